This design comes from an exercise in tuning for small area, a short achievable clock period and few clock cycles per item on the open sky130 flow, not from production work.
At most, simulation tests tie the RTL to the original design; equivalence was not proved.
The runs stand in the order in which they began. Some may have run side by side, so a run need not build on the results above it, and the first need not be the original design.
Not every run is shown, and edits may drop behaviour that the tests do not exercise.
For run 2, only the layout was checked, not whether the RTL still works.
Power is estimated from default activity; no workload was simulated.

--- design/flow/config.mk ---
export PLATFORM = sky130hd
export DESIGN_NAME = attention_microkernel_engine
export DESIGN_NICKNAME = attention_microkernel_engine
export VERILOG_FILES = /design/flow/design.v
export SDC_FILE = /design/flow/constraint.sdc
export NUM_CORES = 4
export LEC_CHECK = 0
export CAP_MARGIN = 20
export CORE_MARGIN = 2
export CORE_UTILIZATION = 40
export SLEW_MARGIN = 20
--- design/flow/constraint.sdc ---
create_clock -name core_clock -period 17.0 [get_ports {clk_i}]
set_input_delay 3.4000 -clock core_clock [delete_from_list [all_inputs] [get_ports {clk_i}]]
set_output_delay 3.4000 -clock core_clock [all_outputs]
set_load 0.01 [all_outputs]
--- design/flow/design.v ---
`timescale 1ns / 1ps
module attention_microkernel_engine #(
    parameter int unsigned XLEN      = 32,
    parameter int unsigned MAX_K     = 256,   
    parameter int unsigned WORD_ELEMS = 4     
) (
    input  logic                   clk_i,
    input  logic                   rst_ni,
    input  logic                   cfg_valid_i,
    input  logic [$clog2(MAX_K+1)-1:0] cfg_k_i,         
    input  logic signed [15:0]      cfg_scale_i,        
    input  logic [3:0]             cfg_shift_i,        
    input  logic signed [31:0]      cfg_clip_min_i,
    input  logic signed [31:0]      cfg_clip_max_i,
    input  logic                   cfg_enable_scale_i,
    input  logic                   cfg_enable_clip_i,
    input  logic                   load_q_valid_i,
    input  logic [$clog2((MAX_K+WORD_ELEMS-1)/WORD_ELEMS)-1:0] load_q_idx_i,
    input  logic [31:0]            load_q_word_i,
    input  logic                   load_k_valid_i,
    input  logic [$clog2((MAX_K+WORD_ELEMS-1)/WORD_ELEMS)-1:0] load_k_idx_i,
    input  logic [31:0]            load_k_word_i,
    input  logic                   start_i,
    output logic                   busy_o,
    output logic                   done_o,
    output logic                   result_valid_o,
    output logic signed [31:0]      result_o
);
  localparam int unsigned MAX_WORDS = (MAX_K + WORD_ELEMS - 1) / WORD_ELEMS;
  localparam int unsigned WORD_W    = $clog2(MAX_WORDS);
  logic [31:0] q_words [0:MAX_WORDS-1];
  logic [31:0] k_words [0:MAX_WORDS-1];
  logic [$clog2(MAX_K+1)-1:0] k_q;
  logic signed [15:0]         scale_q;
  logic [3:0]                 shift_q;
  logic signed [31:0]         clip_min_q, clip_max_q;
  logic                       en_scale_q, en_clip_q;
  typedef enum logic [1:0] {IDLE, RUN, FINALIZE} state_t;
  state_t state_q, state_d;
  logic [WORD_W-1:0] word_idx_q, word_idx_d;
  logic [WORD_W:0]   k_words_q;
  logic signed [31:0] acc_q, acc_d;
  logic signed [31:0] dot4;
  function automatic logic signed [7:0] s8(input logic [7:0] b);
    s8 = $signed(b);
  endfunction
  always @(*) begin
    logic [31:0] qw;
    logic [31:0] kw;
    qw = q_words[word_idx_q];
    kw = k_words[word_idx_q];
    dot4 =
      ($signed(s8(qw[7:0]))   * $signed(s8(kw[7:0])))   +
      ($signed(s8(qw[15:8]))  * $signed(s8(kw[15:8])))  +
      ($signed(s8(qw[23:16])) * $signed(s8(kw[23:16]))) +
      ($signed(s8(qw[31:24])) * $signed(s8(kw[31:24])));
  end
  always_comb begin
    if (k_q > MAX_K) k_words_q = (WORD_W+1)'(MAX_WORDS);
    else k_words_q = (WORD_W+1)'((k_q + (WORD_ELEMS-1)) / WORD_ELEMS);
  end
  always_comb begin
    state_d = state_q;
    word_idx_d = word_idx_q;
    acc_d = acc_q;
    busy_o = (state_q != IDLE);
    done_o = 1'b0;
    result_valid_o = 1'b0;
    result_o = '0;
    case (state_q)
      IDLE: begin
        acc_d = '0;
        word_idx_d = '0;
        if (start_i) begin
          state_d = RUN;
        end
      end
      RUN: begin
        if (k_words_q != '0) acc_d = acc_q + dot4;
        if (k_words_q == '0 || {1'b0, word_idx_q} == (k_words_q - 1'b1)) begin
          state_d = FINALIZE;
        end else begin
          word_idx_d = word_idx_q + 1;
        end
      end
      FINALIZE: begin
        logic signed [31:0] tmp;
        tmp = acc_q;
        if (en_scale_q) begin
          logic signed [47:0] prod;
          prod = $signed(tmp) * $signed(scale_q);  
          tmp = $signed(prod >>> (8 + shift_q));
        end
        if (en_clip_q) begin
          if (tmp > clip_max_q) tmp = clip_max_q;
          else if (tmp < clip_min_q) tmp = clip_min_q;
        end
        result_o = tmp;
        result_valid_o = 1'b1;
        done_o = 1'b1;
        state_d = IDLE;
      end
      default: begin
        state_d = IDLE;
      end
    endcase
  end
  integer i_init;
  always_ff @(posedge clk_i or negedge rst_ni) begin
    if (!rst_ni) begin
      state_q <= IDLE;
      word_idx_q <= '0;
      acc_q <= '0;
      k_q <= '0;
      scale_q <= '0;
      shift_q <= '0;
      clip_min_q <= '0;
      clip_max_q <= '0;
      en_scale_q <= 1'b0;
      en_clip_q <= 1'b0;
      for (i_init = 0; i_init < MAX_WORDS; i_init = i_init + 1) begin
        q_words[i_init] <= '0;
        k_words[i_init] <= '0;
      end
    end else begin
      state_q <= state_d;
      word_idx_q <= word_idx_d;
      acc_q <= acc_d;
      if (cfg_valid_i) begin
        k_q <= cfg_k_i;
        scale_q <= cfg_scale_i;
        shift_q <= cfg_shift_i;
        clip_min_q <= cfg_clip_min_i;
        clip_max_q <= cfg_clip_max_i;
        en_scale_q <= cfg_enable_scale_i;
        en_clip_q <= cfg_enable_clip_i;
      end
      if (load_q_valid_i) begin
        q_words[load_q_idx_i] <= load_q_word_i;
      end
      if (load_k_valid_i) begin
        k_words[load_k_idx_i] <= load_k_word_i;
      end
    end
  end
endmodule
--- design/flow/run.sh ---
#!/bin/bash
# synth_recipe.tcl (not shown) runs the flow's synth.tcl, then flattens the netlist and writes it again
# the make line also repeats each setting of config.mk as NAME=value (left out here)
make -C /OpenROAD-flow-scripts/flow DESIGN_CONFIG=/design/flow/config.mk WORK_HOME=/design/flow/orfs CLKGATE_MAP_FILE= SYNTH_SCRIPT=/design/flow/synth_recipe.tcl finish
==> summary.txt, run 1 <==
RUN STATUS
----------------------------------------------------------------------------------------------------
Status                                                                                  finished clean

CELLS AND AREA
----------------------------------------------------------------------------------------------------
Finished Layout Cells                                                                          24590
Final standard cell utilization of the core                                                   44.99%
Area added between synthesis and finish                                                       11.94%
Number of fill cells                                                                           49490
Layout net count                                                                               18360
Design Area, Final                                                                        245300 µm²
Share of final-layout standard cells stronger than drive strength 1                           33.54%

CLOCK TREE
----------------------------------------------------------------------------------------------------
Clock network latency to the later pin of the worst-skew pair                                1.05 ns
Number of H-tree branching levels                                                                  5
Clock-pin slew reported for the worst setup and hold paths after clock tree synthesis        0.06 ns
Total of cells resized after clock tree synthesis                                                  0
Setup Fix Bufs, Post-CTS                                                                           0
Clock Tree Buf Depth                                                                               4
Clock tree from TritonCTS                                                                      built
Quantity of hold-fixing buffers added after cts                                                    0
# clock sinks                                                                                   4231
Clock root cell                                                                            clkbuf_16
Number of buffers inserted during clock tree synthesis                                           438

GLOBAL ROUTE
----------------------------------------------------------------------------------------------------
Total congestion overflow                                                                          0
Pin count of the biggest net entering global routing                                             184
Global-route wire length before repair                                                       1263 mm
Antenna violations before repair                                                                  83
Peak-usage layer in the global routing report                                                   met2
Fraction of met3 tracks used by global routing                                                7.495%
Met2 track demand over resource                                                               48.28%
Met1 Usage GRT                                                                                43.67%
Global router's overall resource usage                                                        32.40%
Via count of the first global-routing pass                                                    154800

ROUTING
----------------------------------------------------------------------------------------------------
Starting DRC count in detailed routing                                                         22000
Post-detailed-route count of antenna-violating nets                                                0
First-pass iteration count of the detailed router                                                  9
Average wire length per cell after detail routing                                           37.33 µm
DR DRC count                                                                                       0
Via count normalized by instance count                                                         6.502
Final wirelength                                                                            917.8 mm
Overall via count from detail_route                                                           159900

SYNTHESIS
----------------------------------------------------------------------------------------------------
Seq/Total Area, Yosys                                                                         48.31%
Post-synthesis cell count                                                                      17280
Syn. warnings                                                                                      3
Yosys top cell by area                                                                       dfrtp_1
Dominant cell by count in the synthesized netlist                                            dfrtp_1
Unique masters post-synth                                                                         89
Avg Synthesized Cell Area                                                                  12.68 µm²
Fraction of synthesized cell area taken by the top area cell type                             48.31%
Largest cells by area after synthesis                                                   dfrtp_1, mux2_2, fa_1
Most used flip-flop cell after synthesis                                                     dfrtp_1
Synthesized area                                                                          219100 µm²
Synthesized flop and latch total                                                                4231
Number of enable-type register cells in the synthesized netlist                                    0
Most used standard cells in the synthesized netlist                                     dfrtp_1, mux2_2, inv_1
Fraction of registers with async set or reset after synthesis                                 100.0%

SETUP PATH
----------------------------------------------------------------------------------------------------
Startpoint class of the critical path                                                      flip-flop
Type of destination of the critical path                                                primary output
Slowest cell delay on critical path                                                          0.69 ns
Crit path max fanout                                                                              28
Required @ worst endpoint                                                                   13.60 ns
Type of the setup path with the least slack                                             flip-flop to primary output
Critical Path AT                                                                            12.98 ns
Most common cell type on the critical path                                                      fa_1
Cell with the largest stage delay on the worst path                                          dfrtp_1

PLACE
----------------------------------------------------------------------------------------------------
Post-detailed-placement cell area                                                         230400 µm²
Half-perimeter wire length after detailed placement                                         519.2 mm
Inst Count DP                                                                                  23730
IO Port Bufs                                                                                     211
GPL Wtd Cong                                                                                  0.8857

STA
----------------------------------------------------------------------------------------------------
Worst setup skew after layout                                                             0.05232 ns
Maximum operating frequency                                                                61.05 MHz
Hold Vio Cnt, Final                                                                                0
Actual slew at the worst max-slew pin                                                       1.305 ns
Final Cycle Share                                                                             96.35%
Clock period minus worst slack                                                              16.38 ns
Unrepaired setup endpoints after global routing                                                false
Max-slew violations                                                                                0
Slew Limit Headroom                                                                           13.01%
Setup_tns                                                                                       0 ns
Count of endpoints failing setup in the final report                                               0

DIE
----------------------------------------------------------------------------------------------------
Chip Height                                                                                 744.2 µm
Number of I/O pins                                                                               212
Horizontal extent of the die                                                                744.2 µm
Total die area                                                                            553800 µm²
Row Count                                                                                        271
Initial Utilization                                                                           40.19%
Core area                                                                                 545200 µm²

RUN
----------------------------------------------------------------------------------------------------
Max-cap check violation count                                                                      0

MIN PATH
----------------------------------------------------------------------------------------------------
HP Class                                                                                flip-flop to flip-flop

## critical path, delay by kind of cell, from the launching register on
| family | cells | cell delay (ns) |
|---|---|---|
| and+or+nand+nor | 7 | 1.66 |
| adders and majority gates | 8 | 3.70 |
| muxes | 1 | 0.55 |
| AOI/OAI and AO/OA | 13 | 3.81 |
| buffers and inverters | 8 | 1.49 |
| DFF | 1 | 0.69 |
## cells in the final DEF (no fill, tap or decap), types with 32 or more instances in the layout
cell	count
nand4_1	310
dfrtp_1	4225
clkbuf_8	122
o21a_1	39
nor2_1	234
nand2_1	590
a22oi_1	573
buf_12	60
nand2_4	85
xnor2_1	56
buf_4	434
clkbuf_1	99
fa_1	944
a221oi_1	687
a22o_1	679
nand3_1	146
ha_1	303
and2_1	206
a21oi_1	110
clkinv_2	71
inv_1	1189
mux2i_1	85
a31oi_1	40
xor2_1	36
diode_2	58
nand2b_1	32
or2_2	140
nor3_1	83
clkdlybuf4s50_1	145
a21o_1	47
clkbuf_16	444
nor2_4	105
buf_2	53
nor4_1	35
or4_1	34
a222oi_1	66
o21ai_0	195
mux2_2	4135
## per-layer routing
layer,routed length (µm),up-vias
li1,-,61290
met1,359000,85590
met2,398300,10270
met3,100400,2707
met4,59870,36
met5,230,-
## cells by family after synthesis
logic type,after synthesis,share of synthesized area (%)
buffers and inverters,2667,4.585
flip-flops,4231,48.31
XOR/XNOR,92,0.3677
AO/OA/AOI/OAI,2672,9.721
multiplexers,4252,21.87
adder cells (fa/ha/maj),1247,10.35
AND/OR/NAND/NOR,2116,4.784
## state kept, by name, indices dropped and copies added, names as in the netlist
signal,flops
k_words,2048
q_words,2048
acc_q,32
clip_max_q,32
clip_min_q,32
scale_q,16
k_q,9
word_idx_q,6
shift_q,4
state_q,2
en_clip_q,1
en_scale_q,1
## final timing paths
path / end / depth (start not counted) / slack, ns / startpoint
hold / removal: k_words[8][25]$_DFFE_PN0P_ / 1 / 0.50 / k_words[8][25]$_DFFE_PN0P_
hold reg to reg: k_words[8][25]$_DFFE_PN0P_ / 1 / 0.50 / k_words[8][25]$_DFFE_PN0P_
setup / recovery: result_o[29] / 37 / 0.62 / scale_q[3]$_DFFE_PN0P_
setup reg to reg: acc_q[30]$_DFFE_PN0P_ / 34 / 3.84 / word_idx_q[4]$_DFFE_PN0P_
min in group asynchronous: k_words[42][24]$_DFFE_PN0P_ / 1 / 2.33 / rst_ni
max in group asynchronous: q_words[59][7]$_DFFE_PN0P_ / 5 / 10.85 / rst_ni
## cell type report
class	instances	area, µm²	share of cell area [%]
inverters	1195	4486	1.829
clock buffers	665	13160	5.365
well taps	7234	9051	3.690
clock inverters	133	1453	0.5922
repair buffers	695	6259	2.551
diodes	58	145.1	0.05917
flip-flops and latches	4231	105900	43.16
multi-input cells	10380	104900	42.75
## stage by stage
step                      setup WS, ns  hold slack [ns]
after floorplan                  3.666           0.4782
after global placement           1.740           0.4857
after detailed placement         1.519           0.4931
after CTS                       0.3860           0.5060
after global routing           0.07281           0.5107
final                           0.6203           0.5037
Testbench counts, summed over its fixed seeds: cycles 39,432, items 512.
Power of run 1 is not shown: the default activity estimate is doubtful for this run.
==> run 2: changes to the inputs <==
==> design/flow/design.v (replaced) <==
`timescale 1ns / 1ps
module attention_microkernel_engine #(
    parameter int unsigned XLEN      = 32,
    parameter int unsigned MAX_K     = 256,   
    parameter int unsigned WORD_ELEMS = 4     
) (
    input  logic                   clk_i,
    input  logic                   rst_ni,
    input  logic                   cfg_valid_i,
    input  logic [$clog2(MAX_K+1)-1:0] cfg_k_i,
    input  logic signed [15:0]      cfg_scale_i,
    input  logic [3:0]             cfg_shift_i,
    input  logic signed [31:0]      cfg_clip_min_i,
    input  logic signed [31:0]      cfg_clip_max_i,
    input  logic                   cfg_enable_scale_i,
    input  logic                   cfg_enable_clip_i,
    input  logic                   load_q_valid_i,
    input  logic [$clog2((MAX_K+WORD_ELEMS-1)/WORD_ELEMS)-1:0] load_q_idx_i,
    input  logic [31:0]            load_q_word_i,
    input  logic                   load_k_valid_i,
    input  logic [$clog2((MAX_K+WORD_ELEMS-1)/WORD_ELEMS)-1:0] load_k_idx_i,
    input  logic [31:0]            load_k_word_i,
    input  logic                   start_i,
    output logic                   busy_o,
    output logic                   done_o,
    output logic                   result_valid_o,
    output logic signed [31:0]      result_o
);
  localparam int unsigned MAX_WORDS = (MAX_K + WORD_ELEMS - 1) / WORD_ELEMS;
  localparam int unsigned WORD_W    = $clog2(MAX_WORDS);
  localparam int unsigned CNT_W     = WORD_W + 1;
  localparam int unsigned K_W       = $clog2(MAX_K+1);
  localparam int unsigned ACC_W     = 24;
  logic                in_qv, in_kv, in_start;
  logic [WORD_W-1:0]   in_qi, in_ki;
  logic [31:0]         in_qw, in_kw;
  always_ff @(posedge clk_i or negedge rst_ni) begin
    if (!rst_ni) begin
      in_qv    <= 1'b0;
      in_kv    <= 1'b0;
      in_start <= 1'b0;
    end else begin
      in_qv    <= load_q_valid_i;
      in_kv    <= load_k_valid_i;
      in_start <= start_i;
    end
  end
  always_ff @(posedge clk_i) begin
    in_qi <= load_q_idx_i;
    in_qw <= load_q_word_i;
    in_ki <= load_k_idx_i;
    in_kw <= load_k_word_i;
  end
  logic [CNT_W-1:0]    nw_q;        
  logic signed [15:0]  scale_q;
  logic [3:0]          shift_q;
  logic signed [31:0]  clip_min_q, clip_max_q;
  logic                en_scale_q, en_clip_q;
  logic [CNT_W-1:0]    cfg_nw;
  always_comb begin
    if (cfg_k_i > K_W'(MAX_K)) cfg_nw = CNT_W'(MAX_WORDS);
    else cfg_nw = CNT_W'((cfg_k_i + K_W'(WORD_ELEMS-1)) / WORD_ELEMS);
  end
  always_ff @(posedge clk_i or negedge rst_ni) begin
    if (!rst_ni) begin
      nw_q       <= '0;
      en_scale_q <= 1'b0;
      en_clip_q  <= 1'b0;
    end else if (cfg_valid_i) begin
      nw_q       <= cfg_nw;
      en_scale_q <= cfg_enable_scale_i;
      en_clip_q  <= cfg_enable_clip_i;
    end
  end
  always_ff @(posedge clk_i) begin
    if (cfg_valid_i) begin
      scale_q    <= cfg_scale_i;
      shift_q    <= cfg_shift_i;
      clip_min_q <= cfg_clip_min_i;
      clip_max_q <= cfg_clip_max_i;
    end
  end
  logic [MAX_WORDS-1:0][31:0] q_mem, k_mem;
  logic [MAX_WORDS-1:0]       q_vld, k_vld;
  always_ff @(posedge clk_i) begin
    if (in_qv) q_mem[in_qi] <= in_qw;
    if (in_kv) k_mem[in_ki] <= in_kw;
  end
  always_ff @(posedge clk_i or negedge rst_ni) begin
    if (!rst_ni) begin
      q_vld <= '0;
      k_vld <= '0;
    end else begin
      if (in_qv) q_vld[in_qi] <= 1'b1;
      if (in_kv) k_vld[in_ki] <= 1'b1;
    end
  end
  logic [CNT_W-1:0]  cov_q, cov_eff, cov_d;
  logic              restart, ext;
  logic [WORD_W-1:0] rd_idx;
  logic [31:0]       q_rd, k_rd, q_0, k_0, q_op, k_op;
  logic              pend_q, pend_now, tok;
  assign q_rd = q_mem[cov_q[WORD_W-1:0]] & {32{q_vld[cov_q[WORD_W-1:0]]}};
  assign k_rd = k_mem[cov_q[WORD_W-1:0]] & {32{k_vld[cov_q[WORD_W-1:0]]}};
  assign q_0  = q_mem[0] & {32{q_vld[0]}};
  assign k_0  = k_mem[0] & {32{k_vld[0]}};
  always_comb begin
    restart = (in_qv && {1'b0, in_qi} < cov_q) ||
              (in_kv && {1'b0, in_ki} < cov_q) ||
              (cov_q > nw_q);
    cov_eff = restart ? '0 : cov_q;
    ext     = cov_eff < nw_q;
    rd_idx  = cov_eff[WORD_W-1:0];
    if (in_qv && in_qi == rd_idx) q_op = in_qw;
    else q_op = restart ? q_0 : q_rd;
    if (in_kv && in_ki == rd_idx) k_op = in_kw;
    else k_op = restart ? k_0 : k_rd;
    cov_d    = cov_eff + CNT_W'(ext);
    pend_now = pend_q | in_start;
    tok      = pend_now && (cov_d == nw_q);
  end
  logic        op_v, op_clr, op_tok;
  logic [31:0] op_q, op_k;
  always_ff @(posedge clk_i or negedge rst_ni) begin
    if (!rst_ni) begin
      cov_q  <= '0;
      pend_q <= 1'b0;
      op_v   <= 1'b0;
      op_clr <= 1'b0;
      op_tok <= 1'b0;
    end else begin
      cov_q  <= cov_d;
      pend_q <= pend_now & ~tok;
      op_v   <= ext;
      op_clr <= restart;
      op_tok <= tok;
    end
  end
  always_ff @(posedge clk_i) begin
    op_q <= q_op;
    op_k <= k_op;
  end
  logic signed [17:0] dot4, dot_q;
  logic               dot_v, dot_clr, dot_tok;
  always_comb begin
    logic signed [7:0]  qa, kb;
    logic signed [15:0] pr;
    dot4 = '0;
    for (int b = 0; b < 4; b++) begin
      qa   = op_q[8*b +: 8];
      kb   = op_k[8*b +: 8];
      pr   = qa * kb;
      dot4 = dot4 + 18'(pr);
    end
  end
  always_ff @(posedge clk_i or negedge rst_ni) begin
    if (!rst_ni) begin
      dot_v   <= 1'b0;
      dot_clr <= 1'b0;
      dot_tok <= 1'b0;
    end else begin
      dot_v   <= op_v;
      dot_clr <= op_clr;
      dot_tok <= op_tok;
    end
  end
  always_ff @(posedge clk_i) begin
    dot_q <= dot4;
  end
  logic signed [ACC_W-1:0] acc_q;
  logic                    acc_tok;
  always_ff @(posedge clk_i or negedge rst_ni) begin
    if (!rst_ni) begin
      acc_q   <= '0;
      acc_tok <= 1'b0;
    end else begin
      acc_q   <= (dot_clr ? '0 : acc_q) + (dot_v ? ACC_W'(dot_q) : '0);
      acc_tok <= dot_tok;
    end
  end
  logic signed [ACC_W+15:0] prod_q;
  logic                     prod_tok;
  always_ff @(posedge clk_i) begin
    prod_q <= acc_q * scale_q;
  end
  always_ff @(posedge clk_i or negedge rst_ni) begin
    if (!rst_ni) prod_tok <= 1'b0;
    else prod_tok <= acc_tok;
  end
  logic signed [31:0] res_q;
  logic               done_q, busy_q;
  always_ff @(posedge clk_i) begin
    logic signed [ACC_W+15:0] sh;
    logic signed [31:0] tmp;
    if (en_scale_q) begin
      sh  = prod_q >>> (8 + shift_q);
      tmp = 32'(sh);
    end else begin
      tmp = {{(32-ACC_W){acc_q[ACC_W-1]}}, acc_q};
    end
    if (en_clip_q) begin
      if (tmp > clip_max_q) tmp = clip_max_q;
      else if (tmp < clip_min_q) tmp = clip_min_q;
    end
    res_q <= tmp;
  end
  always_ff @(posedge clk_i or negedge rst_ni) begin
    if (!rst_ni) begin
      done_q <= 1'b0;
      busy_q <= 1'b0;
    end else begin
      done_q <= prod_tok;
      busy_q <= start_i | (busy_q & ~done_q);
    end
  end
  assign busy_o         = busy_q;
  assign done_o         = done_q;
  assign result_valid_o = done_q;
  assign result_o       = res_q;
endmodule
==> run 2 against run 1 <==
  * Area after synthesis up 14%
  * Routed wire length fell by 15%
  * Cell area is 13% higher
  * Flip-flop and latch count up 353
  * Synthesized cell count shrank 6.1%
  * Utilization shrank 0.44 points
  * Hold slack got worse by 0.15 ns
  * Non-clock buffer count is 66 lower
  * Via count decreased by 4.4%
  * Die area grew 14%
  * Clock skew grew 0.030 ns
  * First-iteration DRC count is 8.0% lower
  * Highest routed layer unchanged
==> summary.txt, run 2 <==
GLOBAL ROUTE
----------------------------------------------------------------------------------------------------
Via count of the first global-routing pass                                                    150400   -2.9%
Antenna violations before repair                                                                  78   -6.0%
Global router's overall resource usage                                                        24.05%   -8.3 points
Global-route wire length before repair                                                       1119 mm   -11%
Total congestion overflow                                                                          0   unchanged
Pin count of the biggest net entering global routing                                             182   -1.1%

CELLS AND AREA
----------------------------------------------------------------------------------------------------
Final standard cell utilization of the core                                                   44.55%   -0.44 points
Number of fill cells                                                                           55130   +11%
Sequential Area                                                                           134600 µm²   +27%
Leading registers by flop count                                                         k_mem (2048), q_mem (2048)
Area added between synthesis and finish                                                       11.15%
Most frequent standard cell in the layout excluding fill and tap cells                      edfxtp_1
Area of combinational cells with multiple inputs                                          106400 µm²   +1.5%
Share of final-layout standard cells stronger than drive strength 1                           34.59%   +1.1 points
Design Area, Final                                                                        277400 µm²   +13%
Layout net count                                                                               17110   -6.9%
Most used cells in the layout excluding fill and tap cells                              edfxtp_1, mux2_2, mux4_2, nand2_1, inv_1

SETUP PATH
----------------------------------------------------------------------------------------------------
Critical Path AT                                                                             8.19 ns   -4.79 ns
Crit path max fanout                                                                              14   -50%
Type of destination of the critical path                                                   flip-flop
Buffer and inverter count on the worst path                                                        6   -2
Slowest cell delay on critical path                                                          0.65 ns   -0.04 ns
Required @ worst endpoint                                                                   18.00 ns   +4.40 ns
Critical path cell sequence                                                             buf_4, nand2_1, fa_1, inv_1, fa_1, inv_1, fa_1, inv_1, fa_1, inv_1, fa_1, inv_1, fa_1, ha_1, a21o_1, a21o_1, a21oi_1, o31ai_1, a32o_1, a211oi_1, o21ai_0, a21oi_1, o21ai_0, xor2_1
Most common cell type on the critical path                                                      fa_1
Startpoint class of the critical path                                                      flip-flop
Cell with the largest stage delay on the worst path                                         edfxtp_1
Family with the most delay on the worst path                                             adder cells
Type of the setup path with the least slack                                             flip-flop to flip-flop

SYNTHESIS
----------------------------------------------------------------------------------------------------
Largest cells by area after synthesis                                                   edfxtp_1, mux2_2, mux4_2
Synthesized flop and latch total                                                                4584   +8.3%
Most used standard cells in the synthesized netlist                                     edfxtp_1, mux2_2, mux4_2
Fraction of synthesized cell area taken by the top area cell type                             50.30%   +2.0 points
Avg Synthesized Cell Area                                                                  15.39 µm²   +21%
Synthesized area                                                                          249600 µm²   +14%
Dominant cell by count in the synthesized netlist                                           edfxtp_1
Fraction of registers with async set or reset after synthesis                                 3.970%   -96 points
Unique masters post-synth                                                                         72   -19%
Syn. warnings                                                                                      1   -2
Post-synthesis cell count                                                                      16220   -6.1%
Number of enable-type register cells in the synthesized netlist                                 4180   +4180
Most used flip-flop cell after synthesis                                                    edfxtp_1
Seq/Total Area, Yosys                                                                         53.90%   +5.6 points
Yosys top cell by area                                                                      edfxtp_1

DIE
----------------------------------------------------------------------------------------------------
Initial Utilization                                                                           40.08%   -0.11 points
Core area                                                                                 622600 µm²   +14%
Number of I/O pins                                                                               212   unchanged
Row Count                                                                                        290   +7.0%
Total die area                                                                            630200 µm²   +14%
Chip Height                                                                                 793.9 µm   +6.7%
Horizontal extent of the die                                                                793.9 µm   +6.7%

ROUTING
----------------------------------------------------------------------------------------------------
Starting DRC count in detailed routing                                                         20230   -8.0%
Post-detailed-route count of antenna-violating nets                                                0   unchanged
Final wirelength                                                                            781.2 mm   -15%
First-pass iteration count of the detailed router                                                  6   -3
Via count normalized by instance count                                                         6.179   -5.0%
DR DRC count                                                                                       0   unchanged
Average wire length per cell after detail routing                                           31.58 µm   -15%
Overall via count from detail_route                                                           152800   -4.4%

CLOCK TREE
----------------------------------------------------------------------------------------------------
Clock tree from TritonCTS                                                                      built
Clock-pin slew reported for the worst setup and hold paths after clock tree synthesis        0.06 ns   about the same
Total of cells resized after clock tree synthesis                                                  0   unchanged
Clock network latency to the later pin of the worst-skew pair                                1.12 ns   +0.07 ns
Quantity of hold-fixing buffers added after cts                                                    0   unchanged
Clock Tree Buf Depth                                                                               4   unchanged
Setup Fix Bufs, Post-CTS                                                                           0   unchanged
Number of buffers inserted during clock tree synthesis                                           532   +21%
# clock sinks                                                                                   4584   +8.3%
Number of H-tree branching levels                                                                  6   +1
Clock root cell                                                                            clkbuf_16

STA
----------------------------------------------------------------------------------------------------
Maximum operating frequency                                                                139.0 MHz   +130%
Clock period minus worst slack                                                              7.193 ns   -9.186 ns
Final hold slack                                                                           0.3535 ns   -0.1503 ns
Worst setup skew after layout                                                             0.08238 ns   +0.03005 ns
Max-slew violations                                                                                0   unchanged
Unrepaired setup endpoints after global routing                                                false
Hold Vio Cnt, Final                                                                                0   unchanged
Actual slew at the worst max-slew pin                                                       1.246 ns   -0.05837 ns
Final Cycle Share                                                                             42.31%   -54 points
Slew Limit Headroom                                                                           16.90%   +3.9 points
Count of endpoints failing setup in the final report                                               0   unchanged

RUN
----------------------------------------------------------------------------------------------------
Max-cap check violation count                                                                      0   unchanged

POWER
----------------------------------------------------------------------------------------------------
VDD IR-drop max                                                                            0.9962 mV
Total power density per cell area                                                       194.9 nW/µm²
Leakage power                                                                              0.1006 µW

PLACE
----------------------------------------------------------------------------------------------------
Half-perimeter wire length after detailed placement                                         455.9 mm   -12%
GPL Wtd Cong                                                                                  0.8598   -2.9%
IO Port Bufs                                                                                     211   unchanged
Post-detailed-placement cell area                                                         260500 µm²   +13%

RUN STATUS
----------------------------------------------------------------------------------------------------
Status                                                                                  finished clean

MIN PATH
----------------------------------------------------------------------------------------------------
HP Class                                                                                flip-flop to flip-flop

-- run 2: cell types whose count changed after synthesis, sizes merged, moves of 252 or more --
cell | previous run | this run
dfrtp | 4231 | 182
mux4 | 16 | 1408
a22o | 679 | 346
edfxtp | 0 | 4180
o21ai | 205 | 627
nand2 | 678 | 1144
a32o | 1 | 435
nand4 | 310 | 21
mux2 | 4135 | 2910
a22oi | 573 | 0
fa | 944 | 692
a221oi | 688 | 3
-- run 2: kinds of logic (layout without fill, tap and decap cells) --
kind of cell	count (synthesis)	in the layout	synth area share, %
AOI/OAI and AO/OA	1806	1806	5.388
other	0	66	0
adders and majority gates	1005	1005	7.121
DFF	4584	4584	53.90
muxes	4346	4346	25.95
and+or+nand+nor	1942	1942	3.462
buffers and inverters	2417	2542	3.749
xor gates and xnor gates	120	120	0.4267
-- run 2: area by class of cell --
| class | count | share of cell area [%] |
|---|---|---|
| diodes | 66 | 0.05954 |
| clock inverters | 234 | 0.7632 |
| well taps | 8322 | 3.754 |
| inverters | 957 | 1.300 |
| multi-input cells | 9219 | 38.36 |
| clock buffers | 722 | 5.245 |
| flip-flops and latches | 4584 | 48.53 |
| repair buffers | 629 | 1.988 |
-- run 2: power by group --
| group | internal [µW] | switching [µW] |
|---|---|---|
| Sequential | 13800 | 823 |
| Combinational | 12700 | 15500 |
| Clock | 6370 | 4870 |
| Total | 32800 | 21200 |
-- run 2: metal layers --
layer | up-vias | global-route usage (%) | routed length [µm]
met1 | 81890 | 35.00 | 331200
met4 | 24 | 7.226 | 25710
met2 | 7605 | 36.45 | 348400
met3 | 1285 | 4.925 | 75660
met5 | - | 0 | 162
li1 | 62020 | - | -
-- run 2: worst paths after layout --
path | start | slack, ns | depth (start not counted) | to
worst max-delay path | scale_q[1]$_DFFE_PP_ | 9.81 | 24 | prod_q[32]$_DFF_P_
worst min-delay path | op_v$_DFF_PN0_ | 0.35 | 0 | dot_v$_DFF_PN0_
worst max register to register | scale_q[1]$_DFFE_PP_ | 9.81 | 24 | prod_q[32]$_DFF_P_
worst min register to register | op_v$_DFF_PN0_ | 0.35 | 0 | dot_v$_DFF_PN0_
max in group asynchronous | rst_ni | 13.46 | 2 | in_qv$_DFF_PN0_
min in group asynchronous | rst_ni | 2.31 | 1 | en_scale_q$_DFFE_PN0P_
-- run 2: worst register-to-register path, cell delays in order (launching register included) --
cell and delay, ns:
edfxtp_1 0.65, buf_4 0.32, nand2_1 0.11, fa_1 0.55, inv_1 0.06, fa_1 0.54
inv_1 0.06, fa_1 0.50, inv_1 0.06, fa_1 0.55, inv_1 0.05, fa_1 0.48
inv_1 0.05, fa_1 0.43, ha_1 0.36, a21o_1 0.18, a21o_1 0.23, a21oi_1 0.16
o31ai_1 0.17, a32o_1 0.29, a211oi_1 0.45, o21ai_0 0.24, a21oi_1 0.29, o21ai_0 0.14
xor2_1 0.15
-- run 2: per-stage QoR --
step	setup TNS, ns	instances	worst slack, ns	total power (µW)
2_1_floorplan	-7.536	16220	-1.640	35390
3_3_place_gp	0	23710	9.786	42810
3_5_place_dp	0	23710	9.746	42990
4_1_cts	0	24670	9.763	54380
5_1_grt	0	24690	9.346	57920
6_report	0	24730	9.807	54050
## Run 3: large edit since run 2, in outline
design/flow/design.v: 220 -> 1281 lines; modules unchanged: 0
  attention_microkernel_engine: edited, 219 -> 1253 lines, shown in part
  attn_ks_add: new, 27 lines
==> module attention_microkernel_engine, changes in run 3, first 52 of 1272 lines <==
@@ -29,27 +29,7 @@
   localparam int unsigned WORD_W    = $clog2(MAX_WORDS);
   localparam int unsigned CNT_W     = WORD_W + 1;
   localparam int unsigned K_W       = $clog2(MAX_K+1);
-  localparam int unsigned ACC_W     = 24;
-  logic                in_qv, in_kv, in_start;
-  logic [WORD_W-1:0]   in_qi, in_ki;
-  logic [31:0]         in_qw, in_kw;
-  always_ff @(posedge clk_i or negedge rst_ni) begin
-    if (!rst_ni) begin
-      in_qv    <= 1'b0;
-      in_kv    <= 1'b0;
-      in_start <= 1'b0;
-    end else begin
-      in_qv    <= load_q_valid_i;
-      in_kv    <= load_k_valid_i;
-      in_start <= start_i;
-    end
-  end
-  always_ff @(posedge clk_i) begin
-    in_qi <= load_q_idx_i;
-    in_qw <= load_q_word_i;
-    in_ki <= load_k_idx_i;
-    in_kw <= load_k_word_i;
-  end
+  localparam int unsigned ACC_W     = 24;    
   logic [CNT_W-1:0]    nw_q;        
   logic signed [15:0]  scale_q;
   logic [3:0]          shift_q;
@@ -79,108 +59,1162 @@
       clip_max_q <= cfg_clip_max_i;
     end
   end
-  logic [MAX_WORDS-1:0][31:0] q_mem, k_mem;
+  logic [MAX_WORDS-1:0][31:0] q_mem, k_ring;
   logic [MAX_WORDS-1:0]       q_vld, k_vld;
-  always_ff @(posedge clk_i) begin
-    if (in_qv) q_mem[in_qi] <= in_qw;
-    if (in_kv) k_mem[in_ki] <= in_kw;
+  logic [MAX_WORDS-1:0]       q_we, k_we;
+  logic [WORD_W-1:0]          k_head;      
+  logic [WORD_W-1:0]          k_head1;     
+  logic [WORD_W-1:0]          k_slot;      
+  assign k_slot = load_k_idx_i - k_head1;
+  always_comb begin
+    for (int w = 0; w < MAX_WORDS; w++) begin
+      q_we[w] = load_q_valid_i && (load_q_idx_i == WORD_W'(w));
+      k_we[w] = load_k_valid_i && (k_slot == WORD_W'(w));
+    end
+  end
+  for (genvar w = 0; w < MAX_WORDS; w++) begin : g_mem
+    always_ff @(posedge clk_i) begin
==> module attn_ks_add as of run 3 <==
module attn_ks_add #(
    parameter int unsigned W = 24
) (
    input  logic [W-1:0] a,
    input  logic [W-1:0] b,
    output logic [W-1:0] y
);
  localparam int unsigned L = $clog2(W);
  logic [L:0][W-1:0] g, p;
  always_comb begin
    g[0] = a & b;
    p[0] = a ^ b;
    for (int l = 0; l < L; l++) begin
      for (int i = 0; i < W; i++) begin
        if (i >= (1 << l)) begin
          g[l+1][i] = g[l][i] | (p[l][i] & g[l][i - (1 << l)]);
          p[l+1][i] = p[l][i] & p[l][i - (1 << l)];
        end else begin
          g[l+1][i] = g[l][i];
          p[l+1][i] = p[l][i];
        end
      end
    end
    y[0] = p[0][0];
    for (int i = 1; i < W; i++) y[i] = p[0][i] ^ g[L][i-1];
  end
endmodule
==> run 3 against run 2 <==
  * Sequential power is 8% lower
  * Maximum frequency decreased by 7.7%
  * Clock-buffer cell count shrank 72
  * Routed wire length is 23% lower
  * Register-to-register slack lost 0.60 ns
  * Flip-flop and latch count is 73 lower
  * Cell area down 28%
  * Worst setup slack lost 0.60 ns
  * Largest cell class unchanged
==> summary.txt, run 3 <==
RUN STATUS
----------------------------------------------------------------------------------------------------
Status                                                                                  finished clean

DIE
----------------------------------------------------------------------------------------------------
Total die area                                                                            445600 µm²   -29%
Number of I/O pins                                                                               212   unchanged
Horizontal extent of the die                                                                667.5 µm   -16%
Row Count                                                                                        243   -16%
Chip Height                                                                                 667.5 µm   -16%
Initial Utilization                                                                           40.19%   +0.11 points
Core area                                                                                 438100 µm²   -30%

CLOCK TREE
----------------------------------------------------------------------------------------------------
Clock-pin slew reported for the worst setup and hold paths after clock tree synthesis        0.06 ns   about the same
# clock sinks                                                                                   4511   -1.6%
Clock Tree Buf Depth                                                                               4   unchanged
Quantity of hold-fixing buffers added after cts                                                    0   unchanged
Number of H-tree branching levels                                                                  5   -1
Total of cells resized after clock tree synthesis                                                  0   unchanged
Clock tree from TritonCTS                                                                      built
Number of buffers inserted during clock tree synthesis                                           451   -15%
Setup Fix Bufs, Post-CTS                                                                           0   unchanged
Clock network latency to the later pin of the worst-skew pair                                1.07 ns   -0.05 ns
Clock root cell                                                                            clkbuf_16

STA
----------------------------------------------------------------------------------------------------
Actual slew at the worst max-slew pin                                                       1.322 ns   +0.07563 ns
Max-slew violations                                                                                0   unchanged
Hold Vio Cnt, Final                                                                                0   unchanged
Count of endpoints failing setup in the final report                                               0   unchanged
Setup_tns                                                                                       0 ns   unchanged
Maximum operating frequency                                                                128.3 MHz   -7.7%
Final Cycle Share                                                                             45.84%   +3.5 points
Slew Limit Headroom                                                                           11.86%   -5.0 points
Worst setup skew after layout                                                              0.1347 ns   +0.05237 ns
Unrepaired setup endpoints after global routing                                                false
Clock period minus worst slack                                                              7.792 ns   +0.5987 ns

CELLS AND AREA
----------------------------------------------------------------------------------------------------
Share of final-layout standard cells stronger than drive strength 1                           27.05%   -7.5 points
Layout net count                                                                               13230   -23%
Final standard cell utilization of the core                                                   45.68%   +1.1 points
Leading registers by flop count                                                         k_ring (2048), q_mem (2048)
Area added between synthesis and finish                                                       13.66%
Most frequent standard cell in the layout excluding fill and tap cells                       dfxtp_1
Design Area, Final                                                                        200100 µm²   -28%
Most used cells in the layout excluding fill and tap cells                              dfxtp_1, edfxtp_1, mux2_2, a22oi_1, inv_1
Finished Layout Cells                                                                          18880   -24%

SYNTHESIS
----------------------------------------------------------------------------------------------------
Seq/Total Area, Yosys                                                                         63.93%   +10 points
Fraction of synthesized cell area taken by the top area cell type                             36.36%   -14 points
Most used flip-flop cell after synthesis                                                     dfxtp_1
Avg Synthesized Cell Area                                                                  13.97 µm²   -9.2%
Combinational family with the most area after synthesis                                 multiplexers
Area fraction in compound gates after synthesis                                               8.463%   +3.1 points
Most used standard cells in the synthesized netlist                                     dfxtp_1, edfxtp_1, mux2_2
Synthesized area                                                                          176100 µm²   -29%
Dominant cell by count in the synthesized netlist                                            dfxtp_1
Synthesized flop and latch total                                                                4511   -1.6%
Parity-gate share of the synthesized area counting xor and xnor cells                         1.388%   +0.96 points
Yosys top cell by area                                                                      edfxtp_1
Multiplexer share of the synthesized area                                                     13.83%   -12 points
Fraction of registers with async set or reset after synthesis                                 4.145%   +0.18 points
Post-synthesis cell count                                                                      12610   -22%
Largest cells by area after synthesis                                                   edfxtp_1, dfxtp_1, mux2_2
Number of enable-type register cells in the synthesized netlist                                 2132   -49%
Unique masters post-synth                                                                         81   +13%
Post-synthesis adder-cell area fraction                                                       4.498%   -2.6 points
Syn. warnings                                                                                      3   +2
Area share of and/or/nand/nor cells after synthesis                                           4.537%   +1.1 points

PLACE
----------------------------------------------------------------------------------------------------
Half-perimeter wire length after detailed placement                                         337.6 mm   -26%
Post-detailed-placement cell area                                                         184900 µm²   -29%
GPL Wtd Cong                                                                                  0.8748   +1.7%
IO Port Bufs                                                                                     211   unchanged
Inst Count DP                                                                                  18010   -24%

SETUP PATH
----------------------------------------------------------------------------------------------------
Type of destination of the critical path                                                   flip-flop
Critical Path AT                                                                             8.61 ns   +0.42 ns
Startpoint class of the critical path                                                      flip-flop
Crit path max fanout                                                                               8   -6
Register-to-Register Path Depth                                                                   24   unchanged
Required @ worst endpoint                                                                   17.82 ns   -0.18 ns
Type of the setup path with the least slack                                             flip-flop to flip-flop

GLOBAL ROUTE
----------------------------------------------------------------------------------------------------
Global-route wire length before repair                                                      837.0 mm   -25%
Global router's overall resource usage                                                        26.28%   +2.2 points
Antenna violations before repair                                                                  60   -23%
Via count of the first global-routing pass                                                    106400   -29%
Total congestion overflow                                                                          0   unchanged
Pin count of the biggest net entering global routing                                              74   -59%

RUN
----------------------------------------------------------------------------------------------------
Max-cap check violation count                                                                      0   unchanged

ROUTING
----------------------------------------------------------------------------------------------------
Starting DRC count in detailed routing                                                         16020   -21%
Via count normalized by instance count                                                         5.936   -3.9%
Final wirelength                                                                            601.8 mm   -23%
Post-detailed-route count of antenna-violating nets                                                0   unchanged
Overall via count from detail_route                                                           112000   -27%
First-pass iteration count of the detailed router                                                  8   +2
Average wire length per cell after detail routing                                           31.88 µm   +0.94%
DR DRC count                                                                                       0   unchanged

MIN PATH
----------------------------------------------------------------------------------------------------
Hold depth                                                                                         0   unchanged
HP Class                                                                                flip-flop to flip-flop

POWER
----------------------------------------------------------------------------------------------------
Leakage power                                                                             0.07566 µW   -25%
Total power density per cell area                                                       175.1 nW/µm²   -10%
VDD IR-drop max                                                                            0.3350 mV   -66%

## run 3: changes by cell type in the layout (fill, tap and decap cells not counted), sizes merged, moves of 161 or more
cell	before	now
a221oi	3	164
o21ai	627	174
dfxtp	222	2192
nand2	1144	360
mux4	1408	18
nor2	209	495
fa	692	267
edfxtp	4180	2132
a22oi	0	1001
and2	305	27
mux2	2910	2065
a22o	346	74
inv	981	540
a32o	435	0
## run 3: path summary, 6_finish.rpt
kind / start / to / slack [ns]
worst min-delay path: prod_tok$_DFF_PN0_ / done_q$_DFF_PN0_ / 0.35
worst min register to register: prod_tok$_DFF_PN0_ / done_q$_DFF_PN0_ / 0.35
max in group asynchronous: rst_ni / busy_q$_DFF_PN0_ / 13.21
min in group asynchronous: rst_ni / en_clip_q$_DFFE_PN0P_ / 2.34
worst max register to register: op_q[3]$_DFF_P_ / acc_q[22]$_DFF_PN0_ / 9.21
worst max-delay path: op_q[3]$_DFF_P_ / acc_q[22]$_DFF_PN0_ / 9.21
## run 3: worst max-delay path: stages (launching register included)
cell and delay, ns:
dfxtp_1 0.81, a22oi_1 0.22, xnor2_1 0.24, fa_1 0.21, inv_1 0.05, fa_1 0.47, inv_1 0.09, fa_1 0.51
inv_1 0.06, fa_1 0.41, inv_1 0.08, fa_1 0.45, fa_1 0.56, inv_1 0.06, fa_1 0.50, inv_1 0.04
ha_1 0.36, a21o_1 0.19, a21oi_1 0.16, o21ai_0 0.16, a2111oi_0 0.77, nor3_1 0.22, nor4_1 0.44, nor2_1 0.14
o311ai_0 0.34
## run 3: kinds of logic after synthesis
group,count (synthesis)
AOI/OAI and AO/OA,2004
adders and majority gates,474
and+or+nand+nor,1629
xor gates and xnor gates,279
DFF,4511
buffers and inverters,1557
muxes,2153
## run 3: power by group
group / total (µW) / switching, µW / internal (µW)
sequential: 13500 / 561 / 12900
combinational: 11400 / 6320 / 5090
clock: 10200 / 4330 / 5840
## run 3: layout make-up
cell class	instances	area, µm²
diodes	21	52.55
clock buffers	650	13060
clock inverters	195	2147
fillers	38830	238000
inverters	544	2042
multi-input cells	6539	58440
flip-flops and latches	4511	112600
well taps	5880	7357
repair buffers	536	4467
## run 3: per-stage QoR
step	total power [µW]	setup WS [ns]	hold slack, ns
floorplan	22060	10.34	0.3312
global placement	24880	8.367	0.3411
detailed placement	25010	8.220	0.3425
CTS	35130	9.235	0.3562
global route	37130	8.932	0.3577
finish	35040	9.208	0.3530
## run 3: routing by layer
layer / part of all wire [%] / track usage (%)
met1: 38 / 35.04
met2: 44 / 40.66
met3: 12 / 6.305
met4: 5.3 / 11.68
met5: 0.023 / 0
Testbench counts for the RTL of run 3, summed over its fixed seeds: cycles 21,256, items 512.
## Run 4: large edit since run 3, in outline
design/flow/design.v: 1281 -> 1360 lines; modules unchanged: 1
  attention_microkernel_engine: edited, 1253 -> 1332 lines, shown in part
==> module attention_microkernel_engine, changes in run 4, first 55 of 2039 lines <==
@@ -30,11 +30,34 @@
   localparam int unsigned CNT_W     = WORD_W + 1;
   localparam int unsigned K_W       = $clog2(MAX_K+1);
   localparam int unsigned ACC_W     = 24;    
+  localparam int unsigned P_W       = 40;    
+  logic                in_qv, in_kv, in_start, in_cfg;
+  logic [WORD_W-1:0]   in_qi, in_ki;
+  logic [31:0]         in_qw, in_kw;
+  always_ff @(posedge clk_i or negedge rst_ni) begin
+    if (!rst_ni) begin
+      in_qv    <= 1'b0;
+      in_kv    <= 1'b0;
+      in_start <= 1'b0;
+      in_cfg   <= 1'b0;
+    end else begin
+      in_qv    <= load_q_valid_i;
+      in_kv    <= load_k_valid_i;
+      in_start <= start_i;
+      in_cfg   <= cfg_valid_i;
+    end
+  end
+  always_ff @(posedge clk_i) begin
+    in_qi <= load_q_idx_i;
+    in_qw <= load_q_word_i;
+    in_ki <= load_k_idx_i;
+    in_kw <= load_k_word_i;
+  end
   logic [CNT_W-1:0]    nw_q;        
-  logic signed [15:0]  scale_q;
   logic [3:0]          shift_q;
   logic signed [31:0]  clip_min_q, clip_max_q;
   logic                en_scale_q, en_clip_q;
+  logic [7:0]          sc_one, sc_two, sc_neg;    
   logic [CNT_W-1:0]    cfg_nw;
   always_comb begin
     if (cfg_k_i > K_W'(MAX_K)) cfg_nw = CNT_W'(MAX_WORDS);
@@ -53,29 +76,50 @@
   end
   always_ff @(posedge clk_i) begin
     if (cfg_valid_i) begin
-      scale_q    <= cfg_scale_i;
       shift_q    <= cfg_shift_i;
       clip_min_q <= cfg_clip_min_i;
       clip_max_q <= cfg_clip_max_i;
+      for (int d = 0; d < 8; d++) begin
+        logic b2, b1, b0;
+        b2 = cfg_scale_i[2*d+1];
+        b1 = cfg_scale_i[2*d];
+        b0 = (d == 0) ? 1'b0 : cfg_scale_i[2*d-1];
+        sc_one[d] <= b1 ^ b0;
+        sc_two[d] <= (b2 & ~b1 & ~b0) | (~b2 & b1 & b0);
+        sc_neg[d] <= b2;
+      end
     end
   end
--- a/design/flow/config.mk
+++ b/design/flow/config.mk
@@ -5,6 +5,7 @@
 export SDC_FILE = /design/flow/constraint.sdc
 export NUM_CORES = 4
 export LEC_CHECK = 0
+export ABC_AREA = 1
 export CAP_MARGIN = 20
 export CORE_MARGIN = 2
 export CORE_UTILIZATION = 40
==> run 4 against run 3 <==
  * Maximum frequency rose by 34%
  * Clock skew is 0.031 ns lower
  * Clock power is essentially flat
  * Routed wire length grew 5.8%
  * Synthesized cell count rose by 41%
  * Combinational power increased by 11%
  * Critical path depth shrank 2
  * Flip-flop and latch count rose by 271
  * Critical endpoint is now pc_q[19]$_DFF_P_
  * Highest routed layer unchanged
==> summary.txt, run 4 <==
RUN STATUS
----------------------------------------------------------------------------------------------------
Status                                                                                  finished clean

GLOBAL ROUTE
----------------------------------------------------------------------------------------------------
Antenna violations before repair                                                                  36   -40%
Global-route wire length before repair                                                      905.4 mm   +8.2%
Global router's overall resource usage                                                        26.19%   -0.087 points
Total congestion overflow                                                                          0   unchanged
Pin count of the biggest net entering global routing                                              90   +22%
Via count of the first global-routing pass                                                    125800   +18%

STA
----------------------------------------------------------------------------------------------------
Max-slew violations                                                                                0   unchanged
Hold Vio Cnt, Final                                                                                0   unchanged
Least setup slack across all paths after layout                                             11.17 ns   +1.962 ns
Final Cycle Share                                                                             34.30%   -12 points
Setup_tns                                                                                       0 ns   unchanged
Maximum operating frequency                                                                171.5 MHz   +34%
Unrepaired setup endpoints after global routing                                                false
Slew Limit Headroom                                                                           16.69%   +4.8 points
Count of endpoints failing setup in the final report                                               0   unchanged
Actual slew at the worst max-slew pin                                                       1.247 ns   -0.07536 ns
Worst setup skew after layout                                                              0.1037 ns   -0.03102 ns
Clock period minus worst slack                                                              5.830 ns   -1.962 ns

SYNTHESIS
----------------------------------------------------------------------------------------------------
Post-synthesis cell count                                                                      17830   +41%
Most used standard cells in the synthesized netlist                                     nand2_1, o21ai_0, dfxtp_1
Fraction of registers with async set or reset after synthesis                                 4.475%   +0.33 points
Synthesized area                                                                          186600 µm²   +5.9%
Seq/Total Area, Yosys                                                                         63.37%   -0.56 points
Yosys top cell by area                                                                      edfxtp_1
Dominant cell by count in the synthesized netlist                                            nand2_1
Unique masters post-synth                                                                         67   -17%
Syn. warnings                                                                                      3   unchanged
Number of enable-type register cells in the synthesized netlist                                 2140   +0.38%
Most used flip-flop cell after synthesis                                                     dfxtp_1
Largest cells by area after synthesis                                                   edfxtp_1, dfxtp_1, nand2_1
Synthesized flop and latch total                                                                4782   +6.0%
Avg Synthesized Cell Area                                                                  10.46 µm²   -25%
Fraction of synthesized cell area taken by the top area cell type                             34.45%   -1.9 points

CELLS AND AREA
----------------------------------------------------------------------------------------------------
Share of final-layout standard cells stronger than drive strength 1                           7.870%   -19 points
Most used cells in the layout excluding fill and tap cells                              nand2_1, o21ai_0, dfxtp_1, edfxtp_1, inv_1
Most frequent standard cell in the layout excluding fill and tap cells                       nand2_1
Leading registers by flop count                                                         k_ring (2048), q_mem (2048)
Number of fill cells                                                                           43050   +11%
Area added between synthesis and finish                                                       13.20%
Layout net count                                                                               18550   +40%
Design Area, Final                                                                        211200 µm²   +5.5%
Finished Layout Cells                                                                          24390   +29%

DIE
----------------------------------------------------------------------------------------------------
Chip Height                                                                                 686.9 µm   +2.9%
Total die area                                                                            471900 µm²   +5.9%
Number of I/O pins                                                                               212   unchanged
Horizontal extent of the die                                                                686.9 µm   +2.9%
Core area                                                                                 463900 µm²   +5.9%
Row Count                                                                                        250   +2.9%
Initial Utilization                                                                           40.22%   about the same

CLOCK TREE
----------------------------------------------------------------------------------------------------
Clock network latency to the later pin of the worst-skew pair                                1.06 ns   about the same
Clock Tree Buf Depth                                                                               4   unchanged
Quantity of hold-fixing buffers added after cts                                                    0   unchanged
# clock sinks                                                                                   4782   +6.0%
Clock-pin slew reported for the worst setup and hold paths after clock tree synthesis        0.06 ns   about the same
Number of buffers inserted during clock tree synthesis                                           475   +5.3%
Total of cells resized after clock tree synthesis                                                  0   unchanged
Clock root cell                                                                            clkbuf_16
Setup Fix Bufs, Post-CTS                                                                           0   unchanged
Number of H-tree branching levels                                                                  5   unchanged
Clock tree from TritonCTS                                                                      built

MIN PATH
----------------------------------------------------------------------------------------------------
Worst Min Path Start                                                                    acc_tok$_DFF_PN0_
HP Class                                                                                flip-flop to flip-flop

ROUTING
----------------------------------------------------------------------------------------------------
Via count normalized by instance count                                                         5.488   -7.5%
Final wirelength                                                                            636.9 mm   +5.8%
Starting DRC count in detailed routing                                                         16430   +2.6%
Overall via count from detail_route                                                           133800   +19%
DR DRC count                                                                                       0   unchanged
First-pass iteration count of the detailed router                                                  7   -1
Post-detailed-route count of antenna-violating nets                                                0   unchanged
Average wire length per cell after detail routing                                           26.12 µm   -18%

SETUP PATH
----------------------------------------------------------------------------------------------------
Setup crit start                                                                        acc_s[1]$_DFF_PN0_
End of the worst register-to-register path                                              pc_q[19]$_DFF_P_
Type of destination of the critical path                                                   flip-flop
Last element of the critical path                                                       pc_q[19]$_DFF_P_
Startpoint class of the critical path                                                      flip-flop
Register-to-Register Path Depth                                                                   22   -8.3%
Critical Path AT                                                                             6.72 ns   -1.89 ns
Worst reg2reg startpoint                                                                acc_s[1]$_DFF_PN0_
Type of the setup path with the least slack                                             flip-flop to flip-flop
Required @ worst endpoint                                                                   17.89 ns   +0.07 ns
Crit path max fanout                                                                              17   +9
Reg2reg setup slack                                                                         11.17 ns   +1.96 ns

PLACE
----------------------------------------------------------------------------------------------------
Inst Count DP                                                                                  23480   +30%
GPL Wtd Cong                                                                                  0.9387   +7.3%
IO Port Bufs                                                                                     211   unchanged
Pre-CTS setup slack                                                                         11.26 ns   +3.036 ns
Half-perimeter wire length after detailed placement                                         400.3 mm   +19%
Post-detailed-placement cell area                                                         195300 µm²   +5.7%

RUN
----------------------------------------------------------------------------------------------------
Max-cap check violation count                                                                      0   unchanged

POWER
----------------------------------------------------------------------------------------------------
VDD IR-drop max                                                                            0.2152 mV   -36%
Total power density per cell area                                                       177.6 nW/µm²   +1.5%
Leakage power                                                                             0.08275 µW   +9.4%

run 4: changes by cell type after synthesis, moves of 171 or more:
cell / change
a22o_1: +307
inv_1: +827
dfxtp_1: +236
nand3_1: +445
o22ai_1: +237
xnor2_1: -171
a22oi_1: -986
mux2_2: -2055
nand2_1: +3815
xor2_1: +270
o21ai_0: +2289
run 4: worst min-delay path by stage:
stage	end	slack [ns]	cells past startpoint
2_1_floorplan	acc_tok$_DFF_PN0_	0.33	0
3_3_place_gp	acc_tok$_DFF_PN0_	0.35	0
3_5_place_dp	done_q$_DFF_PN0_	0.34	0
4_1_cts	prod_tok$_DFF_PN0_	0.35	0
5_1_grt	prod_tok$_DFF_PN0_	0.34	0
6_report	prod_tok$_DFF_PN0_	0.32	0
run 4: layout make-up:
class                           count  area, µm²  share of cell area [%]
Clock buffer                      647      13350                   6.322
Timing Repair Buffer              535       4584                   2.171
Multi-Input combinational cell  10540      59440                   28.15
Inverter                         1446       5433                   2.573
Antenna cell                       17      42.54                 0.02014
Tap cell                         6174       7725                   3.658
Clock inverter                    242       2328                   1.103
Sequential cell                  4782     118300                   56.00
run 4: critical path: stages, from the launching register on:
cell,delay [ns]
dfrtp_1,0.38
ha_1,0.23
fa_1,0.44
nand2_1,0.09
inv_1,0.05
o21ai_0,0.19
nand2_1,0.16
a31oi_1,0.22
inv_1,0.10
nand2_1,0.09
nand3_1,0.06
nand2_1,0.45
clkinv_1,0.77
nand2_1,0.27
nand2_1,0.08
nand2_1,0.07
nand2_1,0.09
fa_1,0.40
fa_1,0.51
inv_1,0.06
fa_1,0.54
inv_1,0.06
fa_1,0.43
run 4: metal layers:
layer | track usage (%) | share of wire [%]
met1 | 34.94 | 40
met2 | 41.08 | 45
met3 | 5.557 | 9.9
met4 | 11.70 | 5.2
met5 | 0 | 0.023
run 4: where the power goes:
part / internal, µW / total (µW) / switching (µW)
registers: 13700 / 14300 / 560
logic: 4570 / 12700 / 8160
clock network: 5910 / 10500 / 4620
total: 24200 / 37500 / 13300
run 4: stage by stage:
step	power [µW]	util, %	hold slack [ns]
2_1_floorplan	23000	-	0.3312
3_3_place_gp	26970	42.10	0.3480
3_5_place_dp	27160	42.11	0.3378
4_1_cts	37650	45.49	0.3463
5_1_grt	39980	45.52	0.3415
6_report	37510	45.52	0.3203
run 4: logic make-up after synthesis:
logic type      after synthesis  share of synthesized area (%)
mux                          58                         0.3172
compound gates             3784                          11.68
flops                      4782                          63.37
buf+inv                    2507                          5.153
simple gates               5731                          12.56
other cells                   1                       0.002010
xor+xnor                    381                          1.801
fa+ha+maj                   587                          5.120
Testbench counts for the RTL of run 4, summed over its fixed seeds: cycles 21,768, items 512.
==> run 5: changes to the inputs <==
==> design/flow/flow/run.sh (new file) <==
#!/bin/bash
# The standard layout (standard.sh), with two changes to how it is made:
# - ports are buffered with buf_4 cells instead of the cell buffer_ports picks;
# - repair_timing aims for 12 ns of setup slack (a 5 ns period) instead of 0,
#   so it sizes the paths that would set the achieved period.
# The clock period and all constraints are the design's.
set -euo pipefail
bash standard.sh \
  BUFFER_PORTS_ARGS="-buffer_cell sky130_fd_sc_hd__buf_4" \
  SETUP_SLACK_MARGIN=12 \
  finish > make_finish.log 2>&1
==> design/flow/standard.sh (new file) <==
#!/bin/bash
# synth_recipe.tcl (not shown) runs the flow's synth.tcl, then flattens the netlist and writes it again
# the make line also repeats each setting of config.mk as NAME=value (left out here)
make -C /OpenROAD-flow-scripts/flow DESIGN_CONFIG=/design/flow/config.mk WORK_HOME=/design/flow/orfs CLKGATE_MAP_FILE= SYNTH_SCRIPT=/design/flow/synth_recipe.tcl "${@:-finish}"
removed: design/flow/run.sh
==> run 5 against run 4 <==
  * Flip-flop and latch count stayed put
  * Synthesized cell count stayed put
  * Cell area hardly changed
  * Total power hardly changed
  * Area after synthesis stayed put
  * Die area stayed put
  * Critical endpoint is now op_q[30]$_DFF_P_
  * Clock skew is 0.0044 ns higher
  * Still clean on timing, DRC and antenna
==> summary.txt, run 5 <==
DIE
----------------------------------------------------------------------------------------------------
Horizontal extent of the die                                                                686.9 µm   unchanged
Number of I/O pins                                                                               212   unchanged
Initial Utilization                                                                           40.22%   unchanged
Total die area                                                                            471900 µm²   unchanged
Row Count                                                                                        250   unchanged
Core area                                                                                 463900 µm²   unchanged
Chip Height                                                                                 686.9 µm   unchanged

POWER
----------------------------------------------------------------------------------------------------
Fraction of power spent switching nets                                                        35.62%   +0.067 points
P_sw                                                                                        13360 µW   +0.21%
Combinational Power Share                                                                      34.6%   +0.7 points
Leakage power                                                                             0.08280 µW   about the same
Clk pwr share                                                                                  27.4%   -0.7 points
Total power density per cell area                                                       177.8 nW/µm²   +0.10%
Part of the power in registers                                                                 38.0%   about the same
VDD IR-drop max                                                                            0.2826 mV   +31%
Design internal power                                                                       24150 µW   about the same

SETUP PATH
----------------------------------------------------------------------------------------------------
Required @ worst endpoint                                                                   17.92 ns   +0.03 ns
Type of destination of the critical path                                                   flip-flop
Startpoint class of the critical path                                                      flip-flop
Critical Path AT                                                                             5.96 ns   -0.76 ns
Type of the setup path with the least slack                                             flip-flop to flip-flop
Crit path max fanout                                                                              24   +7

SYNTHESIS
----------------------------------------------------------------------------------------------------
Syn. warnings                                                                                      3   unchanged
Number of enable-type register cells in the synthesized netlist                                 2140   unchanged
Area share of and/or/nand/nor cells after synthesis                                           12.56%   unchanged
Parity-gate share of the synthesized area counting xor and xnor cells                         1.801%   unchanged
Multiplexer share of the synthesized area                                                    0.3172%   unchanged
Combinational family with the most area after synthesis                                 simple AND/OR/NAND/NOR gates
Dominant cell by count in the synthesized netlist                                            nand2_1
Synthesized flop and latch total                                                                4782   unchanged
Yosys top cell by area                                                                      edfxtp_1
Most used flip-flop cell after synthesis                                                     dfxtp_1
Fraction of registers with async set or reset after synthesis                                 4.475%   unchanged
Avg Synthesized Cell Area                                                                  10.46 µm²   unchanged
Largest cells by area after synthesis                                                   edfxtp_1, dfxtp_1, nand2_1
Area fraction in compound gates after synthesis                                               11.68%   unchanged
Fraction of synthesized cell area taken by the top area cell type                             34.45%   unchanged
Most used standard cells in the synthesized netlist                                     nand2_1, o21ai_0, dfxtp_1
Post-synthesis adder-cell area fraction                                                       5.120%   unchanged
Seq/Total Area, Yosys                                                                         63.37%   unchanged
Post-synthesis cell count                                                                      17830   unchanged
Synthesized area                                                                          186600 µm²   unchanged
Unique masters post-synth                                                                         67   unchanged

ROUTING
----------------------------------------------------------------------------------------------------
Starting DRC count in detailed routing                                                         17180   +4.6%
Overall via count from detail_route                                                           133800   -0.041%
First-pass iteration count of the detailed router                                                  6   -1
Post-detailed-route count of antenna-violating nets                                                0   unchanged
DR DRC count                                                                                       0   unchanged
Via count normalized by instance count                                                         5.482   -0.10%
Final wirelength                                                                            640.2 mm   +0.53%
Average wire length per cell after detail routing                                           26.24 µm   +0.47%

CELLS AND AREA
----------------------------------------------------------------------------------------------------
Leading registers by flop count                                                         k_ring (2048), q_mem (2048)
Most frequent standard cell in the layout excluding fill and tap cells                       nand2_1
Layout net count                                                                               18570   +0.14%
Share of final-layout standard cells stronger than drive strength 1                           9.365%   +1.5 points
Area added between synthesis and finish                                                       13.10%   about the same
Most used cells in the layout excluding fill and tap cells                              nand2_1, o21ai_0, dfxtp_1, edfxtp_1, inv_1

STA
----------------------------------------------------------------------------------------------------
Slew Limit Headroom                                                                           12.47%   -4.2 points
Least setup slack across all paths after layout                                             11.96 ns   +0.7900 ns
Final Cycle Share                                                                             29.65%   -4.6 points
Unrepaired setup endpoints after global routing                                                 true
Actual slew at the worst max-slew pin                                                       1.310 ns   +0.06312 ns
Clock period minus worst slack                                                              5.040 ns   -0.7900 ns
Worst setup skew after layout                                                              0.1081 ns   +0.004414 ns
Count of endpoints failing setup in the final report                                               0   unchanged
Maximum operating frequency                                                                198.4 MHz   +16%
Hold Vio Cnt, Final                                                                                0   unchanged
Setup_tns                                                                                       0 ns   unchanged
Max-slew violations                                                                                0   unchanged

CLOCK TREE
----------------------------------------------------------------------------------------------------
Clock network latency to the later pin of the worst-skew pair                                1.07 ns   about the same
Clock tree from TritonCTS                                                                      built
Number of H-tree branching levels                                                                  5   unchanged
# clock sinks                                                                                   4782   unchanged
Clock root cell                                                                            clkbuf_16
Clock-pin slew reported for the worst setup and hold paths after clock tree synthesis        0.06 ns   about the same
Number of buffers inserted during clock tree synthesis                                           470   -1.1%
Quantity of hold-fixing buffers added after cts                                                    0   unchanged
Clock Tree Buf Depth                                                                               4   unchanged

GLOBAL ROUTE
----------------------------------------------------------------------------------------------------
Global router's overall resource usage                                                        26.36%   +0.16 points
Total congestion overflow                                                                          0   unchanged
Pin count of the biggest net entering global routing                                             138   +53%
Antenna violations before repair                                                                  37   +2.8%
Global-route wire length before repair                                                      910.9 mm   +0.60%
Via count of the first global-routing pass                                                    126200   +0.33%

PLACE
----------------------------------------------------------------------------------------------------
IO Port Bufs                                                                                     211   unchanged
Half-perimeter wire length after detailed placement                                         405.3 mm   +1.3%
Pre-CTS setup slack                                                                         11.22 ns   -0.03160 ns
GPL Wtd Cong                                                                                  0.9694   +3.3%

RUN STATUS
----------------------------------------------------------------------------------------------------
Status                                                                                  finished clean

RUN
----------------------------------------------------------------------------------------------------
Max-cap check violation count                                                                      0   unchanged

MIN PATH
----------------------------------------------------------------------------------------------------
HP Class                                                                                flip-flop to flip-flop

run 5: cell counts after synthesis:
Identical to the previous run, type by type.
run 5: worst max-delay path: stages (launching register included):
cell	delay, ns
dfrtp_1	0.46
inv_1	0.20
ha_1	0.37
inv_1	0.10
nor2_1	0.57
nand3_1	0.73
inv_1	0.56
buf_4	0.56
nand2_1	0.10
nand2_1	0.08
inv_1	0.04
nand4_1	0.09
a211oi_1	0.09
nand3_1	0.19
o21ai_0	0.29
nand3_1	0.19
o211ai_1	0.15
inv_1	0.09
run 5: area by class of cell:
type                       instances  area, µm²
antenna                           11      27.53
clock buffer                     705      13520
clock inverter                   174       1623
fill                           43020     252900
inverter                        1446       5488
multi-input combinational      10550      59930
sequential                      4782     118300
tap                             6174       7725
timing repair buffer             563       4412
timing repair inverter             1      7.507
run 5: layer usage:
layer / vias up / GRT usage [%] / share of wire [%]
met1: 65150 / 35.03 / 40
li1: 60280 / - / -
met2: 6749 / 40.91 / 44
met5: - / 0 / 0.026
met4: 18 / 12.81 / 5.7
met3: 1587 / 5.727 / 10
run 5: logic make-up after synthesis:
kind of cell | after synthesis
AOI/OAI and AO/OA | 3784
xor gates and xnor gates | 381
adders and majority gates | 587
buffers and inverters | 2507
DFF | 4782
muxes | 58
other | 1
and+or+nand+nor | 5731
run 5: path summary, 6_finish.rpt:
check,start,end,slack [ns],depth (start not counted)
min in group asynchronous,rst_ni,q_vld[5]$_DFFE_PN0P_,2.36,1
max in group asynchronous,rst_ni,acc_s[1]$_DFF_PN0_,13.14,2
max reg2reg,cov_q[0]$_DFF_PN0_,op_q[30]$_DFF_P_,11.96,17
min,k_ring[960]$_DFF_P_,k_ring[928]$_DFF_P_,0.34,2
min reg2reg,k_ring[960]$_DFF_P_,k_ring[928]$_DFF_P_,0.34,2
max,cov_q[0]$_DFF_PN0_,op_q[30]$_DFF_P_,11.96,17
run 5: repair_timing:
action / CTS / global route
buffers inserted: 6 / 20
pin swaps: 0 / 15
endpoints found under the setup margin: 90 / 120
gates cloned: 1 / 4
resized for setup: 60 / 91
run 5: per-stage QoR:
step,utilization [%],hold slack [ns],std cells,area [µm²],total power (µW)
after floorplan,-,0.3312,17830,186600,23000
after global placement,41.99,0.3357,23480,194800,26890
after detailed placement,41.99,0.3381,23480,194800,27060
after CTS,45.31,0.3452,24360,210200,37400
after global routing,45.48,0.3475,24390,211000,40120
final,45.48,0.3389,24400,211000,37520
run 5: power by group through the flow:
| stage | registers [µW] | clock network [µW] | logic (µW) |
|---|---|---|---|
| floorplan | 14300 | 0 | 8720 |
| global placement | 14500 | 0 | 12400 |
| detailed placement | 14500 | 0 | 12600 |
| CTS | 14300 | 10400 | 12800 |
| global route | 14400 | 10800 | 14900 |
| finish | 14300 | 10300 | 13000 |
==> run 6: changes to the inputs <==
--- a/design/flow/design.v
+++ b/design/flow/design.v
@@ -35,25 +35,14 @@
   logic                in_qv, in_kv, in_start, in_cfg;
   logic [WORD_W-1:0]   in_qi, in_ki;
   logic [31:0]         in_qw, in_kw;
-  always_ff @(posedge clk_i or negedge rst_ni) begin
-    if (!rst_ni) begin
-      in_qv    <= 1'b0;
-      in_kv    <= 1'b0;
-      in_start <= 1'b0;
-      in_cfg   <= 1'b0;
-    end else begin
-      in_qv    <= load_q_valid_i;
-      in_kv    <= load_k_valid_i;
-      in_start <= start_i;
-      in_cfg   <= cfg_valid_i;
-    end
-  end
-  always_ff @(posedge clk_i) begin
-    in_qi <= load_q_idx_i;
-    in_qw <= load_q_word_i;
-    in_ki <= load_k_idx_i;
-    in_kw <= load_k_word_i;
-  end
+  assign in_qv    = load_q_valid_i;
+  assign in_kv    = load_k_valid_i;
+  assign in_start = start_i;
+  assign in_cfg   = cfg_valid_i;
+  assign in_qi    = load_q_idx_i;
+  assign in_qw    = load_q_word_i;
+  assign in_ki    = load_k_idx_i;
+  assign in_kw    = load_k_word_i;
   logic [CNT_W-1:0]    nw_q;        
   logic [3:0]          shift_q;
   logic signed [31:0]  clip_min_q, clip_max_q;
@@ -110,17 +99,28 @@
   logic [WORD_W-1:0]          k_head;      
   logic [WORD_W-1:0]          k_head1;     
   logic [WORD_W-1:0]          k_slot;      
-  assign k_slot = in_ki - k_head1;
+  logic                kp_v;
+  logic [WORD_W-1:0]   kp_i;
+  logic [31:0]         kp_w;
+  always_ff @(posedge clk_i or negedge rst_ni) begin
+    if (!rst_ni) kp_v <= 1'b0;
+    else kp_v <= in_kv;
+  end
+  always_ff @(posedge clk_i) begin
+    kp_i <= in_ki;
+    kp_w <= in_kw;
+  end
+  assign k_slot = kp_i - k_head1;
   always_comb begin
     for (int w = 0; w < MAX_WORDS; w++) begin
       q_we[w] = in_qv && (in_qi == WORD_W'(w));
-      k_we[w] = in_kv && (k_slot == WORD_W'(w));
+      k_we[w] = kp_v && (k_slot == WORD_W'(w));
     end
   end
   for (genvar w = 0; w < MAX_WORDS; w++) begin : g_mem
     always_ff @(posedge clk_i) begin
       if (q_we[w]) q_mem[w] <= in_qw;
-      k_ring[w] <= k_we[w] ? in_kw : k_ring[(w + 1) % MAX_WORDS];
+      k_ring[w] <= k_we[w] ? kp_w : k_ring[(w + 1) % MAX_WORDS];
     end
   end
   always_ff @(posedge clk_i or negedge rst_ni) begin
@@ -147,7 +147,7 @@
     q_rd = '0;
     for (int w = 0; w < MAX_WORDS; w++) q_rd = q_rd | (q_mem[w] & {32{cov_oh[w] & q_vld[w]}});
   end
-  assign k_rd = k_ring[0] & {32{k_vld[0]}};
+  assign k_rd = (kp_v && kp_i == k_head) ? kp_w : (k_ring[0] & {32{k_vld[0]}});
   assign q_0  = q_mem[0] & {32{q_vld[0]}};
   always_comb begin
     logic qbyp0, kbyp0, npos0, ext0, tok0;
@@ -157,9 +157,9 @@
               (in_kv && {1'b0, in_ki} < cov_q);
     qbyp0 = in_qv && in_qi == '0;
     kbyp0 = in_kv && in_ki == '0;
-    npos0 = nw_q != '0;
+    npos0 = in_cfg ? (cfg_k_i != '0) : (nw_q != '0);
     ext0  = npos0 && (kbyp0 || k_head == '0);
-    tok0  = ext0 ? (nw_q == CNT_W'(1)) : !npos0;
+    tok0  = ext0 ? (in_cfg ? (cfg_k_i <= K_W'(WORD_ELEMS)) : (nw_q == CNT_W'(1))) : !npos0;
     qbyp1 = in_qv && in_qi == cov_q[WORD_W-1:0];
     kbyp1 = in_kv && in_ki == cov_q[WORD_W-1:0];
     ext1  = (cov_q < nw_q) && (kbyp1 || k_head == cov_q[WORD_W-1:0]);
@@ -176,7 +176,6 @@
   logic        op_clr, op_tok;
   logic [31:0] op_q;
   logic [15:0] op_one, op_two, op_neg;
-  logic [ACC_W-1:0] op_nk;
   localparam logic [ACC_W-1:0] MAC_K = ACC_W'(16690176);
   always_ff @(posedge clk_i or negedge rst_ni) begin
     if (!rst_ni) begin
@@ -202,10 +201,6 @@
       op_two[d] <= (b2 & ~b1 & ~b0) | (~b2 & b1 & b0);
       op_neg[d] <= b2;
     end
-    op_nk <= MAC_K + ACC_W'({k_op[31], 1'b0, k_op[29], 1'b0, k_op[27], 1'b0, k_op[25]})
-                   + ACC_W'({k_op[23], 1'b0, k_op[21], 1'b0, k_op[19], 1'b0, k_op[17]})
-                   + ACC_W'({k_op[15], 1'b0, k_op[13], 1'b0, k_op[11], 1'b0, k_op[9]})
-                   + ACC_W'({k_op[7], 1'b0, k_op[5], 1'b0, k_op[3], 1'b0, k_op[1]});
   end
   logic [7:0]        op_qb0, op_qb1, op_qb2, op_qb3;
   logic [ACC_W-1:0]  acc_in_s, acc_in_c, mac_s, mac_c, acc_s, acc_c;
@@ -213,6 +208,12 @@
   assign {op_qb3, op_qb2, op_qb1, op_qb0} = op_q;
   assign acc_in_s = op_clr ? '0 : acc_s;
   assign acc_in_c = op_clr ? '0 : acc_c;
+  logic [ACC_W-1:0] mac_nk;
+  always_comb begin
+    mac_nk = MAC_K;
+    for (int b = 0; b < 4; b++)
+      mac_nk = mac_nk + ACC_W'({op_neg[4*b+3], 1'b0, op_neg[4*b+2], 1'b0, op_neg[4*b+1], 1'b0, op_neg[4*b]});
+  end
   wire mac_w0 = ((op_one[0] & op_qb0[0]) | (op_two[0] & 1'b0)) ^ op_neg[0];
   wire mac_w1 = ((op_one[0] & op_qb0[1]) | (op_two[0] & op_qb0[0])) ^ op_neg[0];
   wire mac_w2 = ((op_one[0] & op_qb0[2]) | (op_two[0] & op_qb0[1])) ^ op_neg[0];
@@ -391,8 +392,8 @@
   wire mac_w175 = (mac_w87 & mac_w94) | (mac_w87 & mac_w101) | (mac_w94 & mac_w101);
   wire mac_w176 = ~mac_w116 ^ mac_w123 ^ mac_w130;
   wire mac_w177 = (~mac_w116 & mac_w123) | (~mac_w116 & mac_w130) | (mac_w123 & mac_w130);
-  wire mac_w178 = mac_w137 ^ op_nk[8];
-  wire mac_w179 = mac_w137 & op_nk[8];
+  wire mac_w178 = mac_w137 ^ acc_in_s[8];
+  wire mac_w179 = mac_w137 & acc_in_s[8];
   wire mac_w180 = mac_w16 ^ mac_w23 ^ mac_w30;
   wire mac_w181 = (mac_w16 & mac_w23) | (mac_w16 & mac_w30) | (mac_w23 & mac_w30);
   wire mac_w182 = mac_w52 ^ mac_w59 ^ mac_w66;
@@ -427,64 +428,64 @@
   wire mac_w211 = (mac_w55 & mac_w77) | (mac_w55 & mac_w84) | (mac_w77 & mac_w84);
   wire mac_w212 = mac_w91 ^ mac_w113 ^ mac_w120;
   wire mac_w213 = (mac_w91 & mac_w113) | (mac_w91 & mac_w120) | (mac_w113 & mac_w120);
-  wire mac_w214 = mac_w127 ^ op_nk[5];
-  wire mac_w215 = mac_w127 & op_nk[5];
+  wire mac_w214 = mac_w127 ^ acc_in_s[5];
+  wire mac_w215 = mac_w127 & acc_in_s[5];
   wire mac_w216 = mac_w147 ^ mac_w149 ^ mac_w150;
   wire mac_w217 = (mac_w147 & mac_w149) | (mac_w147 & mac_w150) | (mac_w149 & mac_w150);
   wire mac_w218 = mac_w152 ^ mac_w154 ^ mac_w156;
   wire mac_w219 = (mac_w152 & mac_w154) | (mac_w152 & mac_w156) | (mac_w154 & mac_w156);
   wire mac_w220 = mac_w114 ^ mac_w121 ^ mac_w128;
   wire mac_w221 = (mac_w114 & mac_w121) | (mac_w114 & mac_w128) | (mac_w121 & mac_w128);
-  wire mac_w222 = mac_w135 ^ op_nk[6] ^ acc_in_s[6];
-  wire mac_w223 = (mac_w135 & op_nk[6]) | (mac_w135 & acc_in_s[6]) | (op_nk[6] & acc_in_s[6]);
+  wire mac_w222 = mac_w135 ^ acc_in_s[6] ^ acc_in_c[6];
+  wire mac_w223 = (mac_w135 & acc_in_s[6]) | (mac_w135 & acc_in_c[6]) | (acc_in_s[6] & acc_in_c[6]);
   wire mac_w224 = mac_w151 ^ mac_w153 ^ mac_w155;
   wire mac_w225 = (mac_w151 & mac_w153) | (mac_w151 & mac_w155) | (mac_w153 & mac_w155);
   wire mac_w226 = mac_w157 ^ mac_w158 ^ mac_w160;
   wire mac_w227 = (mac_w157 & mac_w158) | (mac_w157 & mac_w160) | (mac_w158 & mac_w160);
   wire mac_w228 = mac_w162 ^ mac_w164 ^ mac_w166;
   wire mac_w229 = (mac_w162 & mac_w164) | (mac_w162 & mac_w166) | (mac_w164 & mac_w166);
-  wire mac_w230 = mac_w136 ^ op_nk[7] ^ acc_in_s[7];
-  wire mac_w231 = (mac_w136 & op_nk[7]) | (mac_w136 & acc_in_s[7]) | (op_nk[7] & acc_in_s[7]);
+  wire mac_w230 = mac_w136 ^ acc_in_s[7] ^ acc_in_c[7];
+  wire mac_w231 = (mac_w136 & acc_in_s[7]) | (mac_w136 & acc_in_c[7]) | (acc_in_s[7] & acc_in_c[7]);
   wire mac_w232 = mac_w159 ^ mac_w161 ^ mac_w163;
   wire mac_w233 = (mac_w159 & mac_w161) | (mac_w159 & mac_w163) | (mac_w161 & mac_w163);
   wire mac_w234 = mac_w165 ^ mac_w167 ^ mac_w168;
   wire mac_w235 = (mac_w165 & mac_w167) | (mac_w165 & mac_w168) | (mac_w167 & mac_w168);
   wire mac_w236 = mac_w170 ^ mac_w172 ^ mac_w174;
   wire mac_w237 = (mac_w170 & mac_w172) | (mac_w170 & mac_w174) | (mac_w172 & mac_w174);
-  wire mac_w238 = mac_w176 ^ mac_w178 ^ acc_in_s[8];
-  wire mac_w239 = (mac_w176 & mac_w178) | (mac_w176 & acc_in_s[8]) | (mac_w178 & acc_in_s[8]);
+  wire mac_w238 = mac_w176 ^ mac_w178 ^ acc_in_c[8];
+  wire mac_w239 = (mac_w176 & mac_w178) | (mac_w176 & acc_in_c[8]) | (mac_w178 & acc_in_c[8]);
   wire mac_w240 = mac_w169 ^ mac_w171 ^ mac_w173;
   wire mac_w241 = (mac_w169 & mac_w171) | (mac_w169 & mac_w173) | (mac_w171 & mac_w173);
   wire mac_w242 = mac_w175 ^ mac_w177 ^ mac_w179;
   wire mac_w243 = (mac_w175 & mac_w177) | (mac_w175 & mac_w179) | (mac_w177 & mac_w179);
   wire mac_w244 = mac_w180 ^ mac_w182 ^ mac_w184;
   wire mac_w245 = (mac_w180 & mac_w182) | (mac_w180 & mac_w184) | (mac_w182 & mac_w184);
-  wire mac_w246 = mac_w186 ^ op_nk[9] ^ acc_in_s[9];
-  wire mac_w247 = (mac_w186 & op_nk[9]) | (mac_w186 & acc_in_s[9]) | (op_nk[9] & acc_in_s[9]);
+  wire mac_w246 = mac_w186 ^ acc_in_s[9] ^ acc_in_c[9];
+  wire mac_w247 = (mac_w186 & acc_in_s[9]) | (mac_w186 & acc_in_c[9]) | (acc_in_s[9] & acc_in_c[9]);
   wire mac_w248 = mac_w181 ^ mac_w183 ^ mac_w185;
   wire mac_w249 = (mac_w181 & mac_w183) | (mac_w181 & mac_w185) | (mac_w183 & mac_w185);
   wire mac_w250 = mac_w187 ^ mac_w188 ^ mac_w190;
   wire mac_w251 = (mac_w187 & mac_w188) | (mac_w187 & mac_w190) | (mac_w188 & mac_w190);
   wire mac_w252 = mac_w192 ^ ~mac_w125 ^ mac_w132;
   wire mac_w253 = (mac_w192 & ~mac_w125) | (mac_w192 & mac_w132) | (~mac_w125 & mac_w132);
-  wire mac_w254 = mac_w139 ^ op_nk[10] ^ acc_in_s[10];
-  wire mac_w255 = (mac_w139 & op_nk[10]) | (mac_w139 & acc_in_s[10]) | (op_nk[10] & acc_in_s[10]);
+  wire mac_w254 = mac_w139 ^ acc_in_s[10] ^ acc_in_c[10];
+  wire mac_w255 = (mac_w139 & acc_in_s[10]) | (mac_w139 & acc_in_c[10]) | (acc_in_s[10] & acc_in_c[10]);
   wire mac_w256 = mac_w189 ^ mac_w191 ^ mac_w193;
   wire mac_w257 = (mac_w189 & mac_w191) | (mac_w189 & mac_w193) | (mac_w191 & mac_w193);
   wire mac_w258 = mac_w194 ^ mac_w61 ^ mac_w68;
   wire mac_w259 = (mac_w194 & mac_w61) | (mac_w194 & mac_w68) | (mac_w61 & mac_w68);
   wire mac_w260 = mac_w97 ^ mac_w104 ^ mac_w133;
   wire mac_w261 = (mac_w97 & mac_w104) | (mac_w97 & mac_w133) | (mac_w104 & mac_w133);
-  wire mac_w262 = mac_w140 ^ op_nk[11] ^ acc_in_s[11];
-  wire mac_w263 = (mac_w140 & op_nk[11]) | (mac_w140 & acc_in_s[11]) | (op_nk[11] & acc_in_s[11]);
+  wire mac_w262 = mac_w140 ^ acc_in_s[11] ^ acc_in_c[11];
+  wire mac_w263 = (mac_w140 & acc_in_s[11]) | (mac_w140 & acc_in_c[11]) | (acc_in_s[11] & acc_in_c[11]);
   wire mac_w264 = mac_w195 ^ ~mac_w26 ^ mac_w33;
   wire mac_w265 = (mac_w195 & ~mac_w26) | (mac_w195 & mac_w33) | (~mac_w26 & mac_w33);
   wire mac_w266 = ~mac_w62 ^ mac_w69 ^ ~mac_w98;
   wire mac_w267 = (~mac_w62 & mac_w69) | (~mac_w62 & ~mac_w98) | (mac_w69 & ~mac_w98);
   wire mac_w268 = mac_w105 ^ ~mac_w134 ^ mac_w141;
   wire mac_w269 = (mac_w105 & ~mac_w134) | (mac_w105 & mac_w141) | (~mac_w134 & mac_w141);
-  wire mac_w270 = op_nk[12] ^ acc_in_s[12];
-  wire mac_w271 = op_nk[12] & acc_in_s[12];
+  wire mac_w270 = acc_in_s[12] ^ acc_in_c[12];
+  wire mac_w271 = acc_in_s[12] & acc_in_c[12];
   wire mac_w272 = mac_w34 ^ mac_w70 ^ mac_w106;
   wire mac_w273 = (mac_w34 & mac_w70) | (mac_w34 & mac_w106) | (mac_w70 & mac_w106);
   wire mac_w274 = mac_w0 ^ mac_w36;
@@ -499,88 +500,88 @@
   wire mac_w283 = (mac_w197 & mac_w198) | (mac_w197 & mac_w200) | (mac_w198 & mac_w200);
   wire mac_w284 = mac_w82 ^ mac_w111 ^ mac_w118;
   wire mac_w285 = (mac_w82 & mac_w111) | (mac_w82 & mac_w118) | (mac_w111 & mac_w118);
-  wire mac_w286 = op_nk[3] ^ acc_in_s[3];
-  wire mac_w287 = op_nk[3] & acc_in_s[3];
+  wire mac_w286 = acc_in_s[3] ^ acc_in_c[3];
+  wire mac_w287 = acc_in_s[3] & acc_in_c[3];
   wire mac_w288 = mac_w199 ^ mac_w201 ^ mac_w202;
   wire mac_w289 = (mac_w199 & mac_w201) | (mac_w199 & mac_w202) | (mac_w201 & mac_w202);
   wire mac_w290 = mac_w204 ^ mac_w206 ^ mac_w126;
   wire mac_w291 = (mac_w204 & mac_w206) | (mac_w204 & mac_w126) | (mac_w206 & mac_w126);
-  wire mac_w292 = op_nk[4] ^ acc_in_s[4] ^ acc_in_c[4];
-  wire mac_w293 = (op_nk[4] & acc_in_s[4]) | (op_nk[4] & acc_in_c[4]) | (acc_in_s[4] & acc_in_c[4]);
+  wire mac_w292 = acc_in_s[4] ^ acc_in_c[4] ^ mac_nk[4];
+  wire mac_w293 = (acc_in_s[4] & acc_in_c[4]) | (acc_in_s[4] & mac_nk[4]) | (acc_in_c[4] & mac_nk[4]);
   wire mac_w294 = mac_w203 ^ mac_w205 ^ mac_w207;
   wire mac_w295 = (mac_w203 & mac_w205) | (mac_w203 & mac_w207) | (mac_w205 & mac_w207);
   wire mac_w296 = mac_w208 ^ mac_w210 ^ mac_w212;
   wire mac_w297 = (mac_w208 & mac_w210) | (mac_w208 & mac_w212) | (mac_w210 & mac_w212);
-  wire mac_w298 = mac_w214 ^ acc_in_s[5] ^ acc_in_c[5];
-  wire mac_w299 = (mac_w214 & acc_in_s[5]) | (mac_w214 & acc_in_c[5]) | (acc_in_s[5] & acc_in_c[5]);
+  wire mac_w298 = mac_w214 ^ acc_in_c[5] ^ mac_nk[5];
+  wire mac_w299 = (mac_w214 & acc_in_c[5]) | (mac_w214 & mac_nk[5]) | (acc_in_c[5] & mac_nk[5]);
   wire mac_w300 = mac_w209 ^ mac_w211 ^ mac_w213;
   wire mac_w301 = (mac_w209 & mac_w211) | (mac_w209 & mac_w213) | (mac_w211 & mac_w213);
   wire mac_w302 = mac_w215 ^ mac_w216 ^ mac_w218;
   wire mac_w303 = (mac_w215 & mac_w216) | (mac_w215 & mac_w218) | (mac_w216 & mac_w218);
-  wire mac_w304 = mac_w220 ^ mac_w222 ^ acc_in_c[6];
-  wire mac_w305 = (mac_w220 & mac_w222) | (mac_w220 & acc_in_c[6]) | (mac_w222 & acc_in_c[6]);
+  wire mac_w304 = mac_w220 ^ mac_w222 ^ mac_nk[6];
+  wire mac_w305 = (mac_w220 & mac_w222) | (mac_w220 & mac_nk[6]) | (mac_w222 & mac_nk[6]);
   wire mac_w306 = mac_w217 ^ mac_w219 ^ mac_w221;
   wire mac_w307 = (mac_w217 & mac_w219) | (mac_w217 & mac_w221) | (mac_w219 & mac_w221);
   wire mac_w308 = mac_w223 ^ mac_w224 ^ mac_w226;
   wire mac_w309 = (mac_w223 & mac_w224) | (mac_w223 & mac_w226) | (mac_w224 & mac_w226);
-  wire mac_w310 = mac_w228 ^ mac_w230 ^ acc_in_c[7];
-  wire mac_w311 = (mac_w228 & mac_w230) | (mac_w228 & acc_in_c[7]) | (mac_w230 & acc_in_c[7]);
+  wire mac_w310 = mac_w228 ^ mac_w230 ^ mac_nk[7];
+  wire mac_w311 = (mac_w228 & mac_w230) | (mac_w228 & mac_nk[7]) | (mac_w230 & mac_nk[7]);
   wire mac_w312 = mac_w225 ^ mac_w227 ^ mac_w229;
   wire mac_w313 = (mac_w225 & mac_w227) | (mac_w225 & mac_w229) | (mac_w227 & mac_w229);
   wire mac_w314 = mac_w231 ^ mac_w232 ^ mac_w234;
   wire mac_w315 = (mac_w231 & mac_w232) | (mac_w231 & mac_w234) | (mac_w232 & mac_w234);
-  wire mac_w316 = mac_w236 ^ mac_w238 ^ acc_in_c[8];
-  wire mac_w317 = (mac_w236 & mac_w238) | (mac_w236 & acc_in_c[8]) | (mac_w238 & acc_in_c[8]);
+  wire mac_w316 = mac_w236 ^ mac_w238 ^ mac_nk[8];
+  wire mac_w317 = (mac_w236 & mac_w238) | (mac_w236 & mac_nk[8]) | (mac_w238 & mac_nk[8]);
   wire mac_w318 = mac_w233 ^ mac_w235 ^ mac_w237;
   wire mac_w319 = (mac_w233 & mac_w235) | (mac_w233 & mac_w237) | (mac_w235 & mac_w237);
   wire mac_w320 = mac_w239 ^ mac_w240 ^ mac_w242;
   wire mac_w321 = (mac_w239 & mac_w240) | (mac_w239 & mac_w242) | (mac_w240 & mac_w242);
-  wire mac_w322 = mac_w244 ^ mac_w246 ^ acc_in_c[9];
-  wire mac_w323 = (mac_w244 & mac_w246) | (mac_w244 & acc_in_c[9]) | (mac_w246 & acc_in_c[9]);
+  wire mac_w322 = mac_w244 ^ mac_w246 ^ mac_nk[9];
+  wire mac_w323 = (mac_w244 & mac_w246) | (mac_w244 & mac_nk[9]) | (mac_w246 & mac_nk[9]);
   wire mac_w324 = mac_w241 ^ mac_w243 ^ mac_w245;
   wire mac_w325 = (mac_w241 & mac_w243) | (mac_w241 & mac_w245) | (mac_w243 & mac_w245);
   wire mac_w326 = mac_w247 ^ mac_w248 ^ mac_w250;
   wire mac_w327 = (mac_w247 & mac_w248) | (mac_w247 & mac_w250) | (mac_w248 & mac_w250);
-  wire mac_w328 = mac_w252 ^ mac_w254 ^ acc_in_c[10];
-  wire mac_w329 = (mac_w252 & mac_w254) | (mac_w252 & acc_in_c[10]) | (mac_w254 & acc_in_c[10]);
+  wire mac_w328 = mac_w252 ^ mac_w254 ^ mac_nk[10];
+  wire mac_w329 = (mac_w252 & mac_w254) | (mac_w252 & mac_nk[10]) | (mac_w254 & mac_nk[10]);
   wire mac_w330 = mac_w249 ^ mac_w251 ^ mac_w253;
   wire mac_w331 = (mac_w249 & mac_w251) | (mac_w249 & mac_w253) | (mac_w251 & mac_w253);
   wire mac_w332 = mac_w255 ^ mac_w256 ^ mac_w258;
   wire mac_w333 = (mac_w255 & mac_w256) | (mac_w255 & mac_w258) | (mac_w256 & mac_w258);
-  wire mac_w334 = mac_w260 ^ mac_w262 ^ acc_in_c[11];
-  wire mac_w335 = (mac_w260 & mac_w262) | (mac_w260 & acc_in_c[11]) | (mac_w262 & acc_in_c[11]);
+  wire mac_w334 = mac_w260 ^ mac_w262 ^ mac_nk[11];
+  wire mac_w335 = (mac_w260 & mac_w262) | (mac_w260 & mac_nk[11]) | (mac_w262 & mac_nk[11]);
   wire mac_w336 = mac_w257 ^ mac_w259 ^ mac_w261;
   wire mac_w337 = (mac_w257 & mac_w259) | (mac_w257 & mac_w261) | (mac_w259 & mac_w261);
   wire mac_w338 = mac_w263 ^ mac_w264 ^ mac_w266;
   wire mac_w339 = (mac_w263 & mac_w264) | (mac_w263 & mac_w266) | (mac_w264 & mac_w266);
-  wire mac_w340 = mac_w268 ^ mac_w270 ^ acc_in_c[12];
-  wire mac_w341 = (mac_w268 & mac_w270) | (mac_w268 & acc_in_c[12]) | (mac_w270 & acc_in_c[12]);
+  wire mac_w340 = mac_w268 ^ mac_w270 ^ mac_nk[12];
+  wire mac_w341 = (mac_w268 & mac_w270) | (mac_w268 & mac_nk[12]) | (mac_w270 & mac_nk[12]);
   wire mac_w342 = mac_w265 ^ mac_w267 ^ mac_w269;
   wire mac_w343 = (mac_w265 & mac_w267) | (mac_w265 & mac_w269) | (mac_w267 & mac_w269);
   wire mac_w344 = mac_w271 ^ mac_w272 ^ mac_w142;
   wire mac_w345 = (mac_w271 & mac_w272) | (mac_w271 & mac_w142) | (mac_w272 & mac_w142);
-  wire mac_w346 = op_nk[13] ^ acc_in_s[13] ^ acc_in_c[13];
-  wire mac_w347 = (op_nk[13] & acc_in_s[13]) | (op_nk[13] & acc_in_c[13]) | (acc_in_s[13] & acc_in_c[13]);
+  wire mac_w346 = acc_in_s[13] ^ acc_in_c[13] ^ mac_nk[13];
+  wire mac_w347 = (acc_in_s[13] & acc_in_c[13]) | (acc_in_s[13] & mac_nk[13]) | (acc_in_c[13] & mac_nk[13]);
   wire mac_w348 = mac_w273 ^ ~mac_w35 ^ ~mac_w71;
   wire mac_w349 = (mac_w273 & ~mac_w35) | (mac_w273 & ~mac_w71) | (~mac_w35 & ~mac_w71);
-  wire mac_w350 = ~mac_w107 ^ ~mac_w143 ^ op_nk[14];
-  wire mac_w351 = (~mac_w107 & ~mac_w143) | (~mac_w107 & op_nk[14]) | (~mac_w143 & op_nk[14]);
-  wire mac_w352 = acc_in_s[14] ^ acc_in_c[14];
-  wire mac_w353 = acc_in_s[14] & acc_in_c[14];
+  wire mac_w350 = ~mac_w107 ^ ~mac_w143 ^ acc_in_s[14];
+  wire mac_w351 = (~mac_w107 & ~mac_w143) | (~mac_w107 & acc_in_s[14]) | (~mac_w143 & acc_in_s[14]);
+  wire mac_w352 = acc_in_c[14] ^ mac_nk[14];
+  wire mac_w353 = acc_in_c[14] & mac_nk[14];
   wire mac_w354 = mac_w274 ^ mac_w72 ^ mac_w108;
   wire mac_w355 = (mac_w274 & mac_w72) | (mac_w274 & mac_w108) | (mac_w72 & mac_w108);
   wire mac_w356 = mac_w275 ^ mac_w276 ^ mac_w109;
   wire mac_w357 = (mac_w275 & mac_w276) | (mac_w275 & mac_w109) | (mac_w276 & mac_w109);
-  wire mac_w358 = op_nk[1] ^ acc_in_s[1];
-  wire mac_w359 = op_nk[1] & acc_in_s[1];
+  wire mac_w358 = acc_in_s[1] ^ acc_in_c[1];
+  wire mac_w359 = acc_in_s[1] & acc_in_c[1];
   wire mac_w360 = mac_w277 ^ mac_w278 ^ mac_w280;
   wire mac_w361 = (mac_w277 & mac_w278) | (mac_w277 & mac_w280) | (mac_w278 & mac_w280);
-  wire mac_w362 = op_nk[2] ^ acc_in_s[2] ^ acc_in_c[2];
-  wire mac_w363 = (op_nk[2] & acc_in_s[2]) | (op_nk[2] & acc_in_c[2]) | (acc_in_s[2] & acc_in_c[2]);
+  wire mac_w362 = acc_in_s[2] ^ acc_in_c[2] ^ mac_nk[2];
+  wire mac_w363 = (acc_in_s[2] & acc_in_c[2]) | (acc_in_s[2] & mac_nk[2]) | (acc_in_c[2] & mac_nk[2]);
   wire mac_w364 = mac_w279 ^ mac_w281 ^ mac_w282;
   wire mac_w365 = (mac_w279 & mac_w281) | (mac_w279 & mac_w282) | (mac_w281 & mac_w282);
-  wire mac_w366 = mac_w284 ^ mac_w286 ^ acc_in_c[3];
-  wire mac_w367 = (mac_w284 & mac_w286) | (mac_w284 & acc_in_c[3]) | (mac_w286 & acc_in_c[3]);
+  wire mac_w366 = mac_w284 ^ mac_w286 ^ mac_nk[3];
+  wire mac_w367 = (mac_w284 & mac_w286) | (mac_w284 & mac_nk[3]) | (mac_w286 & mac_nk[3]);
   wire mac_w368 = mac_w283 ^ mac_w285 ^ mac_w287;
   wire mac_w369 = (mac_w283 & mac_w285) | (mac_w283 & mac_w287) | (mac_w285 & mac_w287);
   wire mac_w370 = mac_w288 ^ mac_w290 ^ mac_w292;
@@ -627,12 +628,12 @@
   wire mac_w411 = (mac_w348 & mac_w350) | (mac_w348 & mac_w352) | (mac_w350 & mac_w352);
   wire mac_w412 = mac_w349 ^ mac_w351 ^ mac_w353;
   wire mac_w413 = (mac_w349 & mac_w351) | (mac_w349 & mac_w353) | (mac_w351 & mac_w353);
-  wire mac_w414 = op_nk[15] ^ acc_in_s[15] ^ acc_in_c[15];
-  wire mac_w415 = (op_nk[15] & acc_in_s[15]) | (op_nk[15] & acc_in_c[15]) | (acc_in_s[15] & acc_in_c[15]);
-  wire mac_w416 = op_nk[16] ^ acc_in_s[16];
-  wire mac_w417 = op_nk[16] & acc_in_s[16];
-  wire mac_w418 = mac_w354 ^ op_nk[0];
-  wire mac_w419 = mac_w354 & op_nk[0];
+  wire mac_w414 = acc_in_s[15] ^ acc_in_c[15] ^ mac_nk[15];
+  wire mac_w415 = (acc_in_s[15] & acc_in_c[15]) | (acc_in_s[15] & mac_nk[15]) | (acc_in_c[15] & mac_nk[15]);
+  wire mac_w416 = acc_in_s[16] ^ acc_in_c[16];
+  wire mac_w417 = acc_in_s[16] & acc_in_c[16];
+  wire mac_w418 = mac_w354 ^ acc_in_s[0];
+  wire mac_w419 = mac_w354 & acc_in_s[0];
   wire mac_w420 = mac_w355 ^ mac_w356 ^ mac_w358;
   wire mac_w421 = (mac_w355 & mac_w356) | (mac_w355 & mac_w358) | (mac_w356 & mac_w358);
   wire mac_w422 = mac_w357 ^ mac_w359 ^ mac_w360;
@@ -665,24 +666,24 @@
   wire mac_w449 = (mac_w409 & mac_w411) | (mac_w409 & mac_w412) | (mac_w411 & mac_w412);
   wire mac_w450 = mac_w413 ^ mac_w415 ^ mac_w416;
   wire mac_w451 = (mac_w413 & mac_w415) | (mac_w413 & mac_w416) | (mac_w415 & mac_w416);
-  wire mac_w452 = mac_w417 ^ op_nk[17] ^ acc_in_s[17];
-  wire mac_w453 = (mac_w417 & op_nk[17]) | (mac_w417 & acc_in_s[17]) | (op_nk[17] & acc_in_s[17]);
-  wire mac_w454 = op_nk[18] ^ acc_in_s[18];
-  wire mac_w455 = op_nk[18] & acc_in_s[18];
-  wire mac_w456 = op_nk[19] ^ acc_in_s[19];
-  wire mac_w457 = op_nk[19] & acc_in_s[19];
-  wire mac_w458 = op_nk[20] ^ acc_in_s[20];
-  wire mac_w459 = op_nk[20] & acc_in_s[20];
-  wire mac_w460 = op_nk[21] ^ acc_in_s[21];
-  wire mac_w461 = op_nk[21] & acc_in_s[21];
-  wire mac_w462 = op_nk[22] ^ acc_in_s[22];
-  wire mac_w463 = op_nk[22] & acc_in_s[22];
-  wire mac_w464 = op_nk[23] ^ acc_in_s[23];
-  wire mac_w465 = op_nk[23] & acc_in_s[23];
-  wire mac_w466 = mac_w418 ^ acc_in_s[0];
-  wire mac_w467 = mac_w418 & acc_in_s[0];
-  wire mac_w468 = mac_w419 ^ mac_w420 ^ acc_in_c[1];
-  wire mac_w469 = (mac_w419 & mac_w420) | (mac_w419 & acc_in_c[1]) | (mac_w420 & acc_in_c[1]);
+  wire mac_w452 = mac_w417 ^ acc_in_s[17] ^ acc_in_c[17];
+  wire mac_w453 = (mac_w417 & acc_in_s[17]) | (mac_w417 & acc_in_c[17]) | (acc_in_s[17] & acc_in_c[17]);
+  wire mac_w454 = acc_in_s[18] ^ acc_in_c[18];
+  wire mac_w455 = acc_in_s[18] & acc_in_c[18];
+  wire mac_w456 = acc_in_s[19] ^ acc_in_c[19];
+  wire mac_w457 = acc_in_s[19] & acc_in_c[19];
+  wire mac_w458 = acc_in_s[20] ^ acc_in_c[20];
+  wire mac_w459 = acc_in_s[20] & acc_in_c[20];
+  wire mac_w460 = acc_in_s[21] ^ acc_in_c[21];
+  wire mac_w461 = acc_in_s[21] & acc_in_c[21];
+  wire mac_w462 = acc_in_s[22] ^ acc_in_c[22];
+  wire mac_w463 = acc_in_s[22] & acc_in_c[22];
+  wire mac_w464 = acc_in_s[23] ^ acc_in_c[23];
+  wire mac_w465 = acc_in_s[23] & acc_in_c[23];
+  wire mac_w466 = mac_w418 ^ acc_in_c[0];
+  wire mac_w467 = mac_w418 & acc_in_c[0];
+  wire mac_w468 = mac_w419 ^ mac_w420 ^ mac_nk[1];
+  wire mac_w469 = (mac_w419 & mac_w420) | (mac_w419 & mac_nk[1]) | (mac_w420 & mac_nk[1]);
   wire mac_w470 = mac_w421 ^ mac_w422 ^ mac_w362;
   wire mac_w471 = (mac_w421 & mac_w422) | (mac_w421 & mac_w362) | (mac_w422 & mac_w362);
   wire mac_w472 = mac_w423 ^ mac_w424 ^ mac_w366;
@@ -711,24 +712,24 @@
   wire mac_w495 = (mac_w445 & mac_w446) | (mac_w445 & mac_w410) | (mac_w446 & mac_w410);
   wire mac_w496 = mac_w447 ^ mac_w448 ^ mac_w414;
   wire mac_w497 = (mac_w447 & mac_w448) | (mac_w447 & mac_w414) | (mac_w448 & mac_w414);
-  wire mac_w498 = mac_w449 ^ mac_w450 ^ acc_in_c[16];
-  wire mac_w499 = (mac_w449 & mac_w450) | (mac_w449 & acc_in_c[16]) | (mac_w450 & acc_in_c[16]);
-  wire mac_w500 = mac_w451 ^ mac_w452 ^ acc_in_c[17];
-  wire mac_w501 = (mac_w451 & mac_w452) | (mac_w451 & acc_in_c[17]) | (mac_w452 & acc_in_c[17]);
-  wire mac_w502 = mac_w453 ^ mac_w454 ^ acc_in_c[18];
-  wire mac_w503 = (mac_w453 & mac_w454) | (mac_w453 & acc_in_c[18]) | (mac_w454 & acc_in_c[18]);
-  wire mac_w504 = mac_w455 ^ mac_w456 ^ acc_in_c[19];
-  wire mac_w505 = (mac_w455 & mac_w456) | (mac_w455 & acc_in_c[19]) | (mac_w456 & acc_in_c[19]);
-  wire mac_w506 = mac_w457 ^ mac_w458 ^ acc_in_c[20];
-  wire mac_w507 = (mac_w457 & mac_w458) | (mac_w457 & acc_in_c[20]) | (mac_w458 & acc_in_c[20]);
-  wire mac_w508 = mac_w459 ^ mac_w460 ^ acc_in_c[21];
-  wire mac_w509 = (mac_w459 & mac_w460) | (mac_w459 & acc_in_c[21]) | (mac_w460 & acc_in_c[21]);
-  wire mac_w510 = mac_w461 ^ mac_w462 ^ acc_in_c[22];
-  wire mac_w511 = (mac_w461 & mac_w462) | (mac_w461 & acc_in_c[22]) | (mac_w462 & acc_in_c[22]);
-  wire mac_w512 = mac_w463 ^ mac_w464 ^ acc_in_c[23];
-  wire mac_w513 = (mac_w463 & mac_w464) | (mac_w463 & acc_in_c[23]) | (mac_w464 & acc_in_c[23]);
+  wire mac_w498 = mac_w449 ^ mac_w450 ^ mac_nk[16];
+  wire mac_w499 = (mac_w449 & mac_w450) | (mac_w449 & mac_nk[16]) | (mac_w450 & mac_nk[16]);
+  wire mac_w500 = mac_w451 ^ mac_w452 ^ mac_nk[17];
+  wire mac_w501 = (mac_w451 & mac_w452) | (mac_w451 & mac_nk[17]) | (mac_w452 & mac_nk[17]);
+  wire mac_w502 = mac_w453 ^ mac_w454 ^ mac_nk[18];
+  wire mac_w503 = (mac_w453 & mac_w454) | (mac_w453 & mac_nk[18]) | (mac_w454 & mac_nk[18]);
+  wire mac_w504 = mac_w455 ^ mac_w456 ^ mac_nk[19];
+  wire mac_w505 = (mac_w455 & mac_w456) | (mac_w455 & mac_nk[19]) | (mac_w456 & mac_nk[19]);
+  wire mac_w506 = mac_w457 ^ mac_w458 ^ mac_nk[20];
+  wire mac_w507 = (mac_w457 & mac_w458) | (mac_w457 & mac_nk[20]) | (mac_w458 & mac_nk[20]);
+  wire mac_w508 = mac_w459 ^ mac_w460 ^ mac_nk[21];
+  wire mac_w509 = (mac_w459 & mac_w460) | (mac_w459 & mac_nk[21]) | (mac_w460 & mac_nk[21]);
+  wire mac_w510 = mac_w461 ^ mac_w462 ^ mac_nk[22];
+  wire mac_w511 = (mac_w461 & mac_w462) | (mac_w461 & mac_nk[22]) | (mac_w462 & mac_nk[22]);
+  wire mac_w512 = mac_w463 ^ mac_w464 ^ mac_nk[23];
+  wire mac_w513 = (mac_w463 & mac_w464) | (mac_w463 & mac_nk[23]) | (mac_w464 & mac_nk[23]);
   assign mac_s = {mac_w511, mac_w509, mac_w507, mac_w505, mac_w503, mac_w501, mac_w499, mac_w497, mac_w495, mac_w493, mac_w491, mac_w489, mac_w487, mac_w485, mac_w483, mac_w481, mac_w479, mac_w477, mac_w475, mac_w473, mac_w471, mac_w469, mac_w467, mac_w466};
-  assign mac_c = {mac_w512, mac_w510, mac_w508, mac_w506, mac_w504, mac_w502, mac_w500, mac_w498, mac_w496, mac_w494, mac_w492, mac_w490, mac_w488, mac_w486, mac_w484, mac_w482, mac_w480, mac_w478, mac_w476, mac_w474, mac_w472, mac_w470, mac_w468, acc_in_c[0]};
+  assign mac_c = {mac_w512, mac_w510, mac_w508, mac_w506, mac_w504, mac_w502, mac_w500, mac_w498, mac_w496, mac_w494, mac_w492, mac_w490, mac_w488, mac_w486, mac_w484, mac_w482, mac_w480, mac_w478, mac_w476, mac_w474, mac_w472, mac_w470, mac_w468, mac_nk[0]};
   always_ff @(posedge clk_i or negedge rst_ni) begin
     if (!rst_ni) begin
       acc_s   <= '0;
==> run 6 against run 5 <==
  * Register-to-register slack got worse by 0.03 ns
  * Largest power group is now combinational logic
  * Synthesized cell count is 0.61% higher
  * Critical path depth shrank 15
  * Clock-buffer cell count decreased by 21
  * Sequential power hardly changed
  * Final cell count increased by 0.39%
  * Area after synthesis about the same
==> summary.txt, run 6 <==
RUN STATUS
----------------------------------------------------------------------------------------------------
Status                                                                                  finished clean

CLOCK TREE
----------------------------------------------------------------------------------------------------
Number of buffers inserted during clock tree synthesis                                           471   +0.21%
Clock tree from TritonCTS                                                                      built
# clock sinks                                                                                   4733   -1.0%
Clock root cell                                                                            clkbuf_16
Clock Tree Buf Depth                                                                               4   unchanged
Clock-pin slew reported for the worst setup and hold paths after clock tree synthesis        0.06 ns   about the same
Quantity of hold-fixing buffers added after cts                                                    0   unchanged
Clock network latency to the later pin of the worst-skew pair                                1.04 ns   -0.03 ns
Number of H-tree branching levels                                                                  5   unchanged

SYNTHESIS
----------------------------------------------------------------------------------------------------
Yosys top cell by area                                                                      edfxtp_1
Syn. warnings                                                                                      3   unchanged
Most used standard cells in the synthesized netlist                                     nand2_1, o21ai_0, dfxtp_1
Number of enable-type register cells in the synthesized netlist                                 2140   unchanged
Fraction of synthesized cell area taken by the top area cell type                             34.46%   about the same
Seq/Total Area, Yosys                                                                         62.87%   -0.50 points
Synthesized flop and latch total                                                                4733   -1.0%
Post-synthesis cell count                                                                      17940   +0.61%
Dominant cell by count in the synthesized netlist                                            nand2_1
Fraction of registers with async set or reset after synthesis                                 4.479%   about the same
Synthesized area                                                                          186500 µm²   about the same
Most used flip-flop cell after synthesis                                                     dfxtp_1
Unique masters post-synth                                                                         74   +10%
Largest cells by area after synthesis                                                   edfxtp_1, dfxtp_1, nand2_1
Avg Synthesized Cell Area                                                                  10.39 µm²   -0.65%

STA
----------------------------------------------------------------------------------------------------
Count of endpoints failing setup in the final report                                               0   unchanged
Maximum operating frequency                                                                192.9 MHz   -2.8%
Worst setup skew after layout                                                              0.1042 ns   -0.003893 ns
Max-slew violations                                                                                0   unchanged
Slew Limit Headroom                                                                           15.06%   +2.6 points
Hold Vio Cnt, Final                                                                                0   unchanged
Final Cycle Share                                                                             30.49%   +0.84 points
Clock period minus worst slack                                                              5.184 ns   +0.1434 ns
Actual slew at the worst max-slew pin                                                       1.274 ns   -0.03575 ns
Unrepaired setup endpoints after global routing                                                 true
Setup_tns                                                                                       0 ns   unchanged

ROUTING
----------------------------------------------------------------------------------------------------
Starting DRC count in detailed routing                                                         15190   -12%
Via count normalized by instance count                                                         5.474   -0.15%
Final wirelength                                                                            623.8 mm   -2.6%
Overall via count from detail_route                                                           134100   +0.24%
Average wire length per cell after detail routing                                           25.47 µm   -2.9%
DR DRC count                                                                                       0   unchanged
Post-detailed-route count of antenna-violating nets                                                0   unchanged
First-pass iteration count of the detailed router                                                  8   +2

RUN
----------------------------------------------------------------------------------------------------
Max-cap check violation count                                                                      0   unchanged

GLOBAL ROUTE
----------------------------------------------------------------------------------------------------
Antenna violations before repair                                                                  36   -2.7%
Global-route wire length before repair                                                      885.5 mm   -2.8%
Via count of the first global-routing pass                                                    123700   -2.0%
Global router's overall resource usage                                                        25.50%   -0.86 points
Pin count of the biggest net entering global routing                                              98   -29%
Total congestion overflow                                                                          0   unchanged

MIN PATH
----------------------------------------------------------------------------------------------------
Worst Hold Path EP                                                                      acc_tok$_DFF_PN0_
Worst Min Path Start                                                                    op_tok$_DFF_PN0_
HP Class                                                                                flip-flop to flip-flop
Hold depth                                                                                         0   -2

SETUP PATH
----------------------------------------------------------------------------------------------------
Register-to-Register Path Depth                                                                   15   -2
Type of the setup path with the least slack                                             flip-flop to primary output
Critical Path AT                                                                             1.78 ns   -4.18 ns
Startpoint class of the critical path                                                      flip-flop
Crit path max fanout                                                                               2   -92%
End of the worst register-to-register path                                              op_q[5]$_DFF_P_
Reg2reg setup slack                                                                         11.93 ns   -0.03 ns
Worst reg2reg startpoint                                                                cov_q[0]$_DFF_PN0_
Type of destination of the critical path                                                primary output
Setup crit start                                                                        done_q$_DFF_PN0_
Required @ worst endpoint                                                                   13.60 ns   -4.32 ns

CELLS AND AREA
----------------------------------------------------------------------------------------------------
Share of final-layout standard cells stronger than drive strength 1                           9.685%   +0.32 points
Design Area, Final                                                                        211700 µm²   +0.32%
Leading registers by flop count                                                         k_ring (2048), q_mem (2048)
Area of combinational cells with multiple inputs                                           61160 µm²   +2.1%
Sequential Area                                                                           117300 µm²   -0.86%
Most used cells in the layout excluding fill and tap cells                              nand2_1, o21ai_0, dfxtp_1, edfxtp_1, inv_1
Number of fill cells                                                                           43180   +0.37%
Area added between synthesis and finish                                                       13.52%
Most frequent standard cell in the layout excluding fill and tap cells                       nand2_1
Layout net count                                                                               18680   +0.57%
Final standard cell utilization of the core                                                   45.63%   +0.15 points

DIE
----------------------------------------------------------------------------------------------------
Chip Height                                                                                 686.8 µm   about the same
Number of I/O pins                                                                               212   unchanged
Total die area                                                                            471600 µm²   about the same
Row Count                                                                                        250   unchanged
Horizontal extent of the die                                                                686.8 µm   about the same
Initial Utilization                                                                           40.20%   about the same
Core area                                                                                 463900 µm²   unchanged

POWER
----------------------------------------------------------------------------------------------------
Total power density per cell area                                                       183.9 nW/µm²   +3.4%
VDD IR-drop max                                                                            0.2410 mV   -15%
Leakage power                                                                             0.08323 µW   +0.52%

PLACE
----------------------------------------------------------------------------------------------------
Post-detailed-placement cell area                                                         194300 µm²   -0.28%
IO Port Bufs                                                                                     211   unchanged
GPL Wtd Cong                                                                                  0.9554   -1.4%
Half-perimeter wire length after detailed placement                                         389.9 mm   -3.8%

-- run 6: changes by cell type in the layout (fill, tap and decap cells not counted), sizes merged, moves of 31 or more --
cell / previous run / this run
nand2: 4176 / 4294
dfxtp: 2428 / 2381
nand3: 574 / 647
a221oi: 171 / 126
xor2: 372 / 339
o21ai: 2555 / 2493
a211oi: 52 / 84
a22o: 381 / 412
o211ai: 30 / 63
-- run 6: per-layer routing --
| metal | global-route usage (%) | routed length (µm) |
|---|---|---|
| met2 | 38.64 | 268800 |
| met5 | 0 | 347 |
| met4 | 10.50 | 30010 |
| met3 | 5.607 | 62630 |
| met1 | 35.38 | 262000 |
-- run 6: how the worst max path moves through the flow --
stage	to	cells past startpoint
floorplan	op_two[10]$_DFF_P_	18
global placement	op_two[14]$_DFF_P_	18
detailed placement	op_two[14]$_DFF_P_	18
CTS	done_o	2
global route	done_o	2
finish	done_o	2
-- run 6: cells by family after synthesis --
family	Yosys count	synth area share, %
compound gates	3805	11.85
xor+xnor	357	1.681
fa+ha+maj	595	5.152
buf+inv	2512	5.280
flops	4733	62.87
mux	52	0.2838
other cells	1	0.002011
simple gates	5885	12.88
-- run 6: through the flow --
step | instances | worst slack (ns) | hold WS, ns | power, µW
final | 24500 | 11.82 | 0.3505 | 38920
after detailed placement | 23520 | 9.659 | 0.3364 | 28230
after global routing | 24470 | 11.80 | 0.3636 | 41510
after global placement | 23510 | 9.614 | 0.3332 | 28030
after CTS | 24400 | 11.78 | 0.3516 | 38780
after floorplan | 17940 | 11.59 | 0.3312 | 23290
-- run 6: layout make-up --
| type | instances | area share, % |
|---|---|---|
| flip-flops and latches | 4733 | 55.39 |
| multi-input cells | 10700 | 28.89 |
| clock buffers | 684 | 6.408 |
| well taps | 6174 | 3.649 |
| inverters | 1423 | 2.566 |
| repair buffers | 573 | 2.186 |
| clock inverters | 178 | 0.8618 |
| diodes | 26 | 0.03074 |
| repair inverters | 2 | 0.01064 |
-- run 6: where the power goes --
| part | switching [µW] | internal (µW) | leakage [µW] | total [µW] |
|---|---|---|---|---|
| Clock | 4520 | 5870 | 0.00756 | 10400 |
| Sequential | 565 | 13600 | 0.0415 | 14100 |
| Combinational | 9080 | 5310 | 0.0342 | 14400 |
| Total | 14200 | 24800 | 0.0832 | 38900 |
-- run 6: repair_timing --
item                       CTS  global route
setup buffers               16            61
cloned                       3             9
pin swaps                   12            42
gates resized for setup     91           146
setup endpoints to repair  161           190
hold endpoints to repair     0             0
-- run 6: worst max-delay path, stage by stage, from the launching register on --
cell and delay [ns]:
dfrtp_2 0.45, buf_12 0.16, buf_6 0.12
Testbench counts for the RTL of run 6, summed over its fixed seeds: cycles 21,256, items 512.
==> run 7: changes to the inputs <==
--- a/design/flow/design.v
+++ b/design/flow/design.v
@@ -142,8 +142,11 @@
   logic              restart, ext, tok, pend_q, pend_now;
   logic [31:0]       q_rd, k_rd, q_0, q_op, k_op;
   logic [MAX_WORDS-1:0] cov_oh;
+  always_ff @(posedge clk_i or negedge rst_ni) begin
+    if (!rst_ni) cov_oh <= MAX_WORDS'(1);
+    else for (int w = 0; w < MAX_WORDS; w++) cov_oh[w] <= (cov_d[WORD_W-1:0] == WORD_W'(w));
+  end
   always_comb begin
-    for (int w = 0; w < MAX_WORDS; w++) cov_oh[w] = (cov_q[WORD_W-1:0] == WORD_W'(w));
     q_rd = '0;
     for (int w = 0; w < MAX_WORDS; w++) q_rd = q_rd | (q_mem[w] & {32{cov_oh[w] & q_vld[w]}});
   end
==> run 7 against run 6 <==
  * Routed wire length rose by 3.0%
  * Sequential share of layout area increased by 0.089 points
  * Largest cell class unchanged
  * Combinational power grew 6%
  * Clock power about the same
  * Hold slack lost 0.017 ns
  * Global-route usage rose by 0.76 points
  * First-iteration DRC count is 10% higher
  * Worst setup slack better by 0.12 ns
  * Die area increased by 0.83%
  * Clock skew is 0.027 ns higher
  * Sequential power hardly changed
==> summary.txt, run 7 <==
STA
----------------------------------------------------------------------------------------------------
Least setup slack across all paths after layout                                             11.93 ns   +0.1151 ns
Unrepaired setup endpoints after global routing                                                 true
Maximum operating frequency                                                                197.3 MHz   +2.3%
Worst setup skew after layout                                                              0.1309 ns   +0.02668 ns
Count of endpoints failing setup in the final report                                               0   unchanged
Actual slew at the worst max-slew pin                                                       1.227 ns   -0.04751 ns
Final Cycle Share                                                                             29.82%   -0.68 points
Setup_tns                                                                                       0 ns   unchanged
Max-slew violations                                                                                0   unchanged
Final hold slack                                                                           0.3336 ns   -0.01693 ns
Clock period minus worst slack                                                              5.069 ns   -0.1151 ns
Slew Limit Headroom                                                                           17.47%   +2.4 points
Hold Vio Cnt, Final                                                                                0   unchanged

PLACE
----------------------------------------------------------------------------------------------------
IO Port Bufs                                                                                     211   unchanged
GPL Wtd Cong                                                                                  0.9475   -0.83%
Half-perimeter wire length after detailed placement                                         396.5 mm   +1.7%
Pre-CTS setup slack                                                                         9.114 ns   -0.5451 ns
Inst Count DP                                                                                  23670   +0.64%
Post-detailed-placement cell area                                                         196100 µm²   +0.94%

ROUTING
----------------------------------------------------------------------------------------------------
Starting DRC count in detailed routing                                                         16730   +10%
Average wire length per cell after detail routing                                           26.06 µm   +2.3%
Final wirelength                                                                            642.5 mm   +3.0%
Via count normalized by instance count                                                         5.475   about the same
Overall via count from detail_route                                                           134900   +0.63%
Post-detailed-route count of antenna-violating nets                                                0   unchanged
First-pass iteration count of the detailed router                                                  7   -1
DR DRC count                                                                                       0   unchanged

RUN STATUS
----------------------------------------------------------------------------------------------------
Status                                                                                  finished clean

SYNTHESIS
----------------------------------------------------------------------------------------------------
Dominant cell by count in the synthesized netlist                                            nand2_1
Fraction of synthesized cell area taken by the top area cell type                             34.18%   -0.29 points
Seq/Total Area, Yosys                                                                         63.20%   +0.33 points
Post-synthesis cell count                                                                      18080   +0.76%
Most used standard cells in the synthesized netlist                                     nand2_1, o21ai_0, dfxtp_1
Fraction of registers with async set or reset after synthesis                                 5.754%   +1.3 points
Synthesized flop and latch total                                                                4797   +1.4%
Synthesized area                                                                          188000 µm²   +0.84%
Avg Synthesized Cell Area                                                                  10.40 µm²   about the same
Syn. warnings                                                                                      3   unchanged
Most used flip-flop cell after synthesis                                                     dfxtp_1
Number of enable-type register cells in the synthesized netlist                                 2140   unchanged
Yosys top cell by area                                                                      edfxtp_1
Largest cells by area after synthesis                                                   edfxtp_1, dfxtp_1, nand2_1
Unique masters post-synth                                                                         70   -5.4%

MIN PATH
----------------------------------------------------------------------------------------------------
Worst Min Path Start                                                                    op_tok$_DFF_PN0_
Hold depth                                                                                         0   unchanged
HP Class                                                                                flip-flop to flip-flop

CELLS AND AREA
----------------------------------------------------------------------------------------------------
Design Area, Final                                                                        214300 µm²   +1.2%
Finished Layout Cells                                                                          24650   +0.62%
Layout net count                                                                               18790   +0.58%
Share of final-layout standard cells stronger than drive strength 1                           10.26%   +0.57 points
Most used cells in the layout excluding fill and tap cells                              nand2_1, o21ai_0, dfxtp_1, edfxtp_1, inv_1
Most frequent standard cell in the layout excluding fill and tap cells                       nand2_1
Leading registers by flop count                                                         k_ring (2048), q_mem (2048)
Area added between synthesis and finish                                                       13.96%

SETUP PATH
----------------------------------------------------------------------------------------------------
Type of destination of the critical path                                                   flip-flop
Critical Path AT                                                                             5.69 ns   +3.91 ns
Worst reg2reg startpoint                                                                acc_s[11]$_DFF_PN0_
Setup crit start                                                                        load_q_valid_i
Startpoint class of the critical path                                                   primary input
Type of the setup path with the least slack                                             primary input to flip-flop
Required @ worst endpoint                                                                   17.62 ns   +4.02 ns
Register-to-Register Path Depth                                                                   14   -1
Crit path max fanout                                                                              19   +17

CLOCK TREE
----------------------------------------------------------------------------------------------------
Clock root cell                                                                            clkbuf_16
Quantity of hold-fixing buffers added after cts                                                    0   unchanged
Clock tree from TritonCTS                                                                      built
Number of buffers inserted during clock tree synthesis                                           475   +0.85%
Clock network latency to the later pin of the worst-skew pair                                1.09 ns   +0.05 ns
Number of H-tree branching levels                                                                  5   unchanged
Clock-pin slew reported for the worst setup and hold paths after clock tree synthesis        0.06 ns   about the same
# clock sinks                                                                                   4797   +1.4%
Clock Tree Buf Depth                                                                               4   unchanged

GLOBAL ROUTE
----------------------------------------------------------------------------------------------------
Pin count of the biggest net entering global routing                                             110   +12%
Via count of the first global-routing pass                                                    125800   +1.7%
Global router's overall resource usage                                                        26.26%   +0.76 points
Global-route wire length before repair                                                      912.5 mm   +3.0%
Antenna violations before repair                                                                  38   +5.6%
Total congestion overflow                                                                          0   unchanged

DIE
----------------------------------------------------------------------------------------------------
Total die area                                                                            475600 µm²   +0.83%
Horizontal extent of the die                                                                689.6 µm   +0.42%
Chip Height                                                                                 689.6 µm   +0.42%
Row Count                                                                                        251   +0.40%
Number of I/O pins                                                                               212   unchanged
Core area                                                                                 467600 µm²   +0.81%
Initial Utilization                                                                           40.21%   about the same

POWER
----------------------------------------------------------------------------------------------------
Leakage power                                                                             0.08427 µW   +1.2%
VDD IR-drop max                                                                            0.4974 mV   +110%
Total power density per cell area                                                       187.4 nW/µm²   +1.9%

RUN
----------------------------------------------------------------------------------------------------
Max-cap check violation count                                                                      0   unchanged

-- run 7: final timing paths --
check / slack (ns) / end
hold / removal: 0.33 / acc_tok$_DFF_PN0_
max in group asynchronous: 12.40 / k_vld[28]$_DFF_PN0_
setup / recovery: 11.93 / q_mem[921]$_DFFE_PP_
hold reg to reg: 0.33 / acc_tok$_DFF_PN0_
min in group asynchronous: 2.44 / cov_oh[32]$_DFF_PN0_
setup reg to reg: 12.09 / pc_q[19]$_DFF_P_
-- run 7: layer usage --
metal | global-route usage [%] | routed length, µm | vias to the layer above
met4 | 11.76 | 34300 | 26
li1 | - | - | 60960
met5 | 0 | 184 | -
met1 | 35.68 | 260700 | 65800
met3 | 4.941 | 62490 | 1457
met2 | 40.88 | 284800 | 6707
-- run 7: layout make-up --
type | count | area [µm²]
fill | 43150 | 253300
sequential | 4797 | 118900
multi-input combinational | 10710 | 61280
clock buffer | 661 | 13410
tap | 6198 | 7755
inverter | 1475 | 5614
timing repair buffer | 552 | 4715
clock inverter | 230 | 2536
antenna | 19 | 47.55
timing repair inverter | 3 | 43.79
-- run 7: what timing repair did --
action	4_1_cts	5_1_grt
setup endpoints to repair	272	240
gates resized for setup	149	179
cloned	7	11
pin swaps	15	54
buffers inserted	25	30
-- run 7: critical path: stages --
cell and delay, ns:
buf_4 0.16, inv_1 0.09, nor3_1 0.17, inv_1 0.06, buf_4 0.28, nor2_4 0.86
buf_4 0.62
-- run 7: logic make-up (layout without fill, tap and decap cells) --
family / Yosys count / after routing / share of synthesized area (%)
mux: 45 / 45 / 0.2442
simple gates: 6023 / 6024 / 13.09
compound gates: 3697 / 3697 / 11.45
fa+ha+maj: 592 / 592 / 5.089
flops: 4797 / 4797 / 63.20
xor+xnor: 354 / 354 / 1.661
other cells: 1 / 21 / 0.001994
buf+inv: 2568 / 2921 / 5.265
-- run 7: power breakdown --
group,internal [µW],switching (µW)
registers,13700,571
logic,5500,9710
clock network,6030,4600
total,25300,14900
-- run 7: stage by stage --
step / power (µW) / util [%]
floorplan: 23200 / -
global placement: 28860 / 41.93
detailed placement: 29060 / 41.93
CTS: 39920 / 45.53
global route: 42730 / 45.81
finish: 40150 / 45.82
Testbench counts for the RTL of run 7, summed over its fixed seeds: cycles 21,256, items 512.
==> run 8: changes to the inputs <==
--- a/design/flow/design.v
+++ b/design/flow/design.v
@@ -1327,7 +1327,7 @@
       busy_q <= 1'b0;
     end else begin
       done_q <= prod_tok;
-      busy_q <= start_i | (busy_q & ~done_q);
+      busy_q <= start_i | pend_q | op_tok | acc_tok | prod_tok;
     end
   end
   assign busy_o         = busy_q;
==> run 8 against run 7 <==
  * Global-route usage decreased by 0.22 points
  * Die area decreased by 0.13%
  * Utilization about the same
  * Register-to-register slack about the same
  * Synthesized cell count decreased by 0.67%
  * Maximum frequency decreased by 0.62%
  * Hold slack got worse by 0.012 ns
  * Clock skew increased by 0.027 ns
  * Sequential share of layout area about the same
  * Routed wire length decreased by 0.76%
  * Critical path type is now flip-flop to primary output
  * Critical endpoint is now done_o
  * Largest power group is now sequential cells
==> summary.txt, run 8 <==
DIE
----------------------------------------------------------------------------------------------------
Total die area                                                                            475000 µm²   -0.13%
Row Count                                                                                        251   unchanged
Number of I/O pins                                                                               212   unchanged
Initial Utilization                                                                           40.18%   about the same
Horizontal extent of the die                                                                689.2 µm   about the same
Core area                                                                                 467300 µm²   about the same
Chip Height                                                                                 689.2 µm   about the same

CELLS AND AREA
----------------------------------------------------------------------------------------------------
Leading registers by flop count                                                         k_ring (2048), q_mem (2048)
Final standard cell utilization of the core                                                   45.85%   about the same
Sequential Area                                                                           118900 µm²   about the same
Number of fill cells                                                                           43370   +0.52%
Most used cells in the layout excluding fill and tap cells                              nand2_1, dfxtp_1, edfxtp_1, o21ai_0, inv_1
Layout net count                                                                               18680   -0.57%
Design Area, Final                                                                        214300 µm²   about the same
Area added between synthesis and finish                                                       14.10%
Most frequent standard cell in the layout excluding fill and tap cells                       nand2_1
Area of combinational cells with multiple inputs                                           61260 µm²   about the same
Share of final-layout standard cells stronger than drive strength 1                           10.53%   +0.27 points

SETUP PATH
----------------------------------------------------------------------------------------------------
Required @ worst endpoint                                                                   13.60 ns   -4.02 ns
Critical path cell sequence                                                                    buf_6
Buffer and inverter count on the worst path                                                        1   -4
Type of the setup path with the least slack                                             flip-flop to primary output
Startpoint class of the critical path                                                      flip-flop
Family with the most delay on the worst path                                              flip-flops
Crit path max fanout                                                                               2   -17
Slowest cell delay on critical path                                                          0.47 ns   -0.39 ns
Type of destination of the critical path                                                primary output
Cell with the largest stage delay on the worst path                                          dfrtp_2
Critical Path AT                                                                             1.70 ns   -3.99 ns

SYNTHESIS
----------------------------------------------------------------------------------------------------
Yosys top cell by area                                                                      edfxtp_1
Post-synthesis cell count                                                                      17960   -0.67%
Syn. warnings                                                                                      3   unchanged
Fraction of synthesized cell area taken by the top area cell type                             34.22%   +0.045 points
Dominant cell by count in the synthesized netlist                                            nand2_1
Number of enable-type register cells in the synthesized netlist                                 2140   unchanged
Unique masters post-synth                                                                         64   -8.6%
Seq/Total Area, Yosys                                                                         63.28%   +0.083 points
Fraction of registers with async set or reset after synthesis                                 5.754%   unchanged
Most used standard cells in the synthesized netlist                                     nand2_1, dfxtp_1, edfxtp_1
Avg Synthesized Cell Area                                                                  10.46 µm²   +0.55%
Synthesized flop and latch total                                                                4797   unchanged
Largest cells by area after synthesis                                                   edfxtp_1, dfxtp_1, nand2_1
Synthesized area                                                                          187800 µm²   -0.13%
Most used flip-flop cell after synthesis                                                     dfxtp_1

POWER
----------------------------------------------------------------------------------------------------
Total power density per cell area                                                       171.6 nW/µm²   -8.4%
VDD IR-drop max                                                                            0.3166 mV   -36%
Leakage power                                                                             0.08384 µW   -0.50%

CLOCK TREE
----------------------------------------------------------------------------------------------------
Clock tree from TritonCTS                                                                      built
Quantity of hold-fixing buffers added after cts                                                    0   unchanged
Number of buffers inserted during clock tree synthesis                                           475   unchanged
Clock network latency to the later pin of the worst-skew pair                                1.08 ns   about the same
Number of H-tree branching levels                                                                  5   unchanged
# clock sinks                                                                                   4797   unchanged
Clock Tree Buf Depth                                                                               4   unchanged
Clock-pin slew reported for the worst setup and hold paths after clock tree synthesis        0.07 ns   about the same
Clock root cell                                                                            clkbuf_16

STA
----------------------------------------------------------------------------------------------------
Worst setup skew after layout                                                              0.1581 ns   +0.02719 ns
Hold Vio Cnt, Final                                                                                0   unchanged
Slew Limit Headroom                                                                           14.77%   -2.7 points
Setup_tns                                                                                       0 ns   unchanged
Max-slew violations                                                                                0   unchanged
Count of endpoints failing setup in the final report                                               0   unchanged
Final hold slack                                                                           0.3215 ns   -0.01201 ns
Clock period minus worst slack                                                              5.100 ns   +0.03170 ns
Final Cycle Share                                                                             30.00%   +0.19 points
Maximum operating frequency                                                                196.1 MHz   -0.62%
Actual slew at the worst max-slew pin                                                       1.267 ns   +0.04018 ns
Unrepaired setup endpoints after global routing                                                 true

PLACE
----------------------------------------------------------------------------------------------------
Post-detailed-placement cell area                                                         196200 µm²   about the same
IO Port Bufs                                                                                     211   unchanged
GPL Wtd Cong                                                                                  0.9344   -1.4%
Half-perimeter wire length after detailed placement                                         395.1 mm   -0.36%

ROUTING
----------------------------------------------------------------------------------------------------
Final wirelength                                                                            637.5 mm   -0.76%
DR DRC count                                                                                       0   unchanged
Starting DRC count in detailed routing                                                         16390   -2.1%
Post-detailed-route count of antenna-violating nets                                                0   unchanged
First-pass iteration count of the detailed router                                                  8   +1
Average wire length per cell after detail routing                                           25.98 µm   -0.32%
Overall via count from detail_route                                                           136300   +0.97%
Via count normalized by instance count                                                         5.553   +1.4%

GLOBAL ROUTE
----------------------------------------------------------------------------------------------------
Pin count of the biggest net entering global routing                                              91   -17%
Global router's overall resource usage                                                        26.04%   -0.22 points
Via count of the first global-routing pass                                                    125500   -0.25%
Total congestion overflow                                                                          0   unchanged
Global-route wire length before repair                                                      906.5 mm   -0.65%
Antenna violations before repair                                                                  47   +24%

RUN
----------------------------------------------------------------------------------------------------
Max-cap check violation count                                                                      0   unchanged

RUN STATUS
----------------------------------------------------------------------------------------------------
Status                                                                                  finished clean

MIN PATH
----------------------------------------------------------------------------------------------------
HP Class                                                                                flip-flop to flip-flop

==> run 8: report_power, final <==
group          internal, µW  total (µW)  switching (µW)
combinational          4330       11800            7430
sequential            13700       14200             537
clock                  6180       10800            4620
total                 24200       36800           12600
==> run 8: cell families (layout without fill, tap and decap cells) <==
family	Yosys count	in the layout	share of synthesized area [%]
mux	58	58	0.3138
fa+ha+maj	592	592	5.096
xor+xnor	366	366	1.711
buf+inv	2531	2894	5.220
flops	4797	4797	63.28
simple gates	5885	5889	12.80
other cells	1	19	0.001997
compound gates	3725	3726	11.57
==> run 8: repair_timing <==
action	in CTS	in global routing
pin swaps	21	61
resized for setup	157	162
setup buffers	33	26
setup endpoints to repair	385	473
cloned	6	5
==> run 8: final timing paths <==
kind	depth (start not counted)	from	to	slack, ns
max	1	done_q$_DFF_PN0_	done_o	11.90
min	1	k_vld[40]$_DFF_PN0_	k_vld[39]$_DFF_PN0_	0.32
max reg2reg	24	acc_c[0]$_DFF_PN0_	pc_q[22]$_DFF_P_	12.08
min reg2reg	1	k_vld[40]$_DFF_PN0_	k_vld[39]$_DFF_PN0_	0.32
max in group asynchronous	5	rst_ni	q_vld[36]$_DFFE_PN0P_	12.29
min in group asynchronous	1	rst_ni	k_vld[39]$_DFF_PN0_	2.32
==> run 8: final cells by class <==
| type | count | share of cell area (%) |
|---|---|---|
| Antenna cell | 17 | 0.01985 |
| Clock buffer | 656 | 6.243 |
| Clock inverter | 234 | 1.244 |
| Inverter | 1433 | 2.565 |
| Multi-Input combinational cell | 10630 | 28.59 |
| Sequential cell | 4797 | 55.48 |
| Tap cell | 6198 | 3.619 |
| Timing Repair Buffer | 568 | 2.214 |
| Timing Repair inverter | 3 | 0.02102 |
==> run 8: stage by stage <==
| step | cells | power, µW | setup slack (ns) |
|---|---|---|---|
| 2_1_floorplan | 17960 | 22010 | 11.71 |
| 3_5_place_dp | 23560 | 25710 | 9.340 |
| 6_report | 24540 | 36770 | 11.90 |
| 4_1_cts | 24490 | 36690 | 11.83 |
| 3_3_place_gp | 23560 | 25480 | 9.259 |
| 5_1_grt | 24520 | 39070 | 11.86 |
==> run 8: metal layers <==
| layer | global-route usage [%] | wire length [µm] |
|---|---|---|
| met1 | 36.61 | 268600 |
| met2 | 38.85 | 272300 |
| met3 | 6.543 | 69460 |
| met4 | 9.439 | 26660 |
| met5 | 0 | 471 |
Testbench counts for the RTL of run 8, summed over its fixed seeds: cycles 21,256, items 512.
==> run 9: changes to the inputs <==
--- a/design/flow/design.v
+++ b/design/flow/design.v
@@ -1327,7 +1327,7 @@
       busy_q <= 1'b0;
     end else begin
       done_q <= prod_tok;
-      busy_q <= start_i | pend_q | op_tok | acc_tok | prod_tok;
+      busy_q <= start_i | (busy_q & ~done_q);
     end
   end
   assign busy_o         = busy_q;
==> design/flow/flow/run.sh (replaced) <==
#!/bin/bash
# The standard layout (standard.sh), with two changes to how it is made:
# - ports are buffered with buf_4 cells instead of the cell buffer_ports picks;
# - repair_timing aims for 12.3 ns of setup slack (a 4.7 ns period) instead of 0,
#   so it sizes the paths that would set the achieved period.
# The clock period and all constraints are the design's.
set -euo pipefail
bash standard.sh \
  BUFFER_PORTS_ARGS="-buffer_cell sky130_fd_sc_hd__buf_4" \
  SETUP_SLACK_MARGIN=12.3 \
  finish > make_finish.log 2>&1
==> run 9 against run 8 <==
  * Utilization rose by 0.70 points
  * Largest power group is now combinational logic
  * Synthesized cell count rose by 0.68%
  * First-iteration DRC count fell by 3.1%
  * Critical path type is now primary input to flip-flop
  * Routed wire length rose by 1.2%
  * Via count fell by 0.28%
  * Clock power barely moved
  * Sequential share of layout area fell by 0.86 points
  * Clock skew fell by 0.012 ns
  * Largest cell class unchanged
  * Final cell count rose by 1.0%
  * Global-route usage rose by 0.27 points
==> summary.txt, run 9 <==
RUN STATUS
----------------------------------------------------------------------------------------------------
Status                                                                                  finished clean

SYNTHESIS
----------------------------------------------------------------------------------------------------
Largest cells by area after synthesis                                                   edfxtp_1, dfxtp_1, nand2_1
Avg Synthesized Cell Area                                                                  10.40 µm²   -0.54%
Number of enable-type register cells in the synthesized netlist                                 2140   unchanged
Most used standard cells in the synthesized netlist                                     nand2_1, o21ai_0, dfxtp_1
Unique masters post-synth                                                                         70   +9.4%
Fraction of registers with async set or reset after synthesis                                 5.754%   unchanged
Seq/Total Area, Yosys                                                                         63.20%   -0.083 points
Post-synthesis cell count                                                                      18080   +0.68%
Most used flip-flop cell after synthesis                                                     dfxtp_1
Synthesized area                                                                          188000 µm²   +0.13%
Syn. warnings                                                                                      3   unchanged
Yosys top cell by area                                                                      edfxtp_1
Dominant cell by count in the synthesized netlist                                            nand2_1
Synthesized flop and latch total                                                                4797   unchanged
Fraction of synthesized cell area taken by the top area cell type                             34.18%   -0.045 points

PLACE
----------------------------------------------------------------------------------------------------
GPL Wtd Cong                                                                                  0.9145   -2.1%
Pre-CTS setup slack                                                                         9.352 ns   +0.01192 ns
Inst Count DP                                                                                  23690   +0.55%
Half-perimeter wire length after detailed placement                                         400.7 mm   +1.4%
IO Port Bufs                                                                                     211   unchanged

ROUTING
----------------------------------------------------------------------------------------------------
DR DRC count                                                                                       0   unchanged
Average wire length per cell after detail routing                                           26.03 µm   +0.20%
Post-detailed-route count of antenna-violating nets                                                0   unchanged
Overall via count from detail_route                                                           135900   -0.28%
First-pass iteration count of the detailed router                                                  7   -1
Via count normalized by instance count                                                         5.482   -1.3%
Final wirelength                                                                            645.3 mm   +1.2%
Starting DRC count in detailed routing                                                         15890   -3.1%

POWER
----------------------------------------------------------------------------------------------------
Total power density per cell area                                                       183.1 nW/µm²   +6.7%
VDD IR-drop max                                                                            0.6426 mV   +100%
Leakage power                                                                             0.08521 µW   +1.6%

CLOCK TREE
----------------------------------------------------------------------------------------------------
Clock tree from TritonCTS                                                                      built
# clock sinks                                                                                   4797   unchanged
Clock-pin slew reported for the worst setup and hold paths after clock tree synthesis        0.06 ns   about the same
Number of H-tree branching levels                                                                  5   unchanged
Clock root cell                                                                            clkbuf_16
Clock network latency to the later pin of the worst-skew pair                                1.08 ns   about the same
Clock Tree Buf Depth                                                                               4   unchanged
Number of buffers inserted during clock tree synthesis                                           477   +0.42%
Quantity of hold-fixing buffers added after cts                                                    0   unchanged

DIE
----------------------------------------------------------------------------------------------------
Initial Utilization                                                                           40.21%   about the same
Horizontal extent of the die                                                                689.6 µm   about the same
Core area                                                                                 467600 µm²   about the same
Chip Height                                                                                 689.6 µm   about the same
Total die area                                                                            475600 µm²   +0.13%
Row Count                                                                                        251   unchanged
Number of I/O pins                                                                               212   unchanged

CELLS AND AREA
----------------------------------------------------------------------------------------------------
Number of fill cells                                                                           42770   -1.4%
Leading registers by flop count                                                         k_ring (2048), q_mem (2048)
Area added between synthesis and finish                                                       15.77%
Most used cells in the layout excluding fill and tap cells                              nand2_1, o21ai_0, dfxtp_1, edfxtp_1, inv_1
Share of final-layout standard cells stronger than drive strength 1                           13.07%   +2.5 points
Most frequent standard cell in the layout excluding fill and tap cells                       nand2_1
Layout net count                                                                               18930   +1.4%
Finished Layout Cells                                                                          24790   +1.0%

GLOBAL ROUTE
----------------------------------------------------------------------------------------------------
Pin count of the biggest net entering global routing                                             113   +24%
Antenna violations before repair                                                                  26   -45%
Via count of the first global-routing pass                                                    127800   +1.8%
Global router's overall resource usage                                                        26.31%   +0.27 points
Total congestion overflow                                                                          0   unchanged
Global-route wire length before repair                                                      916.3 mm   +1.1%

SETUP PATH
----------------------------------------------------------------------------------------------------
Crit path max fanout                                                                              33   +31
Slowest cell delay on critical path                                                          0.65 ns   +0.18 ns
Required @ worst endpoint                                                                   17.92 ns   +4.32 ns
Startpoint class of the critical path                                                   primary input
Cell with the largest stage delay on the worst path                                            buf_4
Type of destination of the critical path                                                   flip-flop
Type of the setup path with the least slack                                             primary input to flip-flop
Critical Path AT                                                                             6.00 ns   +4.30 ns
Critical path cell sequence                                                             buf_4, inv_1, nor3_2, inv_2, nor2_4, buf_4, inv_2, nand2_8, nand2_8, buf_12, buf_16, o211a_1

STA
----------------------------------------------------------------------------------------------------
Actual slew at the worst max-slew pin                                                       1.285 ns   +0.01820 ns
Slew Limit Headroom                                                                           13.68%   -1.1 points
Least setup slack across all paths after layout                                             11.92 ns   +0.02080 ns
Max-slew violations                                                                                0   unchanged
Worst setup skew after layout                                                              0.1458 ns   -0.01232 ns
Maximum operating frequency                                                                196.9 MHz   +0.41%
Count of endpoints failing setup in the final report                                               0   unchanged
Clock period minus worst slack                                                              5.080 ns   -0.02080 ns
Final Cycle Share                                                                             29.88%   -0.12 points
Hold Vio Cnt, Final                                                                                0   unchanged
Setup_tns                                                                                       0 ns   unchanged
Unrepaired setup endpoints after global routing                                                 true

RUN
----------------------------------------------------------------------------------------------------
Max-cap check violation count                                                                      0   unchanged

MIN PATH
----------------------------------------------------------------------------------------------------
HP Class                                                                                flip-flop to flip-flop

[run 9: logic make-up after synthesis]
kind of cell             count (synthesis)  share of synthesized area [%]
multiplexers                            45                         0.2442
AND/OR/NAND/NOR                       6023                          13.09
adder cells (fa/ha/maj)                592                          5.089
AO/OA/AOI/OAI                         3697                          11.45
flip-flops                            4797                          63.20
XOR/XNOR                               354                          1.661
other                                    1                       0.001994
buffers and inverters                 2568                          5.265
[run 9: layer usage]
metal	up-vias	wire, µm	track usage [%]
li1	61240	-	-
met1	66480	255400	34.41
met2	6512	294200	42.41
met3	1623	60040	5.046
met4	26	35450	11.91
met5	-	159	0
[run 9: final timing paths]
path / startpoint / slack (ns) / endpoint / cells past startpoint
setup / recovery: load_q_valid_i / 11.92 / op_q[22]$_DFF_P_ / 12
hold / removal: k_ring[1223]$_DFF_P_ / 0.31 / k_ring[1191]$_DFF_P_ / 2
setup reg to reg: acc_c[4]$_DFF_PN0_ / 12.02 / pc_q[23]$_DFF_P_ / 26
hold reg to reg: k_ring[1223]$_DFF_P_ / 0.31 / k_ring[1191]$_DFF_P_ / 2
max in group asynchronous: rst_ni / 12.54 / k_vld[20]$_DFF_PN0_ / 3
min in group asynchronous: rst_ni / 2.45 / cov_q[4]$_DFF_PN0_ / 1
[run 9: stage by stage]
| stage | area [µm²] | utilization (%) | hold slack (ns) | total power (µW) |
|---|---|---|---|---|
| 6_report | 217700 | 46.55 | 0.3122 | 39860 |
| 5_1_grt | 217700 | 46.55 | 0.3246 | 42350 |
| 4_1_cts | 215000 | 45.98 | 0.3103 | 38990 |
| 3_5_place_dp | 196300 | 41.98 | 0.3363 | 27740 |
| 3_3_place_gp | 196300 | 41.97 | 0.3363 | 27500 |
| 2_1_floorplan | 189100 | - | 0.3312 | 23210 |
[run 9: cell type report]
class	count	area [µm²]	share of cell area, %
clock inverters	222	2396	1.101
well taps	6198	7755	3.563
repair buffers	690	6445	2.961
inverters	1475	5659	2.600
clock buffers	672	13420	6.165
diodes	11	27.53	0.01265
flip-flops and latches	4797	118900	54.62
repair inverters	3	50.05	0.02299
multi-input cells	10720	63030	28.95
[run 9: power breakdown]
group          total [µW]  internal, µW  leakage [µW]  switching, µW
Clock               10600          6050       0.00772           4590
Combinational       14900          5780        0.0350           9140
Sequential          14300         13700        0.0425            547
[run 9: critical path: cells and delay by family]
family	cells	cell delay (ns)
simple gates	4	0.53
compound gates	1	0.22
buf+inv	7	1.77
[run 9: repair_timing]
| action | CTS | global route |
|---|---|---|
| cloned | 22 | 10 |
| pin swaps | 147 | 181 |
| setup buffers | 97 | 60 |
| gates resized for setup | 449 | 482 |
| endpoints found under the setup margin | 838 | 394 |
Testbench counts for the RTL of run 9, summed over its fixed seeds: cycles 21,256, items 512.
==> run 10: changes to the inputs <==
--- a/design/flow/design.v
+++ b/design/flow/design.v
@@ -99,27 +99,34 @@
   logic [WORD_W-1:0]          k_head;      
   logic [WORD_W-1:0]          k_head1;     
   logic [WORD_W-1:0]          k_slot;      
-  logic                kp_v;
-  logic [WORD_W-1:0]   kp_i;
-  logic [31:0]         kp_w;
+  logic                kp_v, qp_v;
+  logic [WORD_W-1:0]   kp_i, qp_i;
+  logic [31:0]         kp_w, qp_w;
   always_ff @(posedge clk_i or negedge rst_ni) begin
-    if (!rst_ni) kp_v <= 1'b0;
-    else kp_v <= in_kv;
+    if (!rst_ni) begin
+      kp_v <= 1'b0;
+      qp_v <= 1'b0;
+    end else begin
+      kp_v <= in_kv;
+      qp_v <= in_qv;
+    end
   end
   always_ff @(posedge clk_i) begin
     kp_i <= in_ki;
     kp_w <= in_kw;
+    qp_i <= in_qi;
+    qp_w <= in_qw;
   end
   assign k_slot = kp_i - k_head1;
   always_comb begin
     for (int w = 0; w < MAX_WORDS; w++) begin
-      q_we[w] = in_qv && (in_qi == WORD_W'(w));
+      q_we[w] = qp_v && (qp_i == WORD_W'(w));
       k_we[w] = kp_v && (k_slot == WORD_W'(w));
     end
   end
   for (genvar w = 0; w < MAX_WORDS; w++) begin : g_mem
     always_ff @(posedge clk_i) begin
-      if (q_we[w]) q_mem[w] <= in_qw;
+      if (q_we[w]) q_mem[w] <= qp_w;
       k_ring[w] <= k_we[w] ? kp_w : k_ring[(w + 1) % MAX_WORDS];
     end
   end
@@ -149,9 +156,10 @@
   always_comb begin
     q_rd = '0;
     for (int w = 0; w < MAX_WORDS; w++) q_rd = q_rd | (q_mem[w] & {32{cov_oh[w] & q_vld[w]}});
+    if (qp_v && qp_i == cov_q[WORD_W-1:0]) q_rd = qp_w;
   end
   assign k_rd = (kp_v && kp_i == k_head) ? kp_w : (k_ring[0] & {32{k_vld[0]}});
-  assign q_0  = q_mem[0] & {32{q_vld[0]}};
+  assign q_0  = (qp_v && qp_i == '0) ? qp_w : (q_mem[0] & {32{q_vld[0]}});
   always_comb begin
     logic qbyp0, kbyp0, npos0, ext0, tok0;
     logic qbyp1, kbyp1, ext1, tok1, qbyp, kbyp;
==> run 10 against run 9 <==
  * Sequential share of layout area down 0.35 points
  * Via count is 2.8% higher
  * Register-to-register slack improved by 0.26 ns
  * Still clean on timing, DRC and antenna
  * Largest cell class unchanged
==> summary.txt, run 10 <==
RUN STATUS
----------------------------------------------------------------------------------------------------
Status                                                                                  finished clean

CLOCK TREE
----------------------------------------------------------------------------------------------------
Quantity of hold-fixing buffers added after cts                                                    0   unchanged
Clock Tree Buf Depth                                                                               4   unchanged
Number of H-tree branching levels                                                                  5   unchanged
Number of buffers inserted during clock tree synthesis                                           480   +0.63%
Clock-pin slew reported for the worst setup and hold paths after clock tree synthesis        0.06 ns   about the same
Clock network latency to the later pin of the worst-skew pair                                1.09 ns   about the same
# clock sinks                                                                                   4836   +0.81%
Clock root cell                                                                            clkbuf_16
Clock tree from TritonCTS                                                                      built

SYNTHESIS
----------------------------------------------------------------------------------------------------
Syn. warnings                                                                                      3   unchanged
Fraction of synthesized cell area taken by the top area cell type                             33.87%   -0.31 points
Fraction of registers with async set or reset after synthesis                                 5.728%   -0.026 points
Largest cells by area after synthesis                                                   edfxtp_1, dfxtp_1, nand2_1
Synthesized area                                                                          189700 µm²   +0.90%
Area fraction in compound gates after synthesis                                               10.85%   -0.60 points
Area share of and/or/nand/nor cells after synthesis                                           13.98%   +0.89 points
Seq/Total Area, Yosys                                                                         63.05%   -0.15 points
Dominant cell by count in the synthesized netlist                                            nand2_1
Multiplexer share of the synthesized area                                                    0.2526%   +0.0084 points
Synthesized flop and latch total                                                                4836   +0.81%
Combinational family with the most area after synthesis                                 simple AND/OR/NAND/NOR gates
Most used standard cells in the synthesized netlist                                     nand2_1, o21ai_0, dfxtp_1
Yosys top cell by area                                                                      edfxtp_1
Post-synthesis adder-cell area fraction                                                       5.044%   -0.045 points
Parity-gate share of the synthesized area counting xor and xnor cells                         1.717%   +0.056 points
Post-synthesis cell count                                                                      18490   +2.3%
Avg Synthesized Cell Area                                                                  10.26 µm²   -1.4%
Most used flip-flop cell after synthesis                                                     dfxtp_1
Number of enable-type register cells in the synthesized netlist                                 2140   unchanged
Unique masters post-synth                                                                         69   -1.4%

SETUP PATH
----------------------------------------------------------------------------------------------------
Type of destination of the critical path                                                   flip-flop
Crit path max fanout                                                                               8   -76%
Family with the most delay on the worst path                                            compound AO/OA/AOI/OAI gates
Critical Path AT                                                                             5.89 ns   -0.11 ns
Critical path cell sequence                                                             buf_8, ha_4, nand2_4, o21ai_2, nand2_1, nand2_1, a21oi_2, o21ai_2, nand3_4, buf_16, o21ai_4, buf_12, buf_16, buf_6, nor2_4, a21oi_4, nor2_2, a211oi_2
Startpoint class of the critical path                                                   primary input
Cell with the largest stage delay on the worst path                                             ha_4
Buffer and inverter count on the worst path                                                        5   -2
Type of the setup path with the least slack                                             primary input to flip-flop
Required @ worst endpoint                                                                   17.84 ns   -0.08 ns
Slowest cell delay on critical path                                                          0.27 ns   -0.38 ns
Reg2reg setup slack                                                                         12.28 ns   +0.26 ns

ROUTING
----------------------------------------------------------------------------------------------------
Overall via count from detail_route                                                           139700   +2.8%
Final wirelength                                                                            678.1 mm   +5.1%
First-pass iteration count of the detailed router                                                  9   +2
Average wire length per cell after detail routing                                           26.77 µm   +2.8%
Via count normalized by instance count                                                         5.514   +0.58%
Starting DRC count in detailed routing                                                         18660   +17%
Post-detailed-route count of antenna-violating nets                                                0   unchanged
DR DRC count                                                                                       0   unchanged

DIE
----------------------------------------------------------------------------------------------------
Core area                                                                                 471700 µm²   +0.87%
Initial Utilization                                                                           40.22%   about the same
Row Count                                                                                        252   +0.40%
Chip Height                                                                                 692.7 µm   +0.45%
Total die area                                                                            479800 µm²   +0.90%
Horizontal extent of the die                                                                692.7 µm   +0.45%
Number of I/O pins                                                                               212   unchanged

STA
----------------------------------------------------------------------------------------------------
Actual slew at the worst max-slew pin                                                       1.295 ns   +0.009911 ns
Hold Vio Cnt, Final                                                                                0   unchanged
Worst setup skew after layout                                                              0.1707 ns   +0.02491 ns
Max-slew violations                                                                                0   unchanged
Slew Limit Headroom                                                                           13.47%   -0.21 points
Final Cycle Share                                                                             29.72%   -0.16 points
Count of endpoints failing setup in the final report                                               0   unchanged
Maximum operating frequency                                                                197.9 MHz   +0.54%
Clock period minus worst slack                                                              5.052 ns   -0.02730 ns
Unrepaired setup endpoints after global routing                                                 true
Setup_tns                                                                                       0 ns   unchanged

CELLS AND AREA
----------------------------------------------------------------------------------------------------
Design Area, Final                                                                        220700 µm²   +1.4%
Layout net count                                                                               19440   +2.7%
Area added between synthesis and finish                                                       16.30%
Most used cells in the layout excluding fill and tap cells                              nand2_1, o21ai_0, dfxtp_1, edfxtp_1, inv_1
Most frequent standard cell in the layout excluding fill and tap cells                       nand2_1
Share of final-layout standard cells stronger than drive strength 1                           12.98%   -0.086 points
Leading registers by flop count                                                         k_ring (2048), q_mem (2048)

POWER
----------------------------------------------------------------------------------------------------
VDD IR-drop max                                                                            0.3320 mV   -48%
Total power density per cell area                                                       174.9 nW/µm²   -4.5%
Leakage power                                                                             0.08697 µW   +2.1%

PLACE
----------------------------------------------------------------------------------------------------
Half-perimeter wire length after detailed placement                                         414.9 mm   +3.5%
IO Port Bufs                                                                                     211   unchanged
GPL Wtd Cong                                                                                  0.9214   +0.75%
Post-detailed-placement cell area                                                         198600 µm²   +1.2%

GLOBAL ROUTE
----------------------------------------------------------------------------------------------------
Global router's overall resource usage                                                        27.24%   +0.93 points
Via count of the first global-routing pass                                                    128700   +0.76%
Total congestion overflow                                                                          0   unchanged
Pin count of the biggest net entering global routing                                             167   +48%
Antenna violations before repair                                                                  34   +31%
Global-route wire length before repair                                                      953.9 mm   +4.1%

MIN PATH
----------------------------------------------------------------------------------------------------
HP Class                                                                                flip-flop to flip-flop

RUN
----------------------------------------------------------------------------------------------------
Max-cap check violation count                                                                      0   unchanged

run 10: cell count changes in the layout (fill, tap and decap cells not counted), moves of 37 or more:
| cell | change |
|---|---|
| a221oi_1 | -87 |
| buf_4 | +66 |
| inv_2 | -55 |
| nand2_1 | +342 |
| nor2_1 | +81 |
| o21ai_1 | -37 |
run 10: final timing paths:
| kind | from | endpoint | depth (start not counted) |
|---|---|---|---|
| max | load_k_idx_i[2] | op_two[3]$_DFF_P_ | 18 |
| min | k_ring[1937]$_DFF_P_ | k_ring[1905]$_DFF_P_ | 2 |
| max reg2reg | cov_q[4]$_DFF_PN0_ | op_q[3]$_DFF_P_ | 13 |
| min reg2reg | k_ring[1937]$_DFF_P_ | k_ring[1905]$_DFF_P_ | 2 |
| max in group asynchronous | rst_ni | k_vld[39]$_DFF_PN0_ | 3 |
| min in group asynchronous | rst_ni | q_vld[47]$_DFFE_PN0P_ | 1 |
run 10: metal layers:
| layer | global-route usage, % | vias to the layer above | share of wire [%] |
|---|---|---|---|
| met1 | 36.93 | 68000 | 40 |
| li1 | - | 62490 | - |
| met2 | 40.87 | 7467 | 43 |
| met5 | 0 | - | 0.023 |
| met4 | 14.50 | 16 | 6.4 |
| met3 | 5.842 | 1711 | 11 |
run 10: area by class of cell:
cell class              count  area (µm²)
clock buffers             679       13690
repair inverters            1       7.507
diodes                     31       77.57
fillers                 43190      251000
inverters                1472        5664
well taps                6223        7786
clock inverters           212        2317
repair buffers            758        7007
flip-flops and latches   4836      119700
multi-input cells       11120       64360
run 10: timing repair:
action                     in CTS  in global routing
setup endpoints to repair     318                326
setup buffers                 105                 89
cloned                         21                  5
gates resized for setup       425                539
pin swaps                      80                202
run 10: per-stage QoR:
step	worst slack [ns]	util, %	hold slack [ns]	total power (µW)	instances
floorplan	11.67	-	0.3312	22280	18490
CTS	11.94	46.15	0.2620	37540	25210
global route	11.89	46.77	0.2966	40840	25320
finish	11.95	46.78	0.2866	38590	25330
global placement	9.689	42.08	0.3392	25980	24190
detailed placement	9.742	42.10	0.3534	26270	24190
run 10: power by group:
group          switching, µW  internal, µW  leakage (µW)
logic                   8290          5180        0.0363
clock network           4660          6110       0.00782
registers                574         13800        0.0429
run 10: cell families (layout without fill, tap and decap cells):
logic type	Yosys count	after routing
simple gates	6506	6513
flops	4836	4836
compound gates	3596	3596
buf+inv	2542	3122
fa+ha+maj	592	592
xor+xnor	371	371
mux	47	47
other cells	1	33
run 10: worst register-to-register path: cells and delay by family (launching register included):
kind            cells  cell delay (ns)
simple gates        7             2.20
buf+inv             5             1.38
flops               1             0.63
compound gates      1             0.32
Testbench counts for the RTL of run 10, summed over its fixed seeds: cycles 21,256, items 512.

==> re-timing with driven ports <==
No port has a modelled driver above. Below, the same layouts with a new extraction and two added sets of constraints.
Step 1, drivers: a clkbuf_16 drives clk_i and a buf_2 each remaining input, both assumed.
Step 2 adds t to the input delays and takes it off the output delays; t is the mean of the earliest and latest rising clock arrival at the registers after step 1. Input paths then give back, and output paths get back, about the clock's delay inside the block.
Three values: ideal ports, drivers, drivers and shift; two values: the first two.
run | t, ns | setup slack, ns | hold WS [ns] | worst setup path at the end | pins driven straight from the clock port
run 1 | 1.155 | 0.620 / 0.491 / 1.647 | 0.504 / 0.504 / 0.504 | register to output | 1
run 2 | 1.218 | 9.807 / 9.807 / 9.807 | 0.353 / 0.353 / 0.353 | register to register | 1
run 3 | 1.115 | 9.208 / 9.208 / 8.202 | 0.353 / 0.353 / 0.353 | input to register | 1
run 4 | 1.129 | 11.170 / 11.170 / 11.170 | 0.320 / 0.320 / 0.320 | register to register | 1
run 5 | 1.138 | 11.960 / 11.877 / 11.854 | 0.339 / 0.339 / 0.339 | input to register | 1
run 6 | 1.116 | 11.816 / 11.696 / 10.993 | 0.350 / 0.350 / 0.350 | input to register | 1
run 7 | 1.148 | 11.931 / 11.861 / 10.713 | 0.334 / 0.334 / 0.334 | input to register | 1
run 8 | 1.145 | 11.900 / 11.761 / 10.734 | 0.322 / 0.322 / 0.322 | input to register | 1
run 9 | 1.145 | 11.920 / 11.841 / 10.871 | 0.312 / 0.312 / 0.312 | input to register | 1
run 10 | 1.133 | 11.948 / 11.880 / 10.889 | 0.287 / 0.287 / 0.287 | input to register | 1
After both steps every run listed still meets setup and hold. The setup slack of run 7, which loses most, moves by -0.070 ns with the drivers and by -1.218 ns with both steps.
